This is an optimization exercise on Yosys and OpenROAD, whose aim is small area and a short achievable clock period, not a production implementation.
Where RTL was checked, it was by simulation tests only, not by an equivalence proof against the original.
The runs stand in the order in which they began. Some may have run side by side, so a run need not build on the results above it, and the first need not be the original design.
Some runs may be left out. An edit can pass the tests and still lose a function that they never use.
For run 1, only the layout was checked, not whether the RTL still works.
No activity file was given, so power comes from the tool's default toggle rates.

$ cat design.v
`default_nettype none
module alu(src_ina,
           src_inb,
           alu_control,
           alu_result,
           alu_flags,
           swap);
    input [31:0] src_ina;
    input [31:0] src_inb;
    input [2:0] alu_control;
    output reg  [31:0] alu_result;
    output [3:0] alu_flags;
    input swap;
    wire zero,overflow,carry,neg;
    reg cout;
    wire [31:0] src_a,src_b;
    assign src_a = swap? src_inb: src_ina;
    assign src_b = swap? src_ina: src_inb;
    wire carry_in = 1'b0;
    always @(*) begin
        cout <= 1'b0;
        alu_result <= 32'b0;
        case (alu_control)
            3'b000: {cout,alu_result} <=  src_a + src_b;
            3'b001: {cout,alu_result} <=  src_a - src_b;
            3'b010: alu_result <=  src_a & src_b;
            3'b011: alu_result <=  src_a | src_b;
            3'b100: {cout,alu_result} <= src_a + src_b + carry_in;
            3'b101: {cout,alu_result} <= src_a - src_b - carry_in;
            3'b111: alu_result <=  src_a ^ src_b;
        endcase
    end
    assign zero = (alu_result==0)? 1 : 0;
    assign neg = alu_result[31]? 1 : 0;
    assign overflow = ((~(alu_control[0]) & (src_a[31] ~^ src_b[31]) || 
                         (alu_control[0]) & (src_a[31] ^ src_b[31])) &&
                        (src_a[31] ^ alu_result[31]) &&
                       ~(alu_control[1])) ?1:0;
    assign carry = (~alu_control[1]&cout);
    assign alu_flags = {neg,zero,carry,overflow};    
endmodule
`default_nettype none
module cond_logic(clk,reset,pcs,reg_w,mem_w,flag_w,cond,alu_flag,
                 branch,
                 pc_src,reg_write,mem_write,no_write,
                 branch_take);
    input clk,reset,pcs,reg_w,mem_w;
    input [1:0] flag_w;
    input [3:0] alu_flag,cond;
    input branch;
    output pc_src,reg_write,mem_write;
    input no_write;
    output branch_take;
    wire cond_ex;
    wire [3:0] flags;
    wire [1:0] flag_write;
    ff  #(2)ff_h(.clk(clk),
        .reset(reset),
        .en(flag_write[1]),
        .d(alu_flag[3:2]),
        .q(flags[3:2]));
    ff  #(2)ff_l(.clk(clk),
        .reset(reset),
        .en(flag_write[0]),
        .d(alu_flag[1:0]),
        .q(flags[1:0]));
    cond_check cond_check_u(.cond(cond),.flags(flags),.cond_ex(cond_ex));
    assign flag_write = flag_w;
    assign pc_src = pcs & cond_ex;
    assign reg_write = reg_w & cond_ex & ~no_write;
    assign mem_write = (mem_w & cond_ex)?1:0;
    assign branch_take = branch & cond_ex;
endmodule
module cond_check(cond,flags,cond_ex);
    input [3:0] cond,flags;
    output reg cond_ex;
    wire neg,zero,carry,overflow;
    assign {neg,zero,carry,overflow} = flags;
    always @(*) begin
        case (cond)
            4'b0000: cond_ex <= zero;
            4'b0001: cond_ex <= ~zero;
            4'b0010: cond_ex <= carry;
            4'b0011: cond_ex <= ~carry;
            4'b0100: cond_ex <= neg;
            4'b0101: cond_ex <= ~neg;
            4'b0110: cond_ex <= overflow;
            4'b0111: cond_ex <= ~overflow;
            4'b1000: cond_ex <= ~zero & carry;
            4'b1001: cond_ex <= zero | ~carry;
            4'b1010: cond_ex <= ~(neg ^ overflow);
            4'b1011: cond_ex <= neg ^ overflow;
            4'b1100: cond_ex <= ~zero & ~(neg ^ overflow);
            4'b1101: cond_ex <= zero | (neg ^ overflow);
            4'b1110: cond_ex <= 1'b1;
            default: cond_ex <= 1'b0;
        endcase
    end
endmodule
module ff #(parameter W = 8)
          (clk,reset,en,d,q);
 input clk,reset,en;
 input [W-1:0] d;
 output reg [W-1:0] q;
    always @(posedge clk or posedge reset) begin
        if (reset) q<=0;
        else if (en) q<=d;
    end
endmodule
`default_nettype none
module decoder(
               instr_d,
               pcs,
               reg_w,
               mem_w,
               mem_to_reg,
               alu_src,
               imm_src,
               reg_src,
               alu_control,
               flag_w,
               no_write,
               shift_flag,
               swap,
               branch,
               link,
               interrupt_svc,
               cop_src,
               cop_w,
               mul_flag,
               mul_control,
               psr_w,
               psr_select,
               psr_src
               );
    input [31:0] instr_d;
    output pcs,reg_w,mem_w,mem_to_reg,alu_src;
    output [1:0] imm_src,reg_src,flag_w;
    output reg [2:0] alu_control;
    output no_write;
    output shift_flag;
    output swap;
    output branch;
    output link;
    output interrupt_svc;
    output cop_src;
    output cop_w;
    output mul_flag;
    output mul_control;
     output reg psr_w;
     output reg psr_select;
     output reg psr_src;
    wire [1:0] op;
    wire [5:0] funct;
    wire [3:0] rd;
    assign op = instr_d[27:26];
    assign funct = instr_d[25:20];
    assign rd = instr_d[15:12];
    reg [9:0] control;
    wire alu_op;
    always @(*) begin
        psr_src <= 0;
        psr_w <= 0;
        psr_select <= 0;
        case (op)
            2'd0:
                if (funct[5]) begin
                    control <= 10'b0001001001;
                end
                else if (funct==6'b010010) begin
                    control <= 10'b1000000010;    
                end
                else if (funct == 6'b0 && instr_d[7:4]==4'b1001) begin
                    control <= 10'b0001001001;
                end
                else if (funct == 6'b010000) begin
                    psr_src <= 1;
                    psr_w <= 0;
                    psr_select <= 0;
                    control <= 10'b0000000000;
                end
                else if (funct == 6'b010100) begin
                    psr_src <= 1;
                    psr_w <= 0;
                    psr_select <= 1;
                    control <= 10'b0000000000;
                end
                else if (funct == 6'b010100) begin
                    psr_src <= 0;
                    psr_w <= 1;
                    psr_select <= 0;
                    control <= 10'b0000000000;
                end
                else if (funct == 6'b010110) begin
                    psr_src <= 0;
                    psr_w <= 1;
                    psr_select <= 1;
                    control <= 10'b0000000000;
                end
                else if (funct == 6'b110010) begin
                    psr_src <= 0;
                    psr_w <= 1;
                    psr_select <= 0;
                    control <= 10'b0001100000;
                end
                else if (funct == 6'b110110) begin
                    psr_src <= 0;
                    psr_w <= 1;
                    psr_select <= 1;
                    control <= 10'b0001100000;
                end
                else begin
                    control <= 10'b0000001001; 
                end 
            2'd1:
                if (funct[0]) begin
                    control <= 10'b0101011000;                   
                end else begin
                    control <= 10'b0011010100;
                end
            2'd2:
                control <= 10'b1001100010;
            2'd3:
                if (funct[5]) 
                    control <= 10'b1001100010;
                else
                    control <= 10'b0001001001;
        endcase
    end
    assign mul_flag = (funct == 6'b0 && instr_d[7:4]==4'b1001)?1:0;
    assign mul_control = (instr_d[21] == 1)? 1 : 0;
    assign interrupt_svc = (op==2'd3) ? 1'b1 : 1'b0;
   assign cop_src = ({op,funct[5:4],funct[0]} == 5'b11100)?1:0;
   assign cop_w = ({op,funct[5:4],funct[0]} == 5'b11101)?1:0;
    assign link = (branch & (funct[5:4]==2'b11))||(op==2'd3)? 1'b1 : 1'b0;
    assign {branch,mem_to_reg,mem_w,alu_src,imm_src, reg_w,reg_src,alu_op} = control;
    wire [3:0] cmd;
    assign cmd = funct[4:1];
    always @(*) begin
        if (alu_op) begin
            case (cmd) 
                4'b0100: alu_control <= 3'b000;
                4'b0010: alu_control <= 3'b001;
                4'b0000: alu_control <= 3'b010;
                4'b1100: alu_control <= 3'b011;
                4'b1010: alu_control <= 3'b001;
                4'b1000: alu_control <= 3'b010;
                4'b1101: alu_control <= 3'b000;
                4'b1011: alu_control <= 3'b000;
                4'b0101: alu_control <= 3'b100;
                4'b0001: alu_control <=  3'b111;
                4'b0001: alu_control <=  3'b000;
                4'b1001: alu_control <= 3'b111;
                4'b0011: alu_control <= 3'b001;
                default: alu_control <= 3'b000;
            endcase
        end 
        else begin
            alu_control <= 2'b00;
        end
    end
    assign flag_w[1] = alu_op & funct[0];
    assign flag_w[0] = alu_op & funct[0] & 
                            (alu_control == 3'b00 || 
                             alu_control == 3'b01);
    assign no_write = (cmd == 4'b1010 || 
                       cmd == 4'b1011 || 
                       cmd == 4'b1001 ||
                       cmd == 4'b111) && alu_op 
                      ? 1'b1 : 1'b0;
    assign shift_flag = (cmd==4'b1101)||(branch && funct==6'b010010)? 1'b1 : 1'b0;
    assign pcs = ((rd==4'd15)&reg_w)|branch;
    assign swap = (cmd==4'b0011)||(branch && funct==6'b010010)? 1 : 0;
endmodule
`default_nettype none
module extend(instr,imm_src,
              ext_imm);
    input [23:0]instr ;
    input [1:0] imm_src;
    output reg [31:0]ext_imm;
    always @(*) begin
        case (imm_src) 
            2'b00: ext_imm <= {24'b0,instr[7:0]};
            2'b01: ext_imm <= {20'b0,instr[11:0]};
            2'b10: ext_imm <= {{6{instr[23]}},instr[23:0],2'b00};
            default: ext_imm <= 32'b0;
        endcase      
    end        
endmodule
module reg_file(clk,
                reset,
                we3,
                link,
                a1,
                a2,
                a3,
                a4,
                wd3,
                r15,
                mode,
                rd1,
                rd2,
                rd3,
                rd4);
    input clk,reset,we3,link;
    input [3:0] a1,a2,a3,a4;
    input [31:0] wd3,r15;
    input [2:0] mode;
    output [31:0] rd1,rd2,rd3,rd4;
    wire [31:0] r14;
    reg [31:0] cpsr;
    integer i;
    always @(posedge clk) begin
      if (we3) begin 
        if (ra3_sel != 15)
            reg_bank[ra3_sel] <= wd3;
      end
      else if (link) begin
            if (mode==0) 
                reg_bank[14] <= r15-4;
        end
      else if (reset) begin
        for(i=0;i<30;i++) begin
            reg_bank[i] = 32'b0;
        end
      end
    end
    wire [6:0] ra1_sel;
    wire [6:0] ra2_sel;
    wire [6:0] ra3_sel;
    wire [6:0] ra4_sel;
    assign ra1_sel = reg_select(mode,a1);
    assign ra2_sel = reg_select(mode,a2);
    assign ra3_sel = reg_select(mode,a3);
    assign ra4_sel = reg_select(mode,a4);
    assign rd1 = (a1==4'b1111)? r15 : reg_bank[ra1_sel];
    assign rd2 = (a2==4'b1111)? r15 : reg_bank[ra2_sel];
    assign rd3 = (a3==4'b1111)? r15 : reg_bank[ra3_sel];
    assign rd4 = (a4==4'b1111)? r15 : reg_bank[ra4_sel];
    reg [31:0] reg_bank [29:0];
function [4:0] reg_select;
    input [2:0] mode;
    input [3:0] select;
    begin
        casez ({mode,select})
            7'b???0???: reg_select = {2'b0,select}; 
            7'b0001???: reg_select= {2'b0,select};
            7'b0011???: reg_select = select+14;
            7'b0101101: reg_select = 14+4;
            7'b0101110: reg_select = 14+4+1;
            7'b0111101: reg_select = 14+4+2;
            7'b0111110: reg_select = 14+4+3;
            7'b1001101: reg_select = 14+4+4;
            7'b1001110: reg_select = 4+4+5;
            7'b1011101: reg_select = 14+4+6;
            7'b1011110: reg_select = 14+4+7;
            default: reg_select = {1'b0,select};
        endcase
    end
endfunction 
    wire [31:0] r0,r1,r2,r3,r4,r5,r6,r7,r8,r9,r10,r11,r12,r13;
    wire [31:0] r8_fiq,r9_fiq ,r10_fiq,r11_fiq,r12_fiq,r13_fiq,r14_fiq;
    wire [31:0] r13_irq,r14_irq;
    wire [31:0] r13_svc,r14_svc;
    assign r0 = reg_bank[0];
    assign r1 = reg_bank[1];
    assign r2 = reg_bank[2];
    assign r3 = reg_bank[3];
    assign r4 = reg_bank[4];
    assign r5 = reg_bank[5];
    assign r6 = reg_bank[6];
    assign r7 = reg_bank[7];
    assign r8 = reg_bank[8];
    assign r9 = reg_bank[9];
    assign r10 = reg_bank[10];
    assign r11 = reg_bank[11];
    assign r12 = reg_bank[12];
    assign r13 = reg_bank[13];
    assign r14 = reg_bank[14];
    assign r8_fiq = reg_bank[15];
    assign r9_fiq = reg_bank[16];
    assign r10_fiq = reg_bank[17];
    assign r11_fiq = reg_bank[18];
    assign r12_fiq = reg_bank[19];
    assign r13_fiq = reg_bank[20];
    assign r14_fiq = reg_bank[15];
    wire [31:0]spsr_fiq;
    wire [31:0]spsr_irq;
    wire [31:0]spsr_svc;
    wire [31:0]spsr_undef;
    wire [31:0]spsr_abt;
endmodule
module shift(alu_src, instr, rd2, rd3, imm, shift_result);
    input  alu_src;
    input [11:0] instr;
    input [31:0] rd2;
    input [31:0] rd3;
    input [31:0] imm;
    output reg [31:0] shift_result;
    wire [1:0] sh;
    wire [5:0] shamt;
    wire flag;
    assign {shamt,sh,flag} = instr[11:4];
    wire [31:0] src;
    assign src = alu_src ? imm :
                 (instr[7:4]==4'b0001) ? rd2:
                 instr[4] ? rd3 :
                 shamt;
    wire [31:0] ror_out;
    wire carry=1'b0;
    always @(*) begin
        shift_result <= 32'b0;
        if (alu_src==1'b1) begin
            if (instr[11:4]==8'b0) begin
                shift_result <= src;
            end
        end
        else if(instr[7:4]==4'b0001) begin 
                shift_result <= src;
        end
        else
            case (sh)
                2'b00: if (instr[11:4]!=0) 
                        shift_result <= rd2 << src;
                2'b01: shift_result <= rd2 >> src;
                2'b10:
                    shift_result <= rd2 >> src;
                2'b11:
                    if (instr[11:4]==0) begin
                        shift_result <= ror_out;
                    end 
                    else begin
                        shift_result <= ror_out;
                    end 
             endcase 
    end 
assign ror_out = 
                 src[7:0] == 8'd 0  ? {carry, rd2                  } :   
                 src[4:0] == 5'd 0  ? {rd2[31], rd2                    } :   
                 src[4:0] == 5'd 1  ? {rd2[ 0], rd2[    0], rd2[31: 1]} :
                 src[4:0] == 5'd 2  ? {rd2[ 1], rd2[ 1: 0], rd2[31: 2]} :
                 src[4:0] == 5'd 3  ? {rd2[ 2], rd2[ 2: 0], rd2[31: 3]} :
                 src[4:0] == 5'd 4  ? {rd2[ 3], rd2[ 3: 0], rd2[31: 4]} :
                 src[4:0] == 5'd 5  ? {rd2[ 4], rd2[ 4: 0], rd2[31: 5]} :
                 src[4:0] == 5'd 6  ? {rd2[ 5], rd2[ 5: 0], rd2[31: 6]} :
                 src[4:0] == 5'd 7  ? {rd2[ 6], rd2[ 6: 0], rd2[31: 7]} :
                 src[4:0] == 5'd 8  ? {rd2[ 7], rd2[ 7: 0], rd2[31: 8]} :
                 src[4:0] == 5'd 9  ? {rd2[ 8], rd2[ 8: 0], rd2[31: 9]} :
                 src[4:0] == 5'd10  ? {rd2[ 9], rd2[ 9: 0], rd2[31:10]} :
                 src[4:0] == 5'd11  ? {rd2[10], rd2[10: 0], rd2[31:11]} :
                 src[4:0] == 5'd12  ? {rd2[11], rd2[11: 0], rd2[31:12]} :
                 src[4:0] == 5'd13  ? {rd2[12], rd2[12: 0], rd2[31:13]} :
                 src[4:0] == 5'd14  ? {rd2[13], rd2[13: 0], rd2[31:14]} :
                 src[4:0] == 5'd15  ? {rd2[14], rd2[14: 0], rd2[31:15]} :
                 src[4:0] == 5'd16  ? {rd2[15], rd2[15: 0], rd2[31:16]} :
                 src[4:0] == 5'd17  ? {rd2[16], rd2[16: 0], rd2[31:17]} :
                 src[4:0] == 5'd18  ? {rd2[17], rd2[17: 0], rd2[31:18]} :
                 src[4:0] == 5'd19  ? {rd2[18], rd2[18: 0], rd2[31:19]} :
                 src[4:0] == 5'd20  ? {rd2[19], rd2[19: 0], rd2[31:20]} :
                 src[4:0] == 5'd21  ? {rd2[20], rd2[20: 0], rd2[31:21]} :
                 src[4:0] == 5'd22  ? {rd2[21], rd2[21: 0], rd2[31:22]} :
                 src[4:0] == 5'd23  ? {rd2[22], rd2[22: 0], rd2[31:23]} :
                 src[4:0] == 5'd24  ? {rd2[23], rd2[23: 0], rd2[31:24]} :
                 src[4:0] == 5'd25  ? {rd2[24], rd2[24: 0], rd2[31:25]} :
                 src[4:0] == 5'd26  ? {rd2[25], rd2[25: 0], rd2[31:26]} :
                 src[4:0] == 5'd27  ? {rd2[26], rd2[26: 0], rd2[31:27]} :
                 src[4:0] == 5'd28  ? {rd2[27], rd2[27: 0], rd2[31:28]} :
                 src[4:0] == 5'd29  ? {rd2[28], rd2[28: 0], rd2[31:29]} :
                 src[4:0] == 5'd30  ? {rd2[29], rd2[29: 0], rd2[31:30]} :
                                                 {rd2[30], rd2[30: 0], rd2[31:31]} ;
endmodule
module multiply(
    input clk,
    input reset,
    input [31:0] in_a,
    input [31:0] in_b,
    input [31:0] in_c,
    input funct,
    output zero,
    output neg,
    output [31:0] mul_out
);
    wire [63:0] product;
    assign product = funct ? in_a * in_b + in_c :in_a * in_b;
    assign mul_out = product[31:0];
    assign neg = product[32];
    assign zero = product[31:0]==32'b0;
endmodule
module fetch(
    input clk,
    input reset, 
    input [31:0] result_w,
    input pc_src_w,
    input [31:0] instr,
    input stall_f,
    input branch_take_e,
    input [31:0]alu_result_e,
    input interrupt_e,
    input [31:0] interrupt_vector_e,
    output  [31:0] instr_f,
    output reg [31:0] pc_f,
    output [31:0] pc_plus4_f    
);
    wire [31:0] pc_next;
    wire [31:0] pc;
   assign pc_next = interrupt_e? interrupt_vector_e :
                    (pc_src_w)? result_w : 
                    pc_plus4_f;
   assign pc = branch_take_e ? alu_result_e : pc_next;
   assign pc_plus4_f = pc_f + 4;
   always @(posedge clk or posedge reset) begin
         if (reset) begin 
             pc_f <= 32'b0;
         end
         else if (stall_f) begin
            pc_f<=pc_f;
         end
         else begin 
            pc_f <= pc;
         end
   end
    assign instr_f = instr;
endmodule
module decode(
    input clk,
    input reset,
    input [31:0] instr_f,
    input [31:0] pc_plus4_f,
    input we3,
    input [3:0] wa3_w,
    input stall_d,
    input flush_d,
    input [31:0] alu_out_m,
    input irq,
    input firq,
    input irq_mask_e,
    input firq_mask_e,
    output [3:0] ra1_d,
    output [3:0] ra2_d,
    output pc_src_d,
    output reg_write_d,
    output mem_to_reg_d,
    output mem_write_d,
    output [2:0] alu_control_d,
    output branch_d,
    output alu_src_d,
    output [1:0] flag_write_d,
    output [1:0] imm_src_d,
    output [1:0] reg_src_d,
    output [3:0] cond_d,
    output [31:0] rd1_d,
    output [31:0] rd2_d,
    output [31:0] rs_d,
    output swap_d,
    output [31:0] ext_imm_d,
    output shift_flag_d,
    output [31:0] shift_result_d,
    output [3:0] wa3_d,
    output [3:0] interrupt_request_d,
    output  irq_mask_d,
    output  firq_mask_d,
    output mul_flag_d,
    output mul_control_d
);
    wire [2:0] mode;
    reg firq_mask;
    reg irq_mask;
    reg [31:0] instr_d;
    always @(posedge clk) begin
        if (reset) begin
            instr_d <=32'b0;
            firq_mask <= 1'b0;
            irq_mask <= 1'b0;
        end
        else if (stall_d) 
            instr_d<=32'b0;
        else  begin
            instr_d <= instr_f;
            firq_mask <= firq_mask_e;
            irq_mask <= irq_mask_e;
        end
    end
    assign interrupt_request_d =  firq ? 1 :
                                  irq ? 2 :
                                  interrupt_svc? 3 :
                                  0;
    wire [1:0] op;
    wire [5:0] funct;
    wire [3:0] rd;
    wire [3:0] ra1;
    wire [3:0] ra2;
    wire [3:0] ra4;
    wire [31:0] rd4;
    assign cond_d = instr_d[31:28];
    assign op = instr_d[27:26];
    assign funct = instr_d[25:20];
    assign wa3_d = (mul_flag_d==1'b1)? instr_d[19:16] : instr_d[15:12];
    assign rd = instr_d[15:12];
    assign ra1 = (reg_src_d[0]) ? 4'd15 : 
                 (mul_flag_d==1'b1) ? instr_d[15:12] 
                 : instr_d[19:16];
    assign ra2 = (reg_src_d[1]) ? instr_d[15:12] : instr_d[3:0];
    assign ra4 = instr_d[11:8];
    wire [31:0] rd3;
    assign rs_d = rd4;
   wire [31:0] ext_imm;
   extend extend_u(.instr(instr_d[23:0]),.imm_src(imm_src_d),
              .ext_imm(ext_imm_d));
    assign ra1_d = ra1;
    assign ra2_d = ra2;
    wire [31:0] pc_plus8_d;
    assign pc_plus8_d = pc_plus4_f + 4;
    wire [31:0] src_a,src_b;
    reg_file reg_file_u(.clk(clk),
                        .reset(reset),
                        .we3(we3),
                        .link(link),
                        .a1(ra1),
                        .a2(ra2),
                        .a3(wa3_w),
                        .a4(ra4),
                        .wd3(alu_out_m),
                        .r15(pc_plus8_d),
                        .mode(mode),
                        .rd1(rd1_d),
                        .rd2(rd2_d),
                        .rd3(rd3),
                        .rd4(rd4));
    wire no_write_d;
    wire [31:0] psr_out;
    wire [31:0] psr_in;
    wire psr_w;
    wire psr_src;
    assign psr_in = (alu_src_d) ? ext_imm_d : rd2_d;
    psr psr_u(
        .clk(clk),
        .reset(reset),
        .we(psr_w),
        .mode(mode),
        .psr_select(psr_select),
        .write(psr_in),
        .read(psr_out));
    wire [31:0] shift_result;
    shift shift_u(.alu_src(alu_src_d), 
                .instr(instr_d[11:0]), 
                .rd2(rd2_d), 
                .rd3(rd3), 
                .imm(ext_imm_d), 
                .shift_result(shift_result_d));
    wire link;
    wire interrupt_svc;
    wire cop_src;
    wire cop_w;
    assign mode = firq ? 1 :
                  irq ? 2 :
                  interrupt_svc ? 3 :                  
                  0;
    assign firq_mask_d = firq;
    assign irq_mask_d = irq | firq | interrupt_svc;
    wire psr_select;
    decoder decoder_u(
                .instr_d(instr_d),
                .pcs(pc_src_d),
                .reg_w(reg_write_d),
                .mem_w(mem_write_d),
                .mem_to_reg(mem_to_reg_d),
                .alu_src(alu_src_d),
                .imm_src(imm_src_d),
                .reg_src(reg_src_d),
                .alu_control(alu_control_d),
                .flag_w(flag_write_d),
                .no_write(no_write_d),
                .shift_flag(shift_flag_d),
                .swap(swap_d),
                .branch(branch_d),
                .link(link),
                .interrupt_svc(interrupt_svc),
                .cop_src(cop_src),
                .cop_w(cop_w),
                .mul_flag(mul_flag_d),
                .mul_control(mul_control_d),
                .psr_w(psr_w),
                .psr_select(psr_select),
                .psr_src(psr_src)
                );
wire [31:0] coprocessor_data;
coprocessor coprocessor_u(
     .clk(clk),
     .reset(reset),
     .write_enable(instr_d[20]),
     .opcode1(instr_d[23:21]),
     .opcode2(instr_d[7:5]),
     .cp_num(instr_d[11:8]),
     .crn(instr_d[19:16]),
     .crm(instr_d[3:0]),
     .rd(rd3),
     .read_data(coprocessor_data)
);
endmodule
module coprocessor(
    input clk,
    input reset,
    input write_enable,
    input [2:0] opcode1,
    input [2:0] opcode2,
    input [3:0] cp_num,
    input [3:0] crn,
    input [3:0] crm,
    input [31:0] rd,
    output reg [31:0] read_data
);
    reg [2:0] cache_control;
    reg [31:0] cacheable_area;
    always @(posedge clk) begin
        if (reset) begin
            cache_control = 2'b0;
            cacheable_area = 32'b0;
        end
        else if (write_enable)
            case (crn) 
                2: cache_control <= rd[1:0];
                3: cacheable_area <= rd;
            endcase
        else
            case (crn)
                2: read_data <= {30'b0,cache_control};
                3: read_data <= cacheable_area;
                default read_data <= 32'b0;
            endcase
    end
endmodule
module psr(
    input clk,
    input reset,
    input we,
    input [2:0]mode,
    input psr_select,
    input [31:0] write,
    output reg [31:0] read
);
    reg [31:0] r[2:0];
    wire reg_select;
    assign reg_select = psr_select ? mode : 0;
    integer i;
    always @(posedge clk) begin
        if (reset) begin
            for (i=0;i<5;i++) begin
                r[i] <= 31'b0;
            end
        end
        else if (we) 
            r[reg_select] <= write;
        else       
            read <= r[reg_select];
    end
endmodule
module execute(
    input clk,
    input reset,
    input pc_src_d,
    input reg_write_d,
    input mem_to_reg_d,
    input mem_write_d,
    input branch_d,
    input [1:0] flag_write_d,
    input [3:0] cond_d,
    input [2:0] alu_control_d,
    input swap_d,
    input alu_src_d,
    input [1:0] imm_src_d,
    input [31:0] result_w,
    input [31:0] alu_out_m,
    input [3:0] wa3_w,
    input [1:0] forward_a_e,
    input [1:0] forward_b_e,
    input [31:0] rd1_d,
    input [31:0] rd2_d,
    input [31:0] rs_d,
    input [31:0] ext_imm_d,
    input shift_flag_d,
    input [31:0] shift_result_d,
    input flush_e,
    input [3:0] wa3_d,
    input [3:0] interrupt_request_d,
    input irq_mask_d,
    input firq_mask_d,
    input mul_flag_d,
    input mul_control_d,
    output reg pc_src_e,
    output reg reg_write_e,
    output reg mem_to_reg_e,
    output reg mem_write_e,
    output [31:0] alu_result_e,
    output [31:0] write_data_e,
    output reg [3:0] wa3_e,
    output branch_take_e,
    output [31:0] interrupt_vector_e,
    output interrupt_e,
    output reg irq_mask_e,
    output reg firq_mask_e
);
    wire [31:0] src_a_e;
    wire [31:0] src_b_e;
    reg branch_e;
    reg flag_wirte_e;
    reg alu_src_e;
    reg [31:0] ext_imm_e;
    reg [2:0] alu_control_e;
    reg [3:0] cond_e;
    reg [1:0] flag_write_e;
    reg [31:0] rd1_e;
    reg [31:0] rd2_e;
    reg [31:0] rs_e;
    reg flag_e;
    wire flags = 1'b0;
    reg shift_flag_e;
    reg [31:0] shift_result_e;
    reg swap_e;
    reg [3:0] interrupt_request_e;
    reg mul_control_e;
    always @(posedge clk) begin
        if (reset || flush_e) begin
            pc_src_e <=1'b0;
            reg_write_e <=1'b0;
            mem_to_reg_e<=1'b0;
            mem_write_e<=1'b0;
            alu_control_e<=3'b0;
            branch_e<=1'b0;
            alu_src_e<=1'b0;
            flag_write_e<=2'b0;
            cond_e<=4'b0;
            flag_e<=2'b0;
            rd1_e<=32'b0;
            rd2_e<=32'b0;
            ext_imm_e<=32'b0;
            cond_e<=4'b0;
            wa3_e <= 4'b0;
            shift_flag_e <=0;
            shift_result_e <= 32'b0;
            swap_e <= 1'b0;
            interrupt_request_e <= 4'b0;
            irq_mask_e <= 1'b0;
            firq_mask_e <= 1'b0;
            rs_e <= 32'b0;
            mul_control_e <= 32'b0;
        end
        else begin
            pc_src_e <=pc_src_d;
            reg_write_e <=reg_write_d;
            mem_to_reg_e<=mem_to_reg_d;
            mem_write_e<=mem_write_d;
            alu_control_e<=alu_control_d;
            branch_e<=branch_d;
            alu_src_e<=alu_src_d;
            flag_write_e<=flag_write_d;
            cond_e<=cond_d;
            flag_e<=flags;
            rd1_e<=rd1_d;
            rd2_e<=rd2_d;
            ext_imm_e<=ext_imm_d;
            wa3_e <= wa3_d;
            shift_flag_e <= shift_flag_d;
            shift_result_e <= shift_result_d;
            swap_e <= swap_d;
            interrupt_request_e <= interrupt_request_d;
            irq_mask_e <= irq_mask_d;
            firq_mask_e <= firq_mask_d;
            rs_e <= rs_d;
            mul_control_e <= mul_control_d;
        end
    end
    assign interrupt_vector_e = (interrupt_request_e == 4'd1) ? 32'h0000001c : 
                                (interrupt_request_e == 4'd2) ? 32'h00000018 :
                                (interrupt_request_e == 4'd3) ? 32'h00000008 : 
                                32'h0;
    assign interrupt_e = interrupt_request_e? 1'b1 : 1'b0;
    wire [3:0] alu_flags;
    wire [31:0] src_b;
    assign src_a_e = (forward_a_e == 2'b00) ? rd1_e :
                     (forward_a_e == 2'b01) ? result_w :
                     (forward_a_e == 2'b10) ? alu_out_m :
                     rd1_d;
    assign src_b = (forward_b_e == 2'b00) ? rd2_e :
                   (forward_b_e == 2'b01) ? result_w :
                   (forward_b_e == 2'b10) ? alu_out_m :
                   rd2_d;
   assign write_data_e = src_b;
   assign src_b_e = alu_src_e ? ext_imm_e : src_b;
    wire [31:0] alu_result;
    alu alu_u(
    .src_ina(src_a_e),
    .src_inb(src_b_e),
    .alu_control(alu_control_e),
    .alu_result(alu_result),
    .alu_flags(alu_flags),
    .swap(swap_e));
    wire [31:0] mul_out;
    wire mul_neg;
    wire mul_zero;
    multiply multiply_u(
        .clk(clk),
        .reset(reset),
        .in_a(rd1_e),
        .in_b(rs_e),
        .in_c(rd2_e),
        .funct(mul_control_e),
        .neg(mul_neg),
        .zero(mul_zero),
        .mul_out(mul_out)
    );
    assign alu_result_e = shift_flag_e ? shift_result_e : 
                          mul_flag_d ? mul_out : 
                          alu_result;
wire pc_src;
wire reg_write;
wire mem_write;
wire no_write = 1'b0;
cond_logic cond_logic_u(
    .clk(clk),
    .reset(reset),
    .pcs(pc_src_e),
    .reg_w(reg_write_e),
    .mem_w(mem_write_e),
    .flag_w(flag_write_e),
    .cond(cond_e),
    .branch(branch_e),
    .alu_flag(alu_flags),
    .pc_src(pc_src),
    .reg_write(reg_write),
    .mem_write(mem_write),
    .no_write(no_write),
    .branch_take(branch_take_e));
endmodule
module mem(
    input clk,
    input reset,
    input pc_src_e,
    input reg_write_e,
    input mem_to_reg_e,
    input mem_write_e,
    input [31:0] alu_result_e,
    input [31:0] write_data_e,
    input [3:0] wa3_e,
    output reg pc_src_m,
    output reg reg_write_m,
    output reg mem_to_reg_m,
    output reg mem_write_m,
    output [31:0] alu_out_m,
    output reg [31:0] write_data_m,
    output reg [3:0] wa3_m
);
    reg [31:0] alu_result_m;
    always @(posedge clk) begin
        if (reset) begin
            pc_src_m<=1'b0;
            reg_write_m<=1'b0;
            mem_to_reg_m<=1'b0;
            mem_write_m<=1'b0;
            write_data_m<=32'b0;
            wa3_m<=32'b0;
            alu_result_m=32'b0;
        end
        else begin
            pc_src_m <= pc_src_e;
            reg_write_m <= reg_write_e;
            mem_to_reg_m <= mem_to_reg_e;
            mem_write_m <= mem_write_e;
            write_data_m <= write_data_e;
            wa3_m <= wa3_e;
            alu_result_m <= alu_result_e;
        end
    end
    assign alu_out_m = alu_result_m;
endmodule
module wb(
    input clk,
    input reset,
    input pc_src_m,
    input reg_write_m,
    input mem_to_reg_m,
    input [31:0] rd_m,
    input [31:0] alu_out_m,
    input [3:0] wa3_m,
    output reg pc_src_w,
    output reg reg_write_w,
    output [31:0] result_w,
    output reg [3:0] wa3_w
);
reg [31:0] read_draw_w;
reg [31:0] alu_out_w;
reg mem_to_reg_w;
    always @(posedge clk) begin
        if (reset) begin
            pc_src_w<=1'b0;
            reg_write_w<=1'b0;
            mem_to_reg_w<=1'b0;
            read_draw_w<=0;
            alu_out_w<=32'b0;
            wa3_w <=4'b0;
        end
        else begin
            pc_src_w<=pc_src_m;
            reg_write_w<=reg_write_m;
            mem_to_reg_w<=mem_to_reg_m;
            read_draw_w<=rd_m;
            alu_out_w<=alu_out_m;
            wa3_w <=wa3_m;
        end
    end
    assign result_w = mem_to_reg_w ? read_draw_w : alu_out_w;
endmodule
module data_path (
    input clk,
    input reset,
    input [31:0] instr,
    input [31:0] read_data,
    input irq,
    input firq,
    output [31:0] pc,
    output [31:0] addr_data,
    output [31:0] write_data,
    output we
    );
localparam [3:0] USER_MODE = 4'd0,
                 SYSTEM_MODE = 4'd1,
                 SVC_MODE = 4'd2,
                 IRQ_MODE = 4'd6;
    wire [31:0] result_w;
    wire [31:0] alu_out_m;
    wire [31:0] alu_result_e;
    wire ldr_stall;
    wire pc_write_pending_f;
    wire mul_control_d;
    wire [31:0] rs_d;
    wire [31:0] alu_result;
    wire pc_src_w;
    wire [31:0] instr_f;
    wire [31:0] pc_f;
    wire [31:0] pc_plus4_f;
    assign pc = pc_f;
    wire branch_take_e;
    wire interrupt_e;
    wire [31:0] interrupt_vector_e;
    wire irq_mask_e;
    wire firq_mask_e;
    wire irq_mask_d;
    wire firq_mask_d;
    fetch fetch_u(
     .clk(clk),
     .reset(reset), 
    .result_w(result_w),
     .pc_src_w(pc_src_w),
     .instr(instr),
     .stall_f(ldr_stall | pc_write_pending_f),
     .branch_take_e(branch_take_e),
     .alu_result_e(alu_result_e),
     .interrupt_e(interrupt_e),
     .interrupt_vector_e(interrupt_vector_e),
     .instr_f(instr_f),
      .pc_f(pc_f),
      .pc_plus4_f(pc_plus4_f)
    );
    wire pc_src_d;
    wire reg_write_d;
    wire mem_to_reg_d;
    wire mem_write_d;
    wire [2:0] alu_control_d;
    wire branch_d;
    wire [1:0] flag_write_d;
    wire [1:0] imm_src_d;
    wire [1:0] reg_src_d;
    wire [3:0] cond_d;
    wire [31:0] instr_d;
    wire [31:0] rd1_d;
    wire [31:0] rd2_d;
    wire [31:0] ext_imm_d;
    wire [3:0] wa3_w;
    wire reg_write_w;
    wire alu_src_d;
    wire [31:0] shift_result;
    wire shift_flag;
    wire [3:0] wa3_d;
    wire [3:0] ra1_d;
    wire [3:0] ra2_d;
    wire swap_d;
    wire [3:0] interrupt_request_d;
    wire mul_flag_d;
    wire [31:0] mul_out_d;
    decode decode_u(
        .clk(clk),
        .reset(reset),
         .instr_f(instr_f),
        .pc_plus4_f(pc_plus4_f),
        .we3(reg_write_w),
        .wa3_w(wa3_w),
        .stall_d(ldr_stall),
        .flush_d(pc_write_pending_f | pc_src_w | branch_take_e),
        .irq(irq),
        .firq(firq),
        .irq_mask_e(irq_mask_e),
        .firq_mask_e(firq_mask_e),
        .alu_out_m(result_w),
        .ra1_d(ra1_d),
        .ra2_d(ra2_d),
        .pc_src_d(pc_src_d),
        .reg_write_d(reg_write_d),
        .mem_to_reg_d(mem_to_reg_d),
        .mem_write_d(mem_write_d),
        .alu_control_d(alu_control_d),
        .branch_d(branch_d),
        .alu_src_d(alu_src_d),
        .flag_write_d(flag_write_d),
        .imm_src_d(imm_src_d),
        .reg_src_d(reg_src_d),
        .cond_d(cond_d),
        .rd1_d(rd1_d),
        .rd2_d(rd2_d),
        .swap_d(swap_d),
        .ext_imm_d(ext_imm_d),
        .shift_flag_d(shift_flag),
        .shift_result_d(shift_result),
        .wa3_d(wa3_d),
        .interrupt_request_d(interrupt_request_d),
        .irq_mask_d(irq_mask_d),
        .firq_mask_d(firq_mask_d),
        .mul_flag_d(mul_flag_d),
        .mul_control_d(mul_control_d),
        .rs_d(rs_d)
    );
     wire pc_src_e;
     wire reg_write_e;
     wire mem_to_reg_e;
     wire mem_write_e;
     wire [31:0] write_data_e;
     wire [3:0] wa3_e;
     wire [1:0] forward_a_e;
     wire [1:0] forward_b_e;
    execute execute_u(
        .clk(clk),
        .reset(reset),
        .pc_src_d(pc_src_d),
        .reg_write_d(reg_write_d),
        .mem_to_reg_d(mem_to_reg_d),
        .mem_write_d(mem_write_d),
        .branch_d(branch_d),
        .flag_write_d(flag_write_d),
        .cond_d(cond_d),
        .alu_control_d(alu_control_d),
        .swap_d(swap_d),
        .alu_src_d(alu_src_d),
        .imm_src_d(imm_src_d),
        .result_w(result_w),
        .alu_out_m(alu_out_m),
        .wa3_w(wa3_w),
        .forward_a_e(forward_a_e),
        .forward_b_e(forward_b_e),
        .rd1_d(rd1_d),
        .rd2_d(rd2_d),
        .ext_imm_d(ext_imm_d),
            .shift_flag_d(shift_flag),
            .shift_result_d(shift_result),
        .flush_e(ldr_stall | branch_take_e),
        .wa3_d(wa3_d),
        .interrupt_request_d(interrupt_request_d),
        .irq_mask_d(irq_mask_d),
        .firq_mask_d(firq_mask_d),
        .mul_flag_d(mul_flag_d),
        .mul_control_d(mul_control_d),
        .rs_d(rs_d),
        .pc_src_e(pc_src_e),
        .reg_write_e(reg_write_e),
        .mem_to_reg_e(mem_to_reg_e),
        .mem_write_e(mem_write_e),
        .alu_result_e(alu_result_e),
        .write_data_e(write_data_e),
        .wa3_e(wa3_e),
        .branch_take_e(branch_take_e),
        .interrupt_vector_e(interrupt_vector_e),
        .interrupt_e(interrupt_e),
        .irq_mask_e(irq_mask_e),
        .firq_mask_e(firq_mask_e)
    );
     wire pc_src_m;
     wire reg_write_m;
     wire mem_to_reg_m;
     wire  mem_write_m;
     wire [31:0] read_data_m;
     wire [31:0] write_data_m;
     wire [3:0] wa3_m;
    assign we = mem_write_m;
    assign addr_data = alu_out_m;
    assign write_data = write_data_m;
    mem mem_u(
        .clk(clk),
        .reset(reset),
        .pc_src_e(pc_src_e),
        .reg_write_e(reg_write_e),
        .mem_to_reg_e(mem_to_reg_e),
        .mem_write_e(mem_write_e),
        .alu_result_e(alu_result_e),
        .write_data_e(write_data_e),
        .wa3_e(wa3_e),
        .pc_src_m(pc_src_m),
        .reg_write_m(reg_write_m),
        .mem_to_reg_m(mem_to_reg_m),
        .mem_write_m(mem_write_m),
        .alu_out_m(alu_out_m),
        .write_data_m(write_data_m),
        .wa3_m(wa3_m)
    );
    wb wb_u(
        .clk(clk),
        .reset(reset),
        .pc_src_m(pc_src_m),
        .reg_write_m(reg_write_m),
        .mem_to_reg_m(mem_to_reg_m),
        .rd_m(read_data),
        .alu_out_m(alu_out_m),
        .wa3_m(wa3_m),
        .pc_src_w(pc_src_w),
        .reg_write_w(reg_write_w),
        .result_w(result_w),
        .wa3_w(wa3_w)
    );
    assign forward_a_e = ((wa3_m == ra1_d) & reg_write_m) ? 2'b10:
                         ((wa3_w == ra1_d) & reg_write_w) ? 2'b01:
                                                            2'b00;
    assign forward_b_e = (wa3_m == ra2_d) & (reg_write_m) ? 2'b10:
                         (wa3_w == ra2_d) & (reg_write_w) ? 2'b01:
                                                            2'b00;                                  
    wire stall_d;
    wire stall_f;
    wire flush_e;
    assign ldr_stall = ((ra1_d == wa3_e) | (ra2_d == wa3_e)) & mem_to_reg_e;
    assign pc_write_pending_f = pc_src_d | pc_src_e | pc_src_m;
endmodule
$ cat run.sh
#!/bin/bash
# synth_recipe.tcl (not shown) runs the flow's synth.tcl, then flattens the netlist and writes it again
# the make line also repeats each setting of config.mk as NAME=value (left out here)
make -C /OpenROAD-flow-scripts/flow DESIGN_CONFIG=/design/flow/config.mk WORK_HOME=/design/flow/orfs CLKGATE_MAP_FILE= SYNTH_SCRIPT=/design/flow/synth_recipe.tcl finish
$ cat config.mk
export PLATFORM = sky130hd
export DESIGN_NAME = data_path
export DESIGN_NICKNAME = data_path
export VERILOG_FILES = /design/flow/design.v
export SDC_FILE = /design/flow/constraint.sdc
export NUM_CORES = 4
export LEC_CHECK = 0
export CAP_MARGIN = 20
export CELL_PAD_IN_SITES_DETAIL_PLACEMENT = 1
export CELL_PAD_IN_SITES_GLOBAL_PLACEMENT = 2
export CORE_MARGIN = 2
export CORE_UTILIZATION = 35
export PLACE_DENSITY = 0.42
export SLEW_MARGIN = 20
$ cat constraint.sdc
create_clock -name core_clock -period 15.0 [get_ports {clk}]
set_input_delay 3.0000 -clock core_clock [delete_from_list [all_inputs] [get_ports {clk}]]
set_output_delay 3.0000 -clock core_clock [all_outputs]
set_load 0.01 [all_outputs]
==> parameters.txt, run 1 <==
Parameter                              Value

Floorplan
  Boundary pin count ... 165
  Die H ... 599 um
  Standard-cell rows ... 218
  Total Die Area ... 0.359 mm2
  Starting utilization of the core area ... between 30% and 40%
  Die X-Extent ... 599 um
  Core ar. ... approximately 0.35 mm2

Synthesis
  Part of the Yosys area used for sequential elements ... between 20% and 30%
  Post-synthesis net count ... 16700
  Ys Warns ... 14
  Number of distinct library cell variants in the gate-level netlist after synthesis ... 117
  Number of flops mapped to enable cells by yosys ... 96
  Post-synth design cell area ... 0.124 mm2
  Mean instance size in the synthesized netlist ... 7.77 um2
  Register bit count reported by yosys ... 1416
  Number of cells produced by synthesis ... around 16000
  Async S/R FF share, synth ... 2.54%
  Top FF cell, synth ... sky130_fd_sc_hd__dfxtp_1

Route
  DRC Markers ... 0
  Vias per Instance ... 7.06
  Vias after detailed routing ... approximately 140k
  Post-DR wirelength/cell ... 43.4 um
  Final routed wirelength across all metal layers ... 880000 um
  First-pass DRT Iterations ... 6
  Antenna-violating nets left ... 0
  DRT iter0 DRCs ... 22300

Global routing
  Number of global-route vias before repair ... 139000
  Pin count of the biggest net entering global routing ... 204
  Overall track demand over capacity in global routing ... 47.5%
  Global-route wire length before repair ... 1190000 um
  Final global-route overflow total ... 0
  Initial antenna violation count ... 122

Clocking
  Hold buffer count at cts ... 0
  Maximum clock path buffer count ... 4
  TritonCTS clock tree ... done
  Number of setup buffers added after CTS ... 0
  Number of sinks driven by the clock tree ... 1416
  Root cell of the clock tree ... sky130_fd_sc_hd__clkbuf_16
  Clock slew at the register clock pins of the worst setup and hold paths ... around 0.060 ns
  Number of instances resized during post-cts repair ... 0
  Number of CTS-inserted buffers ... 184
  Number of H-tree branching levels ... 4
  Insertion delay to the later sink of the worst-skew pair ... 0.98 ns

Placed design
  Routability-driven placement congestion ratio ... 1.08
  Total of buffers placed on input and output ports ... 164
  HPWL after detailed placement ... 601000 um
  Post-placement setup slack ... 2.57 ns
  Area after detailed placement ... 0.132 mm2

Timing
  Setup clock skew after layout ... 0.0973 ns
  Slew Viols, Final ... 0
  Hold violation total from the final report ... 0
  Smallest setup slack after layout ... between 2 and 3 ns
  Setup TNS Final ... 0 ns
  Min Tclk post-route ... 12.36 ns
  Setup repair after global routing missed its margin ... no
  Tightest slew margin relative to the limit ... 7.96%
  Peak clock frequency supported by timing ... 80.9 MHz
  Period utilization ... ~82%
  Final setup violation count ... 0
  Transition time of the tightest slew-check pin ... 1.38 ns

Finish
  Final core occ ... 39.2%
  Area growth from synthesis to layout ... 11.4%
  Most common library cell in the layout ignoring fill and taps ... sky130_fd_sc_hd__nand2_1
  Fraction of final layout cells with drive strength greater than 1 ... a little under an eighth
  Area of all placed cells without fillers ... 0.138 mm2
  Total Nets Final ... 16100
  Top library cells by usage in the layout, fill and taps aside ... 2763 x sky130_fd_sc_hd__nand2_1, 1593 x sky130_fd_sc_hd__nor2_1, 1327 x sky130_fd_sc_hd__a211oi_1

Pwr
  Largest voltage drop on the vdd net ... roughly 97 uV
  PnR Total Power ... 0.0149 W
  Power density over cell area ... roughly 110 mW/mm2
  Standby leakage power ... roughly 49 nW

Worst setup path
  Category of the most critical setup path ... in -> reg
  Endpoint arrival time on the critical path ... about 13 ns
  Series of cell instances along the critical path ... clkdlybuf4s50_1, nand2b_1, nor4_4, buf_4, or4_4, nand2_8, buf_12, mux2_2, a2111oi_0, a211o_1, o211ai_1, a21o_2, nor2_1, nand2_2, buf_4, nor2_1, a222oi_1, nor4_1, o311ai_1, a221oi_1
  CP max-delay cell ... sky130_fd_sc_hd__nor2_1
  Biggest cell delay along the critical path ... 0.77 ns
  Critical-path maximum fanout ... 88
  WP buf/inv ... 4
  Launching element of the worst setup path ... irq
  Element type at the critical path start ... primary input
  CP required ... approximately 16 ns
  Category of the worst setup path capture point ... register
  Beginning of the worst register-to-register path ... decode_u.instr_d[26]
  Cell family with most CP delay ... simple AND/OR/NAND/NOR gates

Flow run
  Max cap viols ... 0

Status
  Outcome ... complete, no violations

Hold path
  Worst min path class ... reg -> reg
==> Yosys cell counts (24+ instances only) <==
cell	count	share of area (%)
sky130_fd_sc_hd__mux2i_1	269	2.2
sky130_fd_sc_hd__and2_1	280	1.4
sky130_fd_sc_hd__ha_1	266	2.7
sky130_fd_sc_hd__and3_1	439	2.2
sky130_fd_sc_hd__buf_1	178	0.54
sky130_fd_sc_hd__mux2_2	71	0.65
sky130_fd_sc_hd__dfxtp_1	1284	21
sky130_fd_sc_hd__o22ai_1	219	1.1
sky130_fd_sc_hd__mux4_2	532	9.7
sky130_fd_sc_hd__o31ai_1	24	0.15
sky130_fd_sc_hd__a31oi_1	314	1.6
sky130_fd_sc_hd__nand2_1	2777	8.4
sky130_fd_sc_hd__inv_1	709	2.1
sky130_fd_sc_hd__o2111ai_1	24	0.17
sky130_fd_sc_hd__a221oi_1	56	0.40
sky130_fd_sc_hd__o21ai_0	701	2.8
sky130_fd_sc_hd__xnor2_1	175	1.2
sky130_fd_sc_hd__a211o_1	37	0.26
sky130_fd_sc_hd__a2111oi_0	35	0.25
sky130_fd_sc_hd__o21a_1	58	0.35
sky130_fd_sc_hd__a21oi_1	583	2.4
sky130_fd_sc_hd__a311oi_1	192	1.4
sky130_fd_sc_hd__nand4_1	47	0.24
sky130_fd_sc_hd__dfrtp_1	36	0.73
sky130_fd_sc_hd__o211ai_1	101	0.61
sky130_fd_sc_hd__or3_1	26	0.13
sky130_fd_sc_hd__o21bai_1	28	0.17
sky130_fd_sc_hd__nand3_1	472	1.9
sky130_fd_sc_hd__nor4_1	73	0.37
sky130_fd_sc_hd__nand2b_1	54	0.27
sky130_fd_sc_hd__a22oi_1	68	0.41
sky130_fd_sc_hd__buf_2	203	0.82
sky130_fd_sc_hd__a21o_1	45	0.27
sky130_fd_sc_hd__nor2_1	1644	5.0
sky130_fd_sc_hd__nor3_1	173	0.70
sky130_fd_sc_hd__clkbuf_1	1190	3.6
sky130_fd_sc_hd__edfxtp_1	96	2.3
sky130_fd_sc_hd__a211oi_1	1333	8.1
sky130_fd_sc_hd__o221ai_1	115	0.81
sky130_fd_sc_hd__xor2_1	83	0.59
sky130_fd_sc_hd__nor2b_1	94	0.47
sky130_fd_sc_hd__fa_1	411	6.6
==> where the power goes <==
part           internal (W)  switching (W)
Combinational       0.00148        0.00447
Sequential          0.00392       0.000253
Clock               0.00270        0.00204
==> cells by family after synthesis <==
family	synth area share [%]
compound gates	23.3
xor+xnor	1.82
fa+ha+maj	9.33
buf+inv	7.37
flops	23.8
mux	12.5
simple gates	21.9
==> stage by stage <==
step / hold WS, ns / cells
final: 0.411 / 20300
after global routing: 0.421 / 20200
after CTS: 0.415 / 20200
after detailed placement: 0.407 / 19800
after global placement: 0.405 / 19800
after floorplan: 0.388 / 16000
==> sequential cells by signal (all words and copies together) (netlist names), 2 cells and up, named ones only <==
signal and cells:
execute_u.cond_logic_u.ff_h.q 2, mem_u.alu_result_m 32, execute_u.wa3_e 4, fetch_u.pc_f 32, execute_u.flag_write_e 2, wb_u.read_draw_w 32, execute_u.interrupt_request_e 2, wb_u.alu_out_w 32
execute_u.ext_imm_e 26, execute_u.rs_e 32, execute_u.rd1_e 32, decode_u.instr_d 32, execute_u.cond_logic_u.ff_l.q 2, execute_u.cond_e 4, decode_u.reg_file_u.reg_bank 1024, wb_u.wa3_w 4
execute_u.alu_control_e 3, mem_u.wa3_m 4, execute_u.shift_result_e 32, execute_u.rd2_e 32, mem_u.write_data_m 32
==> cell type report <==
| type | instances | area [um2] |
|---|---|---|
| antenna | 69 | 173 |
| inverter | 715 | 2680 |
| clock buffer | 260 | 5300 |
| fill | 41800 | 214000 |
| tap | 4730 | 5920 |
| multi-input combinational | 12200 | 86900 |
| timing repair buffer | 776 | 6720 |
| clock inverter | 71 | 793 |
| sequential | 1416 | 29500 |
==> metal layers <==
metal,vias up,part of all wire (%),wire length (um),GRT usage [%]
met5,-,0.070,618,0.348
met4,76,9.0,78800,36.1
met3,3182,13,118000,18.0
met2,11100,40,353000,66.6
met1,72500,37,330000,58.7
li1,56200,-,-,-
==> path summary, 6_finish.rpt <==
check	slack [ns]	depth (start not counted)	end
hold / removal	0.41	1	execute_u.flag_write_e[0]
setup / recovery	2.64	20	execute_u.shift_result_e[11]
hold reg to reg	0.41	1	execute_u.flag_write_e[0]
min in group asynchronous	2.55	2	execute_u.cond_logic_u.ff_h.q[0]
setup reg to reg	3.54	30	fetch_u.pc_f[31]
max in group asynchronous	11.30	3	fetch_u.pc_f[12]
==> inputs of run 2 (changes only) <==
==> design.v (replaced) <==
`default_nettype none
module alu(
    input  wire [31:0] src_ina,
    input  wire [31:0] src_inb,
    input  wire [2:0]  alu_control,
    input  wire        swap,
    output reg  [31:0] alu_result,
    output wire [3:0]  alu_flags
);
    wire [31:0] a = swap ? src_inb : src_ina;
    wire [31:0] b = swap ? src_ina : src_inb;
    wire        sub = alu_control[0];
    wire [32:0] sum = {1'b0, a} + {1'b0, b ^ {32{sub}}} + {32'd0, sub};
    wire        cout = sum[32] ^ sub;
    always @(*) begin
        case (alu_control)
            3'b000, 3'b001, 3'b100, 3'b101: alu_result = sum[31:0];
            3'b010: alu_result = a & b;
            3'b011: alu_result = a | b;
            3'b111: alu_result = a ^ b;
            default: alu_result = 32'b0;
        endcase
    end
    wire zero     = (alu_result == 32'b0);
    wire neg      = alu_result[31];
    wire overflow = ~alu_control[1] & ((a[31] ^ b[31]) == sub) & (a[31] ^ alu_result[31]);
    wire carry    = ~alu_control[1] & cout;
    assign alu_flags = {neg, zero, carry, overflow};
endmodule
`default_nettype none
module cond_check(
    input  wire [3:0] cond,
    input  wire [3:0] flags,
    output reg        cond_ex
);
    wire neg, zero, carry, overflow;
    assign {neg, zero, carry, overflow} = flags;
    always @(*) begin
        case (cond)
            4'b0000: cond_ex = zero;
            4'b0001: cond_ex = ~zero;
            4'b0010: cond_ex = carry;
            4'b0011: cond_ex = ~carry;
            4'b0100: cond_ex = neg;
            4'b0101: cond_ex = ~neg;
            4'b0110: cond_ex = overflow;
            4'b0111: cond_ex = ~overflow;
            4'b1000: cond_ex = ~zero & carry;
            4'b1001: cond_ex = zero | ~carry;
            4'b1010: cond_ex = ~(neg ^ overflow);
            4'b1011: cond_ex = neg ^ overflow;
            4'b1100: cond_ex = ~zero & ~(neg ^ overflow);
            4'b1101: cond_ex = zero | (neg ^ overflow);
            4'b1110: cond_ex = 1'b1;
            default: cond_ex = 1'b0;
        endcase
    end
endmodule
`default_nettype none
module decoder(
    input  wire [31:0] instr_d,
    output wire        pcs,
    output wire        reg_w,
    output wire        mem_w,
    output wire        mem_to_reg,
    output wire        alu_src,
    output wire [1:0]  imm_src,
    output wire [1:0]  reg_src,
    output reg  [2:0]  alu_control,
    output wire [1:0]  flag_w,
    output wire        shift_flag,
    output wire        swap,
    output wire        branch,
    output wire        link,
    output wire        interrupt_svc,
    output wire        mul_flag,
    output wire        mul_control
);
    wire [1:0] op    = instr_d[27:26];
    wire [5:0] funct = instr_d[25:20];
    wire [3:0] cmd   = funct[4:1];
    wire is_bx  = (funct == 6'b010010);
    wire is_mul = (funct == 6'b000000) && (instr_d[7:4] == 4'b1001);
    wire is_psr = (funct == 6'b010000) || (funct == 6'b010100) || (funct == 6'b010110);
    reg [9:0] control;
    always @(*) begin
        case (op)
            2'd0:
                if (funct[5])     control = 10'b0001001001;
                else if (is_bx)   control = 10'b1000000010;
                else if (is_mul)  control = 10'b0001001001;
                else if (is_psr)  control = 10'b0000000000;
                else              control = 10'b0000001001;
            2'd1:
                if (funct[0])     control = 10'b0101011000;
                else              control = 10'b0011010100;
            2'd2:                 control = 10'b1001100010;
            default:
                if (funct[5])     control = 10'b1001100010;
                else              control = 10'b0001001001;
        endcase
    end
    wire alu_op;
    assign {branch, mem_to_reg, mem_w, alu_src, imm_src, reg_w, reg_src, alu_op} = control;
    always @(*) begin
        alu_control = 3'b000;
        if (alu_op)
            case (cmd)
                4'b0010, 4'b1010, 4'b0011: alu_control = 3'b001;
                4'b0000, 4'b1000:          alu_control = 3'b010;
                4'b1100:                   alu_control = 3'b011;
                4'b0101:                   alu_control = 3'b100;
                4'b0001, 4'b1001:          alu_control = 3'b111;
                default:                   alu_control = 3'b000;
            endcase
    end
    assign mul_flag      = is_mul;
    assign mul_control   = instr_d[21];
    assign interrupt_svc = (op == 2'd3);
    assign link          = (branch & (funct[5:4] == 2'b11)) | (op == 2'd3);
    assign flag_w[1]     = alu_op & funct[0];
    assign flag_w[0]     = alu_op & funct[0] & (alu_control[2:1] == 2'b00);
    assign shift_flag    = (cmd == 4'b1101) | (branch & is_bx);
    assign swap          = (cmd == 4'b0011) | (branch & is_bx);
    assign pcs           = ((instr_d[15:12] == 4'd15) & reg_w) | branch;
endmodule
`default_nettype none
module data_path (
    input  wire        clk,
    input  wire        reset,
    input  wire [31:0] instr,
    input  wire [31:0] read_data,
    input  wire        irq,
    input  wire        firq,
    output wire [31:0] pc,
    output wire [31:0] addr_data,
    output wire [31:0] write_data,
    output wire        we
);
    genvar g;
    reg  [31:0] pc_f;
    reg  [31:0] instr_d;
    reg         pc_src_e, reg_write_e, mem_to_reg_e, mem_write_e;
    reg  [2:0]  alu_control_e;
    reg         branch_e, alu_src_e, shift_flag_e, swap_e;
    reg  [1:0]  flag_write_e;
    reg  [3:0]  cond_e;
    reg  [31:0] rd1_e, rd2_e, rs_e;
    reg  [25:0] ext_imm_e;
    reg  [3:0]  wa3_e;
    reg  [1:0]  int_req_e;
    reg         mul_control_e;
    reg  [1:0]  sh_kind_e;
    reg  [4:0]  sh_amt_e;
    reg         sh_big_e;
    reg         fam, faw, fbm, fbw;
    reg  [3:0]  flags;
    reg         pc_src_m, reg_write_m, mem_to_reg_m, mem_write_m;
    reg  [31:0] alu_result_m, write_data_m;
    reg  [3:0]  wa3_m;
    reg         pc_src_w, reg_write_w, mem_to_reg_w;
    reg  [31:0] read_draw_w, alu_out_w;
    reg  [3:0]  wa3_w;
    wire [31:0] result_w = mem_to_reg_w ? read_draw_w : alu_out_w;
    wire        pc_src_d, reg_write_d, mem_to_reg_d, mem_write_d, alu_src_d;
    wire [1:0]  imm_src_d, reg_src_d, flag_write_d;
    wire [2:0]  alu_control_d;
    wire        shift_flag_d, swap_d, branch_d, link_d, svc_d;
    wire        mul_flag_d, mul_control_d;
    decoder decoder_u(
        .instr_d(instr_d), .pcs(pc_src_d), .reg_w(reg_write_d),
        .mem_w(mem_write_d), .mem_to_reg(mem_to_reg_d), .alu_src(alu_src_d),
        .imm_src(imm_src_d), .reg_src(reg_src_d), .alu_control(alu_control_d),
        .flag_w(flag_write_d), .shift_flag(shift_flag_d), .swap(swap_d),
        .branch(branch_d), .link(link_d), .interrupt_svc(svc_d),
        .mul_flag(mul_flag_d), .mul_control(mul_control_d));
    wire [3:0] ra1_d = reg_src_d[0] ? 4'd15 :
                       mul_flag_d   ? instr_d[15:12] : instr_d[19:16];
    wire [3:0] ra2_d = reg_src_d[1] ? instr_d[15:12] : instr_d[3:0];
    wire [3:0] ra4_d = instr_d[11:8];
    wire [3:0] wa3_d = mul_flag_d ? instr_d[19:16] : instr_d[15:12];
    wire m_fiq = firq;
    wire m_irq = ~firq & irq;
    wire m_svc = ~firq & ~irq & svc_d;
    wire m_usr = ~firq & ~irq & ~svc_d;
    wire ldr_stall = ((ra1_d == wa3_e) | (ra2_d == wa3_e)) & mem_to_reg_e;
    wire [31:0] pc_plus4 = pc_f + 32'd4;
    wire [31:0] pc_plus8 = pc_f + 32'd8;
    wire        we3      = reg_write_w;
    wire        link_w   = ~we3 & link_d & m_usr;
    wire        clear_rf = reset & ~we3 & ~link_d;
    wire [31:0] wdata    = we3 ? result_w : link_d ? pc_plus4 : 32'd0;
    wire        whz      = |wdata[31:5];
    wire [25:0] rf_en;
    wire [32:0] rf_q [0:25];
    generate
        for (g = 0; g < 26; g = g + 1) begin : g_rf
            localparam integer LR = (g < 15) ? g : (g < 22) ? g - 7 :
                                    (g < 24) ? g - 9 : g - 11;
            wire hit = we3 & (wa3_w == LR);
            wire sel = (g < 8)  ? 1'b1 :
                       (g < 13) ? ~m_fiq :
                       (g < 15) ? m_usr :
                       (g < 22) ? m_fiq :
                       (g < 24) ? m_irq : m_svc;
            assign rf_en[g] = (hit & sel) | clear_rf | ((g == 14) ? link_w : 1'b0);
            reg [32:0] q;
            always @(posedge clk)
                if (rf_en[g]) q <= {whz, wdata};
            assign rf_q[g] = q;
        end
    endgenerate
    wire [32:0] lr [0:15];
    generate
        for (g = 0; g < 8; g = g + 1) begin : g_lo
            assign lr[g] = rf_q[g];
        end
        for (g = 8; g < 13; g = g + 1) begin : g_mid
            assign lr[g] = m_fiq ? rf_q[g + 7] : rf_q[g];
        end
        for (g = 13; g < 15; g = g + 1) begin : g_hi
            assign lr[g] = m_fiq ? rf_q[g + 7] :
                           m_irq ? rf_q[g + 9] :
                           m_svc ? rf_q[g + 11] : rf_q[g];
        end
    endgenerate
    assign lr[15] = {|pc_plus8[31:5], pc_plus8};
    wire [32:0] rd1_x = lr[ra1_d];
    wire [32:0] rd2_x = lr[ra2_d];
    wire [32:0] rs_x  = lr[ra4_d];
    wire [32:0] rd3_x = lr[wa3_w];
    wire [31:0] rd1_d = rd1_x[31:0];
    wire [31:0] rd2_d = rd2_x[31:0];
    wire [31:0] rs_d  = rs_x[31:0];
    wire [25:0] ext_imm_d = (imm_src_d == 2'b00) ? {18'b0, instr_d[7:0]} :
                            (imm_src_d == 2'b01) ? {14'b0, instr_d[11:0]} :
                            (imm_src_d == 2'b10) ? {instr_d[23:0], 2'b00} : 26'b0;
    localparam [1:0] SK_LSL = 2'd0, SK_LSR = 2'd1, SK_ROR = 2'd2, SK_IMM = 2'd3;
    wire        i11_4_zero = (instr_d[11:4] == 8'b0);
    wire        regsh      = instr_d[4];
    wire [4:0]  amt        = regsh ? rd3_x[4:0] : instr_d[11:7];
    wire        big        = regsh & rd3_x[32];
    reg  [1:0]  sh_kind_d;
    reg  [4:0]  sh_amt_d;
    reg         sh_big_d;
    always @(*) begin
        sh_kind_d = SK_ROR;
        sh_amt_d  = 5'd0;
        sh_big_d  = 1'b0;
        if (alu_src_d) begin
            if (i11_4_zero) sh_kind_d = SK_IMM;
            else begin sh_kind_d = SK_LSR; sh_big_d = 1'b1; end
        end else if (instr_d[7:4] == 4'b0001) begin
            sh_kind_d = SK_ROR;
        end else case (instr_d[6:5])
            2'b00: if (i11_4_zero) begin sh_kind_d = SK_LSR; sh_big_d = 1'b1; end
                   else begin sh_kind_d = SK_LSL; sh_amt_d = amt; sh_big_d = big; end
            2'b11: begin sh_kind_d = SK_ROR; sh_amt_d = amt; end
            default: begin sh_kind_d = SK_LSR; sh_amt_d = amt; sh_big_d = big; end
        endcase
    end
    wire [31:0] instr_n = (reset | ldr_stall) ? 32'b0 : instr;
    wire [1:0]  reg_src_n;
    wire        mul_flag_n;
    decoder decoder_n(
        .instr_d(instr_n), .pcs(), .reg_w(), .mem_w(), .mem_to_reg(),
        .alu_src(), .imm_src(), .reg_src(reg_src_n), .alu_control(),
        .flag_w(), .shift_flag(), .swap(), .branch(), .link(),
        .interrupt_svc(), .mul_flag(mul_flag_n), .mul_control());
    wire [3:0] ra1_n = reg_src_n[0] ? 4'd15 :
                       mul_flag_n   ? instr_n[15:12] : instr_n[19:16];
    wire [3:0] ra2_n = reg_src_n[1] ? instr_n[15:12] : instr_n[3:0];
    always @(posedge clk) begin
        fam <= ~reset & reg_write_e & (ra1_n == wa3_e);
        faw <= ~reset & reg_write_m & (ra1_n == wa3_m);
        fbm <= ~reset & reg_write_e & (ra2_n == wa3_e);
        fbw <= ~reset & reg_write_m & (ra2_n == wa3_m);
    end
    wire        cond_ex;
    cond_check cond_check_u(.cond(cond_e), .flags(flags), .cond_ex(cond_ex));
    wire        branch_take_e = branch_e & cond_ex;
    wire        flush_e = reset | ldr_stall | branch_take_e;
    always @(posedge clk) begin
        if (flush_e) begin
            pc_src_e      <= 1'b0;
            reg_write_e   <= 1'b0;
            mem_to_reg_e  <= 1'b0;
            mem_write_e   <= 1'b0;
            alu_control_e <= 3'b0;
            branch_e      <= 1'b0;
            alu_src_e     <= 1'b0;
            flag_write_e  <= 2'b0;
            rd1_e         <= 32'b0;
            rd2_e         <= 32'b0;
            rs_e          <= 32'b0;
            wa3_e         <= 4'b0;
            shift_flag_e  <= 1'b0;
            swap_e        <= 1'b0;
            int_req_e     <= 2'b0;
        end else begin
            pc_src_e      <= pc_src_d;
            reg_write_e   <= reg_write_d;
            mem_to_reg_e  <= mem_to_reg_d;
            mem_write_e   <= mem_write_d;
            alu_control_e <= alu_control_d;
            branch_e      <= branch_d;
            alu_src_e     <= alu_src_d;
            flag_write_e  <= flag_write_d;
            rd1_e         <= rd1_d;
            rd2_e         <= rd2_d;
            rs_e          <= rs_d;
            wa3_e         <= wa3_d;
            shift_flag_e  <= shift_flag_d;
            swap_e        <= swap_d;
            int_req_e     <= {m_irq | m_svc, m_fiq | m_svc};
        end
    end
    always @(posedge clk) begin
        cond_e        <= instr_d[31:28];
        ext_imm_e     <= ext_imm_d;
        mul_control_e <= mul_control_d;
        sh_kind_e     <= sh_kind_d;
        sh_amt_e      <= sh_amt_d;
        sh_big_e      <= sh_big_d;
    end
    wire [31:0] ext_imm_x = {{6{ext_imm_e[25]}}, ext_imm_e};
    wire [31:0] src_a = fam ? alu_result_m : faw ? result_w : rd1_e;
    wire [31:0] src_b = fbm ? alu_result_m : fbw ? result_w : rd2_e;
    wire [31:0] src_bi = alu_src_e ? ext_imm_x : src_b;
    wire [31:0] alu_result;
    wire [3:0]  alu_flags;
    alu alu_u(.src_ina(src_a), .src_inb(src_bi), .alu_control(alu_control_e),
              .swap(swap_e), .alu_result(alu_result), .alu_flags(alu_flags));
    wire [31:0] mul_out = rd1_e * rs_e + (mul_control_e ? rd2_e : 32'd0);
    wire [4:0]  rot_amt = (sh_kind_e == SK_LSL) ? (5'd0 - sh_amt_e) : sh_amt_e;
    wire [31:0] rot_s0 = rot_amt[0] ? {rd2_e[0],     rd2_e[31:1]}  : rd2_e;
    wire [31:0] rot_s1 = rot_amt[1] ? {rot_s0[1:0],  rot_s0[31:2]} : rot_s0;
    wire [31:0] rot_s2 = rot_amt[2] ? {rot_s1[3:0],  rot_s1[31:4]} : rot_s1;
    wire [31:0] rot_s3 = rot_amt[3] ? {rot_s2[7:0],  rot_s2[31:8]} : rot_s2;
    wire [31:0] rot    = rot_amt[4] ? {rot_s3[15:0], rot_s3[31:16]} : rot_s3;
    wire [31:0] sh_mask;
    generate
        for (g = 0; g < 32; g = g + 1) begin : g_mask
            assign sh_mask[g] = ~sh_big_e &
                ((sh_kind_e == SK_LSL) ? (sh_amt_e <= g) :
                 (sh_kind_e == SK_LSR) ? (sh_amt_e <= 31 - g) : 1'b1);
        end
    endgenerate
    wire [31:0] shift_out = (sh_kind_e == SK_IMM) ? ext_imm_x : (rot & sh_mask);
    wire [31:0] alu_result_e = shift_flag_e ? shift_out :
                               mul_flag_d   ? mul_out : alu_result;
    always @(posedge clk or posedge reset) begin
        if (reset) flags <= 4'b0;
        else begin
            if (flag_write_e[1]) flags[3:2] <= alu_flags[3:2];
            if (flag_write_e[0]) flags[1:0] <= alu_flags[1:0];
        end
    end
    wire        interrupt_e = |int_req_e;
    wire [31:0] interrupt_vector_e = (int_req_e == 2'd1) ? 32'h1c :
                                     (int_req_e == 2'd2) ? 32'h18 :
                                     (int_req_e == 2'd3) ? 32'h08 : 32'h0;
    always @(posedge clk) begin
        if (reset) begin
            pc_src_m     <= 1'b0;
            reg_write_m  <= 1'b0;
            mem_to_reg_m <= 1'b0;
            mem_write_m  <= 1'b0;
            write_data_m <= 32'b0;
            wa3_m        <= 4'b0;
            alu_result_m <= 32'b0;
        end else begin
            pc_src_m     <= pc_src_e;
            reg_write_m  <= reg_write_e;
            mem_to_reg_m <= mem_to_reg_e;
            mem_write_m  <= mem_write_e;
            write_data_m <= src_b;
            wa3_m        <= wa3_e;
            alu_result_m <= alu_result_e;
        end
    end
    always @(posedge clk) begin
        if (reset) begin
            pc_src_w     <= 1'b0;
            reg_write_w  <= 1'b0;
            mem_to_reg_w <= 1'b0;
            wa3_w        <= 4'b0;
        end else begin
            pc_src_w     <= pc_src_m;
            reg_write_w  <= reg_write_m;
            mem_to_reg_w <= mem_to_reg_m;
            wa3_w        <= wa3_m;
        end
    end
    always @(posedge clk) begin
        read_draw_w <= read_data;
        alu_out_w   <= alu_result_m;
    end
    wire stall_f = ldr_stall | pc_src_d | pc_src_e | pc_src_m;
    wire [31:0] pc_alt  = interrupt_e ? interrupt_vector_e :
                          pc_src_w    ? result_w : pc_plus4;
    wire [31:0] pc_next = branch_take_e ? alu_result_e : pc_alt;
    always @(posedge clk or posedge reset) begin
        if (reset) pc_f <= 32'b0;
        else if (!stall_f) pc_f <= pc_next;
    end
    always @(posedge clk) begin
        if (reset | ldr_stall) instr_d <= 32'b0;
        else instr_d <= instr;
    end
    assign pc         = pc_f;
    assign addr_data  = alu_result_m;
    assign write_data = write_data_m;
    assign we         = mem_write_m;
endmodule
==> parameters.txt, run 2 <==
Parameter                              Value

Route
  Detail Route met2 WL ... between 150000 and 200000 um
  Vias per Instance ... about 6.2
  Antenna-violating nets left ... 0
  First-pass DRT Iterations ... 9
  DRC Markers ... 0
  Post-DR wirelength/cell ... 38.3 um
  Final routed wirelength across all metal layers ... 421000 um
  Highest layer used for signal routing ... met5
  DRT iter0 DRCs ... around 7700
  Metal1 wirelength ... about 170000 um
  Vias after detailed routing ... 67900
  Met3 Routed Length ... ~32000 um

Synthesis
  Share of synthesized area spent on multiplexers ... 6.77%
  Part of the Yosys area used for sequential elements ... about two fifths
  Library cell with the largest summed area after synthesis ... sky130_fd_sc_hd__edfxtp_1
  Area fraction in and, or, nand and nor cells after synthesis ... 13.3%
  Async S/R FF share, synth ... 2.93%
  Number of cells produced by synthesis ... 7766
  Mean instance size in the synthesized netlist ... 10.2 um2
  Leading cell types by total area after synthesis ... sky130_fd_sc_hd__edfxtp_1 32%, sky130_fd_sc_hd__fa_1 11%, sky130_fd_sc_hd__dfxtp_1 8.5%
  Compound-Gate Fraction of Synth Area ... between 15 and 20%
  Top cells by count, synth ... 858 x sky130_fd_sc_hd__edfxtp_1, 774 x sky130_fd_sc_hd__nand2_1, 607 x sky130_fd_sc_hd__inv_1
  Synth Area in Adders ... 14.8%
  Main combinational cell family by area after synthesis ... compound AO/OA/AOI/OAI gates
  Post-synth design cell area ... 0.0796 mm2
  Number of flops mapped to enable cells by yosys ... 858
  Most frequent cell after synthesis ... sky130_fd_sc_hd__edfxtp_1
  Area fraction of the dominant cell type after synthesis ... 32.4%
  Post-synthesis net count ... 8512
  Register bit count reported by yosys ... 1230
  Ys Warns ... 4
  Number of distinct library cell variants in the gate-level netlist after synthesis ... around 100
  Top FF cell, synth ... sky130_fd_sc_hd__edfxtp_1
  Xor/xnor cell area share of the yosys netlist ... 2.40%

Worst setup path
  Category of the most critical setup path ... reg -> reg
  CP required ... 15.70 ns
  Category of the worst setup path capture point ... register
  Endpoint arrival time on the critical path ... between 9 and 10 ns
  Critical-path maximum fanout ... 17
  Element type at the critical path start ... register

Pwr
  Power density over cell area ... 134 mW/mm2
  Largest voltage drop on the vdd net ... 92.2 uV
  Standby leakage power ... 35.2 nW

Placed design
  DP Cell Count ... 10700
  Total of buffers placed on input and output ports ... 164
  Routability-driven placement congestion ratio ... approximately 0.97
  HPWL after detailed placement ... around 300000 um

Timing
  Final setup violation count ... 0
  Peak clock frequency supported by timing ... 115 MHz
  Setup clock skew after layout ... 0.0934 ns
  Setup TNS Final ... 0 ns
  Tightest slew margin relative to the limit ... between 10% and 20%
  Hold violation total from the final report ... 0
  Min Tclk post-route ... 8.71 ns
  Period utilization ... 58.0%
  Slew Viols, Final ... 0
  Setup repair after global routing missed its margin ... no
  Transition time of the tightest slew-check pin ... 1.29 ns
  Smallest hold slack ... 0.335 ns

Clocking
  Number of sinks driven by the clock tree ... between 1000 and 1500
  TritonCTS clock tree ... done
  Number of setup buffers added after CTS ... 0
  Maximum clock path buffer count ... 3
  Hold buffer count at cts ... 0
  Number of H-tree branching levels ... 4
  Number of CTS-inserted buffers ... 151
  Root cell of the clock tree ... sky130_fd_sc_hd__clkbuf_16
  Clock slew at the register clock pins of the worst setup and hold paths ... roughly 0.06 ns
  Insertion delay to the later sink of the worst-skew pair ... 0.87 ns
  Number of instances resized during post-cts repair ... 0

Finish
  Total Nets Final ... 8602
  Area growth from synthesis to layout ... 14.8%
  Top library cells by usage in the layout, fill and taps aside ... 858 x sky130_fd_sc_hd__edfxtp_1, 768 x sky130_fd_sc_hd__nand2_1, 606 x sky130_fd_sc_hd__inv_1
  Fraction of final layout cells with drive strength greater than 1 ... 10.9%
  Number of flip-flops under the largest register name ... about 860
  Register ranked first by flip-flop count ... g_rf.q
  Filler Cells Inserted ... 24700
  Most common library cell in the layout ignoring fill and taps ... sky130_fd_sc_hd__edfxtp_1
  Layout Cells excl Fill ... 11000

Floorplan
  Core ar. ... 0.227 mm2
  Boundary pin count ... 165
  Standard-cell rows ... 175
  Die X-Extent ... 481 um
  Starting utilization of the core area ... a little over a third
  Die H ... about 480 um
  Total Die Area ... 0.231 mm2

Global routing
  Overall track demand over capacity in global routing ... a little over a third
  Global-route wire length before repair ... 580000 um
  Pin count of the biggest net entering global routing ... between 100 and 150
  Initial antenna violation count ... 32
  Final global-route overflow total ... 0
  Number of global-route vias before repair ... 68400

Flow run
  Max cap viols ... 0

Status
  Outcome ... complete, no violations

Hold path
  Worst min path class ... reg -> reg
-- run 2: cell count changes in the layout (fill, tap and decap cells not counted), moves of 243 or more --
cell / previous run / this run
sky130_fd_sc_hd__dfxtp_1: 1273 / 323
sky130_fd_sc_hd__a31oi_1: 307 / 17
sky130_fd_sc_hd__nor2_1: 1593 / 488
sky130_fd_sc_hd__buf_4: 571 / 274
sky130_fd_sc_hd__mux4_2: 532 / 39
sky130_fd_sc_hd__a211oi_1: 1327 / 88
sky130_fd_sc_hd__o21ai_0: 682 / 439
sky130_fd_sc_hd__nand2_1: 2763 / 768
sky130_fd_sc_hd__edfxtp_1: 96 / 858
sky130_fd_sc_hd__and3_1: 438 / 21
sky130_fd_sc_hd__nand3_1: 467 / 113
-- run 2: power by group --
part | total, W | switching, W | internal [W] | leakage (nW)
registers | 0.00435 | 0.000361 | 0.00399 | 12.0
logic | 0.00394 | 0.00269 | 0.00125 | 20.7
clock network | 0.00390 | 0.00168 | 0.00222 | 2.53
total | 0.0122 | 0.00473 | 0.00746 | 35.2
-- run 2: worst max-delay path, cell delays in order, from the launching register on --
cell and delay (ns):
sky130_fd_sc_hd__dfxtp_1 0.93, sky130_fd_sc_hd__nand2_1 0.17, sky130_fd_sc_hd__fa_1 0.53, sky130_fd_sc_hd__inv_1 0.06, sky130_fd_sc_hd__fa_1 0.44, sky130_fd_sc_hd__fa_1 0.52, sky130_fd_sc_hd__inv_1 0.07, sky130_fd_sc_hd__fa_1 0.53
sky130_fd_sc_hd__inv_1 0.05, sky130_fd_sc_hd__fa_1 0.49, sky130_fd_sc_hd__inv_1 0.05, sky130_fd_sc_hd__fa_1 0.53, sky130_fd_sc_hd__inv_1 0.05, sky130_fd_sc_hd__fa_1 0.48, sky130_fd_sc_hd__inv_1 0.05, sky130_fd_sc_hd__fa_1 0.48
sky130_fd_sc_hd__inv_1 0.04, sky130_fd_sc_hd__ha_1 0.34, sky130_fd_sc_hd__and3_1 0.26, sky130_fd_sc_hd__a2111oi_0 0.58, sky130_fd_sc_hd__nand4_1 0.23, sky130_fd_sc_hd__a31oi_1 0.31, sky130_fd_sc_hd__o21ai_0 0.26, sky130_fd_sc_hd__a311oi_1 0.39
sky130_fd_sc_hd__o31ai_1 0.14, sky130_fd_sc_hd__o21ai_0 0.31, sky130_fd_sc_hd__o221ai_1 0.16, sky130_fd_sc_hd__o21a_1 0.14
-- run 2: area by class of cell --
cell class	instances	area (um2)	area share, %
Timing Repair Buffer	442	3750	4.10
Multi-Input combinational cell	5416	42700	46.8
Clock inverter	90	1220	1.34
Sequential cell	1230	33400	36.6
Clock buffer	185	4060	4.45
Inverter	615	2310	2.53
Antenna cell	17	42.5	0.0466
Tap cell	3009	3760	4.12
-- run 2: path summary, 6_finish.rpt --
| path | slack, ns | start | depth (start not counted) | to |
|---|---|---|---|---|
| worst min-delay path | 0.33 | instr_d[29] | 0 | cond_e[1] |
| min in group asynchronous | 2.88 | reset | 3 | flags[3] |
| worst min register to register | 0.33 | instr_d[29] | 0 | cond_e[1] |
| worst max register to register | 6.29 | rd1_e[16] | 27 | pc_f[28] |
| worst max-delay path | 6.29 | rd1_e[16] | 27 | pc_f[28] |
| max in group asynchronous | 10.95 | reset | 4 | pc_f[29] |
-- run 2: logic make-up after synthesis --
| family | Yosys count |
|---|---|
| AND/OR/NAND/NOR | 2217 |
| flip-flops | 1230 |
| adder cells (fa/ha/maj) | 678 |
| multiplexers | 473 |
| buffers and inverters | 1120 |
| XOR/XNOR | 217 |
| AO/OA/AOI/OAI | 1831 |
-- run 2: per-layer routing --
layer | GRT usage (%) | vias up
met3 | 6.41 | 1043
met4 | 18.4 | 18
met5 | 0 | -
met2 | 56.9 | 3490
li1 | - | 28000
met1 | 47.1 | 35300
-- run 2: through the flow --
stage | setup WS, ns | area, um2 | util (%) | total power (W)
CTS | 6.21 | 91200 | 40.3 | 0.0122
detailed placement | 6.24 | 86000 | 37.9 | 0.00833
global route | 5.84 | 91300 | 40.3 | 0.0127
finish | 6.29 | 91300 | 40.3 | 0.0122
global placement | 6.39 | 85900 | 37.9 | 0.00830
floorplan | 7.35 | 79600 | - | 0.00638
==> inputs of run 3 (changes only) <==
--- a/design.v
+++ b/design.v
@@ -27,6 +27,898 @@
     wire carry    = ~alu_control[1] & cout;
     assign alu_flags = {neg, zero, carry, overflow};
 endmodule
+module mul32p(
+    input  wire [31:0] a,
+    input  wire [15:0] b_one,
+    input  wire [15:0] b_two,
+    input  wire [15:0] b_neg,
+    input  wire [31:0] c,
+    output wire [31:0] p
+);
+    wire one0 = b_one[0];
+    wire two0 = b_two[0];
+    wire neg0 = b_neg[0];
+    wire [31:0] pp0;
+    assign pp0[0] = ((one0 & a[0]) | (two0 & 1'b0)) ^ neg0;
+    assign pp0[1] = ((one0 & a[1]) | (two0 & a[0])) ^ neg0;
+    assign pp0[2] = ((one0 & a[2]) | (two0 & a[1])) ^ neg0;
+    assign pp0[3] = ((one0 & a[3]) | (two0 & a[2])) ^ neg0;
+    assign pp0[4] = ((one0 & a[4]) | (two0 & a[3])) ^ neg0;
+    assign pp0[5] = ((one0 & a[5]) | (two0 & a[4])) ^ neg0;
+    assign pp0[6] = ((one0 & a[6]) | (two0 & a[5])) ^ neg0;
+    assign pp0[7] = ((one0 & a[7]) | (two0 & a[6])) ^ neg0;
+    assign pp0[8] = ((one0 & a[8]) | (two0 & a[7])) ^ neg0;
+    assign pp0[9] = ((one0 & a[9]) | (two0 & a[8])) ^ neg0;
+    assign pp0[10] = ((one0 & a[10]) | (two0 & a[9])) ^ neg0;
+    assign pp0[11] = ((one0 & a[11]) | (two0 & a[10])) ^ neg0;
+    assign pp0[12] = ((one0 & a[12]) | (two0 & a[11])) ^ neg0;
+    assign pp0[13] = ((one0 & a[13]) | (two0 & a[12])) ^ neg0;
+    assign pp0[14] = ((one0 & a[14]) | (two0 & a[13])) ^ neg0;
+    assign pp0[15] = ((one0 & a[15]) | (two0 & a[14])) ^ neg0;
+    assign pp0[16] = ((one0 & a[16]) | (two0 & a[15])) ^ neg0;
+    assign pp0[17] = ((one0 & a[17]) | (two0 & a[16])) ^ neg0;
+    assign pp0[18] = ((one0 & a[18]) | (two0 & a[17])) ^ neg0;
+    assign pp0[19] = ((one0 & a[19]) | (two0 & a[18])) ^ neg0;
+    assign pp0[20] = ((one0 & a[20]) | (two0 & a[19])) ^ neg0;
+    assign pp0[21] = ((one0 & a[21]) | (two0 & a[20])) ^ neg0;
+    assign pp0[22] = ((one0 & a[22]) | (two0 & a[21])) ^ neg0;
+    assign pp0[23] = ((one0 & a[23]) | (two0 & a[22])) ^ neg0;
+    assign pp0[24] = ((one0 & a[24]) | (two0 & a[23])) ^ neg0;
+    assign pp0[25] = ((one0 & a[25]) | (two0 & a[24])) ^ neg0;
+    assign pp0[26] = ((one0 & a[26]) | (two0 & a[25])) ^ neg0;
+    assign pp0[27] = ((one0 & a[27]) | (two0 & a[26])) ^ neg0;
+    assign pp0[28] = ((one0 & a[28]) | (two0 & a[27])) ^ neg0;
+    assign pp0[29] = ((one0 & a[29]) | (two0 & a[28])) ^ neg0;
+    assign pp0[30] = ((one0 & a[30]) | (two0 & a[29])) ^ neg0;
+    assign pp0[31] = ((one0 & a[31]) | (two0 & a[30])) ^ neg0;
+    wire one1 = b_one[1];
+    wire two1 = b_two[1];
+    wire neg1 = b_neg[1];
+    wire [29:0] pp1;
+    assign pp1[0] = ((one1 & a[0]) | (two1 & 1'b0)) ^ neg1;
+    assign pp1[1] = ((one1 & a[1]) | (two1 & a[0])) ^ neg1;
+    assign pp1[2] = ((one1 & a[2]) | (two1 & a[1])) ^ neg1;
+    assign pp1[3] = ((one1 & a[3]) | (two1 & a[2])) ^ neg1;
+    assign pp1[4] = ((one1 & a[4]) | (two1 & a[3])) ^ neg1;
+    assign pp1[5] = ((one1 & a[5]) | (two1 & a[4])) ^ neg1;
+    assign pp1[6] = ((one1 & a[6]) | (two1 & a[5])) ^ neg1;
+    assign pp1[7] = ((one1 & a[7]) | (two1 & a[6])) ^ neg1;
+    assign pp1[8] = ((one1 & a[8]) | (two1 & a[7])) ^ neg1;
+    assign pp1[9] = ((one1 & a[9]) | (two1 & a[8])) ^ neg1;
+    assign pp1[10] = ((one1 & a[10]) | (two1 & a[9])) ^ neg1;
+    assign pp1[11] = ((one1 & a[11]) | (two1 & a[10])) ^ neg1;
+    assign pp1[12] = ((one1 & a[12]) | (two1 & a[11])) ^ neg1;
+    assign pp1[13] = ((one1 & a[13]) | (two1 & a[12])) ^ neg1;
+    assign pp1[14] = ((one1 & a[14]) | (two1 & a[13])) ^ neg1;
+    assign pp1[15] = ((one1 & a[15]) | (two1 & a[14])) ^ neg1;
+    assign pp1[16] = ((one1 & a[16]) | (two1 & a[15])) ^ neg1;
+    assign pp1[17] = ((one1 & a[17]) | (two1 & a[16])) ^ neg1;
+    assign pp1[18] = ((one1 & a[18]) | (two1 & a[17])) ^ neg1;
+    assign pp1[19] = ((one1 & a[19]) | (two1 & a[18])) ^ neg1;
+    assign pp1[20] = ((one1 & a[20]) | (two1 & a[19])) ^ neg1;
+    assign pp1[21] = ((one1 & a[21]) | (two1 & a[20])) ^ neg1;
+    assign pp1[22] = ((one1 & a[22]) | (two1 & a[21])) ^ neg1;
+    assign pp1[23] = ((one1 & a[23]) | (two1 & a[22])) ^ neg1;
+    assign pp1[24] = ((one1 & a[24]) | (two1 & a[23])) ^ neg1;
+    assign pp1[25] = ((one1 & a[25]) | (two1 & a[24])) ^ neg1;
+    assign pp1[26] = ((one1 & a[26]) | (two1 & a[25])) ^ neg1;
+    assign pp1[27] = ((one1 & a[27]) | (two1 & a[26])) ^ neg1;
+    assign pp1[28] = ((one1 & a[28]) | (two1 & a[27])) ^ neg1;
+    assign pp1[29] = ((one1 & a[29]) | (two1 & a[28])) ^ neg1;
+    wire one2 = b_one[2];
+    wire two2 = b_two[2];
+    wire neg2 = b_neg[2];
+    wire [27:0] pp2;
+    assign pp2[0] = ((one2 & a[0]) | (two2 & 1'b0)) ^ neg2;
+    assign pp2[1] = ((one2 & a[1]) | (two2 & a[0])) ^ neg2;
+    assign pp2[2] = ((one2 & a[2]) | (two2 & a[1])) ^ neg2;
+    assign pp2[3] = ((one2 & a[3]) | (two2 & a[2])) ^ neg2;
+    assign pp2[4] = ((one2 & a[4]) | (two2 & a[3])) ^ neg2;
+    assign pp2[5] = ((one2 & a[5]) | (two2 & a[4])) ^ neg2;
+    assign pp2[6] = ((one2 & a[6]) | (two2 & a[5])) ^ neg2;
+    assign pp2[7] = ((one2 & a[7]) | (two2 & a[6])) ^ neg2;
+    assign pp2[8] = ((one2 & a[8]) | (two2 & a[7])) ^ neg2;
+    assign pp2[9] = ((one2 & a[9]) | (two2 & a[8])) ^ neg2;
+    assign pp2[10] = ((one2 & a[10]) | (two2 & a[9])) ^ neg2;
+    assign pp2[11] = ((one2 & a[11]) | (two2 & a[10])) ^ neg2;
+    assign pp2[12] = ((one2 & a[12]) | (two2 & a[11])) ^ neg2;
+    assign pp2[13] = ((one2 & a[13]) | (two2 & a[12])) ^ neg2;
+    assign pp2[14] = ((one2 & a[14]) | (two2 & a[13])) ^ neg2;
+    assign pp2[15] = ((one2 & a[15]) | (two2 & a[14])) ^ neg2;
+    assign pp2[16] = ((one2 & a[16]) | (two2 & a[15])) ^ neg2;
+    assign pp2[17] = ((one2 & a[17]) | (two2 & a[16])) ^ neg2;
+    assign pp2[18] = ((one2 & a[18]) | (two2 & a[17])) ^ neg2;
+    assign pp2[19] = ((one2 & a[19]) | (two2 & a[18])) ^ neg2;
+    assign pp2[20] = ((one2 & a[20]) | (two2 & a[19])) ^ neg2;
+    assign pp2[21] = ((one2 & a[21]) | (two2 & a[20])) ^ neg2;
+    assign pp2[22] = ((one2 & a[22]) | (two2 & a[21])) ^ neg2;
+    assign pp2[23] = ((one2 & a[23]) | (two2 & a[22])) ^ neg2;
+    assign pp2[24] = ((one2 & a[24]) | (two2 & a[23])) ^ neg2;
+    assign pp2[25] = ((one2 & a[25]) | (two2 & a[24])) ^ neg2;
+    assign pp2[26] = ((one2 & a[26]) | (two2 & a[25])) ^ neg2;
+    assign pp2[27] = ((one2 & a[27]) | (two2 & a[26])) ^ neg2;
+    wire one3 = b_one[3];
+    wire two3 = b_two[3];
+    wire neg3 = b_neg[3];
+    wire [25:0] pp3;
+    assign pp3[0] = ((one3 & a[0]) | (two3 & 1'b0)) ^ neg3;
+    assign pp3[1] = ((one3 & a[1]) | (two3 & a[0])) ^ neg3;
+    assign pp3[2] = ((one3 & a[2]) | (two3 & a[1])) ^ neg3;
+    assign pp3[3] = ((one3 & a[3]) | (two3 & a[2])) ^ neg3;
+    assign pp3[4] = ((one3 & a[4]) | (two3 & a[3])) ^ neg3;
+    assign pp3[5] = ((one3 & a[5]) | (two3 & a[4])) ^ neg3;
+    assign pp3[6] = ((one3 & a[6]) | (two3 & a[5])) ^ neg3;
+    assign pp3[7] = ((one3 & a[7]) | (two3 & a[6])) ^ neg3;
+    assign pp3[8] = ((one3 & a[8]) | (two3 & a[7])) ^ neg3;
+    assign pp3[9] = ((one3 & a[9]) | (two3 & a[8])) ^ neg3;
+    assign pp3[10] = ((one3 & a[10]) | (two3 & a[9])) ^ neg3;
+    assign pp3[11] = ((one3 & a[11]) | (two3 & a[10])) ^ neg3;
+    assign pp3[12] = ((one3 & a[12]) | (two3 & a[11])) ^ neg3;
+    assign pp3[13] = ((one3 & a[13]) | (two3 & a[12])) ^ neg3;
+    assign pp3[14] = ((one3 & a[14]) | (two3 & a[13])) ^ neg3;
+    assign pp3[15] = ((one3 & a[15]) | (two3 & a[14])) ^ neg3;
+    assign pp3[16] = ((one3 & a[16]) | (two3 & a[15])) ^ neg3;
+    assign pp3[17] = ((one3 & a[17]) | (two3 & a[16])) ^ neg3;
+    assign pp3[18] = ((one3 & a[18]) | (two3 & a[17])) ^ neg3;
+    assign pp3[19] = ((one3 & a[19]) | (two3 & a[18])) ^ neg3;
+    assign pp3[20] = ((one3 & a[20]) | (two3 & a[19])) ^ neg3;
+    assign pp3[21] = ((one3 & a[21]) | (two3 & a[20])) ^ neg3;
+    assign pp3[22] = ((one3 & a[22]) | (two3 & a[21])) ^ neg3;
+    assign pp3[23] = ((one3 & a[23]) | (two3 & a[22])) ^ neg3;
+    assign pp3[24] = ((one3 & a[24]) | (two3 & a[23])) ^ neg3;
+    assign pp3[25] = ((one3 & a[25]) | (two3 & a[24])) ^ neg3;
+    wire one4 = b_one[4];
+    wire two4 = b_two[4];
+    wire neg4 = b_neg[4];
+    wire [23:0] pp4;
+    assign pp4[0] = ((one4 & a[0]) | (two4 & 1'b0)) ^ neg4;
+    assign pp4[1] = ((one4 & a[1]) | (two4 & a[0])) ^ neg4;
+    assign pp4[2] = ((one4 & a[2]) | (two4 & a[1])) ^ neg4;
+    assign pp4[3] = ((one4 & a[3]) | (two4 & a[2])) ^ neg4;
+    assign pp4[4] = ((one4 & a[4]) | (two4 & a[3])) ^ neg4;
+    assign pp4[5] = ((one4 & a[5]) | (two4 & a[4])) ^ neg4;
+    assign pp4[6] = ((one4 & a[6]) | (two4 & a[5])) ^ neg4;
+    assign pp4[7] = ((one4 & a[7]) | (two4 & a[6])) ^ neg4;
+    assign pp4[8] = ((one4 & a[8]) | (two4 & a[7])) ^ neg4;
+    assign pp4[9] = ((one4 & a[9]) | (two4 & a[8])) ^ neg4;
+    assign pp4[10] = ((one4 & a[10]) | (two4 & a[9])) ^ neg4;
+    assign pp4[11] = ((one4 & a[11]) | (two4 & a[10])) ^ neg4;
+    assign pp4[12] = ((one4 & a[12]) | (two4 & a[11])) ^ neg4;
+    assign pp4[13] = ((one4 & a[13]) | (two4 & a[12])) ^ neg4;
+    assign pp4[14] = ((one4 & a[14]) | (two4 & a[13])) ^ neg4;
+    assign pp4[15] = ((one4 & a[15]) | (two4 & a[14])) ^ neg4;
+    assign pp4[16] = ((one4 & a[16]) | (two4 & a[15])) ^ neg4;
+    assign pp4[17] = ((one4 & a[17]) | (two4 & a[16])) ^ neg4;
+    assign pp4[18] = ((one4 & a[18]) | (two4 & a[17])) ^ neg4;
+    assign pp4[19] = ((one4 & a[19]) | (two4 & a[18])) ^ neg4;
+    assign pp4[20] = ((one4 & a[20]) | (two4 & a[19])) ^ neg4;
+    assign pp4[21] = ((one4 & a[21]) | (two4 & a[20])) ^ neg4;
+    assign pp4[22] = ((one4 & a[22]) | (two4 & a[21])) ^ neg4;
+    assign pp4[23] = ((one4 & a[23]) | (two4 & a[22])) ^ neg4;
+    wire one5 = b_one[5];
+    wire two5 = b_two[5];
+    wire neg5 = b_neg[5];
+    wire [21:0] pp5;
+    assign pp5[0] = ((one5 & a[0]) | (two5 & 1'b0)) ^ neg5;
+    assign pp5[1] = ((one5 & a[1]) | (two5 & a[0])) ^ neg5;
+    assign pp5[2] = ((one5 & a[2]) | (two5 & a[1])) ^ neg5;
+    assign pp5[3] = ((one5 & a[3]) | (two5 & a[2])) ^ neg5;
+    assign pp5[4] = ((one5 & a[4]) | (two5 & a[3])) ^ neg5;
+    assign pp5[5] = ((one5 & a[5]) | (two5 & a[4])) ^ neg5;
+    assign pp5[6] = ((one5 & a[6]) | (two5 & a[5])) ^ neg5;
+    assign pp5[7] = ((one5 & a[7]) | (two5 & a[6])) ^ neg5;
+    assign pp5[8] = ((one5 & a[8]) | (two5 & a[7])) ^ neg5;
+    assign pp5[9] = ((one5 & a[9]) | (two5 & a[8])) ^ neg5;
+    assign pp5[10] = ((one5 & a[10]) | (two5 & a[9])) ^ neg5;
+    assign pp5[11] = ((one5 & a[11]) | (two5 & a[10])) ^ neg5;
+    assign pp5[12] = ((one5 & a[12]) | (two5 & a[11])) ^ neg5;
+    assign pp5[13] = ((one5 & a[13]) | (two5 & a[12])) ^ neg5;
+    assign pp5[14] = ((one5 & a[14]) | (two5 & a[13])) ^ neg5;
+    assign pp5[15] = ((one5 & a[15]) | (two5 & a[14])) ^ neg5;
+    assign pp5[16] = ((one5 & a[16]) | (two5 & a[15])) ^ neg5;
+    assign pp5[17] = ((one5 & a[17]) | (two5 & a[16])) ^ neg5;
+    assign pp5[18] = ((one5 & a[18]) | (two5 & a[17])) ^ neg5;
+    assign pp5[19] = ((one5 & a[19]) | (two5 & a[18])) ^ neg5;
+    assign pp5[20] = ((one5 & a[20]) | (two5 & a[19])) ^ neg5;
+    assign pp5[21] = ((one5 & a[21]) | (two5 & a[20])) ^ neg5;
+    wire one6 = b_one[6];
+    wire two6 = b_two[6];
+    wire neg6 = b_neg[6];
+    wire [19:0] pp6;
+    assign pp6[0] = ((one6 & a[0]) | (two6 & 1'b0)) ^ neg6;
+    assign pp6[1] = ((one6 & a[1]) | (two6 & a[0])) ^ neg6;
+    assign pp6[2] = ((one6 & a[2]) | (two6 & a[1])) ^ neg6;
+    assign pp6[3] = ((one6 & a[3]) | (two6 & a[2])) ^ neg6;
+    assign pp6[4] = ((one6 & a[4]) | (two6 & a[3])) ^ neg6;
+    assign pp6[5] = ((one6 & a[5]) | (two6 & a[4])) ^ neg6;
+    assign pp6[6] = ((one6 & a[6]) | (two6 & a[5])) ^ neg6;
+    assign pp6[7] = ((one6 & a[7]) | (two6 & a[6])) ^ neg6;
+    assign pp6[8] = ((one6 & a[8]) | (two6 & a[7])) ^ neg6;
+    assign pp6[9] = ((one6 & a[9]) | (two6 & a[8])) ^ neg6;
+    assign pp6[10] = ((one6 & a[10]) | (two6 & a[9])) ^ neg6;
+    assign pp6[11] = ((one6 & a[11]) | (two6 & a[10])) ^ neg6;
+    assign pp6[12] = ((one6 & a[12]) | (two6 & a[11])) ^ neg6;
+    assign pp6[13] = ((one6 & a[13]) | (two6 & a[12])) ^ neg6;
+    assign pp6[14] = ((one6 & a[14]) | (two6 & a[13])) ^ neg6;
+    assign pp6[15] = ((one6 & a[15]) | (two6 & a[14])) ^ neg6;
+    assign pp6[16] = ((one6 & a[16]) | (two6 & a[15])) ^ neg6;
+    assign pp6[17] = ((one6 & a[17]) | (two6 & a[16])) ^ neg6;
+    assign pp6[18] = ((one6 & a[18]) | (two6 & a[17])) ^ neg6;
+    assign pp6[19] = ((one6 & a[19]) | (two6 & a[18])) ^ neg6;
+    wire one7 = b_one[7];
+    wire two7 = b_two[7];
+    wire neg7 = b_neg[7];
+    wire [17:0] pp7;
+    assign pp7[0] = ((one7 & a[0]) | (two7 & 1'b0)) ^ neg7;
+    assign pp7[1] = ((one7 & a[1]) | (two7 & a[0])) ^ neg7;
+    assign pp7[2] = ((one7 & a[2]) | (two7 & a[1])) ^ neg7;
+    assign pp7[3] = ((one7 & a[3]) | (two7 & a[2])) ^ neg7;
+    assign pp7[4] = ((one7 & a[4]) | (two7 & a[3])) ^ neg7;
+    assign pp7[5] = ((one7 & a[5]) | (two7 & a[4])) ^ neg7;
+    assign pp7[6] = ((one7 & a[6]) | (two7 & a[5])) ^ neg7;
+    assign pp7[7] = ((one7 & a[7]) | (two7 & a[6])) ^ neg7;
+    assign pp7[8] = ((one7 & a[8]) | (two7 & a[7])) ^ neg7;
+    assign pp7[9] = ((one7 & a[9]) | (two7 & a[8])) ^ neg7;
+    assign pp7[10] = ((one7 & a[10]) | (two7 & a[9])) ^ neg7;
+    assign pp7[11] = ((one7 & a[11]) | (two7 & a[10])) ^ neg7;
+    assign pp7[12] = ((one7 & a[12]) | (two7 & a[11])) ^ neg7;
+    assign pp7[13] = ((one7 & a[13]) | (two7 & a[12])) ^ neg7;
+    assign pp7[14] = ((one7 & a[14]) | (two7 & a[13])) ^ neg7;
+    assign pp7[15] = ((one7 & a[15]) | (two7 & a[14])) ^ neg7;
+    assign pp7[16] = ((one7 & a[16]) | (two7 & a[15])) ^ neg7;
+    assign pp7[17] = ((one7 & a[17]) | (two7 & a[16])) ^ neg7;
+    wire one8 = b_one[8];
+    wire two8 = b_two[8];
+    wire neg8 = b_neg[8];
+    wire [15:0] pp8;
+    assign pp8[0] = ((one8 & a[0]) | (two8 & 1'b0)) ^ neg8;
+    assign pp8[1] = ((one8 & a[1]) | (two8 & a[0])) ^ neg8;
+    assign pp8[2] = ((one8 & a[2]) | (two8 & a[1])) ^ neg8;
+    assign pp8[3] = ((one8 & a[3]) | (two8 & a[2])) ^ neg8;
+    assign pp8[4] = ((one8 & a[4]) | (two8 & a[3])) ^ neg8;
+    assign pp8[5] = ((one8 & a[5]) | (two8 & a[4])) ^ neg8;
+    assign pp8[6] = ((one8 & a[6]) | (two8 & a[5])) ^ neg8;
+    assign pp8[7] = ((one8 & a[7]) | (two8 & a[6])) ^ neg8;
+    assign pp8[8] = ((one8 & a[8]) | (two8 & a[7])) ^ neg8;
+    assign pp8[9] = ((one8 & a[9]) | (two8 & a[8])) ^ neg8;
+    assign pp8[10] = ((one8 & a[10]) | (two8 & a[9])) ^ neg8;
+    assign pp8[11] = ((one8 & a[11]) | (two8 & a[10])) ^ neg8;
+    assign pp8[12] = ((one8 & a[12]) | (two8 & a[11])) ^ neg8;
+    assign pp8[13] = ((one8 & a[13]) | (two8 & a[12])) ^ neg8;
+    assign pp8[14] = ((one8 & a[14]) | (two8 & a[13])) ^ neg8;
+    assign pp8[15] = ((one8 & a[15]) | (two8 & a[14])) ^ neg8;
+    wire one9 = b_one[9];
+    wire two9 = b_two[9];
+    wire neg9 = b_neg[9];
+    wire [13:0] pp9;
+    assign pp9[0] = ((one9 & a[0]) | (two9 & 1'b0)) ^ neg9;
+    assign pp9[1] = ((one9 & a[1]) | (two9 & a[0])) ^ neg9;
+    assign pp9[2] = ((one9 & a[2]) | (two9 & a[1])) ^ neg9;
+    assign pp9[3] = ((one9 & a[3]) | (two9 & a[2])) ^ neg9;
+    assign pp9[4] = ((one9 & a[4]) | (two9 & a[3])) ^ neg9;
+    assign pp9[5] = ((one9 & a[5]) | (two9 & a[4])) ^ neg9;
+    assign pp9[6] = ((one9 & a[6]) | (two9 & a[5])) ^ neg9;
+    assign pp9[7] = ((one9 & a[7]) | (two9 & a[6])) ^ neg9;
+    assign pp9[8] = ((one9 & a[8]) | (two9 & a[7])) ^ neg9;
+    assign pp9[9] = ((one9 & a[9]) | (two9 & a[8])) ^ neg9;
+    assign pp9[10] = ((one9 & a[10]) | (two9 & a[9])) ^ neg9;
+    assign pp9[11] = ((one9 & a[11]) | (two9 & a[10])) ^ neg9;
+    assign pp9[12] = ((one9 & a[12]) | (two9 & a[11])) ^ neg9;
+    assign pp9[13] = ((one9 & a[13]) | (two9 & a[12])) ^ neg9;
+    wire one10 = b_one[10];
+    wire two10 = b_two[10];
+    wire neg10 = b_neg[10];
+    wire [11:0] pp10;
+    assign pp10[0] = ((one10 & a[0]) | (two10 & 1'b0)) ^ neg10;
+    assign pp10[1] = ((one10 & a[1]) | (two10 & a[0])) ^ neg10;
+    assign pp10[2] = ((one10 & a[2]) | (two10 & a[1])) ^ neg10;
+    assign pp10[3] = ((one10 & a[3]) | (two10 & a[2])) ^ neg10;
+    assign pp10[4] = ((one10 & a[4]) | (two10 & a[3])) ^ neg10;
+    assign pp10[5] = ((one10 & a[5]) | (two10 & a[4])) ^ neg10;
+    assign pp10[6] = ((one10 & a[6]) | (two10 & a[5])) ^ neg10;
+    assign pp10[7] = ((one10 & a[7]) | (two10 & a[6])) ^ neg10;
+    assign pp10[8] = ((one10 & a[8]) | (two10 & a[7])) ^ neg10;
+    assign pp10[9] = ((one10 & a[9]) | (two10 & a[8])) ^ neg10;
+    assign pp10[10] = ((one10 & a[10]) | (two10 & a[9])) ^ neg10;
+    assign pp10[11] = ((one10 & a[11]) | (two10 & a[10])) ^ neg10;
+    wire one11 = b_one[11];
+    wire two11 = b_two[11];
+    wire neg11 = b_neg[11];
+    wire [9:0] pp11;
+    assign pp11[0] = ((one11 & a[0]) | (two11 & 1'b0)) ^ neg11;
+    assign pp11[1] = ((one11 & a[1]) | (two11 & a[0])) ^ neg11;
+    assign pp11[2] = ((one11 & a[2]) | (two11 & a[1])) ^ neg11;
+    assign pp11[3] = ((one11 & a[3]) | (two11 & a[2])) ^ neg11;
+    assign pp11[4] = ((one11 & a[4]) | (two11 & a[3])) ^ neg11;
+    assign pp11[5] = ((one11 & a[5]) | (two11 & a[4])) ^ neg11;
+    assign pp11[6] = ((one11 & a[6]) | (two11 & a[5])) ^ neg11;
+    assign pp11[7] = ((one11 & a[7]) | (two11 & a[6])) ^ neg11;
+    assign pp11[8] = ((one11 & a[8]) | (two11 & a[7])) ^ neg11;
+    assign pp11[9] = ((one11 & a[9]) | (two11 & a[8])) ^ neg11;
+    wire one12 = b_one[12];
+    wire two12 = b_two[12];
+    wire neg12 = b_neg[12];
+    wire [7:0] pp12;
+    assign pp12[0] = ((one12 & a[0]) | (two12 & 1'b0)) ^ neg12;
+    assign pp12[1] = ((one12 & a[1]) | (two12 & a[0])) ^ neg12;
+    assign pp12[2] = ((one12 & a[2]) | (two12 & a[1])) ^ neg12;
+    assign pp12[3] = ((one12 & a[3]) | (two12 & a[2])) ^ neg12;
+    assign pp12[4] = ((one12 & a[4]) | (two12 & a[3])) ^ neg12;
+    assign pp12[5] = ((one12 & a[5]) | (two12 & a[4])) ^ neg12;
+    assign pp12[6] = ((one12 & a[6]) | (two12 & a[5])) ^ neg12;
+    assign pp12[7] = ((one12 & a[7]) | (two12 & a[6])) ^ neg12;
+    wire one13 = b_one[13];
+    wire two13 = b_two[13];
+    wire neg13 = b_neg[13];
+    wire [5:0] pp13;
+    assign pp13[0] = ((one13 & a[0]) | (two13 & 1'b0)) ^ neg13;
+    assign pp13[1] = ((one13 & a[1]) | (two13 & a[0])) ^ neg13;
+    assign pp13[2] = ((one13 & a[2]) | (two13 & a[1])) ^ neg13;
+    assign pp13[3] = ((one13 & a[3]) | (two13 & a[2])) ^ neg13;
+    assign pp13[4] = ((one13 & a[4]) | (two13 & a[3])) ^ neg13;
+    assign pp13[5] = ((one13 & a[5]) | (two13 & a[4])) ^ neg13;
+    wire one14 = b_one[14];
+    wire two14 = b_two[14];
+    wire neg14 = b_neg[14];
+    wire [3:0] pp14;
+    assign pp14[0] = ((one14 & a[0]) | (two14 & 1'b0)) ^ neg14;
+    assign pp14[1] = ((one14 & a[1]) | (two14 & a[0])) ^ neg14;
+    assign pp14[2] = ((one14 & a[2]) | (two14 & a[1])) ^ neg14;
+    assign pp14[3] = ((one14 & a[3]) | (two14 & a[2])) ^ neg14;
+    wire one15 = b_one[15];
+    wire two15 = b_two[15];
+    wire neg15 = b_neg[15];
+    wire [1:0] pp15;
+    assign pp15[0] = ((one15 & a[0]) | (two15 & 1'b0)) ^ neg15;
+    assign pp15[1] = ((one15 & a[1]) | (two15 & a[0])) ^ neg15;
+    wire t1 = pp0[22] ^ pp1[20];
+    wire t2 = pp0[22] & pp1[20];
+    wire t3 = pp0[23] ^ pp1[21];
+    wire t4 = pp0[23] & pp1[21];
+    wire t5 = pp0[24] ^ pp1[22] ^ pp2[20];
+    wire t6 = (pp0[24] & pp1[22]) | (pp0[24] & pp2[20]) | (pp1[22] & pp2[20]);
+    wire t7 = pp3[18] ^ pp4[16];
+    wire t8 = pp3[18] & pp4[16];
+    wire t9 = pp0[25] ^ pp1[23] ^ pp2[21];
+    wire t10 = (pp0[25] & pp1[23]) | (pp0[25] & pp2[21]) | (pp1[23] & pp2[21]);
+    wire t11 = pp3[19] ^ pp4[17];
+    wire t12 = pp3[19] & pp4[17];
+    wire t13 = pp0[26] ^ pp1[24] ^ pp2[22];
+    wire t14 = (pp0[26] & pp1[24]) | (pp0[26] & pp2[22]) | (pp1[24] & pp2[22]);
+    wire t15 = pp3[20] ^ pp4[18] ^ pp5[16];
+    wire t16 = (pp3[20] & pp4[18]) | (pp3[20] & pp5[16]) | (pp4[18] & pp5[16]);
+    wire t17 = pp6[14] ^ pp7[12];
+    wire t18 = pp6[14] & pp7[12];
+    wire t19 = pp0[27] ^ pp1[25] ^ pp2[23];
+    wire t20 = (pp0[27] & pp1[25]) | (pp0[27] & pp2[23]) | (pp1[25] & pp2[23]);
+    wire t21 = pp3[21] ^ pp4[19] ^ pp5[17];
+    wire t22 = (pp3[21] & pp4[19]) | (pp3[21] & pp5[17]) | (pp4[19] & pp5[17]);
+    wire t23 = pp6[15] ^ pp7[13];
+    wire t24 = pp6[15] & pp7[13];
+    wire t25 = pp0[28] ^ pp1[26] ^ pp2[24];
+    wire t26 = (pp0[28] & pp1[26]) | (pp0[28] & pp2[24]) | (pp1[26] & pp2[24]);
+    wire t27 = pp3[22] ^ pp4[20] ^ pp5[18];
+    wire t28 = (pp3[22] & pp4[20]) | (pp3[22] & pp5[18]) | (pp4[20] & pp5[18]);
+    wire t29 = pp6[16] ^ pp7[14] ^ pp8[12];
+    wire t30 = (pp6[16] & pp7[14]) | (pp6[16] & pp8[12]) | (pp7[14] & pp8[12]);
+    wire t31 = pp9[10] ^ pp10[8];
+    wire t32 = pp9[10] & pp10[8];
+    wire t33 = pp0[29] ^ pp1[27] ^ pp2[25];
+    wire t34 = (pp0[29] & pp1[27]) | (pp0[29] & pp2[25]) | (pp1[27] & pp2[25]);
+    wire t35 = pp3[23] ^ pp4[21] ^ pp5[19];
+    wire t36 = (pp3[23] & pp4[21]) | (pp3[23] & pp5[19]) | (pp4[21] & pp5[19]);
+    wire t37 = pp6[17] ^ pp7[15] ^ pp8[13];
+    wire t38 = (pp6[17] & pp7[15]) | (pp6[17] & pp8[13]) | (pp7[15] & pp8[13]);
+    wire t39 = pp9[11] ^ pp10[9];
+    wire t40 = pp9[11] & pp10[9];
+    wire t41 = pp0[30] ^ pp1[28] ^ pp2[26];
+    wire t42 = (pp0[30] & pp1[28]) | (pp0[30] & pp2[26]) | (pp1[28] & pp2[26]);
+    wire t43 = pp3[24] ^ pp4[22] ^ pp5[20];
+    wire t44 = (pp3[24] & pp4[22]) | (pp3[24] & pp5[20]) | (pp4[22] & pp5[20]);
+    wire t45 = pp6[18] ^ pp7[16] ^ pp8[14];
+    wire t46 = (pp6[18] & pp7[16]) | (pp6[18] & pp8[14]) | (pp7[16] & pp8[14]);
+    wire t47 = pp9[12] ^ pp10[10] ^ pp11[8];
+    wire t48 = (pp9[12] & pp10[10]) | (pp9[12] & pp11[8]) | (pp10[10] & pp11[8]);
+    wire t49 = pp12[6] ^ pp13[4];
+    wire t50 = pp12[6] & pp13[4];
+    wire t51 = pp0[31] ^ pp1[29] ^ pp2[27];
+    wire t52 = (pp0[31] & pp1[29]) | (pp0[31] & pp2[27]) | (pp1[29] & pp2[27]);
+    wire t53 = pp3[25] ^ pp4[23] ^ pp5[21];
+    wire t54 = (pp3[25] & pp4[23]) | (pp3[25] & pp5[21]) | (pp4[23] & pp5[21]);
+    wire t55 = pp6[19] ^ pp7[17] ^ pp8[15];
+    wire t56 = (pp6[19] & pp7[17]) | (pp6[19] & pp8[15]) | (pp7[17] & pp8[15]);
+    wire t57 = pp9[13] ^ pp10[11] ^ pp11[9];
+    wire t58 = (pp9[13] & pp10[11]) | (pp9[13] & pp11[9]) | (pp10[11] & pp11[9]);
+    wire t59 = pp12[7] ^ pp13[5];
+    wire t60 = pp12[7] & pp13[5];
+    wire t61 = pp0[14] ^ pp1[12];
+    wire t62 = pp0[14] & pp1[12];
+    wire t63 = pp0[15] ^ pp1[13];
+    wire t64 = pp0[15] & pp1[13];
+    wire t65 = pp0[16] ^ pp1[14] ^ pp2[12];
+    wire t66 = (pp0[16] & pp1[14]) | (pp0[16] & pp2[12]) | (pp1[14] & pp2[12]);
+    wire t67 = pp3[10] ^ pp4[8];
+    wire t68 = pp3[10] & pp4[8];
+    wire t69 = pp0[17] ^ pp1[15] ^ pp2[13];
+    wire t70 = (pp0[17] & pp1[15]) | (pp0[17] & pp2[13]) | (pp1[15] & pp2[13]);
+    wire t71 = pp3[11] ^ pp4[9];
+    wire t72 = pp3[11] & pp4[9];
+    wire t73 = pp0[18] ^ pp1[16] ^ pp2[14];
+    wire t74 = (pp0[18] & pp1[16]) | (pp0[18] & pp2[14]) | (pp1[16] & pp2[14]);
+    wire t75 = pp3[12] ^ pp4[10] ^ pp5[8];
+    wire t76 = (pp3[12] & pp4[10]) | (pp3[12] & pp5[8]) | (pp4[10] & pp5[8]);
+    wire t77 = pp6[6] ^ pp7[4];
+    wire t78 = pp6[6] & pp7[4];
+    wire t79 = pp0[19] ^ pp1[17] ^ pp2[15];
+    wire t80 = (pp0[19] & pp1[17]) | (pp0[19] & pp2[15]) | (pp1[17] & pp2[15]);
+    wire t81 = pp3[13] ^ pp4[11] ^ pp5[9];
+    wire t82 = (pp3[13] & pp4[11]) | (pp3[13] & pp5[9]) | (pp4[11] & pp5[9]);
+    wire t83 = pp6[7] ^ pp7[5];
+    wire t84 = pp6[7] & pp7[5];
+    wire t85 = pp0[20] ^ pp1[18] ^ pp2[16];
+    wire t86 = (pp0[20] & pp1[18]) | (pp0[20] & pp2[16]) | (pp1[18] & pp2[16]);
+    wire t87 = pp3[14] ^ pp4[12] ^ pp5[10];
+    wire t88 = (pp3[14] & pp4[12]) | (pp3[14] & pp5[10]) | (pp4[12] & pp5[10]);
+    wire t89 = pp6[8] ^ pp7[6] ^ pp8[4];
+    wire t90 = (pp6[8] & pp7[6]) | (pp6[8] & pp8[4]) | (pp7[6] & pp8[4]);
+    wire t91 = pp9[2] ^ pp10[0];
+    wire t92 = pp9[2] & pp10[0];
+    wire t93 = pp0[21] ^ pp1[19] ^ pp2[17];
+    wire t94 = (pp0[21] & pp1[19]) | (pp0[21] & pp2[17]) | (pp1[19] & pp2[17]);
+    wire t95 = pp3[15] ^ pp4[13] ^ pp5[11];
+    wire t96 = (pp3[15] & pp4[13]) | (pp3[15] & pp5[11]) | (pp4[13] & pp5[11]);
+    wire t97 = pp6[9] ^ pp7[7] ^ pp8[5];
+    wire t98 = (pp6[9] & pp7[7]) | (pp6[9] & pp8[5]) | (pp7[7] & pp8[5]);
+    wire t99 = pp9[3] ^ pp10[1];
+    wire t100 = pp9[3] & pp10[1];
+    wire t101 = t1 ^ pp2[18] ^ pp3[16];
+    wire t102 = (t1 & pp2[18]) | (t1 & pp3[16]) | (pp2[18] & pp3[16]);
+    wire t103 = pp4[14] ^ pp5[12] ^ pp6[10];
+    wire t104 = (pp4[14] & pp5[12]) | (pp4[14] & pp6[10]) | (pp5[12] & pp6[10]);
+    wire t105 = pp7[8] ^ pp8[6] ^ pp9[4];
+    wire t106 = (pp7[8] & pp8[6]) | (pp7[8] & pp9[4]) | (pp8[6] & pp9[4]);
+    wire t107 = pp10[2] ^ pp11[0] ^ neg11;
+    wire t108 = (pp10[2] & pp11[0]) | (pp10[2] & neg11) | (pp11[0] & neg11);
+    wire t109 = t3 ^ pp2[19] ^ pp3[17];
+    wire t110 = (t3 & pp2[19]) | (t3 & pp3[17]) | (pp2[19] & pp3[17]);
+    wire t111 = pp4[15] ^ pp5[13] ^ pp6[11];
+    wire t112 = (pp4[15] & pp5[13]) | (pp4[15] & pp6[11]) | (pp5[13] & pp6[11]);
+    wire t113 = pp7[9] ^ pp8[7] ^ pp9[5];
+    wire t114 = (pp7[9] & pp8[7]) | (pp7[9] & pp9[5]) | (pp8[7] & pp9[5]);
+    wire t115 = pp10[3] ^ pp11[1] ^ c[23];
+    wire t116 = (pp10[3] & pp11[1]) | (pp10[3] & c[23]) | (pp11[1] & c[23]);
+    wire t117 = t5 ^ t7 ^ pp5[14];
+    wire t118 = (t5 & t7) | (t5 & pp5[14]) | (t7 & pp5[14]);
+    wire t119 = pp6[12] ^ pp7[10] ^ pp8[8];
+    wire t120 = (pp6[12] & pp7[10]) | (pp6[12] & pp8[8]) | (pp7[10] & pp8[8]);
+    wire t121 = pp9[6] ^ pp10[4] ^ pp11[2];
+    wire t122 = (pp9[6] & pp10[4]) | (pp9[6] & pp11[2]) | (pp10[4] & pp11[2]);
+    wire t123 = pp12[0] ^ neg12 ^ c[24];
+    wire t124 = (pp12[0] & neg12) | (pp12[0] & c[24]) | (neg12 & c[24]);
+    wire t125 = t9 ^ t11 ^ pp5[15];
+    wire t126 = (t9 & t11) | (t9 & pp5[15]) | (t11 & pp5[15]);
+    wire t127 = pp6[13] ^ pp7[11] ^ pp8[9];
+    wire t128 = (pp6[13] & pp7[11]) | (pp6[13] & pp8[9]) | (pp7[11] & pp8[9]);
+    wire t129 = pp9[7] ^ pp10[5] ^ pp11[3];
+    wire t130 = (pp9[7] & pp10[5]) | (pp9[7] & pp11[3]) | (pp10[5] & pp11[3]);
+    wire t131 = pp12[1] ^ c[25] ^ t6;
+    wire t132 = (pp12[1] & c[25]) | (pp12[1] & t6) | (c[25] & t6);
+    wire t133 = t13 ^ t15 ^ t17;
+    wire t134 = (t13 & t15) | (t13 & t17) | (t15 & t17);
+    wire t135 = pp8[10] ^ pp9[8] ^ pp10[6];
+    wire t136 = (pp8[10] & pp9[8]) | (pp8[10] & pp10[6]) | (pp9[8] & pp10[6]);
+    wire t137 = pp11[4] ^ pp12[2] ^ pp13[0];
+    wire t138 = (pp11[4] & pp12[2]) | (pp11[4] & pp13[0]) | (pp12[2] & pp13[0]);
+    wire t139 = neg13 ^ c[26] ^ t10;
+    wire t140 = (neg13 & c[26]) | (neg13 & t10) | (c[26] & t10);
+    wire t141 = t19 ^ t21 ^ t23;
+    wire t142 = (t19 & t21) | (t19 & t23) | (t21 & t23);
+    wire t143 = pp8[11] ^ pp9[9] ^ pp10[7];
+    wire t144 = (pp8[11] & pp9[9]) | (pp8[11] & pp10[7]) | (pp9[9] & pp10[7]);
+    wire t145 = pp11[5] ^ pp12[3] ^ pp13[1];
+    wire t146 = (pp11[5] & pp12[3]) | (pp11[5] & pp13[1]) | (pp12[3] & pp13[1]);
+    wire t147 = c[27] ^ t14 ^ t16;
+    wire t148 = (c[27] & t14) | (c[27] & t16) | (t14 & t16);
+    wire t149 = t25 ^ t27 ^ t29;
+    wire t150 = (t25 & t27) | (t25 & t29) | (t27 & t29);
+    wire t151 = t31 ^ pp11[6] ^ pp12[4];
+    wire t152 = (t31 & pp11[6]) | (t31 & pp12[4]) | (pp11[6] & pp12[4]);
+    wire t153 = pp13[2] ^ pp14[0] ^ neg14;
+    wire t154 = (pp13[2] & pp14[0]) | (pp13[2] & neg14) | (pp14[0] & neg14);
+    wire t155 = c[28] ^ t20 ^ t22;
+    wire t156 = (c[28] & t20) | (c[28] & t22) | (t20 & t22);
+    wire t157 = t33 ^ t35 ^ t37;
+    wire t158 = (t33 & t35) | (t33 & t37) | (t35 & t37);
+    wire t159 = t39 ^ pp11[7] ^ pp12[5];
+    wire t160 = (t39 & pp11[7]) | (t39 & pp12[5]) | (pp11[7] & pp12[5]);
+    wire t161 = pp13[3] ^ pp14[1] ^ c[29];
+    wire t162 = (pp13[3] & pp14[1]) | (pp13[3] & c[29]) | (pp14[1] & c[29]);
+    wire t163 = t26 ^ t28 ^ t30;
+    wire t164 = (t26 & t28) | (t26 & t30) | (t28 & t30);
+    wire t165 = t41 ^ t43 ^ t45;
+    wire t166 = (t41 & t43) | (t41 & t45) | (t43 & t45);
+    wire t167 = t47 ^ t49 ^ pp14[2];
+    wire t168 = (t47 & t49) | (t47 & pp14[2]) | (t49 & pp14[2]);
+    wire t169 = pp15[0] ^ neg15 ^ c[30];
+    wire t170 = (pp15[0] & neg15) | (pp15[0] & c[30]) | (neg15 & c[30]);
+    wire t171 = t34 ^ t36 ^ t38;
+    wire t172 = (t34 & t36) | (t34 & t38) | (t36 & t38);
+    wire t173 = t51 ^ t53 ^ t55;
+    wire t174 = (t51 & t53) | (t51 & t55) | (t53 & t55);
+    wire t175 = t57 ^ t59 ^ pp14[3];
+    wire t176 = (t57 & t59) | (t57 & pp14[3]) | (t59 & pp14[3]);
+    wire t177 = pp15[1] ^ c[31] ^ t42;
+    wire t178 = (pp15[1] & c[31]) | (pp15[1] & t42) | (c[31] & t42);
+    wire t179 = t44 ^ t46 ^ t48;
+    wire t180 = (t44 & t46) | (t44 & t48) | (t46 & t48);
+    wire t181 = pp0[8] ^ pp1[6];
+    wire t182 = pp0[8] & pp1[6];
+    wire t183 = pp0[9] ^ pp1[7];
+    wire t184 = pp0[9] & pp1[7];
+    wire t185 = pp0[10] ^ pp1[8] ^ pp2[6];
+    wire t186 = (pp0[10] & pp1[8]) | (pp0[10] & pp2[6]) | (pp1[8] & pp2[6]);
+    wire t187 = pp3[4] ^ pp4[2];
+    wire t188 = pp3[4] & pp4[2];
+    wire t189 = pp0[11] ^ pp1[9] ^ pp2[7];
+    wire t190 = (pp0[11] & pp1[9]) | (pp0[11] & pp2[7]) | (pp1[9] & pp2[7]);
+    wire t191 = pp3[5] ^ pp4[3];
+    wire t192 = pp3[5] & pp4[3];
+    wire t193 = pp0[12] ^ pp1[10] ^ pp2[8];
+    wire t194 = (pp0[12] & pp1[10]) | (pp0[12] & pp2[8]) | (pp1[10] & pp2[8]);
+    wire t195 = pp3[6] ^ pp4[4] ^ pp5[2];
+    wire t196 = (pp3[6] & pp4[4]) | (pp3[6] & pp5[2]) | (pp4[4] & pp5[2]);
+    wire t197 = pp6[0] ^ neg6;
+    wire t198 = pp6[0] & neg6;
+    wire t199 = pp0[13] ^ pp1[11] ^ pp2[9];
+    wire t200 = (pp0[13] & pp1[11]) | (pp0[13] & pp2[9]) | (pp1[11] & pp2[9]);
+    wire t201 = pp3[7] ^ pp4[5] ^ pp5[3];
+    wire t202 = (pp3[7] & pp4[5]) | (pp3[7] & pp5[3]) | (pp4[5] & pp5[3]);
+    wire t203 = pp6[1] ^ c[13];
+    wire t204 = pp6[1] & c[13];
+    wire t205 = t61 ^ pp2[10] ^ pp3[8];
+    wire t206 = (t61 & pp2[10]) | (t61 & pp3[8]) | (pp2[10] & pp3[8]);
+    wire t207 = pp4[6] ^ pp5[4] ^ pp6[2];
+    wire t208 = (pp4[6] & pp5[4]) | (pp4[6] & pp6[2]) | (pp5[4] & pp6[2]);
+    wire t209 = pp7[0] ^ neg7 ^ c[14];
+    wire t210 = (pp7[0] & neg7) | (pp7[0] & c[14]) | (neg7 & c[14]);
+    wire t211 = t63 ^ pp2[11] ^ pp3[9];
+    wire t212 = (t63 & pp2[11]) | (t63 & pp3[9]) | (pp2[11] & pp3[9]);
+    wire t213 = pp4[7] ^ pp5[5] ^ pp6[3];
+    wire t214 = (pp4[7] & pp5[5]) | (pp4[7] & pp6[3]) | (pp5[5] & pp6[3]);
+    wire t215 = pp7[1] ^ c[15] ^ t62;
+    wire t216 = (pp7[1] & c[15]) | (pp7[1] & t62) | (c[15] & t62);
+    wire t217 = t65 ^ t67 ^ pp5[6];
+    wire t218 = (t65 & t67) | (t65 & pp5[6]) | (t67 & pp5[6]);
+    wire t219 = pp6[4] ^ pp7[2] ^ pp8[0];
+    wire t220 = (pp6[4] & pp7[2]) | (pp6[4] & pp8[0]) | (pp7[2] & pp8[0]);
+    wire t221 = neg8 ^ c[16] ^ t64;
+    wire t222 = (neg8 & c[16]) | (neg8 & t64) | (c[16] & t64);
+    wire t223 = t69 ^ t71 ^ pp5[7];
+    wire t224 = (t69 & t71) | (t69 & pp5[7]) | (t71 & pp5[7]);
+    wire t225 = pp6[5] ^ pp7[3] ^ pp8[1];
+    wire t226 = (pp6[5] & pp7[3]) | (pp6[5] & pp8[1]) | (pp7[3] & pp8[1]);
+    wire t227 = c[17] ^ t66 ^ t68;
+    wire t228 = (c[17] & t66) | (c[17] & t68) | (t66 & t68);
+    wire t229 = t73 ^ t75 ^ t77;
+    wire t230 = (t73 & t75) | (t73 & t77) | (t75 & t77);
+    wire t231 = pp8[2] ^ pp9[0] ^ neg9;
+    wire t232 = (pp8[2] & pp9[0]) | (pp8[2] & neg9) | (pp9[0] & neg9);
+    wire t233 = c[18] ^ t70 ^ t72;
+    wire t234 = (c[18] & t70) | (c[18] & t72) | (t70 & t72);
+    wire t235 = t79 ^ t81 ^ t83;
+    wire t236 = (t79 & t81) | (t79 & t83) | (t81 & t83);
+    wire t237 = pp8[3] ^ pp9[1] ^ c[19];
+    wire t238 = (pp8[3] & pp9[1]) | (pp8[3] & c[19]) | (pp9[1] & c[19]);
+    wire t239 = t74 ^ t76 ^ t78;
+    wire t240 = (t74 & t76) | (t74 & t78) | (t76 & t78);
+    wire t241 = t85 ^ t87 ^ t89;
+    wire t242 = (t85 & t87) | (t85 & t89) | (t87 & t89);
+    wire t243 = t91 ^ neg10 ^ c[20];
+    wire t244 = (t91 & neg10) | (t91 & c[20]) | (neg10 & c[20]);
+    wire t245 = t80 ^ t82 ^ t84;
+    wire t246 = (t80 & t82) | (t80 & t84) | (t82 & t84);
+    wire t247 = t93 ^ t95 ^ t97;
+    wire t248 = (t93 & t95) | (t93 & t97) | (t95 & t97);
+    wire t249 = t99 ^ c[21] ^ t86;
+    wire t250 = (t99 & c[21]) | (t99 & t86) | (c[21] & t86);
+    wire t251 = t88 ^ t90 ^ t92;
+    wire t252 = (t88 & t90) | (t88 & t92) | (t90 & t92);
+    wire t253 = t101 ^ t103 ^ t105;
+    wire t254 = (t101 & t103) | (t101 & t105) | (t103 & t105);
+    wire t255 = t107 ^ c[22] ^ t94;
+    wire t256 = (t107 & c[22]) | (t107 & t94) | (c[22] & t94);
+    wire t257 = t96 ^ t98 ^ t100;
+    wire t258 = (t96 & t98) | (t96 & t100) | (t98 & t100);
+    wire t259 = t109 ^ t111 ^ t113;
+    wire t260 = (t109 & t111) | (t109 & t113) | (t111 & t113);
+    wire t261 = t115 ^ t2 ^ t102;
+    wire t262 = (t115 & t2) | (t115 & t102) | (t2 & t102);
+    wire t263 = t104 ^ t106 ^ t108;
+    wire t264 = (t104 & t106) | (t104 & t108) | (t106 & t108);
+    wire t265 = t117 ^ t119 ^ t121;
+    wire t266 = (t117 & t119) | (t117 & t121) | (t119 & t121);
+    wire t267 = t123 ^ t4 ^ t110;
+    wire t268 = (t123 & t4) | (t123 & t110) | (t4 & t110);
+    wire t269 = t112 ^ t114 ^ t116;
+    wire t270 = (t112 & t114) | (t112 & t116) | (t114 & t116);
+    wire t271 = t125 ^ t127 ^ t129;
+    wire t272 = (t125 & t127) | (t125 & t129) | (t127 & t129);
+    wire t273 = t131 ^ t8 ^ t118;
+    wire t274 = (t131 & t8) | (t131 & t118) | (t8 & t118);
+    wire t275 = t120 ^ t122 ^ t124;
+    wire t276 = (t120 & t122) | (t120 & t124) | (t122 & t124);
+    wire t277 = t133 ^ t135 ^ t137;
+    wire t278 = (t133 & t135) | (t133 & t137) | (t135 & t137);
+    wire t279 = t139 ^ t12 ^ t126;
+    wire t280 = (t139 & t12) | (t139 & t126) | (t12 & t126);
+    wire t281 = t128 ^ t130 ^ t132;
+    wire t282 = (t128 & t130) | (t128 & t132) | (t130 & t132);
+    wire t283 = t141 ^ t143 ^ t145;
+    wire t284 = (t141 & t143) | (t141 & t145) | (t143 & t145);
+    wire t285 = t147 ^ t18 ^ t134;
+    wire t286 = (t147 & t18) | (t147 & t134) | (t18 & t134);
+    wire t287 = t136 ^ t138 ^ t140;
+    wire t288 = (t136 & t138) | (t136 & t140) | (t138 & t140);
+    wire t289 = t149 ^ t151 ^ t153;
+    wire t290 = (t149 & t151) | (t149 & t153) | (t151 & t153);
+    wire t291 = t155 ^ t24 ^ t142;
+    wire t292 = (t155 & t24) | (t155 & t142) | (t24 & t142);
+    wire t293 = t144 ^ t146 ^ t148;
+    wire t294 = (t144 & t146) | (t144 & t148) | (t146 & t148);
+    wire t295 = t157 ^ t159 ^ t161;
+    wire t296 = (t157 & t159) | (t157 & t161) | (t159 & t161);
+    wire t297 = t163 ^ t32 ^ t150;
+    wire t298 = (t163 & t32) | (t163 & t150) | (t32 & t150);
+    wire t299 = t152 ^ t154 ^ t156;
+    wire t300 = (t152 & t154) | (t152 & t156) | (t154 & t156);
+    wire t301 = t165 ^ t167 ^ t169;
+    wire t302 = (t165 & t167) | (t165 & t169) | (t167 & t169);
+    wire t303 = t171 ^ t40 ^ t158;
+    wire t304 = (t171 & t40) | (t171 & t158) | (t40 & t158);
+    wire t305 = t160 ^ t162 ^ t164;
+    wire t306 = (t160 & t162) | (t160 & t164) | (t162 & t164);
+    wire t307 = t173 ^ t175 ^ t177;
+    wire t308 = (t173 & t175) | (t173 & t177) | (t175 & t177);
+    wire t309 = t179 ^ t50 ^ t166;
+    wire t310 = (t179 & t50) | (t179 & t166) | (t50 & t166);
+    wire t311 = t168 ^ t170 ^ t172;
+    wire t312 = (t168 & t170) | (t168 & t172) | (t170 & t172);
+    wire t313 = pp0[4] ^ pp1[2];
+    wire t314 = pp0[4] & pp1[2];
+    wire t315 = pp0[5] ^ pp1[3];
+    wire t316 = pp0[5] & pp1[3];
+    wire t317 = pp0[6] ^ pp1[4] ^ pp2[2];
+    wire t318 = (pp0[6] & pp1[4]) | (pp0[6] & pp2[2]) | (pp1[4] & pp2[2]);
+    wire t319 = pp3[0] ^ neg3;
+    wire t320 = pp3[0] & neg3;
+    wire t321 = pp0[7] ^ pp1[5] ^ pp2[3];
+    wire t322 = (pp0[7] & pp1[5]) | (pp0[7] & pp2[3]) | (pp1[5] & pp2[3]);
+    wire t323 = pp3[1] ^ c[7];
+    wire t324 = pp3[1] & c[7];
+    wire t325 = t181 ^ pp2[4] ^ pp3[2];
+    wire t326 = (t181 & pp2[4]) | (t181 & pp3[2]) | (pp2[4] & pp3[2]);
+    wire t327 = pp4[0] ^ neg4 ^ c[8];
+    wire t328 = (pp4[0] & neg4) | (pp4[0] & c[8]) | (neg4 & c[8]);
+    wire t329 = t183 ^ pp2[5] ^ pp3[3];
+    wire t330 = (t183 & pp2[5]) | (t183 & pp3[3]) | (pp2[5] & pp3[3]);
+    wire t331 = pp4[1] ^ c[9] ^ t182;
+    wire t332 = (pp4[1] & c[9]) | (pp4[1] & t182) | (c[9] & t182);
+    wire t333 = t185 ^ t187 ^ pp5[0];
+    wire t334 = (t185 & t187) | (t185 & pp5[0]) | (t187 & pp5[0]);
+    wire t335 = neg5 ^ c[10] ^ t184;
+    wire t336 = (neg5 & c[10]) | (neg5 & t184) | (c[10] & t184);
+    wire t337 = t189 ^ t191 ^ pp5[1];
+    wire t338 = (t189 & t191) | (t189 & pp5[1]) | (t191 & pp5[1]);
+    wire t339 = c[11] ^ t186 ^ t188;
+    wire t340 = (c[11] & t186) | (c[11] & t188) | (t186 & t188);
+    wire t341 = t193 ^ t195 ^ t197;
+    wire t342 = (t193 & t195) | (t193 & t197) | (t195 & t197);
+    wire t343 = c[12] ^ t190 ^ t192;
+    wire t344 = (c[12] & t190) | (c[12] & t192) | (t190 & t192);
+    wire t345 = t199 ^ t201 ^ t203;
+    wire t346 = (t199 & t201) | (t199 & t203) | (t201 & t203);
+    wire t347 = t194 ^ t196 ^ t198;
+    wire t348 = (t194 & t196) | (t194 & t198) | (t196 & t198);
+    wire t349 = t205 ^ t207 ^ t209;
+    wire t350 = (t205 & t207) | (t205 & t209) | (t207 & t209);
+    wire t351 = t200 ^ t202 ^ t204;
+    wire t352 = (t200 & t202) | (t200 & t204) | (t202 & t204);
+    wire t353 = t211 ^ t213 ^ t215;
+    wire t354 = (t211 & t213) | (t211 & t215) | (t213 & t215);
+    wire t355 = t206 ^ t208 ^ t210;
+    wire t356 = (t206 & t208) | (t206 & t210) | (t208 & t210);
+    wire t357 = t217 ^ t219 ^ t221;
+    wire t358 = (t217 & t219) | (t217 & t221) | (t219 & t221);
+    wire t359 = t212 ^ t214 ^ t216;
+    wire t360 = (t212 & t214) | (t212 & t216) | (t214 & t216);
+    wire t361 = t223 ^ t225 ^ t227;
+    wire t362 = (t223 & t225) | (t223 & t227) | (t225 & t227);
+    wire t363 = t218 ^ t220 ^ t222;
+    wire t364 = (t218 & t220) | (t218 & t222) | (t220 & t222);
+    wire t365 = t229 ^ t231 ^ t233;
+    wire t366 = (t229 & t231) | (t229 & t233) | (t231 & t233);
+    wire t367 = t224 ^ t226 ^ t228;
+    wire t368 = (t224 & t226) | (t224 & t228) | (t226 & t228);
+    wire t369 = t235 ^ t237 ^ t239;
+    wire t370 = (t235 & t237) | (t235 & t239) | (t237 & t239);
+    wire t371 = t230 ^ t232 ^ t234;
+    wire t372 = (t230 & t232) | (t230 & t234) | (t232 & t234);
+    wire t373 = t241 ^ t243 ^ t245;
+    wire t374 = (t241 & t243) | (t241 & t245) | (t243 & t245);
+    wire t375 = t236 ^ t238 ^ t240;
+    wire t376 = (t236 & t238) | (t236 & t240) | (t238 & t240);
+    wire t377 = t247 ^ t249 ^ t251;
+    wire t378 = (t247 & t249) | (t247 & t251) | (t249 & t251);
+    wire t379 = t242 ^ t244 ^ t246;
+    wire t380 = (t242 & t244) | (t242 & t246) | (t244 & t246);
+    wire t381 = t253 ^ t255 ^ t257;
+    wire t382 = (t253 & t255) | (t253 & t257) | (t255 & t257);
+    wire t383 = t248 ^ t250 ^ t252;
+    wire t384 = (t248 & t250) | (t248 & t252) | (t250 & t252);
+    wire t385 = t259 ^ t261 ^ t263;
+    wire t386 = (t259 & t261) | (t259 & t263) | (t261 & t263);
+    wire t387 = t254 ^ t256 ^ t258;
+    wire t388 = (t254 & t256) | (t254 & t258) | (t256 & t258);
+    wire t389 = t265 ^ t267 ^ t269;
+    wire t390 = (t265 & t267) | (t265 & t269) | (t267 & t269);
+    wire t391 = t260 ^ t262 ^ t264;
+    wire t392 = (t260 & t262) | (t260 & t264) | (t262 & t264);
+    wire t393 = t271 ^ t273 ^ t275;
+    wire t394 = (t271 & t273) | (t271 & t275) | (t273 & t275);
+    wire t395 = t266 ^ t268 ^ t270;
+    wire t396 = (t266 & t268) | (t266 & t270) | (t268 & t270);
+    wire t397 = t277 ^ t279 ^ t281;
+    wire t398 = (t277 & t279) | (t277 & t281) | (t279 & t281);
+    wire t399 = t272 ^ t274 ^ t276;
+    wire t400 = (t272 & t274) | (t272 & t276) | (t274 & t276);
+    wire t401 = t283 ^ t285 ^ t287;
+    wire t402 = (t283 & t285) | (t283 & t287) | (t285 & t287);
+    wire t403 = t278 ^ t280 ^ t282;
+    wire t404 = (t278 & t280) | (t278 & t282) | (t280 & t282);
+    wire t405 = t289 ^ t291 ^ t293;
+    wire t406 = (t289 & t291) | (t289 & t293) | (t291 & t293);
+    wire t407 = t284 ^ t286 ^ t288;
+    wire t408 = (t284 & t286) | (t284 & t288) | (t286 & t288);
+    wire t409 = t295 ^ t297 ^ t299;
+    wire t410 = (t295 & t297) | (t295 & t299) | (t297 & t299);
+    wire t411 = t290 ^ t292 ^ t294;
+    wire t412 = (t290 & t292) | (t290 & t294) | (t292 & t294);
+    wire t413 = t301 ^ t303 ^ t305;
+    wire t414 = (t301 & t303) | (t301 & t305) | (t303 & t305);
+    wire t415 = t296 ^ t298 ^ t300;
+    wire t416 = (t296 & t298) | (t296 & t300) | (t298 & t300);
+    wire t417 = t307 ^ t309 ^ t311;
+    wire t418 = (t307 & t309) | (t307 & t311) | (t309 & t311);
+    wire t419 = t302 ^ t304 ^ t306;
+    wire t420 = (t302 & t304) | (t302 & t306) | (t304 & t306);
+    wire t421 = pp0[2] ^ pp1[0];
+    wire t422 = pp0[2] & pp1[0];
+    wire t423 = pp0[3] ^ pp1[1];
+    wire t424 = pp0[3] & pp1[1];
+    wire t425 = t313 ^ pp2[0] ^ neg2;
+    wire t426 = (t313 & pp2[0]) | (t313 & neg2) | (pp2[0] & neg2);
+    wire t427 = t315 ^ pp2[1] ^ c[5];
+    wire t428 = (t315 & pp2[1]) | (t315 & c[5]) | (pp2[1] & c[5]);
+    wire t429 = t317 ^ t319 ^ c[6];
+    wire t430 = (t317 & t319) | (t317 & c[6]) | (t319 & c[6]);
+    wire t431 = t321 ^ t323 ^ t318;
+    wire t432 = (t321 & t323) | (t321 & t318) | (t323 & t318);
+    wire t433 = t325 ^ t327 ^ t322;
+    wire t434 = (t325 & t327) | (t325 & t322) | (t327 & t322);
+    wire t435 = t329 ^ t331 ^ t326;
+    wire t436 = (t329 & t331) | (t329 & t326) | (t331 & t326);
+    wire t437 = t333 ^ t335 ^ t330;
+    wire t438 = (t333 & t335) | (t333 & t330) | (t335 & t330);
+    wire t439 = t337 ^ t339 ^ t334;
+    wire t440 = (t337 & t339) | (t337 & t334) | (t339 & t334);
+    wire t441 = t341 ^ t343 ^ t338;
+    wire t442 = (t341 & t343) | (t341 & t338) | (t343 & t338);
+    wire t443 = t345 ^ t347 ^ t342;
+    wire t444 = (t345 & t347) | (t345 & t342) | (t347 & t342);
+    wire t445 = t349 ^ t351 ^ t346;
+    wire t446 = (t349 & t351) | (t349 & t346) | (t351 & t346);
+    wire t447 = t353 ^ t355 ^ t350;
+    wire t448 = (t353 & t355) | (t353 & t350) | (t355 & t350);
+    wire t449 = t357 ^ t359 ^ t354;
+    wire t450 = (t357 & t359) | (t357 & t354) | (t359 & t354);
+    wire t451 = t361 ^ t363 ^ t358;
+    wire t452 = (t361 & t363) | (t361 & t358) | (t363 & t358);
+    wire t453 = t365 ^ t367 ^ t362;
+    wire t454 = (t365 & t367) | (t365 & t362) | (t367 & t362);
+    wire t455 = t369 ^ t371 ^ t366;
+    wire t456 = (t369 & t371) | (t369 & t366) | (t371 & t366);
+    wire t457 = t373 ^ t375 ^ t370;
+    wire t458 = (t373 & t375) | (t373 & t370) | (t375 & t370);
+    wire t459 = t377 ^ t379 ^ t374;
+    wire t460 = (t377 & t379) | (t377 & t374) | (t379 & t374);
+    wire t461 = t381 ^ t383 ^ t378;
+    wire t462 = (t381 & t383) | (t381 & t378) | (t383 & t378);
+    wire t463 = t385 ^ t387 ^ t382;
+    wire t464 = (t385 & t387) | (t385 & t382) | (t387 & t382);
+    wire t465 = t389 ^ t391 ^ t386;
+    wire t466 = (t389 & t391) | (t389 & t386) | (t391 & t386);
+    wire t467 = t393 ^ t395 ^ t390;
+    wire t468 = (t393 & t395) | (t393 & t390) | (t395 & t390);
+    wire t469 = t397 ^ t399 ^ t394;
+    wire t470 = (t397 & t399) | (t397 & t394) | (t399 & t394);
+    wire t471 = t401 ^ t403 ^ t398;
+    wire t472 = (t401 & t403) | (t401 & t398) | (t403 & t398);
+    wire t473 = t405 ^ t407 ^ t402;
+    wire t474 = (t405 & t407) | (t405 & t402) | (t407 & t402);
+    wire t475 = t409 ^ t411 ^ t406;
+    wire t476 = (t409 & t411) | (t409 & t406) | (t411 & t406);
+    wire t477 = t413 ^ t415 ^ t410;
+    wire t478 = (t413 & t415) | (t413 & t410) | (t415 & t410);
+    wire t479 = t417 ^ t419 ^ t414;
+    wire t480 = (t417 & t419) | (t417 & t414) | (t419 & t414);
+    wire t481 = pp0[0] ^ neg0;
+    wire t482 = pp0[0] & neg0;
+    wire t483 = pp0[1] ^ c[1];
+    wire t484 = pp0[1] & c[1];
+    wire t485 = t421 ^ neg1 ^ c[2];
+    wire t486 = (t421 & neg1) | (t421 & c[2]) | (neg1 & c[2]);
+    wire t487 = t423 ^ c[3] ^ t422;
+    wire t488 = (t423 & c[3]) | (t423 & t422) | (c[3] & t422);
+    wire t489 = t425 ^ c[4] ^ t424;
+    wire t490 = (t425 & c[4]) | (t425 & t424) | (c[4] & t424);
+    wire t491 = t427 ^ t314 ^ t426;
+    wire t492 = (t427 & t314) | (t427 & t426) | (t314 & t426);
+    wire t493 = t429 ^ t316 ^ t428;
+    wire t494 = (t429 & t316) | (t429 & t428) | (t316 & t428);
+    wire t495 = t431 ^ t320 ^ t430;
+    wire t496 = (t431 & t320) | (t431 & t430) | (t320 & t430);
+    wire t497 = t433 ^ t324 ^ t432;
+    wire t498 = (t433 & t324) | (t433 & t432) | (t324 & t432);
+    wire t499 = t435 ^ t328 ^ t434;
+    wire t500 = (t435 & t328) | (t435 & t434) | (t328 & t434);
+    wire t501 = t437 ^ t332 ^ t436;
+    wire t502 = (t437 & t332) | (t437 & t436) | (t332 & t436);
+    wire t503 = t439 ^ t336 ^ t438;
+    wire t504 = (t439 & t336) | (t439 & t438) | (t336 & t438);
+    wire t505 = t441 ^ t340 ^ t440;
+    wire t506 = (t441 & t340) | (t441 & t440) | (t340 & t440);
+    wire t507 = t443 ^ t344 ^ t442;
+    wire t508 = (t443 & t344) | (t443 & t442) | (t344 & t442);
+    wire t509 = t445 ^ t348 ^ t444;
+    wire t510 = (t445 & t348) | (t445 & t444) | (t348 & t444);
+    wire t511 = t447 ^ t352 ^ t446;
+    wire t512 = (t447 & t352) | (t447 & t446) | (t352 & t446);
+    wire t513 = t449 ^ t356 ^ t448;
+    wire t514 = (t449 & t356) | (t449 & t448) | (t356 & t448);
+    wire t515 = t451 ^ t360 ^ t450;
+    wire t516 = (t451 & t360) | (t451 & t450) | (t360 & t450);
+    wire t517 = t453 ^ t364 ^ t452;
+    wire t518 = (t453 & t364) | (t453 & t452) | (t364 & t452);
+    wire t519 = t455 ^ t368 ^ t454;
+    wire t520 = (t455 & t368) | (t455 & t454) | (t368 & t454);
+    wire t521 = t457 ^ t372 ^ t456;
+    wire t522 = (t457 & t372) | (t457 & t456) | (t372 & t456);
+    wire t523 = t459 ^ t376 ^ t458;
+    wire t524 = (t459 & t376) | (t459 & t458) | (t376 & t458);
+    wire t525 = t461 ^ t380 ^ t460;
+    wire t526 = (t461 & t380) | (t461 & t460) | (t380 & t460);
+    wire t527 = t463 ^ t384 ^ t462;
+    wire t528 = (t463 & t384) | (t463 & t462) | (t384 & t462);
+    wire t529 = t465 ^ t388 ^ t464;
+    wire t530 = (t465 & t388) | (t465 & t464) | (t388 & t464);
+    wire t531 = t467 ^ t392 ^ t466;
+    wire t532 = (t467 & t392) | (t467 & t466) | (t392 & t466);
+    wire t533 = t469 ^ t396 ^ t468;
+    wire t534 = (t469 & t396) | (t469 & t468) | (t396 & t468);
+    wire t535 = t471 ^ t400 ^ t470;
+    wire t536 = (t471 & t400) | (t471 & t470) | (t400 & t470);
+    wire t537 = t473 ^ t404 ^ t472;
+    wire t538 = (t473 & t404) | (t473 & t472) | (t404 & t472);
+    wire t539 = t475 ^ t408 ^ t474;
+    wire t540 = (t475 & t408) | (t475 & t474) | (t408 & t474);
+    wire t541 = t477 ^ t412 ^ t476;
+    wire t542 = (t477 & t412) | (t477 & t476) | (t412 & t476);
+    wire t543 = t479 ^ t416 ^ t478;
+    wire t544 = (t479 & t416) | (t479 & t478) | (t416 & t478);
+    wire [31:0] r0 = {t543, t541, t539, t537, t535, t533, t531, t529, t527, t525, t523, t521, t519, t517, t515, t513, t511, t509, t507, t505, t503, t501, t499, t497, t495, t493, t491, t489, t487, t485, t483, t481};
+    wire [31:0] r1 = {t542, t540, t538, t536, t534, t532, t530, t528, t526, t524, t522, t520, t518, t516, t514, t512, t510, t508, t506, t504, t502, t500, t498, t496, t494, t492, t490, t488, t486, t484, t482, c[0]};
+    assign p = r0 + r1;
+endmodule
 `default_nettype none
 module cond_check(
     input  wire [3:0] cond,
@@ -145,7 +1037,8 @@
     reg         branch_e, alu_src_e, shift_flag_e, swap_e;
     reg  [1:0]  flag_write_e;
     reg  [3:0]  cond_e;
-    reg  [31:0] rd1_e, rd2_e, rs_e;
+    reg  [31:0] rd1_e, rd2_e;
+    reg  [15:0] m_one_e, m_two_e, m_neg_e;
     reg  [25:0] ext_imm_e;
     reg  [3:0]  wa3_e;
     reg  [1:0]  int_req_e;
@@ -159,9 +1052,8 @@
     reg  [31:0] alu_result_m, write_data_m;
     reg  [3:0]  wa3_m;
     reg         pc_src_w, reg_write_w, mem_to_reg_w;
-    reg  [31:0] read_draw_w, alu_out_w;
+    reg  [31:0] result_w;
     reg  [3:0]  wa3_w;
-    wire [31:0] result_w = mem_to_reg_w ? read_draw_w : alu_out_w;
     wire        pc_src_d, reg_write_d, mem_to_reg_d, mem_write_d, alu_src_d;
     wire [1:0]  imm_src_d, reg_src_d, flag_write_d;
     wire [2:0]  alu_control_d;
@@ -232,6 +1124,16 @@
     wire [31:0] rd1_d = rd1_x[31:0];
     wire [31:0] rd2_d = rd2_x[31:0];
     wire [31:0] rs_d  = rs_x[31:0];
+    wire [32:0] rs_bx = {rs_d, 1'b0};
+    wire [15:0] m_one_d, m_two_d, m_neg_d;
+    generate
+        for (g = 0; g < 16; g = g + 1) begin : g_booth
+            assign m_one_d[g] = rs_bx[2*g+1] ^ rs_bx[2*g];
+            assign m_two_d[g] = (rs_bx[2*g+2] & ~rs_bx[2*g+1] & ~rs_bx[2*g]) |
+                                (~rs_bx[2*g+2] & rs_bx[2*g+1] & rs_bx[2*g]);
+            assign m_neg_d[g] = rs_bx[2*g+2];
+        end
+    endgenerate
     wire [25:0] ext_imm_d = (imm_src_d == 2'b00) ? {18'b0, instr_d[7:0]} :
                             (imm_src_d == 2'b01) ? {14'b0, instr_d[11:0]} :
                             (imm_src_d == 2'b10) ? {instr_d[23:0], 2'b00} : 26'b0;
@@ -292,7 +1194,9 @@
             flag_write_e  <= 2'b0;
             rd1_e         <= 32'b0;
             rd2_e         <= 32'b0;
-            rs_e          <= 32'b0;
+            m_one_e       <= 16'b0;
+            m_two_e       <= 16'b0;
+            m_neg_e       <= 16'b0;
             wa3_e         <= 4'b0;
             shift_flag_e  <= 1'b0;
             swap_e        <= 1'b0;
@@ -308,7 +1212,9 @@
             flag_write_e  <= flag_write_d;
             rd1_e         <= rd1_d;
             rd2_e         <= rd2_d;
-            rs_e          <= rs_d;
+            m_one_e       <= m_one_d;
+            m_two_e       <= m_two_d;
+            m_neg_e       <= m_neg_d;
             wa3_e         <= wa3_d;
             shift_flag_e  <= shift_flag_d;
             swap_e        <= swap_d;
@@ -331,7 +1237,9 @@
     wire [3:0]  alu_flags;
     alu alu_u(.src_ina(src_a), .src_inb(src_bi), .alu_control(alu_control_e),
               .swap(swap_e), .alu_result(alu_result), .alu_flags(alu_flags));
-    wire [31:0] mul_out = rd1_e * rs_e + (mul_control_e ? rd2_e : 32'd0);
+    wire [31:0] mul_out;
+    mul32p mul_u(.a(rd1_e), .b_one(m_one_e), .b_two(m_two_e), .b_neg(m_neg_e),
+                 .c(mul_control_e ? rd2_e : 32'd0), .p(mul_out));
     wire [4:0]  rot_amt = (sh_kind_e == SK_LSL) ? (5'd0 - sh_amt_e) : sh_amt_e;
     wire [31:0] rot_s0 = rot_amt[0] ? {rd2_e[0],     rd2_e[31:1]}  : rd2_e;
     wire [31:0] rot_s1 = rot_amt[1] ? {rot_s0[1:0],  rot_s0[31:2]} : rot_s0;
@@ -392,10 +1300,8 @@
             wa3_w        <= wa3_m;
         end
     end
-    always @(posedge clk) begin
-        read_draw_w <= read_data;
-        alu_out_w   <= alu_result_m;
-    end
+    always @(posedge clk)
+        result_w <= mem_to_reg_m ? read_data : alu_result_m;
     wire stall_f = ldr_stall | pc_src_d | pc_src_e | pc_src_m;
     wire [31:0] pc_alt  = interrupt_e ? interrupt_vector_e :
                           pc_src_w    ? result_w : pc_plus4;
==> flow/run.sh (new file) <==
#!/bin/bash
# Layout: the standard ORFS flow (standard.sh), unchanged except that
# timing repair (floorplan, CTS and global-route repair_timing) aims for a
# larger setup slack than the default, so that it sizes and buffers the
# critical paths instead of stopping once the 15 ns clock is met.  The SDC,
# clock period, synthesis and every other step are the standard ones.
set -euo pipefail
cd "$(dirname "$0")/.."
bash standard.sh SETUP_SLACK_MARGIN=8.5 finish > flow_make.log 2>&1
==> standard.sh (new file) <==
#!/bin/bash
# synth_recipe.tcl (not shown) runs the flow's synth.tcl, then flattens the netlist and writes it again
# the make line also repeats each setting of config.mk as NAME=value (left out here)
make -C /OpenROAD-flow-scripts/flow DESIGN_CONFIG=/design/flow/config.mk WORK_HOME=/design/flow/orfs CLKGATE_MAP_FILE= SYNTH_SCRIPT=/design/flow/synth_recipe.tcl "${@:-finish}"
--- a/config.mk
+++ b/config.mk
@@ -5,10 +5,10 @@
 export SDC_FILE = /design/flow/constraint.sdc
 export NUM_CORES = 4
 export LEC_CHECK = 0
-export CAP_MARGIN = 20
+export CAP_MARGIN = 30
 export CELL_PAD_IN_SITES_DETAIL_PLACEMENT = 1
 export CELL_PAD_IN_SITES_GLOBAL_PLACEMENT = 2
 export CORE_MARGIN = 2
 export CORE_UTILIZATION = 35
 export PLACE_DENSITY = 0.42
-export SLEW_MARGIN = 20
+export SLEW_MARGIN = 30
removed: run.sh
==> parameters.txt, run 3 <==
Parameter                              Value

Status
  Outcome ... complete, no violations

Synthesis
  Async S/R FF share, synth ... 2.97%
  Library cell with the largest summed area after synthesis ... sky130_fd_sc_hd__edfxtp_1
  Top cells by count, synth ... 858 x sky130_fd_sc_hd__edfxtp_1, 644 x sky130_fd_sc_hd__nor2_1, 543 x sky130_fd_sc_hd__nand2_1
  Leading cell types by total area after synthesis ... sky130_fd_sc_hd__edfxtp_1 34%, sky130_fd_sc_hd__dfxtp_1 8.5%, sky130_fd_sc_hd__fa_1 5.8%
  Number of cells produced by synthesis ... 7394
  Register bit count reported by yosys ... 1213
  Most frequent cell after synthesis ... sky130_fd_sc_hd__edfxtp_1
  Post-synth design cell area ... 0.0754 mm2
  Mean instance size in the synthesized netlist ... 10.2 um2
  Number of flops mapped to enable cells by yosys ... between 800 and 900
  Number of distinct library cell variants in the gate-level netlist after synthesis ... 89
  Post-synthesis net count ... between 7000 and 8000
  Ys Warns ... 4
  Part of the Yosys area used for sequential elements ... 43.8%
  Area fraction of the dominant cell type after synthesis ... 34.2%
  Top FF cell, synth ... sky130_fd_sc_hd__edfxtp_1

Finish
  Register ranked first by flip-flop count ... g_rf.q
  Total Nets Final ... slightly below 8000
  Storage cell area ... around 0.033 mm2
  Fraction of final layout cells with drive strength greater than 1 ... between 10% and 20%
  Most common library cell in the layout ignoring fill and taps ... sky130_fd_sc_hd__edfxtp_1
  Layout Cells excl Fill ... ~10000
  Filler Cells Inserted ... 23400
  Area of the multi-input gates ... about 0.040 mm2
  Number of flip-flops under the largest register name ... 858
  Area growth from synthesis to layout ... 16.8%
  Top library cells by usage in the layout, fill and taps aside ... 858 x sky130_fd_sc_hd__edfxtp_1, 615 x sky130_fd_sc_hd__nor2_1, 536 x sky130_fd_sc_hd__nand2_1

Route
  DRT iter0 DRCs ... 8832
  Antenna-violating nets left ... 0
  Final routed wirelength across all metal layers ... 429000 um
  Vias after detailed routing ... 67800
  Post-DR wirelength/cell ... 41.1 um
  DRC Markers ... 0
  Vias per Instance ... 6.49
  First-pass DRT Iterations ... 6

Placed design
  Routability-driven placement congestion ratio ... 0.958
  Total of buffers placed on input and output ports ... ~160
  HPWL after detailed placement ... 288000 um
  DP Cell Count ... 10100

Worst setup path
  Worst R2R End ... pc_f[23]
  Beginning of the worst register-to-register path ... m_one_e[0]
  Critical-path maximum fanout ... 16
  Worst setup path endpoint ... pc_f[23]
  Category of the worst setup path capture point ... register
  Category of the most critical setup path ... reg -> reg
  Element type at the critical path start ... register
  Worst reg2reg setup slack ... 8.53 ns
  Cells on worst reg2reg path ... 20
  Launching element of the worst setup path ... m_one_e[0]
  CP required ... 15.74 ns
  Endpoint arrival time on the critical path ... 7.22 ns

Global routing
  Grt met2 use ... about three fifths
  Layer carrying the most global-route usage ... met2
  Grt met1 use ... 49.1%
  Overall track demand over capacity in global routing ... between 30% and 40%
  Pin count of the biggest net entering global routing ... 105
  Global Route met3 Usage ... 9.00%
  Final global-route overflow total ... 0
  Number of global-route vias before repair ... 67400
  Global-route wire length before repair ... about 580000 um
  Initial antenna violation count ... 25

Timing
  Min Tclk post-route ... 6.47 ns
  Period utilization ... 43.2%
  Setup clock skew after layout ... 0.0650 ns
  Hold violation total from the final report ... 0
  Transition time of the tightest slew-check pin ... ~1.2 ns
  Setup TNS Final ... 0 ns
  Final setup violation count ... 0
  Peak clock frequency supported by timing ... roughly 150 MHz
  Setup repair after global routing missed its margin ... yes
  Slew Viols, Final ... 0
  Tightest slew margin relative to the limit ... 21.1%

Pwr
  Largest voltage drop on the vdd net ... 391 uV
  Standby leakage power ... between 30 and 40 nW
  Power density over cell area ... ~210 mW/mm2

Clocking
  Clock slew at the register clock pins of the worst setup and hold paths ... 0.06 ns
  Number of CTS-inserted buffers ... 150
  Number of H-tree branching levels ... 4
  Maximum clock path buffer count ... 3
  Number of sinks driven by the clock tree ... roughly 1200
  Insertion delay to the later sink of the worst-skew pair ... 0.87 ns
  Hold buffer count at cts ... 0
  TritonCTS clock tree ... done
  Root cell of the clock tree ... sky130_fd_sc_hd__clkbuf_16

Flow run
  Max cap viols ... 0

Hold path
  Worst min path class ... reg -> reg

Floorplan
  Starting utilization of the core area ... 35.2%
  Die H ... 468 um
  Core ar. ... around 0.21 mm2
  Total Die Area ... 0.219 mm2
  Boundary pin count ... roughly 170
  Standard-cell rows ... 170
  Die X-Extent ... 468 um
==> run 3: where the power goes <==
group,total [W],internal [W],switching [W]
Sequential,0.00439,0.00394,0.000453
Combinational,0.0105,0.00388,0.00657
Clock,0.00386,0.00218,0.00168
==> run 3: final cells by class <==
class / instances / share of cell area, %
clock buffer: 186 / 4.50
antenna: 11 / 0.0313
inverter: 353 / 1.51
tap: 2838 / 4.03
sequential: 1213 / 37.7
multi-input combinational: 5251 / 45.4
timing repair buffer: 493 / 5.45
clock inverter: 93 / 1.41
==> run 3: worst max-delay path: stages (launching register included) <==
cell and delay, ns:
sky130_fd_sc_hd__dfxtp_4 0.36, sky130_fd_sc_hd__buf_12 0.15, sky130_fd_sc_hd__a22oi_2 0.20, sky130_fd_sc_hd__xnor2_1 0.17, sky130_fd_sc_hd__ha_1 0.29, sky130_fd_sc_hd__fa_1 0.55, sky130_fd_sc_hd__fa_1 0.44, sky130_fd_sc_hd__fa_1 0.49
sky130_fd_sc_hd__inv_1 0.06, sky130_fd_sc_hd__fa_1 0.50, sky130_fd_sc_hd__inv_1 0.06, sky130_fd_sc_hd__fa_1 0.50, sky130_fd_sc_hd__ha_2 0.32, sky130_fd_sc_hd__and4_1 0.23, sky130_fd_sc_hd__a221o_1 0.34, sky130_fd_sc_hd__a31oi_1 0.30
sky130_fd_sc_hd__xnor2_1 0.24, sky130_fd_sc_hd__nor2_1 0.21, sky130_fd_sc_hd__a211oi_2 0.36, sky130_fd_sc_hd__a21oi_2 0.15, sky130_fd_sc_hd__a221o_1 0.40
==> run 3: worst min path at each step <==
stage | start | endpoint | slack, ns | cells past startpoint
floorplan | instr_d[28] | cond_e[0] | 0.31 | 0
global placement | instr_d[28] | cond_e[0] | 0.31 | 0
detailed placement | instr_d[30] | cond_e[2] | 0.31 | 0
CTS | instr_d[30] | cond_e[2] | 0.32 | 0
global route | instr_d[30] | cond_e[2] | 0.33 | 0
finish | instr_d[31] | cond_e[3] | 0.32 | 0
==> run 3: kinds of logic after synthesis <==
kind of cell	after synthesis	share of synthesized area (%)
AOI/OAI and AO/OA	2118	19.0
xor gates and xnor gates	474	5.51
adders and majority gates	393	8.70
buffers and inverters	930	4.68
DFF	1213	43.8
muxes	509	7.81
and+or+nand+nor	1757	10.5
==> run 3: metal layers <==
metal / routed length [um] / vias up
li1: - / 27600
met4: 26800 / 10
met2: 191000 / 4063
met1: 171000 / 35000
met3: 40500 / 1172
met5: 59 / -
==> run 3: stage by stage <==
stage	total power, W	util (%)	hold WS [ns]	area [um2]	setup WS [ns]
floorplan	0.00999	-	0.310	75500	7.97
finish	0.0187	41.1	0.324	88000	8.53
detailed placement	0.0141	38.0	0.313	81500	6.92
global route	0.0196	41.1	0.331	88000	8.37
global placement	0.0140	37.9	0.310	81200	6.53
CTS	0.0184	40.7	0.324	87200	8.47
==> run 3: timing repair <==
item | CTS | global route
pin swaps | 4 | 14
resized for setup | 116 | 82
setup buffers | 9 | 20
endpoints found under the setup margin | 34 | 29
cloned | 2 | 10
==> inputs of run 4 (changes only) <==
--- a/flow/run.sh
+++ b/flow/run.sh
@@ -6,4 +6,4 @@
 # clock period, synthesis and every other step are the standard ones.
 set -euo pipefail
 cd "$(dirname "$0")/.."
-bash standard.sh SETUP_SLACK_MARGIN=8.5 finish > flow_make.log 2>&1
+bash standard.sh SETUP_SLACK_MARGIN=9.5 finish > flow_make.log 2>&1
--- a/config.mk
+++ b/config.mk
@@ -9,6 +9,6 @@
 export CELL_PAD_IN_SITES_DETAIL_PLACEMENT = 1
 export CELL_PAD_IN_SITES_GLOBAL_PLACEMENT = 2
 export CORE_MARGIN = 2
-export CORE_UTILIZATION = 35
-export PLACE_DENSITY = 0.42
+export CORE_UTILIZATION = 45
+export PLACE_DENSITY = 0.55
 export SLEW_MARGIN = 30
==> parameters.txt, run 4 <==
Parameter                              Value

Hold path
  Worst min path class ... reg -> reg

Pwr
  Share of total power in sequential cells ... approximately a fifth
  Power density over cell area ... 235 mW/mm2
  Cell internal pwr ... 0.0115 W
  Switch Pwr ... 0.00959 W
  Standby leakage power ... 33.1 nW
  Proportion of total power due to net switching ... 45.4%
  Gate power share ... 62.6%
  Largest voltage drop on the vdd net ... 946 uV
  Portion of total power attributed to the clock network ... roughly 17%

Placed design
  DP Cell Count ... roughly 9500
  Area after detailed placement ... slightly above 0.08 mm2
  Post-placement setup slack ... ~7.6 ns
  Total of buffers placed on input and output ports ... around 160
  Routability-driven placement congestion ratio ... 1.03
  HPWL after detailed placement ... 262000 um

Finish
  Top library cells by usage in the layout, fill and taps aside ... 858 x sky130_fd_sc_hd__edfxtp_1, 603 x sky130_fd_sc_hd__nor2_1, 532 x sky130_fd_sc_hd__nand2_1
  Fraction of final layout cells with drive strength greater than 1 ... 17.6%
  Area growth from synthesis to layout ... 19.3%
  Filler Cells Inserted ... about 18000
  Register ranked first by flip-flop count ... g_rf.q
  Number of flip-flops under the largest register name ... 858
  Area of the multi-input gates ... 0.0415 mm2
  Layout Cells excl Fill ... 9887
  Most common library cell in the layout ignoring fill and taps ... sky130_fd_sc_hd__edfxtp_1
  Storage cell area ... 0.0332 mm2
  Area of all placed cells without fillers ... 0.0900 mm2
  Total Nets Final ... 8020

Status
  Outcome ... complete, no violations

Synthesis
  Number of flops mapped to enable cells by yosys ... 858
  Mean instance size in the synthesized netlist ... just over 10 um2
  Part of the Yosys area used for sequential elements ... 43.8%
  Ys Warns ... 4
  Post-synthesis net count ... slightly below 8000
  Area fraction of the dominant cell type after synthesis ... 34.2%
  Library cell with the largest summed area after synthesis ... sky130_fd_sc_hd__edfxtp_1
  Number of cells produced by synthesis ... 7394
  Async S/R FF share, synth ... 2.97%
  Top FF cell, synth ... sky130_fd_sc_hd__edfxtp_1
  Number of distinct library cell variants in the gate-level netlist after synthesis ... 89
  Most frequent cell after synthesis ... sky130_fd_sc_hd__edfxtp_1
  Leading cell types by total area after synthesis ... sky130_fd_sc_hd__edfxtp_1 34%, sky130_fd_sc_hd__dfxtp_1 8.5%, sky130_fd_sc_hd__fa_1 5.8%
  Top cells by count, synth ... 858 x sky130_fd_sc_hd__edfxtp_1, 644 x sky130_fd_sc_hd__nor2_1, 543 x sky130_fd_sc_hd__nand2_1
  Register bit count reported by yosys ... between 1000 and 1500
  Post-synth design cell area ... 0.0754 mm2

Floorplan
  Total Die Area ... 0.171 mm2
  Starting utilization of the core area ... 45.2%
  Die X-Extent ... around 410 um
  Boundary pin count ... 165
  Die H ... 413 um
  Core ar. ... 0.167 mm2
  Standard-cell rows ... 150

Global routing
  Final global-route overflow total ... 0
  Overall track demand over capacity in global routing ... 47.4%
  Global-route wire length before repair ... 563000 um
  Number of global-route vias before repair ... 69300
  Pin count of the biggest net entering global routing ... 78
  Initial antenna violation count ... 27

Flow run
  Max cap viols ... 0

Route
  DRC Markers ... 0
  Final routed wirelength across all metal layers ... around 420000 um
  First-pass DRT Iterations ... 10
  DRT iter0 DRCs ... 10400
  Post-DR wirelength/cell ... 42.1 um
  Antenna-violating nets left ... 0
  Vias per Instance ... 7.18
  Vias after detailed routing ... 71000

Timing
  Smallest setup slack after layout ... a little under 9 ns
  Setup clock skew after layout ... 0.0791 ns
  Hold violation total from the final report ... 0
  Setup TNS Final ... 0 ns
  Setup repair after global routing missed its margin ... yes
  Final setup violation count ... 0
  Tightest slew margin relative to the limit ... 23.2%
  Smallest hold slack ... 0.378 ns
  Period utilization ... 41.1%
  Transition time of the tightest slew-check pin ... 1.15 ns
  Min Tclk post-route ... 6.17 ns
  Slew Viols, Final ... 0
  Peak clock frequency supported by timing ... 162 MHz

Clocking
  Number of H-tree branching levels ... 4
  Number of CTS-inserted buffers ... 139
  Root cell of the clock tree ... sky130_fd_sc_hd__clkbuf_16
  Clock slew at the register clock pins of the worst setup and hold paths ... 0.06 ns
  Maximum clock path buffer count ... 3
  TritonCTS clock tree ... done
  Insertion delay to the later sink of the worst-skew pair ... 0.83 ns
  Number of sinks driven by the clock tree ... roughly 1200
  Hold buffer count at cts ... 0

Worst setup path
  Category of the worst setup path capture point ... register
  Category of the most critical setup path ... reg -> reg
  Element type at the critical path start ... register
  Critical-path maximum fanout ... 5
  Endpoint arrival time on the critical path ... 6.81 ns
  CP required ... between 15 and 20 ns
[run 4: cell counts after synthesis]
No cell type changed its count.
[run 4: final timing paths]
path | start | to | slack [ns] | cells past startpoint
hold / removal | instr_d[30] | cond_e[2] | 0.38 | 0
setup reg to reg | m_one_e[0] | pc_f[29] | 8.83 | 23
setup / recovery | m_one_e[0] | pc_f[29] | 8.83 | 23
max in group asynchronous | reset | pc_f[26] | 11.34 | 4
min in group asynchronous | reset | flags[1] | 3.09 | 4
hold reg to reg | instr_d[30] | cond_e[2] | 0.38 | 0
[run 4: routing by layer]
metal / up-vias / GRT usage, % / part of all wire [%]
li1: 27700 / - / -
met1: 35500 / 58.2 / 36
met2: 5787 / 69.4 / 42
met3: 1957 / 16.4 / 13
met4: 16 / 34.2 / 9.4
met5: - / 0 / 0.025
[run 4: cells by family (layout without fill, tap and decap cells)]
| kind of cell | after synthesis | in the layout | share of synthesized area, % |
|---|---|---|---|
| buffers and inverters | 930 | 1203 | 4.68 |
| adder cells (fa/ha/maj) | 393 | 393 | 8.70 |
| XOR/XNOR | 474 | 474 | 5.51 |
| multiplexers | 509 | 509 | 7.81 |
| AO/OA/AOI/OAI | 2118 | 2118 | 19.0 |
| AND/OR/NAND/NOR | 1757 | 1757 | 10.5 |
| flip-flops | 1213 | 1213 | 43.8 |
| other | 0 | 16 | 0 |
[run 4: what timing repair did]
item	in CTS	in global routing
pin swaps	88	54
cloned	27	6
resized for setup	414	211
hold endpoints to repair	0	0
buffers inserted	84	34
setup endpoints to repair	159	95
[run 4: through the flow]
step / utilization [%] / total power, W
finish: 53.9 / 0.0211
global route: 53.9 / 0.0219
CTS: 53.0 / 0.0194
detailed placement: 48.3 / 0.0138
global placement: 48.2 / 0.0136
floorplan: - / 0.0103
[run 4: final cells by class]
type | instances | share of cell area, %
antenna | 16 | 0.0445
clock buffer | 177 | 4.21
clock inverter | 72 | 0.993
inverter | 353 | 1.48
multi-input combinational | 5251 | 46.1
sequential | 1213 | 36.9
tap | 2204 | 3.06
timing repair buffer | 601 | 7.24
[run 4: power by group through the flow]
stage / Combinational, W / Clock (W) / Sequential, W
floorplan: 0.00612 / 0 / 0.00416
global placement: 0.00929 / 0 / 0.00434
detailed placement: 0.00945 / 0 / 0.00435
CTS: 0.0115 / 0.00356 / 0.00430
global route: 0.0138 / 0.00368 / 0.00434
finish: 0.0132 / 0.00356 / 0.00434
[run 4: critical path: stages (launching register included)]
cell and delay [ns]:
sky130_fd_sc_hd__dfxtp_4 0.39, sky130_fd_sc_hd__buf_12 0.16, sky130_fd_sc_hd__a22oi_2 0.17, sky130_fd_sc_hd__xnor2_1 0.15, sky130_fd_sc_hd__ha_1 0.27, sky130_fd_sc_hd__fa_1 0.48
sky130_fd_sc_hd__fa_1 0.50, sky130_fd_sc_hd__fa_1 0.49, sky130_fd_sc_hd__inv_1 0.05, sky130_fd_sc_hd__fa_1 0.50, sky130_fd_sc_hd__inv_2 0.05, sky130_fd_sc_hd__fa_1 0.59
sky130_fd_sc_hd__ha_4 0.23, sky130_fd_sc_hd__buf_6 0.12, sky130_fd_sc_hd__a221o_1 0.39, sky130_fd_sc_hd__and2_4 0.17, sky130_fd_sc_hd__o31a_1 0.29, sky130_fd_sc_hd__buf_4 0.17
sky130_fd_sc_hd__nor3_4 0.15, sky130_fd_sc_hd__xnor2_1 0.13, sky130_fd_sc_hd__nor2_2 0.25, sky130_fd_sc_hd__a21oi_1 0.08, sky130_fd_sc_hd__o21ai_2 0.16, sky130_fd_sc_hd__o21ai_1 0.08
==> inputs of run 5 (changes only) <==
--- a/design.v
+++ b/design.v
@@ -21,7 +21,16 @@
             default: alu_result = 32'b0;
         endcase
     end
-    wire zero     = (alu_result == 32'b0);
+    reg         zero;
+    always @(*) begin
+        case (alu_control)
+            3'b000, 3'b100: zero = ((a ^ b) == ((a | b) << 1));
+            3'b001, 3'b101, 3'b111: zero = (a == b);
+            3'b010: zero = ((a & b) == 32'b0);
+            3'b011: zero = ((a | b) == 32'b0);
+            default: zero = 1'b1;
+        endcase
+    end
     wire neg      = alu_result[31];
     wire overflow = ~alu_control[1] & ((a[31] ^ b[31]) == sub) & (a[31] ^ alu_result[31]);
     wire carry    = ~alu_control[1] & cout;
@@ -1034,7 +1043,7 @@
     reg  [31:0] instr_d;
     reg         pc_src_e, reg_write_e, mem_to_reg_e, mem_write_e;
     reg  [2:0]  alu_control_e;
-    reg         branch_e, alu_src_e, shift_flag_e, swap_e;
+    reg         branch_e, shift_flag_e;
     reg  [1:0]  flag_write_e;
     reg  [3:0]  cond_e;
     reg  [31:0] rd1_e, rd2_e;
@@ -1046,7 +1055,8 @@
     reg  [1:0]  sh_kind_e;
     reg  [4:0]  sh_amt_e;
     reg         sh_big_e;
-    reg         fam, faw, fbm, fbw;
+    reg         fbm, fbw;
+    reg  [4:0]  sel_a, sel_b;    
     reg  [3:0]  flags;
     reg         pc_src_m, reg_write_m, mem_to_reg_m, mem_write_m;
     reg  [31:0] alu_result_m, write_data_m;
@@ -1082,9 +1092,8 @@
     wire        link_w   = ~we3 & link_d & m_usr;
     wire        clear_rf = reset & ~we3 & ~link_d;
     wire [31:0] wdata    = we3 ? result_w : link_d ? pc_plus4 : 32'd0;
-    wire        whz      = |wdata[31:5];
     wire [25:0] rf_en;
-    wire [32:0] rf_q [0:25];
+    wire [31:0] rf_q [0:25];
     generate
         for (g = 0; g < 26; g = g + 1) begin : g_rf
             localparam integer LR = (g < 15) ? g : (g < 22) ? g - 7 :
@@ -1096,13 +1105,13 @@
                        (g < 22) ? m_fiq :
                        (g < 24) ? m_irq : m_svc;
             assign rf_en[g] = (hit & sel) | clear_rf | ((g == 14) ? link_w : 1'b0);
-            reg [32:0] q;
+            reg [31:0] q;
             always @(posedge clk)
-                if (rf_en[g]) q <= {whz, wdata};
+                if (rf_en[g]) q <= wdata;
             assign rf_q[g] = q;
         end
     endgenerate
-    wire [32:0] lr [0:15];
+    wire [31:0] lr [0:15];
     generate
         for (g = 0; g < 8; g = g + 1) begin : g_lo
             assign lr[g] = rf_q[g];
@@ -1116,14 +1125,11 @@
                            m_svc ? rf_q[g + 11] : rf_q[g];
         end
     endgenerate
-    assign lr[15] = {|pc_plus8[31:5], pc_plus8};
-    wire [32:0] rd1_x = lr[ra1_d];
-    wire [32:0] rd2_x = lr[ra2_d];
-    wire [32:0] rs_x  = lr[ra4_d];
-    wire [32:0] rd3_x = lr[wa3_w];
-    wire [31:0] rd1_d = rd1_x[31:0];
-    wire [31:0] rd2_d = rd2_x[31:0];
-    wire [31:0] rs_d  = rs_x[31:0];
+    assign lr[15] = pc_plus8;
+    wire [3:0]  ra3_d = shift_flag_d ? wa3_w : ra4_d;
+    wire [31:0] rd1_d = lr[ra1_d];
+    wire [31:0] rd2_d = lr[ra2_d];
+    wire [31:0] rs_d  = lr[ra3_d];
     wire [32:0] rs_bx = {rs_d, 1'b0};
     wire [15:0] m_one_d, m_two_d, m_neg_d;
     generate
@@ -1140,8 +1146,8 @@
     localparam [1:0] SK_LSL = 2'd0, SK_LSR = 2'd1, SK_ROR = 2'd2, SK_IMM = 2'd3;
     wire        i11_4_zero = (instr_d[11:4] == 8'b0);
     wire        regsh      = instr_d[4];
-    wire [4:0]  amt        = regsh ? rd3_x[4:0] : instr_d[11:7];
-    wire        big        = regsh & rd3_x[32];
+    wire [4:0]  amt        = regsh ? rs_d[4:0] : instr_d[11:7];
+    wire        big        = regsh & (|rs_d[31:5]);
     reg  [1:0]  sh_kind_d;
     reg  [4:0]  sh_amt_d;
     reg         sh_big_d;
@@ -1172,16 +1178,25 @@
     wire [3:0] ra1_n = reg_src_n[0] ? 4'd15 :
                        mul_flag_n   ? instr_n[15:12] : instr_n[19:16];
     wire [3:0] ra2_n = reg_src_n[1] ? instr_n[15:12] : instr_n[3:0];
+    wire fam_n = ~reset & reg_write_e & (ra1_n == wa3_e);
+    wire faw_n = ~reset & reg_write_m & (ra1_n == wa3_m);
+    wire fbm_n = ~reset & reg_write_e & (ra2_n == wa3_e);
+    wire fbw_n = ~reset & reg_write_m & (ra2_n == wa3_m);
+    wire [4:0] opa_n = fam_n ? 5'b00001 : faw_n ? 5'b00010 : 5'b00100;
+    wire [4:0] opb_n = alu_src_n ? 5'b01000 :
+                       fbm_n ? 5'b00001 : fbw_n ? 5'b00010 : 5'b10000;
     always @(posedge clk) begin
-        fam <= ~reset & reg_write_e & (ra1_n == wa3_e);
-        faw <= ~reset & reg_write_m & (ra1_n == wa3_m);
-        fbm <= ~reset & reg_write_e & (ra2_n == wa3_e);
-        fbw <= ~reset & reg_write_m & (ra2_n == wa3_m);
+        fbm   <= fbm_n;
+        fbw   <= fbw_n;
+        sel_a <= swap_n ? opb_n : opa_n;
+        sel_b <= swap_n ? opa_n : opb_n;
     end
     wire        cond_ex;
     cond_check cond_check_u(.cond(cond_e), .flags(flags), .cond_ex(cond_ex));
     wire        branch_take_e = branch_e & cond_ex;
     wire        flush_e = reset | ldr_stall | branch_take_e;
+    wire        swap_n    = ~flush_e & swap_d;
+    wire        alu_src_n = ~flush_e & alu_src_d;
     always @(posedge clk) begin
         if (flush_e) begin
             pc_src_e      <= 1'b0;
@@ -1190,7 +1205,6 @@
             mem_write_e   <= 1'b0;
             alu_control_e <= 3'b0;
             branch_e      <= 1'b0;
-            alu_src_e     <= 1'b0;
             flag_write_e  <= 2'b0;
             rd1_e         <= 32'b0;
             rd2_e         <= 32'b0;
@@ -1199,7 +1213,6 @@
             m_neg_e       <= 16'b0;
             wa3_e         <= 4'b0;
             shift_flag_e  <= 1'b0;
-            swap_e        <= 1'b0;
             int_req_e     <= 2'b0;
         end else begin
             pc_src_e      <= pc_src_d;
@@ -1208,7 +1221,6 @@
             mem_write_e   <= mem_write_d;
             alu_control_e <= alu_control_d;
             branch_e      <= branch_d;
-            alu_src_e     <= alu_src_d;
             flag_write_e  <= flag_write_d;
             rd1_e         <= rd1_d;
             rd2_e         <= rd2_d;
@@ -1217,7 +1229,6 @@
             m_neg_e       <= m_neg_d;
             wa3_e         <= wa3_d;
             shift_flag_e  <= shift_flag_d;
-            swap_e        <= swap_d;
             int_req_e     <= {m_irq | m_svc, m_fiq | m_svc};
         end
     end
@@ -1230,13 +1241,17 @@
         sh_big_e      <= sh_big_d;
     end
     wire [31:0] ext_imm_x = {{6{ext_imm_e[25]}}, ext_imm_e};
-    wire [31:0] src_a = fam ? alu_result_m : faw ? result_w : rd1_e;
     wire [31:0] src_b = fbm ? alu_result_m : fbw ? result_w : rd2_e;
-    wire [31:0] src_bi = alu_src_e ? ext_imm_x : src_b;
+    wire [31:0] op_a = ({32{sel_a[0]}} & alu_result_m) | ({32{sel_a[1]}} & result_w) |
+                       ({32{sel_a[2]}} & rd1_e) | ({32{sel_a[3]}} & ext_imm_x) |
+                       ({32{sel_a[4]}} & rd2_e);
+    wire [31:0] op_b = ({32{sel_b[0]}} & alu_result_m) | ({32{sel_b[1]}} & result_w) |
+                       ({32{sel_b[2]}} & rd1_e) | ({32{sel_b[3]}} & ext_imm_x) |
+                       ({32{sel_b[4]}} & rd2_e);
     wire [31:0] alu_result;
     wire [3:0]  alu_flags;
-    alu alu_u(.src_ina(src_a), .src_inb(src_bi), .alu_control(alu_control_e),
-              .swap(swap_e), .alu_result(alu_result), .alu_flags(alu_flags));
+    alu alu_u(.src_ina(op_a), .src_inb(op_b), .alu_control(alu_control_e),
+              .swap(1'b0), .alu_result(alu_result), .alu_flags(alu_flags));
     wire [31:0] mul_out;
     mul32p mul_u(.a(rd1_e), .b_one(m_one_e), .b_two(m_two_e), .b_neg(m_neg_e),
                  .c(mul_control_e ? rd2_e : 32'd0), .p(mul_out));
==> parameters.txt, run 5 <==
Parameter                              Value

Placed design
  Area after detailed placement ... 0.0798 mm2
  Routability-driven placement congestion ratio ... slightly above 1
  Total of buffers placed on input and output ports ... 164
  HPWL after detailed placement ... 259000 um

Clocking
  Insertion delay to the later sink of the worst-skew pair ... 0.84 ns
  Number of H-tree branching levels ... 4
  TritonCTS clock tree ... done
  Hold buffer count at cts ... 0
  Root cell of the clock tree ... sky130_fd_sc_hd__clkbuf_16
  Number of sinks driven by the clock tree ... 1193
  Number of CTS-inserted buffers ... 137
  Maximum clock path buffer count ... 3
  Clock slew at the register clock pins of the worst setup and hold paths ... 0.07 ns

Synthesis
  Area fraction of the dominant cell type after synthesis ... approximately 34%
  Number of flops mapped to enable cells by yosys ... roughly 830
  Top FF cell, synth ... sky130_fd_sc_hd__edfxtp_1
  Number of cells produced by synthesis ... 7259
  Ys Warns ... 4
  Library cell with the largest summed area after synthesis ... sky130_fd_sc_hd__edfxtp_1
  Top cells by count, synth ... 832 x sky130_fd_sc_hd__edfxtp_1, 570 x sky130_fd_sc_hd__nand2_1, 544 x sky130_fd_sc_hd__nor2_1
  Post-synth design cell area ... between 0.07 and 0.08 mm2
  Leading cell types by total area after synthesis ... sky130_fd_sc_hd__edfxtp_1 34%, sky130_fd_sc_hd__dfxtp_1 8.8%, sky130_fd_sc_hd__fa_1 5.9%
  Async S/R FF share, synth ... 3.02%
  Part of the Yosys area used for sequential elements ... 43.6%
  Post-synthesis net count ... 7733
  Most frequent cell after synthesis ... sky130_fd_sc_hd__edfxtp_1
  Mean instance size in the synthesized netlist ... ~10 um2
  Number of distinct library cell variants in the gate-level netlist after synthesis ... between 100 and 150
  Register bit count reported by yosys ... 1193

Timing
  Hold violation total from the final report ... 0
  Setup TNS Final ... 0 ns
  Peak clock frequency supported by timing ... 158 MHz
  Slew Viols, Final ... 0
  Period utilization ... 42.1%
  Final setup violation count ... 0
  Transition time of the tightest slew-check pin ... 1.23 ns
  Setup clock skew after layout ... 0.0629 ns
  Min Tclk post-route ... 6.32 ns
  Setup repair after global routing missed its margin ... yes
  Tightest slew margin relative to the limit ... about 18%

Worst setup path
  Category of the most critical setup path ... reg -> reg
  Category of the worst setup path capture point ... register
  Cells on worst reg2reg path ... 27
  Element type at the critical path start ... register
  Endpoint arrival time on the critical path ... 7.01 ns
  CP required ... 15.69 ns
  Critical-path maximum fanout ... 26

Finish
  Area of all placed cells without fillers ... ~0.089 mm2
  Most common library cell in the layout ignoring fill and taps ... sky130_fd_sc_hd__edfxtp_1
  Register ranked first by flip-flop count ... g_rf.q
  Area growth from synthesis to layout ... 20.3%
  Fraction of final layout cells with drive strength greater than 1 ... roughly 17%
  Total Nets Final ... between 7000 and 8000
  Filler Cells Inserted ... about 17000
  Number of flip-flops under the largest register name ... 832
  Top library cells by usage in the layout, fill and taps aside ... 832 x sky130_fd_sc_hd__edfxtp_1, 559 x sky130_fd_sc_hd__nand2_1, 519 x sky130_fd_sc_hd__nor2_1

Route
  Vias after detailed routing ... 71500
  Vias per Instance ... 7.30
  Antenna-violating nets left ... 0
  First-pass DRT Iterations ... 10
  Post-DR wirelength/cell ... between 40 and 50 um
  Final routed wirelength across all metal layers ... approximately 420000 um
  DRT iter0 DRCs ... 11800
  DRC Markers ... 0

Floorplan
  Die H ... slightly above 400 um
  Boundary pin count ... 165
  Total Die Area ... 0.168 mm2
  Standard-cell rows ... 149
  Die X-Extent ... 410 um
  Starting utilization of the core area ... approximately 45%
  Core ar. ... 0.164 mm2

Hold path
  Hold Path Cell Cnt ... 0
  Worst min path class ... reg -> reg

Global routing
  Overall track demand over capacity in global routing ... 47.9%
  Global-route wire length before repair ... 561000 um
  Initial antenna violation count ... 31
  Number of global-route vias before repair ... 68700
  Pin count of the biggest net entering global routing ... 80
  Final global-route overflow total ... 0

Status
  Outcome ... complete, no violations

Flow run
  Max cap viols ... 0

Pwr
  Power density over cell area ... approximately 270 mW/mm2
  Standby leakage power ... approximately 33 nW
  Largest voltage drop on the vdd net ... between 1000 and 1500 uV
run 5: area by class of cell:
| type | instances | area, um2 | share of cell area (%) |
|---|---|---|---|
| multi-input cells | 5127 | 41200 | 46.2 |
| diodes | 17 | 42.5 | 0.0476 |
| inverters | 392 | 1480 | 1.65 |
| clock buffers | 171 | 3630 | 4.06 |
| clock inverters | 78 | 962 | 1.08 |
| well taps | 2189 | 2740 | 3.07 |
| repair buffers | 635 | 6770 | 7.57 |
| flip-flops and latches | 1193 | 32500 | 36.4 |
run 5: metrics by stage:
step | util, % | hold WS, ns | setup slack [ns] | total power (W) | cells
final | 54.3 | 0.328 | 8.68 | 0.0244 | 9802
after CTS | 53.0 | 0.328 | 8.76 | 0.0226 | 9696
after detailed placement | 48.5 | 0.313 | 6.63 | 0.0153 | 9332
after global routing | 54.3 | 0.342 | 8.59 | 0.0250 | 9787
after global placement | 48.4 | 0.312 | 6.66 | 0.0151 | 9328
after floorplan | - | 0.310 | 8.82 | 0.0110 | 7259
run 5: final timing paths:
check,slack [ns],to,startpoint
setup reg to reg,8.68,pc_f[20],m_one_e[3]
hold / removal,0.33,cond_e[3],instr_d[31]
max in group asynchronous,11.63,pc_f[18],reset
min in group asynchronous,2.42,pc_f[3],reset
hold reg to reg,0.33,cond_e[3],instr_d[31]
setup / recovery,8.68,pc_f[20],m_one_e[3]
run 5: power by group:
part	switching (W)	leakage, nW	internal [W]
logic	0.00957	19.3	0.00693
registers	0.000468	11.6	0.00389
clock network	0.00149	2.24	0.00203
run 5: what timing repair did:
| item | in CTS | in global routing |
|---|---|---|
| endpoints found under the setup margin | 124 | 79 |
| setup buffers | 97 | 65 |
| resized for setup | 296 | 224 |
| gates cloned | 18 | 24 |
| pin swaps | 69 | 92 |
run 5: worst max-delay path: stages (launching register included):
cell and delay, ns:
sky130_fd_sc_hd__dfxtp_2 0.34, sky130_fd_sc_hd__buf_8 0.26, sky130_fd_sc_hd__a22oi_1 0.16, sky130_fd_sc_hd__xnor2_1 0.25, sky130_fd_sc_hd__ha_1 0.31, sky130_fd_sc_hd__fa_1 0.52
sky130_fd_sc_hd__inv_1 0.06, sky130_fd_sc_hd__fa_1 0.45, sky130_fd_sc_hd__fa_1 0.52, sky130_fd_sc_hd__inv_2 0.05, sky130_fd_sc_hd__fa_2 0.58, sky130_fd_sc_hd__ha_4 0.22
sky130_fd_sc_hd__a21o_1 0.18, sky130_fd_sc_hd__a2111oi_4 0.22, sky130_fd_sc_hd__o21ai_2 0.13, sky130_fd_sc_hd__buf_4 0.15, sky130_fd_sc_hd__buf_4 0.12, sky130_fd_sc_hd__buf_4 0.12
sky130_fd_sc_hd__buf_4 0.12, sky130_fd_sc_hd__buf_6 0.10, sky130_fd_sc_hd__buf_6 0.10, sky130_fd_sc_hd__buf_6 0.10, sky130_fd_sc_hd__buf_6 0.11, sky130_fd_sc_hd__a311oi_4 0.33
sky130_fd_sc_hd__nor3_4 0.11, sky130_fd_sc_hd__o31ai_2 0.24, sky130_fd_sc_hd__buf_4 0.20, sky130_fd_sc_hd__o21ai_1 0.07
run 5: cell families (layout without fill, tap and decap cells):
logic type      Yosys count  in the layout  share of synthesized area [%]
compound gates         2049           2049                           19.1
buf+inv                 939           1276                           4.84
simple gates           1724           1724                           10.7
flops                  1193           1193                           43.6
xor+xnor                491            491                           5.79
fa+ha+maj               406            406                           9.05
other cells               0             17                              0
mux                     457            457                           6.96
run 5: routing by layer:
layer  up-vias  part of all wire [%]  track usage, %  wire length (um)
li1      27500                     -               -                 -
met1     35700                    35            59.5            149000
met2      6294                    41            68.4            173000
met3      2020                    14            16.1             58600
met4        26                   9.9            36.8             41900
met5         -                 0.065           0.316               275
==> inputs of run 6 (changes only) <==
--- a/design.v
+++ b/design.v
@@ -1270,8 +1270,11 @@
         end
     endgenerate
     wire [31:0] shift_out = (sh_kind_e == SK_IMM) ? ext_imm_x : (rot & sh_mask);
-    wire [31:0] alu_result_e = shift_flag_e ? shift_out :
-                               mul_flag_d   ? mul_out : alu_result;
+    wire        e_sh  = shift_flag_e;
+    wire        e_mul = ~shift_flag_e & mul_flag_d;
+    wire        e_alu = ~shift_flag_e & ~mul_flag_d;
+    wire [31:0] alu_result_e = ({32{e_sh}} & shift_out) | ({32{e_mul}} & mul_out) |
+                               ({32{e_alu}} & alu_result);
     always @(posedge clk or posedge reset) begin
         if (reset) flags <= 4'b0;
         else begin
@@ -1320,10 +1323,15 @@
     wire stall_f = ldr_stall | pc_src_d | pc_src_e | pc_src_m;
     wire [31:0] pc_alt  = interrupt_e ? interrupt_vector_e :
                           pc_src_w    ? result_w : pc_plus4;
-    wire [31:0] pc_next = branch_take_e ? alu_result_e : pc_alt;
+    wire        pc_take = ~stall_f & branch_take_e;
+    wire        pc_seq  = ~stall_f & ~branch_take_e;
+    wire [31:0] pc_next = ({32{pc_take & e_mul}} & mul_out) |
+                          ({32{pc_take & e_alu}} & alu_result) |
+                          ({32{pc_take & e_sh}} & shift_out) |
+                          ({32{pc_seq}} & pc_alt) | ({32{stall_f}} & pc_f);
     always @(posedge clk or posedge reset) begin
         if (reset) pc_f <= 32'b0;
-        else if (!stall_f) pc_f <= pc_next;
+        else pc_f <= pc_next;
     end
     always @(posedge clk) begin
         if (reset | ldr_stall) instr_d <= 32'b0;
==> parameters.txt, run 6 <==
Parameter                              Value

Route
  First-pass DRT Iterations ... 8
  DRT iter0 DRCs ... 10900
  DRC Markers ... 0
  Vias per Instance ... 7.31
  Vias after detailed routing ... 70900
  Post-DR wirelength/cell ... 43.3 um
  Final routed wirelength across all metal layers ... around 420000 um
  Antenna-violating nets left ... 0

Global routing
  Global-route wire length before repair ... 563000 um
  Pin count of the biggest net entering global routing ... 66
  Number of global-route vias before repair ... 69300
  Initial antenna violation count ... 34
  Overall track demand over capacity in global routing ... between 40% and 50%
  Final global-route overflow total ... 0

Finish
  Fraction of final layout cells with drive strength greater than 1 ... between 15 and 20%
  Most common library cell in the layout ignoring fill and taps ... sky130_fd_sc_hd__edfxtp_1
  Filler Cells Inserted ... approximately 17000
  Register ranked first by flip-flop count ... g_rf.q
  Top library cells by usage in the layout, fill and taps aside ... 832 x sky130_fd_sc_hd__edfxtp_1, 536 x sky130_fd_sc_hd__nand2_1, 479 x sky130_fd_sc_hd__nor2_1
  Area growth from synthesis to layout ... 19.6%
  Total Nets Final ... 7859
  Number of flip-flops under the largest register name ... around 830
  Layout Cells excl Fill ... between 9000 and 10000

Worst setup path
  Biggest cell delay along the critical path ... 0.61 ns
  CP required ... 15.68 ns
  Most repeated library cell on the critical path ... sky130_fd_sc_hd__fa_1
  Critical-path maximum fanout ... 13
  Element type at the critical path start ... register
  Cell family with most CP delay ... adder cells
  Endpoint arrival time on the critical path ... 7.17 ns
  Category of the worst setup path capture point ... register
  CP max-delay cell ... sky130_fd_sc_hd__fa_1
  Category of the most critical setup path ... reg -> reg
  Series of cell instances along the critical path ... buf_12, buf_4, a22oi_1, xnor2_1, fa_1, fa_1, fa_1, fa_1, inv_1, fa_1, inv_1, fa_1, ha_2, inv_1, nor2_1, a221oi_2, o21ai_1, a311oi_2, o221ai_4, a221o_1
  WP buf/inv ... 5

Synthesis
  Number of cells produced by synthesis ... 7179
  Top cells by count, synth ... 832 x sky130_fd_sc_hd__edfxtp_1, 541 x sky130_fd_sc_hd__nand2_1, 507 x sky130_fd_sc_hd__a22oi_1
  Leading cell types by total area after synthesis ... sky130_fd_sc_hd__edfxtp_1 34%, sky130_fd_sc_hd__dfxtp_1 8.7%, sky130_fd_sc_hd__fa_1 5.9%
  Register bit count reported by yosys ... approximately 1200
  Top FF cell, synth ... sky130_fd_sc_hd__edfxtp_1
  Number of distinct library cell variants in the gate-level netlist after synthesis ... 98
  Ys Warns ... 4
  Number of flops mapped to enable cells by yosys ... 832
  Post-synthesis net count ... 7653
  Area fraction of the dominant cell type after synthesis ... 33.5%
  Async S/R FF share, synth ... 3.02%
  Part of the Yosys area used for sequential elements ... 43.5%
  Mean instance size in the synthesized netlist ... 10.4 um2
  Post-synth design cell area ... 0.0745 mm2
  Library cell with the largest summed area after synthesis ... sky130_fd_sc_hd__edfxtp_1
  Most frequent cell after synthesis ... sky130_fd_sc_hd__edfxtp_1

Floorplan
  Boundary pin count ... ~170
  Total Die Area ... 0.169 mm2
  Die H ... ~410 um
  Core ar. ... 0.165 mm2
  Standard-cell rows ... 149
  Starting utilization of the core area ... a little under half
  Die X-Extent ... 411 um

Pwr
  Power density over cell area ... 257 mW/mm2
  Standby leakage power ... roughly 32 nW
  Largest voltage drop on the vdd net ... 1100 uV

Timing
  Slew Viols, Final ... 0
  Setup repair after global routing missed its margin ... yes
  Setup TNS Final ... 0 ns
  Setup clock skew after layout ... 0.0524 ns
  Tightest slew margin relative to the limit ... 15.0%
  Transition time of the tightest slew-check pin ... between 1 and 1.5 ns
  Hold violation total from the final report ... 0
  Min Tclk post-route ... approximately 6.5 ns
  Period utilization ... 43.3%
  Final setup violation count ... 0
  Peak clock frequency supported by timing ... approximately 150 MHz

Clocking
  TritonCTS clock tree ... done
  Hold buffer count at cts ... 0
  Clock slew at the register clock pins of the worst setup and hold paths ... about 0.07 ns
  Number of CTS-inserted buffers ... 135
  Insertion delay to the later sink of the worst-skew pair ... 0.82 ns
  Root cell of the clock tree ... sky130_fd_sc_hd__clkbuf_16
  Number of sinks driven by the clock tree ... around 1200
  Maximum clock path buffer count ... 3
  Number of H-tree branching levels ... 4

Placed design
  Total of buffers placed on input and output ports ... 164
  Routability-driven placement congestion ratio ... 1.04
  DP Cell Count ... 9279
  HPWL after detailed placement ... 270000 um

Flow run
  Max cap viols ... 0

Status
  Outcome ... complete, no violations

Hold path
  Worst min path class ... reg -> reg
## run 6: cell types whose count changed after synthesis, moves of 36 or more
cell	change
sky130_fd_sc_hd__a221oi_1	-41
sky130_fd_sc_hd__a21oi_1	-37
sky130_fd_sc_hd__mux2i_1	-76
sky130_fd_sc_hd__nor2_1	-42
sky130_fd_sc_hd__mux2_2	+50
sky130_fd_sc_hd__a22oi_1	+78
sky130_fd_sc_hd__o21ai_0	-36
sky130_fd_sc_hd__o22ai_1	-68
## run 6: path summary, 6_finish.rpt
| check | from | endpoint | slack [ns] | depth (start not counted) |
|---|---|---|---|---|
| max reg2reg | m_one_e[7] | pc_f[29] | 8.51 | 20 |
| min reg2reg | instr_d[29] | cond_e[1] | 0.33 | 0 |
| max in group asynchronous | reset | pc_f[12] | 11.49 | 4 |
| max | m_one_e[7] | pc_f[29] | 8.51 | 20 |
| min | instr_d[29] | cond_e[1] | 0.33 | 0 |
| min in group asynchronous | reset | flags[0] | 2.87 | 4 |
## run 6: cell families after synthesis
group | synth area share (%)
AOI/OAI and AO/OA | 19.3
xor gates and xnor gates | 5.57
adders and majority gates | 9.03
buffers and inverters | 4.79
DFF | 43.5
muxes | 7.16
and+or+nand+nor | 10.6
## run 6: through the flow
| step | setup slack (ns) | hold slack (ns) | utilization (%) | power [W] | area, um2 |
|---|---|---|---|---|---|
| global route | 8.42 | 0.346 | 54.1 | 0.0234 | 89000 |
| global placement | 6.96 | 0.312 | 48.6 | 0.0144 | 80000 |
| CTS | 8.64 | 0.328 | 53.1 | 0.0211 | 87300 |
| detailed placement | 6.91 | 0.314 | 48.7 | 0.0146 | 80200 |
| floorplan | 9.11 | 0.310 | - | 0.0105 | 75500 |
| finish | 8.51 | 0.329 | 54.1 | 0.0229 | 89100 |
## run 6: worst reg2reg max path, cell delays in order (launching register included)
cell and delay (ns):
sky130_fd_sc_hd__dfxtp_2 0.34, sky130_fd_sc_hd__buf_12 0.15, sky130_fd_sc_hd__buf_4 0.15, sky130_fd_sc_hd__a22oi_1 0.26, sky130_fd_sc_hd__xnor2_1 0.20, sky130_fd_sc_hd__fa_1 0.48, sky130_fd_sc_hd__fa_1 0.61, sky130_fd_sc_hd__fa_1 0.45
sky130_fd_sc_hd__fa_1 0.49, sky130_fd_sc_hd__inv_1 0.05, sky130_fd_sc_hd__fa_1 0.48, sky130_fd_sc_hd__inv_1 0.05, sky130_fd_sc_hd__fa_1 0.50, sky130_fd_sc_hd__ha_2 0.35, sky130_fd_sc_hd__inv_1 0.14, sky130_fd_sc_hd__nor2_1 0.10
sky130_fd_sc_hd__a221oi_2 0.43, sky130_fd_sc_hd__o21ai_1 0.16, sky130_fd_sc_hd__a311oi_2 0.43, sky130_fd_sc_hd__o221ai_4 0.20, sky130_fd_sc_hd__a221o_1 0.38
## run 6: area by class of cell
cell class / instances / area [um2] / share of cell area, %
diodes: 18 / 45.0 / 0.0506
clock buffers: 171 / 3660 / 4.11
clock inverters: 71 / 825 / 0.926
inverters: 379 / 1450 / 1.63
multi-input cells: 5055 / 41200 / 46.3
flip-flops and latches: 1193 / 32500 / 36.5
well taps: 2189 / 2740 / 3.07
repair buffers: 621 / 6600 / 7.41
## run 6: report_power, final
group / switching, W / internal, W
sequential: 0.000417 / 0.00385
combinational: 0.00904 / 0.00616
clock: 0.00149 / 0.00194
total: 0.0109 / 0.0119
## run 6: layer usage
layer	track usage, %	routed length [um]	vias up
met5	0.0283	152	-
met2	70.7	177000	5870
met4	36.8	41700	24
met3	16.7	55300	2038
li1	-	-	27400
met1	57.1	146000	35600
## run 6: what timing repair did
item,in CTS,in global routing
setup endpoints to repair,105,59
gates resized for setup,344,204
hold endpoints to repair,0,0
buffers inserted,64,59
pin swaps,48,72
cloned,21,14
==> inputs of run 7 (changes only) <==
--- a/config.mk
+++ b/config.mk
@@ -10,5 +10,7 @@
 export CELL_PAD_IN_SITES_GLOBAL_PLACEMENT = 2
 export CORE_MARGIN = 2
 export CORE_UTILIZATION = 45
+export CTS_CLUSTER_DIAMETER = 100
+export CTS_CLUSTER_SIZE = 20
 export PLACE_DENSITY = 0.55
 export SLEW_MARGIN = 30
==> parameters.txt, run 7 <==
Parameter                              Value

Synthesis
  Mean instance size in the synthesized netlist ... around 10 um2
  Most frequent cell after synthesis ... sky130_fd_sc_hd__edfxtp_1
  Number of flops mapped to enable cells by yosys ... approximately 830
  Post-synth design cell area ... 0.0745 mm2
  Register bit count reported by yosys ... 1193
  Top cells by count, synth ... 832 x sky130_fd_sc_hd__edfxtp_1, 541 x sky130_fd_sc_hd__nand2_1, 507 x sky130_fd_sc_hd__a22oi_1
  Post-synthesis net count ... 7653
  Async S/R FF share, synth ... 3.02%
  Number of cells produced by synthesis ... slightly above 7000
  Number of distinct library cell variants in the gate-level netlist after synthesis ... about 100
  Area fraction of the dominant cell type after synthesis ... about a third
  Ys Warns ... 4
  Part of the Yosys area used for sequential elements ... 43.5%
  Library cell with the largest summed area after synthesis ... sky130_fd_sc_hd__edfxtp_1
  Leading cell types by total area after synthesis ... sky130_fd_sc_hd__edfxtp_1 34%, sky130_fd_sc_hd__dfxtp_1 8.7%, sky130_fd_sc_hd__fa_1 5.9%
  Top FF cell, synth ... sky130_fd_sc_hd__edfxtp_1

Timing
  Setup TNS Final ... 0 ns
  Hold violation total from the final report ... 0
  Tightest slew margin relative to the limit ... 19.1%
  Peak clock frequency supported by timing ... 152 MHz
  Slew Viols, Final ... 0
  Setup clock skew after layout ... 0.0481 ns
  Final setup violation count ... 0
  Period utilization ... 43.9%
  Min Tclk post-route ... 6.59 ns
  Transition time of the tightest slew-check pin ... approximately 1.2 ns
  Setup repair after global routing missed its margin ... yes

Hold path
  HP Start ... instr_d[29]
  Worst min path class ... reg -> reg
  Hold Path Cell Cnt ... 0
  End point of the most critical hold path ... cond_e[1]

Finish
  Final core occ ... 53.1%
  Number of flip-flops under the largest register name ... 832
  Fraction of final layout cells with drive strength greater than 1 ... 17.0%
  Total Nets Final ... ~7800
  Most common library cell in the layout ignoring fill and taps ... sky130_fd_sc_hd__edfxtp_1
  Layout Cells excl Fill ... roughly 9600
  Area growth from synthesis to layout ... 17.3%
  Register ranked first by flip-flop count ... g_rf.q
  Top library cells by usage in the layout, fill and taps aside ... 832 x sky130_fd_sc_hd__edfxtp_1, 534 x sky130_fd_sc_hd__nand2_1, 479 x sky130_fd_sc_hd__nor2_1

Placed design
  Routability-driven placement congestion ratio ... 1.04
  HPWL after detailed placement ... 270000 um
  DP Cell Count ... 9279
  Total of buffers placed on input and output ports ... 164

Clocking
  TritonCTS clock tree ... done
  Number of H-tree branching levels ... 3
  Maximum clock path buffer count ... 3
  Insertion delay to the later sink of the worst-skew pair ... around 0.75 ns
  Number of sinks driven by the clock tree ... 1193
  Clock slew at the register clock pins of the worst setup and hold paths ... 0.09 ns
  Number of CTS-inserted buffers ... 72
  Root cell of the clock tree ... sky130_fd_sc_hd__clkbuf_16

Global routing
  Final global-route overflow total ... 0
  Pin count of the biggest net entering global routing ... 93
  Global-route wire length before repair ... 557000 um
  Initial antenna violation count ... 32
  Number of global-route vias before repair ... 68200
  Overall track demand over capacity in global routing ... 47.3%

Worst setup path
  Most repeated library cell on the critical path ... sky130_fd_sc_hd__fa_1
  Biggest cell delay along the critical path ... 0.65 ns
  CP required ... 15.62 ns
  Endpoint arrival time on the critical path ... 7.21 ns
  Cell family with most CP delay ... adder cells
  Worst reg2reg setup slack ... 8.41 ns
  Element type at the critical path start ... register
  Cells on worst reg2reg path ... 18
  Series of cell instances along the critical path ... buf_6, clkinvlp_4, buf_12, xnor2_1, fa_1, fa_1, fa_1, fa_1, fa_1, inv_1, fa_1, ha_1, nor2_1, a221oi_2, o21ai_0, a311oi_2, o221ai_4, a221o_1
  Beginning of the worst register-to-register path ... m_neg_e[8]
  CP max-delay cell ... sky130_fd_sc_hd__fa_1
  Category of the worst setup path capture point ... register
  Critical-path maximum fanout ... 8
  Category of the most critical setup path ... reg -> reg
  WP buf/inv ... 4
  Worst R2R End ... pc_f[29]

Pwr
  Standby leakage power ... 31.5 nW
  Largest voltage drop on the vdd net ... around 1200 uV
  Power density over cell area ... 252 mW/mm2
  PnR Total Power ... 0.0221 W

Route
  Vias after detailed routing ... 70700
  Post-DR wirelength/cell ... ~44 um
  First-pass DRT Iterations ... 10
  Final routed wirelength across all metal layers ... ~420000 um
  Antenna-violating nets left ... 0
  DRC Markers ... 0
  DRT iter0 DRCs ... 10300
  Vias per Instance ... 7.34

Flow run
  Max cap viols ... 0

Floorplan
  Total Die Area ... 0.169 mm2
  Die H ... 411 um
  Starting utilization of the core area ... between 40% and 50%
  Die X-Extent ... slightly above 400 um
  Core ar. ... 0.165 mm2
  Boundary pin count ... between 150 and 200
  Standard-cell rows ... 149

Status
  Outcome ... complete, no violations
-- run 7: cell count changes in the layout (fill, tap and decap cells not counted), sizes merged --
cell,delta
clkbuf,-63
clkinv,-39
o41ai,-1
diode,+11
bufbuf,-3
clkinvlp,-9
inv,-1
bufinv,-11
buf,+39
-- run 7: repair_timing --
action | 4_1_cts | 5_1_grt
gates cloned | 20 | 21
endpoints found under the setup margin | 112 | 81
buffers inserted | 61 | 92
gates resized for setup | 331 | 245
pin swaps | 80 | 83
hold buffers | 0 | 0
-- run 7: metrics by stage --
stage | cell area (um2) | hold slack, ns | setup WS (ns)
floorplan | 75500 | 0.310 | 9.11
finish | 87400 | 0.333 | 8.41
detailed placement | 80200 | 0.314 | 6.91
global route | 87300 | 0.352 | 8.30
CTS | 84900 | 0.334 | 8.63
global placement | 80000 | 0.312 | 6.96
-- run 7: worst max-delay path by stage --
stage | startpoint | to | slack, ns | depth (start not counted)
after global routing | m_one_e[0] | pc_f[29] | 8.30 | 21
after detailed placement | firq | sh_big_e | 6.91 | 14
final | m_neg_e[8] | pc_f[29] | 8.41 | 18
after global placement | firq | sh_big_e | 6.96 | 14
after CTS | m_neg_e[8] | pc_f[29] | 8.63 | 18
after floorplan | reset | g_rf[7].q[0] | 9.11 | 4
-- run 7: layer usage --
layer  global-route usage [%]  share of wire, %  up-vias
li1                         -                 -    27300
met1                     57.0                35    35400
met2                     70.2                42     5975
met3                     16.1                13     2034
met4                     34.7               9.7       18
met5                    0.254             0.039        -
-- run 7: power by group --
part           internal, W  switching, W
registers          0.00384      0.000415
clock network     0.000952       0.00121
logic              0.00633       0.00932
-- run 7: cell type report --
class / instances / area (um2)
repair buffers: 659 / 7030
multi-input cells: 5054 / 41400
diodes: 29 / 72.6
clock buffers: 106 / 2010
clock inverters: 11 / 148
inverters: 379 / 1460
flip-flops and latches: 1193 / 32500
fillers: 17300 / 77200
well taps: 2189 / 2740
-- run 7: cells by family after synthesis --
| logic type | after synthesis | synth area share (%) |
|---|---|---|
| XOR/XNOR | 474 | 5.57 |
| multiplexers | 447 | 7.16 |
| AO/OA/AOI/OAI | 2033 | 19.3 |
| AND/OR/NAND/NOR | 1694 | 10.6 |
| buffers and inverters | 932 | 4.79 |
| flip-flops | 1193 | 43.5 |
| adder cells (fa/ha/maj) | 406 | 9.03 |
==> inputs of run 8 (changes only) <==
==> flow/run.sh (replaced) <==
#!/bin/bash
# Layout: the standard ORFS flow (standard.sh), unchanged except that
# timing repair (floorplan, CTS and global-route repair_timing) aims for a
# larger setup slack than the default and uses only unbuffer, sizing, pin
# swap and cloning moves (no rebuffering), so that it sizes the critical
# paths instead of stopping once the 15 ns clock is met.  The SDC, clock
# period, synthesis and every other step are the standard ones.
set -euo pipefail
cd "$(dirname "$0")/.."
bash standard.sh SETUP_SLACK_MARGIN=9.5 SETUP_MOVE_SEQUENCE=unbuffer,sizeup,swap,clone finish > flow_make.log 2>&1
==> parameters.txt, run 8 <==
Parameter                              Value

Status
  Outcome ... complete, no violations

Synthesis
  Ys Warns ... 4
  Number of distinct library cell variants in the gate-level netlist after synthesis ... 98
  Part of the Yosys area used for sequential elements ... 43.5%
  Library cell with the largest summed area after synthesis ... sky130_fd_sc_hd__edfxtp_1
  Register bit count reported by yosys ... 1193
  Post-synthesis net count ... approximately 7700
  Most frequent cell after synthesis ... sky130_fd_sc_hd__edfxtp_1
  Mean instance size in the synthesized netlist ... 10.4 um2
  Leading cell types by total area after synthesis ... sky130_fd_sc_hd__edfxtp_1 34%, sky130_fd_sc_hd__dfxtp_1 8.7%, sky130_fd_sc_hd__fa_1 5.9%
  Number of flops mapped to enable cells by yosys ... roughly 830
  Top FF cell, synth ... sky130_fd_sc_hd__edfxtp_1
  Area fraction of the dominant cell type after synthesis ... approximately a third
  Number of cells produced by synthesis ... between 7000 and 8000
  Top cells by count, synth ... 832 x sky130_fd_sc_hd__edfxtp_1, 541 x sky130_fd_sc_hd__nand2_1, 507 x sky130_fd_sc_hd__a22oi_1
  Post-synth design cell area ... 0.0745 mm2
  Async S/R FF share, synth ... 3.02%

Route
  Post-DR wirelength/cell ... 43.5 um
  DRT iter0 DRCs ... between 10000 and 15000
  Vias after detailed routing ... 69400
  First-pass DRT Iterations ... 9
  DRC Markers ... 0
  Final routed wirelength across all metal layers ... 411000 um
  Vias per Instance ... 7.34
  Antenna-violating nets left ... 0

Finish
  Top library cells by usage in the layout, fill and taps aside ... 832 x sky130_fd_sc_hd__edfxtp_1, 535 x sky130_fd_sc_hd__nand2_1, 494 x sky130_fd_sc_hd__a22oi_1
  Register ranked first by flip-flop count ... g_rf.q
  Final core occ ... 51.7%
  Total Nets Final ... 7674
  Most common library cell in the layout ignoring fill and taps ... sky130_fd_sc_hd__edfxtp_1
  Area growth from synthesis to layout ... 14.3%
  Layout Cells excl Fill ... 9444
  Fraction of final layout cells with drive strength greater than 1 ... between 10% and 20%
  Number of flip-flops under the largest register name ... 832

Floorplan
  Die X-Extent ... just over 400 um
  Core ar. ... 0.165 mm2
  Boundary pin count ... 165
  Total Die Area ... 0.169 mm2
  Die H ... 411 um
  Standard-cell rows ... 149
  Starting utilization of the core area ... 45.2%

Worst setup path
  Category of the most critical setup path ... reg -> reg
  Category of the worst setup path capture point ... register
  Endpoint arrival time on the critical path ... 7.29 ns
  Critical-path maximum fanout ... 9
  CP required ... 15.62 ns
  Element type at the critical path start ... register

Clocking
  Maximum clock path buffer count ... 3
  Number of H-tree branching levels ... 3
  Hold buffer count at cts ... 0
  Clock slew at the register clock pins of the worst setup and hold paths ... 0.09 ns
  Insertion delay to the later sink of the worst-skew pair ... 0.76 ns
  Number of setup buffers added after CTS ... 0
  TritonCTS clock tree ... done
  Root cell of the clock tree ... sky130_fd_sc_hd__clkbuf_16
  Number of CTS-inserted buffers ... 72
  Number of sinks driven by the clock tree ... 1193

Placed design
  Post-placement setup slack ... just under 7 ns
  HPWL after detailed placement ... 270000 um
  Total of buffers placed on input and output ports ... 164
  Routability-driven placement congestion ratio ... 1.04
  DP Cell Count ... 9279

Timing
  Peak clock frequency supported by timing ... approximately 150 MHz
  Final setup violation count ... 0
  Smallest setup slack after layout ... between 8 and 9 ns
  Transition time of the tightest slew-check pin ... 1.19 ns
  Hold violation total from the final report ... 0
  Period utilization ... between 40 and 50%
  Tightest slew margin relative to the limit ... 20.5%
  Slew Viols, Final ... 0
  Min Tclk post-route ... 6.67 ns
  Setup repair after global routing missed its margin ... yes
  Setup clock skew after layout ... 0.0490 ns
  Setup TNS Final ... 0 ns

Pwr
  Power density over cell area ... 234 mW/mm2
  PnR Total Power ... 0.0200 W
  Standby leakage power ... 30.5 nW
  Largest voltage drop on the vdd net ... about 950 uV

Hold path
  Worst min path class ... reg -> reg

Global routing
  Final global-route overflow total ... 0
  Initial antenna violation count ... 34
  Overall track demand over capacity in global routing ... 46.5%
  Number of global-route vias before repair ... a little under 70000
  Global-route wire length before repair ... roughly 550000 um
  Pin count of the biggest net entering global routing ... 93

Flow run
  Max cap viols ... 0
-- run 8: area by class of cell --
class,count,area [um2]
Sequential cell,1193,32500
Tap cell,2189,2740
Fill cell,17300,79400
Clock buffer,106,2010
Antenna cell,12,30.0
Multi-Input combinational cell,5058,41000
Clock inverter,11,148
Inverter,379,1460
Timing Repair Buffer,496,5320
-- run 8: where the power goes --
| part | switching [W] | internal, W |
|---|---|---|
| registers | 0.000412 | 0.00384 |
| clock network | 0.00121 | 0.000952 |
| logic | 0.00844 | 0.00510 |
-- run 8: repair_timing --
item | 4_1_cts | 5_1_grt
pin swaps | 14 | 48
cloned | 11 | 24
endpoints found under the setup margin | 112 | 79
gates resized for setup | 203 | 222
-- run 8: path summary, 6_finish.rpt --
check / end / cells past startpoint / start / slack [ns]
setup / recovery: pc_f[29] / 23 / rd1_e[3] / 8.33
hold / removal: cond_e[1] / 0 / instr_d[29] / 0.33
setup reg to reg: pc_f[29] / 23 / rd1_e[3] / 8.33
hold reg to reg: cond_e[1] / 0 / instr_d[29] / 0.33
max in group asynchronous: pc_f[6] / 4 / reset / 11.43
min in group asynchronous: flags[0] / 4 / reset / 2.93
-- run 8: critical path, stage by stage (launching register included) --
cell	delay [ns]
sky130_fd_sc_hd__dfxtp_4	0.45
sky130_fd_sc_hd__buf_12	0.21
sky130_fd_sc_hd__buf_16	0.16
sky130_fd_sc_hd__a22oi_2	0.08
sky130_fd_sc_hd__xnor2_2	0.17
sky130_fd_sc_hd__fa_1	0.54
sky130_fd_sc_hd__inv_1	0.06
sky130_fd_sc_hd__fa_1	0.46
sky130_fd_sc_hd__fa_1	0.49
sky130_fd_sc_hd__inv_1	0.05
sky130_fd_sc_hd__fa_1	0.47
sky130_fd_sc_hd__inv_1	0.05
sky130_fd_sc_hd__fa_1	0.54
sky130_fd_sc_hd__ha_4	0.23
sky130_fd_sc_hd__a21o_1	0.19
sky130_fd_sc_hd__a21o_1	0.18
sky130_fd_sc_hd__a221o_1	0.36
sky130_fd_sc_hd__a311oi_2	0.38
sky130_fd_sc_hd__o21bai_2	0.16
sky130_fd_sc_hd__a31oi_4	0.24
sky130_fd_sc_hd__nand2b_4	0.18
sky130_fd_sc_hd__mux2i_4	0.35
sky130_fd_sc_hd__o221ai_4	0.18
sky130_fd_sc_hd__a221o_1	0.35
-- run 8: logic make-up (layout without fill, tap and decap cells) --
| group | count (synthesis) | in the layout | synth area share, % |
|---|---|---|---|
| mux | 447 | 447 | 7.16 |
| xor+xnor | 474 | 474 | 5.57 |
| buf+inv | 932 | 992 | 4.79 |
| compound gates | 2033 | 2036 | 19.3 |
| fa+ha+maj | 406 | 406 | 9.03 |
| simple gates | 1694 | 1695 | 10.6 |
| other cells | 0 | 12 | 0 |
| flops | 1193 | 1193 | 43.5 |
-- run 8: stage by stage --
stage / hold WS, ns / cell area [um2]
4_1_cts: 0.334 / 83600
3_5_place_dp: 0.314 / 80200
3_3_place_gp: 0.312 / 80000
2_1_floorplan: 0.310 / 75500
5_1_grt: 0.352 / 85100
6_report: 0.333 / 85200
-- run 8: per-layer routing --
layer | track usage (%) | vias to the layer above | part of all wire, %
li1 | - | 26900 | -
met5 | 0 | - | 0.058
met3 | 14.7 | 1760 | 12
met4 | 34.1 | 26 | 9.5
met2 | 69.2 | 5647 | 43
met1 | 56.7 | 35000 | 36
==> inputs of run 9 (changes only) <==
==> flow/run.sh (replaced) <==
#!/bin/bash
# Layout: the standard ORFS flow (standard.sh), unchanged except that
# timing repair (floorplan, CTS and global-route repair_timing) aims for a
# larger setup slack than the default, so that it sizes and buffers the
# critical paths instead of stopping once the 15 ns clock is met.  The SDC,
# clock period, synthesis and every other step are the standard ones.
set -euo pipefail
cd "$(dirname "$0")/.."
bash standard.sh SETUP_SLACK_MARGIN=9.5 finish > flow_make.log 2>&1
--- a/config.mk
+++ b/config.mk
@@ -5,6 +5,7 @@
 export SDC_FILE = /design/flow/constraint.sdc
 export NUM_CORES = 4
 export LEC_CHECK = 0
+export ABC_AREA = 1
 export CAP_MARGIN = 30
 export CELL_PAD_IN_SITES_DETAIL_PLACEMENT = 1
 export CELL_PAD_IN_SITES_GLOBAL_PLACEMENT = 2
==> parameters.txt, run 9 <==
Parameter                              Value

Worst setup path
  Element type at the critical path start ... register
  WP buf/inv ... 7
  Cell family with most CP delay ... adder cells
  Biggest cell delay along the critical path ... a little under 0.6 ns
  Category of the most critical setup path ... reg -> reg
  Critical-path maximum fanout ... 5
  CP max-delay cell ... sky130_fd_sc_hd__fa_1
  CP required ... between 15 and 20 ns
  Series of cell instances along the critical path ... clkinvlp_4, buf_4, o22ai_4, xor2_2, fa_1, fa_2, fa_1, fa_1, inv_1, fa_1, inv_2, fa_1, ha_4, inv_2, nor4_4, nand4_1, buf_4, nand3_4, nand3_4, nand3_2, nand2_1, inv_1
  Endpoint arrival time on the critical path ... 7.16 ns
  Most repeated library cell on the critical path ... sky130_fd_sc_hd__fa_1
  Category of the worst setup path capture point ... register

Finish
  Number of flip-flops under the largest register name ... 832
  Register ranked first by flip-flop count ... g_rf.q
  Top library cells by usage in the layout, fill and taps aside ... 1959 x sky130_fd_sc_hd__nand2_1, 1057 x sky130_fd_sc_hd__inv_1, 832 x sky130_fd_sc_hd__edfxtp_1
  Most common library cell in the layout ignoring fill and taps ... sky130_fd_sc_hd__nand2_1
  Storage cell area ... approximately 0.033 mm2
  Filler Cells Inserted ... 19100
  Fraction of final layout cells with drive strength greater than 1 ... 13.3%
  Area growth from synthesis to layout ... 16.8%
  Area of the multi-input gates ... 0.0394 mm2
  Total Nets Final ... between 9000 and 10000
  Layout Cells excl Fill ... 11400

Global routing
  Global-route wire length before repair ... 569000 um
  Initial antenna violation count ... 40
  Overall track demand over capacity in global routing ... 47.5%
  Final global-route overflow total ... 0
  Pin count of the biggest net entering global routing ... ~120
  Number of global-route vias before repair ... 73300

Synthesis
  Register bit count reported by yosys ... 1193
  Number of cells produced by synthesis ... about 8900
  Async S/R FF share, synth ... 3.02%
  Post-synth design cell area ... 0.0755 mm2
  Number of distinct library cell variants in the gate-level netlist after synthesis ... 78
  Ys Warns ... 4
  Most frequent cell after synthesis ... sky130_fd_sc_hd__nand2_1
  Mean instance size in the synthesized netlist ... 8.49 um2
  Number of flops mapped to enable cells by yosys ... 832
  Leading cell types by total area after synthesis ... sky130_fd_sc_hd__edfxtp_1 33%, sky130_fd_sc_hd__nand2_1 9.9%, sky130_fd_sc_hd__dfxtp_1 8.6%
  Top cells by count, synth ... 1987 x sky130_fd_sc_hd__nand2_1, 1108 x sky130_fd_sc_hd__inv_1, 832 x sky130_fd_sc_hd__edfxtp_1
  Post-synthesis net count ... 9363
  Library cell with the largest summed area after synthesis ... sky130_fd_sc_hd__edfxtp_1
  Top FF cell, synth ... sky130_fd_sc_hd__edfxtp_1
  Area fraction of the dominant cell type after synthesis ... around a third
  Part of the Yosys area used for sequential elements ... a little over two fifths

Hold path
  Worst min path class ... reg -> reg

Pwr
  Cell internal pwr ... 0.0106 W
  Switch Pwr ... roughly 0.011 W
  Gate power share ... 70.4%
  Share of total power in sequential cells ... 19.4%
  Portion of total power attributed to the clock network ... 10.2%
  Standby leakage power ... 35.9 nW
  PnR Total Power ... 0.0217 W
  Largest voltage drop on the vdd net ... around 740 uV
  Proportion of total power due to net switching ... roughly half
  Power density over cell area ... 246 mW/mm2

Placed design
  Routability-driven placement congestion ratio ... 1.05
  HPWL after detailed placement ... 297000 um
  DP Cell Count ... 11000
  Total of buffers placed on input and output ports ... 164

Clocking
  Number of H-tree branching levels ... 3
  Number of CTS-inserted buffers ... 74
  Clock slew at the register clock pins of the worst setup and hold paths ... 0.10 ns
  Maximum clock path buffer count ... 3
  TritonCTS clock tree ... done
  Insertion delay to the later sink of the worst-skew pair ... 0.78 ns
  Number of sinks driven by the clock tree ... 1193
  Root cell of the clock tree ... sky130_fd_sc_hd__clkbuf_16

Floorplan
  Starting utilization of the core area ... 45.2%
  Total Die Area ... 0.171 mm2
  Core ar. ... 0.167 mm2
  Boundary pin count ... ~170
  Die H ... between 400 and 500 um
  Die X-Extent ... between 400 and 500 um
  Standard-cell rows ... 150

Route
  DRT iter0 DRCs ... 11100
  Vias per Instance ... 6.77
  Antenna-violating nets left ... 0
  Final routed wirelength across all metal layers ... 439000 um
  Vias after detailed routing ... 77200
  Post-DR wirelength/cell ... 38.5 um
  First-pass DRT Iterations ... 8
  DRC Markers ... 0

Timing
  Peak clock frequency supported by timing ... between 150 and 200 MHz
  Setup TNS Final ... 0 ns
  Hold violation total from the final report ... 0
  Min Tclk post-route ... 6.43 ns
  Period utilization ... 42.9%
  Setup repair after global routing missed its margin ... yes
  Final setup violation count ... 0
  Smallest hold slack ... approximately 0.33 ns
  Transition time of the tightest slew-check pin ... 1.22 ns
  Tightest slew margin relative to the limit ... 16.3%
  Slew Viols, Final ... 0
  Setup clock skew after layout ... 0.0691 ns

Flow run
  Max cap viols ... 0

Status
  Outcome ... complete, no violations
==> run 9: cell count changes in the layout (fill, tap and decap cells not counted), sizes merged, moves of 262 or more <==
cell,previous run,this run
inv,378,1154
o22ai,106,594
nand2,541,2016
a22oi,507,7
xnor2,338,66
mux2i,268,6
==> run 9: cells by family after synthesis <==
kind of cell	after synthesis	synth area share [%]
AO/OA/AOI/OAI	2056	17.3
XOR/XNOR	430	4.99
adder cells (fa/ha/maj)	406	8.91
buffers and inverters	1667	8.55
flip-flops	1193	42.9
multiplexers	6	0.0796
AND/OR/NAND/NOR	3131	17.3
==> run 9: timing repair <==
action	4_1_cts	5_1_grt
hold buffers	0	0
setup endpoints to repair	154	85
gates resized for setup	341	351
endpoints found under the hold margin	0	0
gates cloned	6	29
pin swaps	60	136
buffers inserted	86	109
==> run 9: final cells by class <==
type	count	area share (%)
clock buffer	103	2.27
sequential	1193	36.9
tap	2204	3.13
timing repair buffer	638	7.27
multi-input combinational	6029	44.7
timing repair inverter	3	0.0341
clock inverter	15	0.228
inverter	1198	5.41
antenna	15	0.0426
==> run 9: metal layers <==
layer | up-vias | wire length [um] | GRT usage [%]
li1 | 30800 | - | -
met1 | 37900 | 153000 | 58.6
met2 | 6284 | 185000 | 70.9
met3 | 2092 | 55600 | 13.3
met4 | 32 | 45300 | 35.4
met5 | - | 377 | 0.424
==> run 9: worst paths after layout <==
| check | start | slack, ns | cells after the start | end |
|---|---|---|---|---|
| worst min-delay path | instr_d[28] | 0.33 | 0 | cond_e[0] |
| max in group asynchronous | reset | 11.48 | 3 | pc_f[29] |
| worst min register to register | instr_d[28] | 0.33 | 0 | cond_e[0] |
| min in group asynchronous | reset | 2.44 | 2 | pc_f[1] |
| worst max-delay path | rd1_e[27] | 8.57 | 22 | alu_result_m[31] |
| worst max register to register | rd1_e[27] | 8.57 | 22 | alu_result_m[31] |
==> run 9: power by group through the flow <==
stage               Sequential (W)  Combinational [W]  Clock, W
floorplan                  0.00405            0.00518         0
global placement           0.00423            0.00852         0
detailed placement         0.00424            0.00873         0
CTS                        0.00417             0.0117   0.00220
global route               0.00420             0.0155   0.00230
finish                     0.00421             0.0153   0.00222
==> run 9: stage by stage <==
| stage | utilization (%) | instance area [um2] | setup WS, ns |
|---|---|---|---|
| 2_1_floorplan | - | 75600 | 8.96 |
| 3_3_place_gp | 48.2 | 80400 | 7.00 |
| 3_5_place_dp | 48.3 | 80500 | 6.84 |
| 4_1_cts | 50.9 | 85000 | 9.15 |
| 5_1_grt | 52.8 | 88100 | 8.57 |
| 6_report | 52.8 | 88200 | 8.57 |
==> inputs of run 10 (changes only) <==
==> design.v: back to that of run 3 <==
--- a/config.mk
+++ b/config.mk
@@ -5,7 +5,6 @@
 export SDC_FILE = /design/flow/constraint.sdc
 export NUM_CORES = 4
 export LEC_CHECK = 0
-export ABC_AREA = 1
 export CAP_MARGIN = 30
 export CELL_PAD_IN_SITES_DETAIL_PLACEMENT = 1
 export CELL_PAD_IN_SITES_GLOBAL_PLACEMENT = 2
==> parameters.txt, run 10 <==
Parameter                              Value

Pwr
  Portion of total power attributed to the clock network ... 11.3%
  Largest voltage drop on the vdd net ... 797 uV
  Standby leakage power ... 32.3 nW
  Gate power share ... 66.9%
  Switch Pwr ... 0.00956 W
  Proportion of total power due to net switching ... 47.9%
  Power density over cell area ... around 230 mW/mm2
  Cell internal pwr ... 0.0104 W
  Share of total power in sequential cells ... a little over a fifth

Synthesis
  Top FF cell, synth ... sky130_fd_sc_hd__edfxtp_1
  Leading cell types by total area after synthesis ... sky130_fd_sc_hd__edfxtp_1 34%, sky130_fd_sc_hd__dfxtp_1 8.5%, sky130_fd_sc_hd__fa_1 5.8%
  Number of distinct library cell variants in the gate-level netlist after synthesis ... 89
  Number of flops mapped to enable cells by yosys ... 858
  Post-synthesis net count ... between 7000 and 8000
  Part of the Yosys area used for sequential elements ... 43.8%
  Mean instance size in the synthesized netlist ... 10.2 um2
  Async S/R FF share, synth ... 2.97%
  Library cell with the largest summed area after synthesis ... sky130_fd_sc_hd__edfxtp_1
  Number of cells produced by synthesis ... ~7400
  Register bit count reported by yosys ... about 1200
  Area fraction of the dominant cell type after synthesis ... between 30% and 40%
  Post-synth design cell area ... 0.0754 mm2
  Ys Warns ... 4
  Most frequent cell after synthesis ... sky130_fd_sc_hd__edfxtp_1
  Top cells by count, synth ... 858 x sky130_fd_sc_hd__edfxtp_1, 644 x sky130_fd_sc_hd__nor2_1, 543 x sky130_fd_sc_hd__nand2_1

Status
  Outcome ... complete, no violations

Timing
  Slew Viols, Final ... 0
  Tightest slew margin relative to the limit ... 11.4%
  Hold violation total from the final report ... 0
  Transition time of the tightest slew-check pin ... 1.31 ns
  Peak clock frequency supported by timing ... 159 MHz
  Setup repair after global routing missed its margin ... yes
  Smallest setup slack after layout ... 8.73 ns
  Setup TNS Final ... 0 ns
  Setup clock skew after layout ... 0.0590 ns
  Min Tclk post-route ... 6.27 ns
  Final setup violation count ... 0
  Period utilization ... a little over two fifths

Clocking
  Number of CTS-inserted buffers ... 75
  Root cell of the clock tree ... sky130_fd_sc_hd__clkbuf_16
  Clock slew at the register clock pins of the worst setup and hold paths ... approximately 0.090 ns
  Number of H-tree branching levels ... 3
  Number of sinks driven by the clock tree ... 1213
  TritonCTS clock tree ... done
  Maximum clock path buffer count ... 3
  Insertion delay to the later sink of the worst-skew pair ... 0.77 ns

Worst setup path
  Category of the most critical setup path ... reg -> reg
  Element type at the critical path start ... register
  Launching element of the worst setup path ... m_one_e[0]
  Cell family with most CP delay ... adder cells
  Category of the worst setup path capture point ... register
  WP buf/inv ... 7
  Critical-path maximum fanout ... 4
  Endpoint arrival time on the critical path ... just under 7 ns
  Worst R2R End ... pc_f[29]
  Most repeated library cell on the critical path ... sky130_fd_sc_hd__fa_1
  Beginning of the worst register-to-register path ... m_one_e[0]
  Worst setup path endpoint ... pc_f[29]
  Worst reg2reg setup slack ... 8.73 ns
  Levels on crit path ... 25
  CP max-delay cell ... sky130_fd_sc_hd__fa_1
  Cells on worst reg2reg path ... 25
  Biggest cell delay along the critical path ... 0.53 ns
  CP required ... 15.67 ns

Placed design
  Area after detailed placement ... 0.0806 mm2
  Total of buffers placed on input and output ports ... 164
  HPWL after detailed placement ... 262000 um
  Routability-driven placement congestion ratio ... a little over 1
  DP Cell Count ... roughly 9500
  Post-placement setup slack ... about 7.6 ns

Finish
  Area growth from synthesis to layout ... 17.4%
  Register ranked first by flip-flop count ... g_rf.q
  Number of flip-flops under the largest register name ... 858
  Filler Cells Inserted ... 17700
  Layout Cells excl Fill ... 9820
  Fraction of final layout cells with drive strength greater than 1 ... ~17%
  Area of all placed cells without fillers ... ~0.09 mm2
  Final core occ ... 53.0%
  Most common library cell in the layout ignoring fill and taps ... sky130_fd_sc_hd__edfxtp_1
  Top library cells by usage in the layout, fill and taps aside ... 858 x sky130_fd_sc_hd__edfxtp_1, 601 x sky130_fd_sc_hd__nor2_1, 530 x sky130_fd_sc_hd__nand2_1
  Area of the multi-input gates ... approximately 0.042 mm2
  Total Nets Final ... 8000
  Storage cell area ... 0.0332 mm2

Global routing
  Global-route wire length before repair ... approximately 560000 um
  Pin count of the biggest net entering global routing ... between 70 and 80
  Overall track demand over capacity in global routing ... 47.0%
  Initial antenna violation count ... 33
  Number of global-route vias before repair ... 68500
  Final global-route overflow total ... 0

Route
  DRT iter0 DRCs ... ~11000
  Post-DR wirelength/cell ... approximately 42 um
  Antenna-violating nets left ... 0
  First-pass DRT Iterations ... 9
  Final routed wirelength across all metal layers ... approximately 410000 um
  Vias after detailed routing ... 70800
  DRC Markers ... 0
  Vias per Instance ... slightly above 7

Floorplan
  Starting utilization of the core area ... 45.2%
  Standard-cell rows ... 150
  Total Die Area ... approximately 0.17 mm2
  Die X-Extent ... slightly above 400 um
  Boundary pin count ... 165
  Die H ... 413 um
  Core ar. ... 0.167 mm2

Flow run
  Max cap viols ... 0

Hold path
  Worst min path class ... reg -> reg
==> run 10: cell count changes in the layout (fill, tap and decap cells not counted), moves of 67 or more <==
cell                       change
sky130_fd_sc_hd__a21oi_1      +97
sky130_fd_sc_hd__mux2i_1     +280
sky130_fd_sc_hd__o22ai_1     -384
sky130_fd_sc_hd__xor2_1      -221
sky130_fd_sc_hd__a221oi_1     +67
sky130_fd_sc_hd__and2_1       +76
sky130_fd_sc_hd__mux2_2      +139
sky130_fd_sc_hd__o21ai_0     -175
sky130_fd_sc_hd__nand2_1    -1429
sky130_fd_sc_hd__a22oi_1     +362
sky130_fd_sc_hd__xnor2_1     +262
sky130_fd_sc_hd__inv_1       -717
==> run 10: how the worst min path moves through the flow <==
| stage | start | to | slack, ns | cells past startpoint |
|---|---|---|---|---|
| after floorplan | instr_d[28] | cond_e[0] | 0.31 | 0 |
| after global placement | instr_d[31] | cond_e[3] | 0.38 | 0 |
| after detailed placement | instr_d[28] | cond_e[0] | 0.38 | 0 |
| after CTS | instr_d[29] | cond_e[1] | 0.39 | 0 |
| after global routing | instr_d[31] | cond_e[3] | 0.41 | 0 |
| final | instr_d[31] | cond_e[3] | 0.39 | 0 |
==> run 10: per-layer routing <==
layer	share of wire, %	GRT usage [%]
met5	0.050	0
met4	9.3	32.8
met3	13	16.3
met2	42	69.1
met1	36	57.6
==> run 10: cell type report <==
cell class              count  share of cell area, %
clock buffers             116                   2.37
flip-flops and latches   1213                   37.5
well taps                2204                   3.12
diodes                     24                 0.0679
multi-input cells        5251                   47.2
inverters                 353                   1.51
clock inverters            14                  0.264
repair buffers            645                   7.97
==> run 10: power groups by stage <==
stage	sequential, W	combinational, W	clock (W)
final	0.00434	0.0133	0.00226
after global routing	0.00434	0.0139	0.00237
after CTS	0.00429	0.0114	0.00226
after detailed placement	0.00435	0.00945	0
after global placement	0.00434	0.00929	0
after floorplan	0.00416	0.00612	0
==> run 10: worst reg2reg max path, stage by stage, from the launching register on <==
cell,delay [ns]
sky130_fd_sc_hd__dfxtp_4,0.36
sky130_fd_sc_hd__buf_4,0.16
sky130_fd_sc_hd__buf_16,0.14
sky130_fd_sc_hd__buf_4,0.15
sky130_fd_sc_hd__a22oi_1,0.25
sky130_fd_sc_hd__xnor2_1,0.19
sky130_fd_sc_hd__fa_1,0.49
sky130_fd_sc_hd__fa_1,0.53
sky130_fd_sc_hd__fa_1,0.44
sky130_fd_sc_hd__fa_1,0.50
sky130_fd_sc_hd__inv_1,0.07
sky130_fd_sc_hd__fa_1,0.49
sky130_fd_sc_hd__inv_1,0.06
sky130_fd_sc_hd__fa_1,0.50
sky130_fd_sc_hd__ha_4,0.35
sky130_fd_sc_hd__o21ai_1,0.07
sky130_fd_sc_hd__inv_1,0.07
sky130_fd_sc_hd__and3_1,0.16
sky130_fd_sc_hd__o31a_1,0.19
sky130_fd_sc_hd__buf_4,0.14
sky130_fd_sc_hd__nor3_4,0.04
sky130_fd_sc_hd__xnor2_1,0.29
sky130_fd_sc_hd__nor2_2,0.14
sky130_fd_sc_hd__a21oi_1,0.16
sky130_fd_sc_hd__o21ai_1,0.10
sky130_fd_sc_hd__o21ai_1,0.17
==> run 10: what timing repair did <==
item	CTS	global route
gates cloned	28	10
gates resized for setup	471	263
hold buffers	0	0
setup buffers	106	50
setup endpoints to repair	174	98
pin swaps	85	109
==> run 10: cells by family after synthesis <==
kind of cell | after synthesis | share of synthesized area (%)
XOR/XNOR | 474 | 5.51
buffers and inverters | 930 | 4.68
flip-flops | 1213 | 43.8
AO/OA/AOI/OAI | 2118 | 19.0
AND/OR/NAND/NOR | 1757 | 10.5
multiplexers | 509 | 7.81
adder cells (fa/ha/maj) | 393 | 8.70
==> run 10: through the flow <==
step	total power, W	hold WS [ns]
floorplan	0.0103	0.310
global placement	0.0136	0.377
detailed placement	0.0138	0.380
CTS	0.0180	0.394
global route	0.0206	0.408
finish	0.0199	0.388
==> inputs of run 11 (changes only) <==
==> design.v: back to that of run 6 <==
==> flow/run.sh (replaced) <==
#!/bin/bash
# Layout: the standard ORFS flow (standard.sh), unchanged except that
# timing repair (floorplan, CTS and global-route repair_timing) aims for a
# larger setup slack than the default and uses only unbuffer, sizing, pin
# swap and cloning moves (no rebuffering), so that it sizes the critical
# paths instead of stopping once the 15 ns clock is met.  The SDC, clock
# period, synthesis and every other step are the standard ones.
set -euo pipefail
cd "$(dirname "$0")/.."
bash standard.sh SETUP_SLACK_MARGIN=9.5 SETUP_MOVE_SEQUENCE=unbuffer,sizeup,swap,clone finish > flow_make.log 2>&1
--- a/config.mk
+++ b/config.mk
@@ -5,6 +5,7 @@
 export SDC_FILE = /design/flow/constraint.sdc
 export NUM_CORES = 4
 export LEC_CHECK = 0
+export ABC_AREA = 1
 export CAP_MARGIN = 30
 export CELL_PAD_IN_SITES_DETAIL_PLACEMENT = 1
 export CELL_PAD_IN_SITES_GLOBAL_PLACEMENT = 2
==> parameters.txt, run 11 <==
Parameter                              Value

Status
  Outcome ... complete, no violations

Worst setup path
  Critical-path maximum fanout ... 8
  Category of the worst setup path capture point ... register
  Endpoint arrival time on the critical path ... approximately 7.1 ns
  Beginning of the worst register-to-register path ... rd1_e[16]
  Element type at the critical path start ... register
  Launching element of the worst setup path ... rd1_e[16]
  Category of the most critical setup path ... reg -> reg
  CP required ... 15.69 ns
  Worst reg2reg setup slack ... 8.56 ns

Finish
  Top library cells by usage in the layout, fill and taps aside ... 1961 x sky130_fd_sc_hd__nand2_1, 1077 x sky130_fd_sc_hd__inv_1, 832 x sky130_fd_sc_hd__edfxtp_1
  Number of flip-flops under the largest register name ... ~830
  Fraction of final layout cells with drive strength greater than 1 ... 10.4%
  Register ranked first by flip-flop count ... g_rf.q
  Area of all placed cells without fillers ... 0.0853 mm2
  Most common library cell in the layout ignoring fill and taps ... sky130_fd_sc_hd__nand2_1
  Total Nets Final ... 9415
  Filler Cells Inserted ... 19300
  Area growth from synthesis to layout ... 13.0%

Synthesis
  Library cell with the largest summed area after synthesis ... sky130_fd_sc_hd__edfxtp_1
  Post-synth design cell area ... 0.0755 mm2
  Number of cells produced by synthesis ... 8889
  Post-synthesis net count ... 9363
  Leading cell types by total area after synthesis ... sky130_fd_sc_hd__edfxtp_1 33%, sky130_fd_sc_hd__nand2_1 9.9%, sky130_fd_sc_hd__dfxtp_1 8.6%
  Mean instance size in the synthesized netlist ... between 8 and 9 um2
  Part of the Yosys area used for sequential elements ... 42.9%
  Most frequent cell after synthesis ... sky130_fd_sc_hd__nand2_1
  Top FF cell, synth ... sky130_fd_sc_hd__edfxtp_1
  Area fraction of the dominant cell type after synthesis ... 33.1%
  Top cells by count, synth ... 1987 x sky130_fd_sc_hd__nand2_1, 1108 x sky130_fd_sc_hd__inv_1, 832 x sky130_fd_sc_hd__edfxtp_1
  Number of flops mapped to enable cells by yosys ... 832
  Ys Warns ... 4
  Register bit count reported by yosys ... 1193
  Number of distinct library cell variants in the gate-level netlist after synthesis ... 78
  Async S/R FF share, synth ... 3.02%

Route
  Antenna-violating nets left ... 0
  Vias after detailed routing ... 75000
  DRT iter0 DRCs ... ~11000
  Detail Route met2 WL ... between 150000 and 200000 um
  Metal1 wirelength ... 151000 um
  Met3 Routed Length ... 51500 um
  Final routed wirelength across all metal layers ... roughly 420000 um
  Vias per Instance ... between 6 and 7
  Highest layer used for signal routing ... met5
  Post-DR wirelength/cell ... 37.6 um
  DRC Markers ... 0
  First-pass DRT Iterations ... 7

Timing
  Period utilization ... 42.9%
  Peak clock frequency supported by timing ... around 160 MHz
  Setup TNS Final ... 0 ns
  Final setup violation count ... 0
  Transition time of the tightest slew-check pin ... 1.18 ns
  Tightest slew margin relative to the limit ... between 10% and 20%
  Slew Viols, Final ... 0
  Setup repair after global routing missed its margin ... yes
  Min Tclk post-route ... 6.44 ns
  Setup clock skew after layout ... 0.0750 ns
  Hold violation total from the final report ... 0

Clocking
  Number of setup buffers added after CTS ... 0
  Root cell of the clock tree ... sky130_fd_sc_hd__clkbuf_16
  Number of H-tree branching levels ... 3
  Number of sinks driven by the clock tree ... between 1000 and 1500
  TritonCTS clock tree ... done
  Hold buffer count at cts ... 0
  Number of CTS-inserted buffers ... 74
  Insertion delay to the later sink of the worst-skew pair ... 0.79 ns
  Maximum clock path buffer count ... 3
  Clock slew at the register clock pins of the worst setup and hold paths ... ~0.090 ns

Global routing
  Overall track demand over capacity in global routing ... 47.2%
  Initial antenna violation count ... 35
  Final global-route overflow total ... 0
  Number of global-route vias before repair ... 72300
  Global-route wire length before repair ... approximately 560000 um
  Pin count of the biggest net entering global routing ... 118

Pwr
  Standby leakage power ... 34.5 nW
  Largest voltage drop on the vdd net ... between 600 and 700 uV
  Power density over cell area ... 215 mW/mm2

Placed design
  HPWL after detailed placement ... 297000 um
  Routability-driven placement congestion ratio ... 1.05
  Total of buffers placed on input and output ports ... 164
  Area after detailed placement ... 0.0805 mm2

Flow run
  Max cap viols ... 0

Floorplan
  Starting utilization of the core area ... between 40% and 50%
  Standard-cell rows ... 150
  Die H ... 414 um
  Die X-Extent ... 414 um
  Boundary pin count ... 165
  Total Die Area ... 0.171 mm2
  Core ar. ... about 0.17 mm2

Hold path
  HP Start ... instr_d[29]
  Worst min path class ... reg -> reg
[run 11: changes by cell type after synthesis, sizes merged, moves of 82 or more]
cell and change:
clkbuf -122, a22oi -411, nand2 +1473, mux2 -155, xor2 +237, o22ai +466
o21ai +158, inv +811, xnor2 -281, and2 -82, mux2i -300, a21oi -136
[run 11: worst paths after layout]
| kind | end | cells past startpoint |
|---|---|---|
| setup / recovery | alu_result_m[30] | 24 |
| hold / removal | cond_e[1] | 0 |
| setup reg to reg | alu_result_m[30] | 24 |
| hold reg to reg | cond_e[1] | 0 |
| max in group asynchronous | pc_f[5] | 3 |
| min in group asynchronous | pc_f[1] | 2 |
[run 11: where the power goes]
part / internal, W / switching, W
clock: 0.000959 / 0.00125
sequential: 0.00383 / 0.000378
combinational: 0.00399 / 0.00791
total: 0.00879 / 0.00954
[run 11: critical path, cell delays in order, from the launching register on]
cell                         delay, ns
sky130_fd_sc_hd__dfxtp_4          0.52
sky130_fd_sc_hd__clkinvlp_4       0.48
sky130_fd_sc_hd__o22ai_2          0.26
sky130_fd_sc_hd__xor2_1           0.23
sky130_fd_sc_hd__fa_1             0.48
sky130_fd_sc_hd__fa_1             0.54
sky130_fd_sc_hd__inv_2            0.05
sky130_fd_sc_hd__fa_1             0.51
sky130_fd_sc_hd__fa_1             0.57
sky130_fd_sc_hd__inv_2            0.07
sky130_fd_sc_hd__fa_2             0.49
sky130_fd_sc_hd__ha_4             0.33
sky130_fd_sc_hd__nand2_1          0.13
sky130_fd_sc_hd__o21ai_2          0.16
sky130_fd_sc_hd__a31oi_1          0.10
sky130_fd_sc_hd__o21ai_1          0.14
sky130_fd_sc_hd__a21o_1           0.24
sky130_fd_sc_hd__nand3_2          0.11
sky130_fd_sc_hd__nand2_2          0.11
sky130_fd_sc_hd__nand4_1          0.12
sky130_fd_sc_hd__nand4_1          0.28
sky130_fd_sc_hd__nand3_2          0.20
sky130_fd_sc_hd__nand3_2          0.12
sky130_fd_sc_hd__nand2_1          0.07
sky130_fd_sc_hd__inv_1            0.08
[run 11: final cells by class]
class                           count  area (um2)  area share (%)
Antenna cell                       19        47.5          0.0558
Clock buffer                      103        2000            2.35
Clock inverter                     15         201           0.236
Inverter                         1198        4680            5.49
Multi-Input combinational cell   6030       38900            45.7
Sequential cell                  1193       32500            38.1
Tap cell                         2204        2760            3.23
Timing Repair Buffer              429        4070            4.77
Timing Repair inverter             15         101           0.119
[run 11: metal layers]
layer  GRT usage, %  up-vias
li1               -    30500
met1           58.6    37100
met2           70.1     5626
met3           12.9     1713
met4           35.0       24
met5          0.424        -
[run 11: cells by family (layout without fill, tap and decap cells)]
| group | Yosys count | count (layout) | synth area share, % |
|---|---|---|---|
| simple gates | 3131 | 3132 | 17.3 |
| compound gates | 2056 | 2056 | 17.3 |
| buf+inv | 1667 | 1760 | 8.55 |
| flops | 1193 | 1193 | 42.9 |
| xor+xnor | 430 | 430 | 4.99 |
| fa+ha+maj | 406 | 406 | 8.91 |
| mux | 6 | 6 | 0.0796 |
| other cells | 0 | 19 | 0 |
[run 11: timing repair]
item / CTS / global route
setup endpoints to repair: 154 / 95
pin swaps: 18 / 136
gates cloned: 15 / 20
gates resized for setup: 167 / 315
[run 11: per-stage QoR]
step,util (%),hold slack [ns],total power (W),instances,setup WS [ns]
2_1_floorplan,-,0.310,0.00922,8889,8.96
3_3_place_gp,48.2,0.313,0.0128,11000,7.00
3_5_place_dp,48.3,0.313,0.0130,11000,6.84
4_1_cts,50.0,0.332,0.0163,11200,8.87
5_1_grt,51.1,0.338,0.0189,11200,8.51
6_report,51.1,0.332,0.0183,11200,8.56
==> inputs of run 12 (changes only) <==
==> design.v: back to that of run 3 <==
==> flow/run.sh (replaced) <==
#!/bin/bash
# Layout: the standard ORFS flow (standard.sh), unchanged except that
# timing repair (floorplan, CTS and global-route repair_timing) aims for a
# larger setup slack than the default, so that it sizes and buffers the
# critical paths instead of stopping once the 15 ns clock is met.  The SDC,
# clock period, synthesis and every other step are the standard ones.
set -euo pipefail
cd "$(dirname "$0")/.."
bash standard.sh SETUP_SLACK_MARGIN=9.5 finish > flow_make.log 2>&1
==> parameters.txt, run 12 <==
Parameter                              Value

Worst setup path
  Element type at the critical path start ... register
  CP required ... 15.67 ns
  Endpoint arrival time on the critical path ... 6.87 ns
  Critical-path maximum fanout ... 13
  Category of the worst setup path capture point ... register
  Category of the most critical setup path ... reg -> reg

Timing
  Smallest hold slack ... 0.324 ns
  Final setup violation count ... 0
  Min Tclk post-route ... 6.20 ns
  Transition time of the tightest slew-check pin ... 1.18 ns
  Slew Viols, Final ... 0
  Setup TNS Final ... 0 ns
  Peak clock frequency supported by timing ... 161 MHz
  Period utilization ... 41.3%
  Smallest setup slack after layout ... ~8.8 ns
  Setup clock skew after layout ... 0.0577 ns
  Hold violation total from the final report ... 0
  Tightest slew margin relative to the limit ... 21.4%
  Setup repair after global routing missed its margin ... yes

Floorplan
  Die X-Extent ... 413 um
  Boundary pin count ... roughly 170
  Total Die Area ... between 0.15 and 0.2 mm2
  Starting utilization of the core area ... 45.2%
  Standard-cell rows ... 150
  Core ar. ... around 0.17 mm2
  Die H ... 413 um

Global routing
  Global Route met3 Usage ... 12.4%
  Overall track demand over capacity in global routing ... 46.6%
  Number of global-route vias before repair ... between 70000 and 80000
  Grt met1 use ... approximately three fifths
  Grt met2 use ... 69.4%
  Layer carrying the most global-route usage ... met2
  Global-route wire length before repair ... 561000 um
  Initial antenna violation count ... 26
  Pin count of the biggest net entering global routing ... 115
  Final global-route overflow total ... 0

Finish
  Area of the multi-input gates ... 0.0388 mm2
  Most common library cell in the layout ignoring fill and taps ... sky130_fd_sc_hd__nand2_1
  Fraction of final layout cells with drive strength greater than 1 ... 12.7%
  Top library cells by usage in the layout, fill and taps aside ... 1916 x sky130_fd_sc_hd__nand2_1, 1039 x sky130_fd_sc_hd__inv_1, 858 x sky130_fd_sc_hd__edfxtp_1
  Storage cell area ... approximately 0.033 mm2
  Number of flip-flops under the largest register name ... 858
  Area growth from synthesis to layout ... 15.9%
  Register ranked first by flip-flop count ... g_rf.q
  Total Nets Final ... 9467
  Filler Cells Inserted ... 19100

Route
  DRT iter0 DRCs ... around 10000
  Antenna-violating nets left ... 0
  First-pass DRT Iterations ... 8
  Vias per Instance ... 6.64
  DRC Markers ... 0
  Final routed wirelength across all metal layers ... about 400000 um
  Post-DR wirelength/cell ... 36.5 um
  Vias after detailed routing ... around 75000

Synthesis
  Area fraction of the dominant cell type after synthesis ... between 30 and 40%
  Post-synthesis net count ... between 9000 and 10000
  Number of distinct library cell variants in the gate-level netlist after synthesis ... 80
  Register bit count reported by yosys ... 1213
  Top cells by count, synth ... 1949 x sky130_fd_sc_hd__nand2_1, 1080 x sky130_fd_sc_hd__inv_1, 858 x sky130_fd_sc_hd__edfxtp_1
  Part of the Yosys area used for sequential elements ... a little over two fifths
  Async S/R FF share, synth ... 2.97%
  Most frequent cell after synthesis ... sky130_fd_sc_hd__nand2_1
  Number of cells produced by synthesis ... 8788
  Ys Warns ... 4
  Number of flops mapped to enable cells by yosys ... 858
  Post-synth design cell area ... 0.0753 mm2
  Mean instance size in the synthesized netlist ... 8.57 um2
  Leading cell types by total area after synthesis ... sky130_fd_sc_hd__edfxtp_1 34%, sky130_fd_sc_hd__nand2_1 9.7%, sky130_fd_sc_hd__dfxtp_1 8.5%
  Library cell with the largest summed area after synthesis ... sky130_fd_sc_hd__edfxtp_1
  Top FF cell, synth ... sky130_fd_sc_hd__edfxtp_1

Pwr
  Switch Pwr ... 0.0102 W
  Share of total power in sequential cells ... roughly a fifth
  Largest voltage drop on the vdd net ... 975 uV
  PnR Total Power ... about 0.02 W
  Gate power share ... 67.9%
  Portion of total power attributed to the clock network ... 11.0%
  Standby leakage power ... 35.4 nW
  Power density over cell area ... 236 mW/mm2
  Cell internal pwr ... 0.0104 W
  Proportion of total power due to net switching ... 49.4%

Clocking
  Number of sinks driven by the clock tree ... 1213
  Clock slew at the register clock pins of the worst setup and hold paths ... around 0.090 ns
  Number of CTS-inserted buffers ... 76
  Root cell of the clock tree ... sky130_fd_sc_hd__clkbuf_16
  Hold buffer count at cts ... 0
  Insertion delay to the later sink of the worst-skew pair ... 0.79 ns
  Maximum clock path buffer count ... 3
  Number of H-tree branching levels ... 3
  TritonCTS clock tree ... done

Placed design
  Total of buffers placed on input and output ports ... 164
  HPWL after detailed placement ... 290000 um
  Post-placement setup slack ... about 7.6 ns
  Routability-driven placement congestion ratio ... 1.07

Flow run
  Max cap viols ... 0

Status
  Outcome ... complete, no violations

Hold path
  Worst min path class ... reg -> reg
-- run 12: cell types whose count changed in the layout (fill, tap and decap cells not counted), moves of 28 or more --
cell,before,now
sky130_fd_sc_hd__and3_1,55,5
sky130_fd_sc_hd__or2_2,20,48
sky130_fd_sc_hd__a221oi_1,104,142
sky130_fd_sc_hd__nand2_1,1961,1916
sky130_fd_sc_hd__nor2_1,574,519
sky130_fd_sc_hd__o21ai_0,490,604
sky130_fd_sc_hd__o22ai_1,537,452
sky130_fd_sc_hd__inv_2,58,20
sky130_fd_sc_hd__o211ai_1,91,59
sky130_fd_sc_hd__buf_4,209,351
sky130_fd_sc_hd__xnor2_1,56,26
sky130_fd_sc_hd__inv_1,1077,1039
sky130_fd_sc_hd__mux2i_1,6,36
-- run 12: cells by family after synthesis --
| logic type | count (synthesis) | synth area share [%] |
|---|---|---|
| flip-flops | 1213 | 43.9 |
| XOR/XNOR | 385 | 4.49 |
| AO/OA/AOI/OAI | 2142 | 17.6 |
| adder cells (fa/ha/maj) | 393 | 8.71 |
| AND/OR/NAND/NOR | 3014 | 16.5 |
| multiplexers | 48 | 0.658 |
| buffers and inverters | 1593 | 8.08 |
-- run 12: critical path, stage by stage, from the launching register on --
cell                         delay [ns]
sky130_fd_sc_hd__dfxtp_4           0.37
sky130_fd_sc_hd__clkinvlp_4        0.08
sky130_fd_sc_hd__buf_8             0.16
sky130_fd_sc_hd__buf_4             0.17
sky130_fd_sc_hd__o22ai_1           0.20
sky130_fd_sc_hd__xor2_1            0.26
sky130_fd_sc_hd__fa_1              0.53
sky130_fd_sc_hd__fa_2              0.59
sky130_fd_sc_hd__fa_1              0.44
sky130_fd_sc_hd__fa_1              0.52
sky130_fd_sc_hd__inv_1             0.07
sky130_fd_sc_hd__fa_1              0.49
sky130_fd_sc_hd__inv_1             0.06
sky130_fd_sc_hd__fa_2              0.52
sky130_fd_sc_hd__ha_4              0.36
sky130_fd_sc_hd__buf_12            0.12
sky130_fd_sc_hd__a21oi_4           0.06
sky130_fd_sc_hd__o31ai_4           0.27
sky130_fd_sc_hd__a21oi_4           0.07
sky130_fd_sc_hd__nand3_2           0.09
sky130_fd_sc_hd__nand2_2           0.07
sky130_fd_sc_hd__nor2_4            0.16
sky130_fd_sc_hd__nor2_1            0.06
sky130_fd_sc_hd__nand2_1           0.14
sky130_fd_sc_hd__nand3_2           0.08
sky130_fd_sc_hd__nand2_1           0.08
sky130_fd_sc_hd__nand2_1           0.05
-- run 12: through the flow --
stage                     area [um2]  util [%]  cells
after floorplan                75400         -   8788
after global placement         80300      48.2  10900
after detailed placement       80400      48.2  10900
after CTS                      85600      51.4  11200
after global routing           87200      52.3  11300
final                          87200      52.3  11300
-- run 12: per-layer routing --
layer	wire, um	vias up
met3	47800	1604
met5	128	-
met4	38200	20
li1	-	30600
met2	174000	5454
met1	151000	37200
-- run 12: final cells by class --
cell class              instances  area share [%]
diodes                          8          0.0229
clock buffers                 112            2.39
clock inverters                18           0.248
inverters                    1132            5.10
multi-input cells            5983            44.5
flip-flops and latches       1213            38.0
well taps                    2204            3.16
repair buffers                593            6.48
repair inverters                7          0.0617
-- run 12: timing repair --
| item | CTS | global route |
|---|---|---|
| cloned | 13 | 5 |
| pin swaps | 84 | 78 |
| endpoints found under the setup margin | 135 | 104 |
| resized for setup | 447 | 207 |
| buffers inserted | 119 | 63 |
-- run 12: power by group through the flow --
stage | Sequential [W] | Clock (W) | Combinational [W]
after floorplan | 0.00420 | 0 | 0.00555
after global placement | 0.00437 | 0 | 0.00911
after detailed placement | 0.00439 | 0 | 0.00930
after CTS | 0.00431 | 0.00226 | 0.0125
after global routing | 0.00435 | 0.00236 | 0.0147
final | 0.00434 | 0.00227 | 0.0140
-- run 12: path summary, 6_finish.rpt --
| path | slack [ns] | cells after the start | from | endpoint |
|---|---|---|---|---|
| max in group asynchronous | 11.99 | 3 | reset | pc_f[27] |
| max | 8.80 | 26 | rd1_e[16] | pc_f[31] |
| min reg2reg | 0.32 | 0 | instr_d[29] | cond_e[1] |
| max reg2reg | 8.80 | 26 | rd1_e[16] | pc_f[31] |
| min in group asynchronous | 2.56 | 3 | reset | pc_f[6] |
| min | 0.32 | 0 | instr_d[29] | cond_e[1] |
==> inputs of run 13 (changes only) <==
==> flow/run.sh (replaced) <==
#!/bin/bash
# Layout: the standard ORFS flow (standard.sh), unchanged except that
# timing repair (floorplan, CTS and global-route repair_timing) aims for a
# larger setup slack than the default and uses only unbuffer, sizing, pin
# swap and cloning moves (no rebuffering), so that it sizes the critical
# paths instead of stopping once the 15 ns clock is met.  The SDC, clock
# period, synthesis and every other step are the standard ones.
set -euo pipefail
cd "$(dirname "$0")/.."
bash standard.sh SETUP_SLACK_MARGIN=9.5 SETUP_MOVE_SEQUENCE=unbuffer,sizeup,swap,clone finish > flow_make.log 2>&1
==> parameters.txt, run 13 <==
Parameter                              Value

Status
  Outcome ... complete, no violations

Placed design
  HPWL after detailed placement ... ~290000 um
  Post-placement setup slack ... around 7.6 ns
  Total of buffers placed on input and output ports ... between 150 and 200
  Routability-driven placement congestion ratio ... approximately 1.1

Global routing
  Final global-route overflow total ... 0
  Overall track demand over capacity in global routing ... 45.9%
  Number of global-route vias before repair ... 71900
  Initial antenna violation count ... 34
  Pin count of the biggest net entering global routing ... 115
  Global-route wire length before repair ... 554000 um

Worst setup path
  Element type at the critical path start ... register
  Most repeated library cell on the critical path ... sky130_fd_sc_hd__fa_1
  Cell family with most CP delay ... adder cells
  Category of the most critical setup path ... reg -> reg
  Endpoint arrival time on the critical path ... 7.03 ns
  CP required ... roughly 16 ns
  WP buf/inv ... 4
  Biggest cell delay along the critical path ... just over 0.6 ns
  CP max-delay cell ... sky130_fd_sc_hd__fa_2
  Category of the worst setup path capture point ... register
  Series of cell instances along the critical path ... clkinvlp_4, o22ai_2, xor2_1, fa_2, fa_1, fa_1, fa_1, inv_1, fa_1, inv_1, fa_2, ha_4, a21oi_2, o21ai_0, a21oi_1, xor2_1, o21ai_0, inv_1, nand2_1, nand2_1, nand2_1, a21oi_1
  Critical-path maximum fanout ... 8

Synthesis
  Xor/xnor cell area share of the yosys netlist ... 4.49%
  Synth Area in Adders ... 8.71%
  Number of distinct library cell variants in the gate-level netlist after synthesis ... 80
  Part of the Yosys area used for sequential elements ... 43.9%
  Leading cell types by total area after synthesis ... sky130_fd_sc_hd__edfxtp_1 34%, sky130_fd_sc_hd__nand2_1 9.7%, sky130_fd_sc_hd__dfxtp_1 8.5%
  Share of synthesized area spent on multiplexers ... 0.658%
  Area fraction of the dominant cell type after synthesis ... 34.2%
  Number of flops mapped to enable cells by yosys ... roughly 860
  Most frequent cell after synthesis ... sky130_fd_sc_hd__nand2_1
  Main combinational cell family by area after synthesis ... compound AO/OA/AOI/OAI gates
  Top cells by count, synth ... 1949 x sky130_fd_sc_hd__nand2_1, 1080 x sky130_fd_sc_hd__inv_1, 858 x sky130_fd_sc_hd__edfxtp_1
  Post-synth design cell area ... 0.0753 mm2
  Number of cells produced by synthesis ... roughly 8800
  Area fraction in and, or, nand and nor cells after synthesis ... 16.5%
  Post-synthesis net count ... 9249
  Mean instance size in the synthesized netlist ... around 8.6 um2
  Register bit count reported by yosys ... 1213
  Compound-Gate Fraction of Synth Area ... 17.6%
  Async S/R FF share, synth ... 2.97%
  Library cell with the largest summed area after synthesis ... sky130_fd_sc_hd__edfxtp_1
  Top FF cell, synth ... sky130_fd_sc_hd__edfxtp_1
  Ys Warns ... 4

Timing
  Setup TNS Final ... 0 ns
  Hold violation total from the final report ... 0
  Min Tclk post-route ... 6.35 ns
  Setup clock skew after layout ... 0.0532 ns
  Period utilization ... between 40% and 50%
  Slew Viols, Final ... 0
  Final setup violation count ... 0
  Setup repair after global routing missed its margin ... yes
  Tightest slew margin relative to the limit ... approximately 20%
  Peak clock frequency supported by timing ... 158 MHz
  Transition time of the tightest slew-check pin ... 1.18 ns
  Smallest setup slack after layout ... around 8.7 ns

Route
  Vias after detailed routing ... 73800
  Vias per Instance ... approximately 6.6
  Post-DR wirelength/cell ... 36.4 um
  Highest layer used for signal routing ... met5
  Met3 Routed Length ... about 46000 um
  DRT iter0 DRCs ... 10000
  Metal1 wirelength ... 151000 um
  Final routed wirelength across all metal layers ... ~400000 um
  Detail Route met2 WL ... 170000 um
  DRC Markers ... 0
  Antenna-violating nets left ... 0
  First-pass DRT Iterations ... 6

Clocking
  Number of H-tree branching levels ... 3
  Hold buffer count at cts ... 0
  TritonCTS clock tree ... done
  Number of sinks driven by the clock tree ... 1213
  Root cell of the clock tree ... sky130_fd_sc_hd__clkbuf_16
  Maximum clock path buffer count ... 3
  Number of CTS-inserted buffers ... 76
  Clock slew at the register clock pins of the worst setup and hold paths ... about 0.090 ns
  Insertion delay to the later sink of the worst-skew pair ... 0.78 ns

Finish
  Number of flip-flops under the largest register name ... between 800 and 900
  Area growth from synthesis to layout ... 12.6%
  Fraction of final layout cells with drive strength greater than 1 ... about a tenth
  Filler Cells Inserted ... around 19000
  Final core occ ... 50.9%
  Register ranked first by flip-flop count ... g_rf.q
  Total Nets Final ... slightly above 9000
  Top library cells by usage in the layout, fill and taps aside ... 1924 x sky130_fd_sc_hd__nand2_1, 1042 x sky130_fd_sc_hd__inv_1, 858 x sky130_fd_sc_hd__edfxtp_1
  Most common library cell in the layout ignoring fill and taps ... sky130_fd_sc_hd__nand2_1

Hold path
  Worst min path class ... reg -> reg

Floorplan
  Starting utilization of the core area ... between 40% and 50%
  Core ar. ... 0.167 mm2
  Die H ... 413 um
  Boundary pin count ... 165
  Total Die Area ... approximately 0.17 mm2
  Die X-Extent ... 413 um
  Standard-cell rows ... 150

Pwr
  Power density over cell area ... 218 mW/mm2
  Largest voltage drop on the vdd net ... 642 uV
  Standby leakage power ... between 30 and 40 nW

Flow run
  Max cap viols ... 0
==> run 13: cell count changes in the layout (fill, tap and decap cells not counted), sizes merged <==
cell | previous run | this run
clkdlybuf4s50 | 162 | 161
a21oi | 355 | 356
clkinvlp | 35 | 48
dlymetal6s2s | 0 | 1
bufbuf | 5 | 3
clkbuf | 116 | 114
nor2 | 572 | 574
inv | 1079 | 1082
clkinv | 43 | 46
diode | 8 | 15
buf | 422 | 241
==> run 13: worst paths after layout <==
path / from / end / slack (ns) / cells past startpoint
max: rd1_e[15] / pc_f[29] / 8.65 / 22
min in group asynchronous: reset / flags[1] / 2.57 / 3
max reg2reg: rd1_e[15] / pc_f[29] / 8.65 / 22
min: instr_d[29] / cond_e[1] / 0.32 / 0
min reg2reg: instr_d[29] / cond_e[1] / 0.32 / 0
max in group asynchronous: reset / pc_f[28] / 11.97 / 3
==> run 13: logic make-up after synthesis <==
kind of cell | after synthesis
xor gates and xnor gates | 385
DFF | 1213
and+or+nand+nor | 3014
adders and majority gates | 393
buffers and inverters | 1593
muxes | 48
AOI/OAI and AO/OA | 2142
==> run 13: metrics by stage <==
stage / cells / power (W) / cell area, um2 / hold slack (ns)
global route: 11100 / 0.0193 / 84800 / 0.333
global placement: 10900 / 0.0135 / 80300 / 0.314
finish: 11100 / 0.0185 / 84800 / 0.324
CTS: 11100 / 0.0176 / 84000 / 0.324
detailed placement: 10900 / 0.0137 / 80400 / 0.316
floorplan: 8788 / 0.00975 / 75400 / 0.310
==> run 13: per-layer routing <==
layer,global-route usage [%],vias to the layer above
met5,0,-
met2,68.5,5246
met3,11.9,1544
li1,-,30300
met1,57.9,36700
met4,32.5,12
==> run 13: cell type report <==
| class | instances | area (um2) | area share, % |
|---|---|---|---|
| timing repair buffer | 408 | 3820 | 4.51 |
| clock buffer | 112 | 2090 | 2.46 |
| inverter | 1132 | 4370 | 5.15 |
| timing repair inverter | 26 | 178 | 0.210 |
| clock inverter | 18 | 216 | 0.255 |
| antenna | 15 | 37.5 | 0.0443 |
| multi-input combinational | 5986 | 38200 | 45.0 |
| tap | 2204 | 2760 | 3.25 |
| sequential | 1213 | 33200 | 39.1 |
==> run 13: what timing repair did <==
item | in CTS | in global routing
setup buffers | 0 | 0
hold endpoints to repair | 0 | 0
gates cloned | 29 | 8
pin swaps | 40 | 55
resized for setup | 298 | 155
setup endpoints to repair | 135 | 106
==> run 13: power breakdown <==
group	switching, W	total, W	internal (W)
combinational	0.00768	0.0119	0.00418
clock	0.00128	0.00227	0.000995
sequential	0.000390	0.00436	0.00397
==> inputs of run 14 (changes only) <==
==> flow/run.sh (replaced) <==
#!/bin/bash
# Layout: the standard ORFS flow (standard.sh), unchanged except that
# timing repair (floorplan, CTS and global-route repair_timing) aims for a
# larger setup slack than the default, so that it sizes and buffers the
# critical paths instead of stopping once the 15 ns clock is met.  The SDC,
# clock period, synthesis and every other step are the standard ones.
set -euo pipefail
cd "$(dirname "$0")/.."
bash standard.sh SETUP_SLACK_MARGIN=10 finish > flow_make.log 2>&1
==> parameters.txt, run 14 <==
Parameter                              Value

Worst setup path
  Endpoint arrival time on the critical path ... about 6.9 ns
  Most repeated library cell on the critical path ... sky130_fd_sc_hd__fa_1
  Beginning of the worst register-to-register path ... m_one_e[7]
  Category of the worst setup path capture point ... register
  CP required ... 15.66 ns
  CP max-delay cell ... sky130_fd_sc_hd__fa_2
  Critical-path maximum fanout ... 4
  Launching element of the worst setup path ... m_one_e[7]
  Biggest cell delay along the critical path ... about 0.61 ns
  Series of cell instances along the critical path ... clkinvlp_4, buf_4, o22ai_1, xor2_1, fa_1, fa_2, fa_1, fa_1, fa_2, inv_1, fa_1, ha_4, nand2_1, nor2_1, a211oi_2, o2111ai_4, a21oi_2, o21ai_2, nand3_2, nand2_2, a21oi_1, o21ai_1
  Element type at the critical path start ... register
  Category of the most critical setup path ... reg -> reg

Placed design
  Total of buffers placed on input and output ports ... 164
  HPWL after detailed placement ... 295000 um
  Routability-driven placement congestion ratio ... 1.04
  Area after detailed placement ... approximately 0.08 mm2

Route
  Post-DR wirelength/cell ... 37.2 um
  First-pass DRT Iterations ... 7
  DRT iter0 DRCs ... between 10000 and 15000
  Antenna-violating nets left ... 0
  Vias per Instance ... 6.67
  DRC Markers ... 0
  Vias after detailed routing ... 75100
  Final routed wirelength across all metal layers ... 419000 um

Status
  Outcome ... complete, no violations

Timing
  Smallest hold slack ... 0.334 ns
  Setup repair after global routing missed its margin ... yes
  Setup TNS Final ... 0 ns
  Final setup violation count ... 0
  Tightest slew margin relative to the limit ... approximately a quarter
  Transition time of the tightest slew-check pin ... 1.14 ns
  Period utilization ... 41.3%
  Slew Viols, Final ... 0
  Hold violation total from the final report ... 0
  Peak clock frequency supported by timing ... 161 MHz
  Min Tclk post-route ... ~6.2 ns
  Setup clock skew after layout ... a little under 0.1 ns

Global routing
  Final global-route overflow total ... 0
  Global-route wire length before repair ... 568000 um
  Initial antenna violation count ... 31
  Number of global-route vias before repair ... ~73000
  Overall track demand over capacity in global routing ... 47.2%
  Pin count of the biggest net entering global routing ... 75

Floorplan
  Boundary pin count ... 165
  Standard-cell rows ... 150
  Total Die Area ... 0.171 mm2
  Die H ... around 410 um
  Core ar. ... 0.167 mm2
  Starting utilization of the core area ... 45.2%
  Die X-Extent ... roughly 410 um

Clocking
  Clock slew at the register clock pins of the worst setup and hold paths ... 0.09 ns
  Number of CTS-inserted buffers ... 77
  Insertion delay to the later sink of the worst-skew pair ... 0.81 ns
  Maximum clock path buffer count ... 3
  Number of sinks driven by the clock tree ... between 1000 and 1500
  Root cell of the clock tree ... sky130_fd_sc_hd__clkbuf_16
  Hold buffer count at cts ... 0
  TritonCTS clock tree ... done
  Number of H-tree branching levels ... 3

Synthesis
  Number of distinct library cell variants in the gate-level netlist after synthesis ... 80
  Number of flops mapped to enable cells by yosys ... 858
  Area fraction of the dominant cell type after synthesis ... between 30% and 40%
  Most frequent cell after synthesis ... sky130_fd_sc_hd__nand2_1
  Leading cell types by total area after synthesis ... sky130_fd_sc_hd__edfxtp_1 34%, sky130_fd_sc_hd__nand2_1 9.7%, sky130_fd_sc_hd__dfxtp_1 8.5%
  Post-synth design cell area ... 0.0753 mm2
  Number of cells produced by synthesis ... between 8000 and 9000
  Async S/R FF share, synth ... 2.97%
  Top FF cell, synth ... sky130_fd_sc_hd__edfxtp_1
  Ys Warns ... 4
  Top cells by count, synth ... 1949 x sky130_fd_sc_hd__nand2_1, 1080 x sky130_fd_sc_hd__inv_1, 858 x sky130_fd_sc_hd__edfxtp_1
  Library cell with the largest summed area after synthesis ... sky130_fd_sc_hd__edfxtp_1
  Part of the Yosys area used for sequential elements ... 43.9%
  Register bit count reported by yosys ... 1213
  Mean instance size in the synthesized netlist ... 8.57 um2
  Post-synthesis net count ... just over 9000

Hold path
  HP Start ... instr_d[28]
  Worst min path class ... reg -> reg

Finish
  Area of all placed cells without fillers ... 0.0884 mm2
  Final core occ ... roughly 53%
  Most common library cell in the layout ignoring fill and taps ... sky130_fd_sc_hd__nand2_1
  Number of flip-flops under the largest register name ... 858
  Register ranked first by flip-flop count ... g_rf.q
  Fraction of final layout cells with drive strength greater than 1 ... 14.7%
  Total Nets Final ... roughly 9500
  Top library cells by usage in the layout, fill and taps aside ... 1906 x sky130_fd_sc_hd__nand2_1, 1037 x sky130_fd_sc_hd__inv_1, 858 x sky130_fd_sc_hd__edfxtp_1
  Area growth from synthesis to layout ... 17.3%

Pwr
  Proportion of total power due to net switching ... 50.5%
  Share of total power in sequential cells ... 21.6%
  PnR Total Power ... 0.0203 W
  Standby leakage power ... between 30 and 40 nW
  Switch Pwr ... 0.0102 W
  Gate power share ... 67.1%
  Portion of total power attributed to the clock network ... between 10% and 20%
  Power density over cell area ... 230 mW/mm2
  Cell internal pwr ... about 0.01 W
  Largest voltage drop on the vdd net ... 681 uV

Flow run
  Max cap viols ... 0
-- run 14: changes by cell type in the layout (fill, tap and decap cells not counted), sizes merged --
| cell | previous run | this run |
|---|---|---|
| nor2 | 574 | 571 |
| inv | 1082 | 1086 |
| clkdlybuf4s50 | 161 | 155 |
| clkbuf | 114 | 119 |
| bufinv | 0 | 1 |
| a21oi | 356 | 355 |
| clkinvlp | 48 | 24 |
| bufbuf | 3 | 4 |
| clkinv | 46 | 48 |
| dlymetal6s2s | 1 | 2 |
| dlygate4sd2 | 0 | 4 |
| diode | 15 | 8 |
| buf | 241 | 413 |
-- run 14: through the flow --
| step | worst slack [ns] | instances |
|---|---|---|
| floorplan | 9.65 | 8788 |
| global placement | 8.07 | 10900 |
| detailed placement | 8.04 | 10900 |
| CTS | 8.95 | 11200 |
| global route | 8.66 | 11300 |
| finish | 8.80 | 11300 |
-- run 14: metal layers --
metal	wire length, um	up-vias	part of all wire (%)	GRT usage [%]
li1	-	30600	-	-
met1	154000	37200	37	59.5
met2	174000	5610	42	68.9
met3	51600	1648	12	14.0
met4	39400	18	9.4	33.5
met5	120	-	0.029	0
-- run 14: path summary, 6_finish.rpt --
kind | cells after the start | slack, ns | endpoint
min in group asynchronous | 3 | 2.46 | pc_f[11]
worst max-delay path | 22 | 8.80 | pc_f[30]
worst min-delay path | 0 | 0.33 | cond_e[0]
worst max register to register | 22 | 8.80 | pc_f[30]
worst min register to register | 0 | 0.33 | cond_e[0]
max in group asynchronous | 3 | 12.21 | pc_f[3]
-- run 14: layout make-up --
type                       instances  area (um2)
fill                           19000       78300
multi-input combinational       5982       39500
sequential                      1213       33200
timing repair buffer             597        5910
inverter                        1132        4490
tap                             2204        2760
clock buffer                     100        2010
clock inverter                    21         342
timing repair inverter             6        46.3
antenna                            8        20.0
-- run 14: cells by family after synthesis --
kind of cell | synth area share, %
buf+inv | 8.08
fa+ha+maj | 8.71
simple gates | 16.5
mux | 0.658
flops | 43.9
compound gates | 17.6
xor+xnor | 4.49
-- run 14: power by group through the flow --
stage | Sequential [W] | Combinational, W | Clock, W
after floorplan | 0.00420 | 0.00665 | 0
after global placement | 0.00438 | 0.0102 | 0
after detailed placement | 0.00440 | 0.0105 | 0
after CTS | 0.00433 | 0.0120 | 0.00230
after global routing | 0.00438 | 0.0143 | 0.00240
final | 0.00438 | 0.0136 | 0.00231
-- run 14: critical path: cells and delay by family (launching register included) --
kind	cells	cell delay (ns)
buffers and inverters	3	0.39
DFF	1	0.40
and+or+nand+nor	4	0.40
AOI/OAI and AO/OA	7	1.16
adders and majority gates	7	3.46
xor gates and xnor gates	1	0.29
-- run 14: what timing repair did --
action                     CTS  global route
setup endpoints to repair  207           150
cloned                      11            17
setup buffers               91            80
pin swaps                   45           105
resized for setup          469           408

## what the ideal ports hide
Ports are ideal in the flow. The routed layouts listed here were re-timed in OpenROAD. Step 1 assumes that a clkbuf_16 drives the clock port and a buf_2 every other input. Step 2 adds t to the input delays and takes it off the output delays; t is the mean of the earliest and latest rising clock arrival at the registers after step 1. Input paths then give back, and output paths get back, about the clock's delay inside the block. a / b / c = ideal / step 1 / step 2; a / b = the first two.
run | t (ns) | setup WS [ns] | worst setup path after step 2 | worst data-port slew with drivers (ns)
run 1 | 1.058 | 2.638 / 2.535 / 1.477 | input to register | 0.23
run 2 | 0.928 | 6.294 / 6.294 / 6.294 | register to register | 0.08
run 3 | 0.933 | 8.526 / 8.526 / 7.687 | input to register | 0.06
run 4 | 0.883 | 8.829 / 8.829 / 8.525 | input to register | 0.24
run 5 | 0.906 | 8.682 / 8.682 / 8.252 | input to register | 0.30
run 6 | 0.885 | 8.506 / 8.506 / 8.413 | input to register | 0.36
run 7 | 0.822 | 8.410 / 8.410 / 8.377 | input to register | 0.34
run 8 | 0.829 | 8.332 / 8.333 / 8.333 | register to register | 0.44
run 9 | 0.846 | 8.572 / 8.572 / 8.369 | input to register | 0.30
run 10 | 0.834 | 8.727 / 8.727 / 8.601 | input to register | 0.24
run 11 | 0.850 | 8.562 / 8.562 / 8.147 | input to register | 0.33
run 12 | 0.862 | 8.799 / 8.799 / 8.573 | input to register | 0.13
run 13 | 0.847 | 8.655 / 8.655 / 8.625 | input to register | 0.16
run 14 | 0.846 | 8.802 / 8.802 / 8.802 | register to register | 0.16
After both steps every run listed still meets setup and hold. For run 1, which loses most, drivers alone change the setup slack by -0.103 ns; drivers and shift together by -1.161 ns.
